What follows belongs to an exercise in optimizing a design on an open flow for small area; a production flow would make more cautious choices.
At most, simulation tests tie the RTL to the original design; equivalence was not proved.
Order is by start time. A run may have started before the one above it ended, and the first run may already hold edits.
Some runs may be left out. An edit can pass the tests and still lose a function that they never use.
No functional check of the RTL was part of run 1.

[run.sh]
#!/bin/bash
# synth_recipe.tcl (not shown) runs the flow's synth.tcl, then flattens the netlist and writes it again
# the make line also repeats each setting of config.mk as NAME=value (left out here)
make -C /OpenROAD-flow-scripts/flow DESIGN_CONFIG=/design/flow/config.mk WORK_HOME=/design/flow/orfs CLKGATE_MAP_FILE= SYNTH_SCRIPT=/design/flow/synth_recipe.tcl finish
[config.mk]
export PLATFORM = sky130hd
export DESIGN_NAME = alarmclock
export DESIGN_NICKNAME = alarmclock
export VERILOG_FILES = /design/flow/design.v
export SDC_FILE = /design/flow/constraint.sdc
export NUM_CORES = 4
export LEC_CHECK = 0
export CAP_MARGIN = 20
export CORE_MARGIN = 2
export CORE_UTILIZATION = 40
export SLEW_MARGIN = 20
[constraint.sdc]
create_clock -name core_clock -period 10.0 [get_ports {clk}]
set_input_delay 2.0000 -clock core_clock [delete_from_list [all_inputs] [get_ports {clk}]]
set_output_delay 2.0000 -clock core_clock [all_outputs]
set_load 0.01 [all_outputs]
[design.v]
module keyunit (		
	input      clk   ,		  
	input      rstn  ,    
	input      key   ,       
	output reg shape         
	);
	parameter delay=99;  
	reg [19:0]t20ms;
	reg       t    ;
	reg [ 1:0]cm   ;
	always@(posedge clk or negedge rstn)     
		if(!rstn) t <= 1'b1;
		else t <= key;
	wire thl = t&&(!key);     
	wire tlh = (!t)&&key;     
	always@(posedge clk or negedge rstn)
		begin
			if(!rstn)begin
				shape <= 0;
				t20ms <= 0;
				cm    <= 0;
			end else case(cm)
				0:begin
					if(thl)begin   
						cm    <= 1;
						shape <= 0;
						t20ms <= 0;
					end else begin
						shape <= 0;
						t20ms <= 0;
						cm    <= 0;
					end 
				end
				1:begin
					if(t20ms == delay)begin     
						shape <= 0;
						t20ms <= 0;
						cm    <= 2;
					end else begin
						shape <= 0;
						t20ms <= t20ms+1;
						cm    <= 1;
					end
				end
				2:begin 
					if(tlh)begin   
						shape <= 0;
						t20ms <= 0;
						cm    <= 3;
					end else begin
						shape <= 0;
						t20ms <= 0;
						cm    <= 2;
					end
				end
				3:begin
					if(t20ms == delay)begin     
						shape <= 1;
						t20ms <= 0;
						cm    <= 0;
					end else begin
						shape <= 0;
						t20ms <= t20ms+1;
						cm    <= 3;
					end
				end
				default:begin
					shape <= 0;
					t20ms <= 0;
					cm    <= 0;
				end
			endcase
		end
endmodule
module clock (clk,set,reset,Less_in,Middle_in,Big_in,Sec,Min,Hour,sign_out,Less_uart,Middle_uart,Big_uart,uart_sign);
input set,reset,Less_in,Middle_in,Big_in,clk,uart_sign;
output reg sign_out;
output reg [6:0]Sec;
output reg [6:0] Min;
output reg [6:0] Hour;
input [6:0]Less_uart,Middle_uart,Big_uart;
integer count;
wire flag;
reg clk2;
always@ (posedge clk,negedge reset)
begin
if (!reset)
begin
count <= 0;
clk2 <= 1'b0;
end
else
begin
if (count == 5000)
begin
count <= 1'b0;
clk2 <= 1'b1;
end
else 
begin
count <= count + 1;
clk2 <= 1'b0;
end
end
end 
assign flag = clk2;
always@ (posedge clk , negedge reset)
begin
if (!reset)
begin
Sec <= 6'd58;
Min <= 6'd58;
Hour <= 6'd23;
sign_out <= 1'b0;
end
else if (flag && !set)
begin
if(Sec == 59 && Min != 59 && Hour <=23)  
begin 
Min <= Min + 1;
Sec <= 0;
end
else if (Hour == 23 && Min == 59 && Sec == 59 )  
begin
Hour <= 0;
Min <= 0;
Sec <= 0;
sign_out <= 1'b1;
end
else if (Hour < 23 && Min == 59 && Sec == 59 )  
begin
Hour <= Hour + 1 ;
Min <= 0;
Sec <= 0;
end
else  
begin
Sec <= Sec + 1;
sign_out <= 1'b0;
end
end
else if(set && !uart_sign)
begin
if(Less_in == 1'b1 && Middle_in == 1'b0 && Big_in == 1'b0)
begin
if(Sec == 59) Sec <= 6'b0;
else Sec <= Sec + 1;
end
else if(Less_in == 1'b0 && Middle_in == 1'b1 && Big_in == 1'b0)
begin
if(Min == 59) Min <= 6'b0;
else Min <= Min + 1;
end
else if(Less_in == 1'b0 && Middle_in == 1'b0 && Big_in == 1'b1)
begin
if(Hour == 23) Hour <= 6'b0;
else Hour <= Hour + 1;
end
end
else if (set && uart_sign)
begin
Sec <= Less_uart;
Min <= Middle_uart;
Hour <= Big_uart;
end
end
endmodule
module claendar (clk,Less,Middle,Big,Day,Month,Year,sign_in,reset,set,Less_uart,Middle_uart,Big_uart,uart_sign);
input clk,Less,Middle,Big,sign_in,reset,set,uart_sign;
input [6:0]Less_uart,Middle_uart,Big_uart;
output reg [6:0]Year;
output reg [6:0]Day;
output reg [6:0]Month;
integer x;
wire sign2;
reg flag;
integer y;
always@ (posedge clk,negedge reset)
begin
if (!reset)
begin
x <= 0;
flag <= 1'b0;
end
else if (sign_in == 1'b1 && flag == 0)
begin
x <= 1'b1;
flag <= 1'b1;
end
else if (sign_in == 1'b1 && flag == 1) x <= 1'b0;
else if (sign_in == 1'b0 && flag == 1) flag <= 1'b0;
end
assign sign2 = x[0];
always@ (posedge clk,negedge reset)
begin
if (!reset) y <= 1;
else
case (Month)
7'd1 : y <= 1;
7'd2 : begin if (Year % 4 == 0)y <= 2;else y<=3; end
7'd3 : y <= 1;
7'd4 : y <= 4;
7'd5 : y <= 1;
7'd6 : y <= 4;
7'd7 : y <= 1;
7'd8 : y <= 1;
7'd9 : y <= 4;
7'd10 : y <= 1;
7'd11  : y <= 4;
7'd12 : y <= 1;
default y <= 0;
endcase
end
always@(posedge clk,negedge reset)
begin
if (!reset)
begin
Year <= 7'd24;
Day <= 7'd3;
Month <= 7'd3;
end
else if (set == 1 && uart_sign == 0)
begin
if (Less == 1'b1 && Middle == 1'b0 && Big == 1'b0)
begin
if (Day >= 30 && y==4) Day <= 1;
else if (Day >=31 && y==1) Day <= 1;
else if (Day >= 28 && y==3) Day <= 1;
else if (Day >= 29 && y==2) Day <= 1;
else Day <= Day + 1;
end
else if (Less == 1'b0 && Middle == 1'b1 && Big == 1'b0)
begin
if (Month >= 12)
begin
Month <= 7'd1;
end
else Month <= Month + 1;
end
else if (Less == 1'b0 && Middle ==1'b0 && Big == 1'b1) Year <= Year + 1;
end
else if (set == 1 && uart_sign == 1)
begin
Day <= Less_uart;
Month <= Middle_uart;
Year <= Big_uart;
end
else if (sign2 == 1)
begin
if (Day >= 30 && y==4) 
begin
Day <= 1;
Month <= Month + 1;
end
else if (Day >=31 && y==1) 
begin
Day <= 1;
Month <= Month +1;
end
else if (Day >= 28 && y==3)
begin
Day <= 1;
Month <= Month +1;
end
else if (Day >= 29 && y==2) 
begin
Day <= 1;
Month <= Month +1;
end
else if (Month >12)
begin
Year <= Year + 1;
Month <= 1'b1;
end
else Day <= Day + 1;
end
end
endmodule
module alarm (clk,set,reset,Sec,Min,Hour,Less_in,Big_in,Middle_in,stop,Sec_in,Min_in,Hour_in,music_out,Less_uart,Middle_uart,Big_uart,uart_sign);
input [6:0]Sec_in,Min_in,Hour_in;
input uart_sign;
input set,reset,Less_in,Big_in,Middle_in,clk,stop;
input [6:0] Less_uart,Middle_uart,Big_uart;
output reg [6:0]Sec;
output reg [6:0]Min;
output reg [6:0]Hour;
output reg music_out;
always@ (posedge clk,negedge reset) 
begin
if(!reset)
begin
Sec <= 6'd00;
Min <= 6'd59;
Hour <= 6'd23;
end
else if (set == 1 && uart_sign == 0)
begin
if (Less_in == 1'b1 && Middle_in == 1'b0 && Big_in == 1'b0)
begin
if (Sec >= 6'd59) Sec <= 6'd0;
else Sec <= Sec + 1;
end
else if (Less_in == 1'b0 && Middle_in == 1'b1 && Big_in == 1'b0)
begin
if (Min >= 6'd59) Min <= 6'd0;
else Min <= Min + 1;
end
else if (Less_in == 1'b0 && Middle_in == 1'b0 && Big_in == 1'b1)
begin
if (Hour >= 6'd23) Hour <= 6'd0;
else Hour <= Hour + 1;
end
end
else if (set == 1 && uart_sign == 1)
begin
Sec <= Less_uart;
Min <= Middle_uart;
Hour <=Big_uart;
end 
end
always@(posedge clk , negedge reset)
begin
if (!reset)
begin
music_out <= 1'b0;
end
else if (!stop)
begin
music_out <= 1'b0;
end
else if(Sec == Sec_in && Min == Min_in && Hour == Hour_in)
begin
music_out <= 1'b1;
end
end
endmodule
module baoshi (clk,reset,S_in,M_in,buzz,set_time);
input [6:0] S_in,M_in;
input set_time;
input clk,reset;
output reg buzz;
integer count1,count2;
reg clk_1,clk_2;
always@ (posedge clk,negedge reset)
	begin
		if (!reset)
			begin
				count1 <= 0;
				clk_1 <= 1'b0;
			end
		else if (count1 == 62) 
			begin
				count1 <= 0;
				clk_1 <= ~clk_1;
			end
		else count1 <= count1 +  1;
	end
always@ (posedge clk,negedge reset)
	begin
		if (!reset)
			begin
				count2 <= 0;
				clk_2 <= 1'b0;
			end
		else if (count2 == 50 ) 
			begin
				count2 <= 0;
				clk_2 <= ~clk_2;
			end
		else count2 <= count2 +  1;
	end
always@ (posedge clk,negedge reset)
	begin
	if (!reset) buzz <= 1'b0;
	else if(set_time == 0)
	begin
		if(S_in == 50 && M_in ==59) buzz <= clk_2;
		else if(S_in == 52 && M_in ==59) buzz <= clk_2;
		else if(S_in == 54 && M_in ==59) buzz <= clk_2;
		else if(S_in == 56 && M_in ==59) buzz <= clk_2;
		else if(S_in == 58 && M_in ==59) buzz <= clk_2;
		else if(S_in == 0 && M_in ==0) buzz <= clk_1;
	end
	end
endmodule
module choosedisplay (clk,clock,calendar,set_time,set_clock,set_calendar,out,reset);
input clk,clock,calendar,set_time,set_clock,set_calendar,reset;
output reg [2:0]out;
integer x;
reg flag;
always@ (posedge clk,negedge reset)
begin
if (!reset)
begin
flag <= 1'b0;
x <= 0;
out <= 3'b000;
end
else if (flag == 1'b1)
begin
if (x + 1 == 32'd15000)
begin
flag <= 1'b0;
x <= 0;
end
else x <= x + 1;
end
else if (calendar == 1'b0)
begin
out <= 3'b100;
flag <= 1'b1;
end
else if (clock == 1'b0)
begin
out <= 3'b010;
flag <= 1'b1;
end
else if (set_time == 1'b1) out <= 3'b000;
else if (set_calendar == 1'b1) out <= 3'b100;
else if (set_clock == 1'b1) out <= 3'b010;
else
begin
out <= 3'b000;
flag <= 1'b0;
end
end 
endmodule
module choosesend (
input [6:0]Less,
input [6:0]Middle,
input [6:0]Big,
input set_clock,
input set_ala,
input set_cla,
output [6:0]Less_clock,
output [6:0]Middle_clock,
output [6:0]Big_clock,
output [6:0]Less_cla,
output [6:0]Middle_cla,
output [6:0]Big_cla,
output [6:0]Less_ala,
output [6:0]Middle_ala,
output [6:0]Big_ala
);
assign Less_clock = Less;
assign Middle_clock = Middle;
assign Big_clock = Big;
assign Less_ala = Less;
assign Middle_ala = Middle;
assign Big_ala = Big;
assign Less_cla = Less;
assign Middle_cla = Middle;
assign Big_cla = Big;
endmodule
module distributor (clk,reset,Less_clock,Middle_clock,Big_clock,Less_cla,Middle_cla,Big_cla,Less_ala,Middle_ala,Big_ala,address,Less_out,Middle_out,Big_out);
input reset,clk;
input [6:0] Less_clock,Middle_clock,Big_clock,Less_cla,Middle_cla,Big_cla,Less_ala,Middle_ala,Big_ala;
output reg [6:0] Less_out,Middle_out,Big_out;
input [2:0]address;
always@ (posedge clk,negedge reset)
begin
if (!reset)
begin
Less_out <= 7'd0;
Middle_out <= 7'd0;
Big_out <= 7'd0;
end
else if (address == 3'b000)
begin
Less_out <= Less_clock;
Middle_out <= Middle_clock;
Big_out <= Big_clock;
end 
else if (address == 3'b010)
begin
Less_out <= Less_ala;
Middle_out <= Middle_ala;
Big_out <= Big_ala;
end 
else if (address == 3'b100)
begin
Less_out <= Less_cla;
Middle_out <= Middle_cla;
Big_out <= Big_cla;
end 
end 
endmodule
module display (clk,reset,L,M,B,DIG,Digitron_Out,stop,in);
input stop;
input[2:0]in;
input clk,reset;
input [6:0]L;
input [6:0]M;
input [6:0]B;
output reg [5:0]DIG;
output reg [7:0]Digitron_Out;
integer x,count;
reg clk_out;
always@ (posedge clk,negedge reset)
begin
if (!reset)
begin
x <= 0;
clk_out <= 1'b0;
end
else if (x == 24)
begin
clk_out <= ~clk_out;
x <= 0;
end
else x <= x + 1;
end
always@ (posedge clk,negedge reset)   
begin
if (!reset) DIG <= 6'b111110;
else if (x == 24 && !clk_out) DIG <= {DIG[0],DIG[5:1]};
end
always@ (posedge clk,negedge reset)
begin
if (!reset)
begin
count <= 0;
Digitron_Out <= 8'b00000000;
end
else if (L != 60 && !(stop ==0 && in == 3'b010))
begin
if (DIG[0]==0)
begin
count <= L%10;
case (count)
4'b0000 : {Digitron_Out[7:0]} <= 8'b00111111;
4'b0001 : {Digitron_Out[7:0]} <= 8'b00000110;
4'b0010 : {Digitron_Out[7:0]} <= 8'b01011011;
4'b0011 : {Digitron_Out[7:0]} <= 8'b01001111;
4'b0100 : {Digitron_Out[7:0]} <= 8'b01100110;
4'b0101 : {Digitron_Out[7:0]} <= 8'b01101101;
4'b0110 : {Digitron_Out[7:0]} <= 8'b01111101;
4'b0111 : {Digitron_Out[7:0]} <= 8'b00000111;
4'b1000 : {Digitron_Out[7:0]} <= 8'b01111111;
4'b1001 : {Digitron_Out[7:0]} <= 8'b01101111;
default;
endcase
end
else if (DIG[1]==0)
begin
count <= L/10;
case (count)
4'b0000 : {Digitron_Out[7:0]} <= 8'b00111111;
4'b0001 : {Digitron_Out[7:0]} <= 8'b00000110;
4'b0010 : {Digitron_Out[7:0]} <= 8'b01011011;
4'b0011 : {Digitron_Out[7:0]} <= 8'b01001111;
4'b0100 : {Digitron_Out[7:0]} <= 8'b01100110;
4'b0101 : {Digitron_Out[7:0]} <= 8'b01101101;
4'b0110 : {Digitron_Out[7:0]} <= 8'b01111101;
4'b0111 : {Digitron_Out[7:0]} <= 8'b00000111;
4'b1000 : {Digitron_Out[7:0]} <= 8'b01111111;
4'b1001 : {Digitron_Out[7:0]} <= 8'b01101111;
default;
endcase
end
else if (DIG[2]==0)
begin
count <= M%10;
case (count)
4'b0000 : {Digitron_Out[7:0]} <= 8'b10111111;
4'b0001 : {Digitron_Out[7:0]} <= 8'b10000110;
4'b0010 : {Digitron_Out[7:0]} <= 8'b11011011;
4'b0011 : {Digitron_Out[7:0]} <= 8'b11001111;
4'b0100 : {Digitron_Out[7:0]} <= 8'b11100110;
4'b0101 : {Digitron_Out[7:0]} <= 8'b11101101;
4'b0110 : {Digitron_Out[7:0]} <= 8'b11111101;
4'b0111 : {Digitron_Out[7:0]} <= 8'b10000111;
4'b1000 : {Digitron_Out[7:0]} <= 8'b11111111;
4'b1001 : {Digitron_Out[7:0]} <= 8'b11101111;
default;
endcase
end
else if (DIG[3]==0)
begin
count <= M/10;
case (count)
4'b0000 : {Digitron_Out[7:0]} <= 8'b00111111;
4'b0001 : {Digitron_Out[7:0]} <= 8'b00000110;
4'b0010 : {Digitron_Out[7:0]} <= 8'b01011011;
4'b0011 : {Digitron_Out[7:0]} <= 8'b01001111;
4'b0100 : {Digitron_Out[7:0]} <= 8'b01100110;
4'b0101 : {Digitron_Out[7:0]} <= 8'b01101101;
4'b0110 : {Digitron_Out[7:0]} <= 8'b01111101;
4'b0111 : {Digitron_Out[7:0]} <= 8'b00000111;
4'b1000 : {Digitron_Out[7:0]} <= 8'b01111111;
4'b1001 : {Digitron_Out[7:0]} <= 8'b01101111;
default;
endcase
end
else if (DIG[4]==0)
begin
count <= B%10;
case (count)
4'b0000 : {Digitron_Out[7:0]} <= 8'b10111111;
4'b0001 : {Digitron_Out[7:0]} <= 8'b10000110;
4'b0010 : {Digitron_Out[7:0]} <= 8'b11011011;
4'b0011 : {Digitron_Out[7:0]} <= 8'b11001111;
4'b0100 : {Digitron_Out[7:0]} <= 8'b11100110;
4'b0101 : {Digitron_Out[7:0]} <= 8'b11101101;
4'b0110 : {Digitron_Out[7:0]} <= 8'b11111101;
4'b0111 : {Digitron_Out[7:0]} <= 8'b10000111;
4'b1000 : {Digitron_Out[7:0]} <= 8'b11111111;
4'b1001 : {Digitron_Out[7:0]} <= 8'b11101111;
default;
endcase
end
else if (DIG[5]==0)
begin
count <= B/10;
case (count)
4'b0000 : {Digitron_Out[7:0]} <= 8'b00111111;
4'b0001 : {Digitron_Out[7:0]} <= 8'b00000110;
4'b0010 : {Digitron_Out[7:0]} <= 8'b01011011;
4'b0011 : {Digitron_Out[7:0]} <= 8'b01001111;
4'b0100 : {Digitron_Out[7:0]} <= 8'b01100110;
4'b0101 : {Digitron_Out[7:0]} <= 8'b01101101;
4'b0110 : {Digitron_Out[7:0]} <= 8'b01111101;
4'b0111 : {Digitron_Out[7:0]} <= 8'b00000111;
4'b1000 : {Digitron_Out[7:0]} <= 8'b01111111;
4'b1001 : {Digitron_Out[7:0]} <= 8'b01101111;
default;
endcase
end
end
else if (L == 60|| (stop ==0 && in == 3'b010))  
begin
Digitron_Out <= 8'b01000000;
end
end
endmodule 
module music (
  input key,
  input clk,
  input reset,
  output reg beep
);
  parameter C4 = 262;
  parameter D4 = 294;
  parameter E4 = 330;
  parameter F4 = 349;
  parameter G4 = 392;
  parameter A4 = 440;
  parameter B4 = 494;
  parameter C5 = 523;
  parameter D5 = 587;
  parameter E5 = 659;
  parameter F5 = 698;
  parameter G5 = 784;
  parameter A5 = 880;
  parameter B5 = 988;
  parameter C6 = 1047;
  parameter D6 = 1175;
  parameter E6 = 1319;
  parameter F6 = 1397;
  parameter G6 = 1568;
  parameter A6 = 1760;
  parameter B6 = 1976;
  parameter C7 = 2093;
  parameter D7 = 2349;
  parameter E7 = 2637;
  parameter F7 = 2794;
  parameter G7 = 3136;
  parameter A7 = 3520;
  parameter B7 = 3951;
  parameter D8 = 4699;
  parameter E8 = 5274;
  parameter C8 = 4186;
  parameter F8 = 5588;
  parameter R = 0;
  parameter WHOLE = 5000 / 4;
  parameter HALF = WHOLE / 2;
  parameter QUARTER = HALF / 2;
  parameter EIGHTH = QUARTER / 2;
  parameter SIXTEENTH = EIGHTH / 2;
  parameter THIRTYSECOND = SIXTEENTH / 2;
  reg [31:0] clk2;
  reg quarter;
  integer counter2;
  integer count1,count2,count3,count4,count5,count6,count7,count8,count9,count10,count11,count12,count13,count14,count15,count16,count17,count18,count19,count20,count21,count0,count22,count23,count24,count25,count26,count27,count28,count29,count30,count31;
  always@ (posedge clk,negedge reset)  
	begin
		if (!reset) begin clk2[0] <= 1'b0; count0 <= 0; end
		else if (count0 == 25000/C4-1) begin clk2[0] <= ~clk2[0]; count0 <= 0; end
		else count0 <= count0 + 1;
	end
  always@ (posedge clk,negedge reset)  
	begin
		if (!reset) begin clk2[1] <= 1'b0; count1 <= 0; end
		else if (count1 == 25000/D4-1) begin clk2[1] <= ~clk2[1]; count1 <= 0; end
		else count1 <= count1 + 1;
	end
  always@ (posedge clk,negedge reset)  
	begin
		if (!reset) begin clk2[2] <= 1'b0; count2 <= 0; end
		else if (count2 == 25000/E4-1) begin clk2[2] <= ~clk2[2]; count2 <= 0; end
		else count2 <= count2 + 1;
	end
  always@ (posedge clk,negedge reset)  
	begin
		if (!reset) begin clk2[3] <= 1'b0; count3 <= 0; end
		else if (count3 == 25000/F4-1) begin clk2[3] <= ~clk2[3]; count3 <= 0; end
		else count3 <= count3 + 1;
	end
  always@ (posedge clk,negedge reset)  
	begin
		if (!reset) begin clk2[4] <= 1'b0; count4 <= 0; end
		else if (count4 == 25000/G4-1) begin clk2[4] <= ~clk2[4]; count4 <= 0; end
		else count4 <= count4 + 1;
	end
  always@ (posedge clk,negedge reset)  
	begin
		if (!reset) begin clk2[5] <= 1'b0; count5 <= 0; end
		else if (count5 == 25000/A4-1) begin clk2[5] <= ~clk2[5]; count5 <= 0; end
		else count5 <= count5 + 1;
	end
  always@ (posedge clk,negedge reset)  
	begin
		if (!reset) begin clk2[6] <= 1'b0; count6 <= 0; end
		else if (count6 == 25000/B4-1) begin clk2[6] <= ~clk2[6]; count6 <= 0; end
		else count6 <= count6 + 1;
	end
  always@ (posedge clk,negedge reset)  
	begin
		if (!reset) begin clk2[7] <= 1'b0; count7 <= 0; end
		else if (count7 == 25000/C5-1) begin clk2[7] <= ~clk2[7]; count7 <= 0; end
		else count7 <= count7 + 1;
	end
  always@ (posedge clk,negedge reset)  
	begin
		if (!reset) begin clk2[8] <= 1'b0; count8 <= 0; end
		else if (count8 == 25000/D5-1) begin clk2[8] <= ~clk2[8]; count8 <= 0; end
		else count8 <= count8 + 1;
	end
  always@ (posedge clk,negedge reset)  
	begin
		if (!reset) begin clk2[9] <= 1'b0; count9 <= 0; end
		else if (count9 == 25000/E5-1) begin clk2[9] <= ~clk2[9]; count9 <= 0; end
		else count9 <= count9 + 1;
	end
  always@ (posedge clk,negedge reset)  
	begin
		if (!reset) begin clk2[10] <= 1'b0; count10 <= 0; end
		else if (count10 == 25000/F5-1) begin clk2[10] <= ~clk2[10]; count10 <= 0; end
		else count10 <= count10 + 1;
	end
  always@ (posedge clk,negedge reset)  
	begin
		if (!reset) begin clk2[11] <= 1'b0; count11 <= 0; end
		else if (count11 == 25000/G5-1) begin clk2[11] <= ~clk2[11]; count11 <= 0; end
		else count11 <= count11 + 1;
	end
  always@ (posedge clk,negedge reset)  
	begin
		if (!reset) begin clk2[12] <= 1'b0; count12 <= 0; end
		else if (count12 == 25000/A5-1) begin clk2[12] <= ~clk2[12]; count12 <= 0; end
		else count12 <= count12 + 1;
	end
  always@ (posedge clk,negedge reset)  
	begin
		if (!reset) begin clk2[13] <= 1'b0; count13 <= 0; end
		else if (count13 == 25000/B5-1) begin clk2[13] <= ~clk2[13]; count13 <= 0; end
		else count13 <= count13 + 1;
	end
  always@ (posedge clk,negedge reset)  
	begin
		if (!reset) begin clk2[14] <= 1'b0; count14 <= 0; end
		else if (count14 == 25000/C6-1) begin clk2[14] <= ~clk2[14]; count14 <= 0; end
		else count14 <= count14 + 1;
	end
  always@ (posedge clk,negedge reset)  
	begin
		if (!reset) begin clk2[15] <= 1'b0; count15 <= 0; end
		else if (count15 == 25000/D6-1) begin clk2[15] <= ~clk2[15]; count15 <= 0; end
		else count15 <= count15 + 1;
	end
  always@ (posedge clk,negedge reset)  
	begin
		if (!reset) begin clk2[16] <= 1'b0; count16 <= 0; end
		else if (count16 == 25000/E6-1) begin clk2[16] <= ~clk2[16]; count16 <= 0; end
		else count16 <= count16 + 1;
	end
  always@ (posedge clk,negedge reset)  
	begin
		if (!reset) begin clk2[17] <= 1'b0; count17 <= 0; end
		else if (count17 == 25000/F6-1) begin clk2[17] <= ~clk2[17]; count17 <= 0; end
		else count17 <= count17 + 1;
	end
  always@ (posedge clk,negedge reset)  
	begin
		if (!reset) begin clk2[18] <= 1'b0; count18 <= 0; end
		else if (count18 == 25000/G6-1) begin clk2[18] <= ~clk2[18]; count18 <= 0; end
		else count18 <= count18 + 1;
	end
  always@ (posedge clk,negedge reset)  
	begin
		if (!reset) begin clk2[19] <= 1'b0; count19 <= 0; end
		else if (count19 == 25000/A6-1) begin clk2[19] <= ~clk2[19]; count19 <= 0; end
		else count19 <= count19 + 1;
	end
  always@ (posedge clk,negedge reset)  
	begin
		if (!reset) begin clk2[20] <= 1'b0; count20 <= 0; end
		else if (count20 == 25000/B6-1) begin clk2[20] <= ~clk2[20]; count20 <= 0; end
		else count20 <= count20 + 1;
	end
  always@ (posedge clk,negedge reset)  
	begin
		if (!reset) begin clk2[21] <= 1'b0; count21 <= 0; end
		else if (count21 == 25000/C7-1) begin clk2[21] <= ~clk2[21]; count21 <= 0; end
		else count21 <= count21 + 1;
	end
  always@ (posedge clk,negedge reset)  
	begin
		if (!reset) begin clk2[22] <= 1'b0; count22 <= 0; end
		else if (count22 == 25000/D7-1) begin clk2[22] <= ~clk2[22]; count22 <= 0; end
		else count22 <= count22 + 1;
	end
  always@ (posedge clk,negedge reset)  
	begin
		if (!reset) begin clk2[23] <= 1'b0; count23 <= 0; end
		else if (count23 == 25000/E7-1) begin clk2[23] <= ~clk2[23]; count23 <= 0; end
		else count23 <= count23 + 1;
	end
  always@ (posedge clk,negedge reset)  
	begin
		if (!reset) begin clk2[24] <= 1'b0; count24 <= 0; end
		else if (count24 == 25000/F7-1) begin clk2[24] <= ~clk2[24]; count24 <= 0; end
		else count24 <= count24 + 1;
	end
  always@ (posedge clk,negedge reset)  
	begin
		if (!reset) begin clk2[25] <= 1'b0; count25 <= 0; end
		else if (count25 == 25000/G7-1) begin clk2[25] <= ~clk2[25]; count25 <= 0; end
		else count25 <= count25 + 1;
	end
  always@ (posedge clk,negedge reset)  
	begin
		if (!reset) begin clk2[26] <= 1'b0; count26 <= 0; end
		else if (count26 == 25000/A7-1) begin clk2[26] <= ~clk2[26]; count26 <= 0; end
		else count26 <= count26 + 1;
	end
  always@ (posedge clk,negedge reset)  
	begin
		if (!reset) begin clk2[27] <= 1'b0; count27 <= 0; end
		else if (count27 == 25000/B7-1) begin clk2[27] <= ~clk2[27]; count27 <= 0; end
		else count27 <= count27 + 1;
	end
  always@ (posedge clk,negedge reset)  
	begin
		if (!reset) begin clk2[28] <= 1'b0; count28 <= 0; end
		else if (count28 == 25000/D8-1) begin clk2[28] <= ~clk2[28]; count28 <= 0; end
		else count28 <= count28 + 1;
	end
  always@ (posedge clk,negedge reset)  
	begin
		if (!reset) begin clk2[29] <= 1'b0; count29 <= 0; end
		else if (count29 == 25000/E8-1) begin clk2[29] <= ~clk2[29]; count29 <= 0; end
		else count29 <= count29 + 1;
	end
  always@ (posedge clk,negedge reset)  
	begin
		if (!reset) begin clk2[30] <= 1'b0; count30 <= 0; end
		else if (count30 == 25000/C8-1) begin clk2[30] <= ~clk2[30]; count30 <= 0; end
		else count30 <= count30 + 1;
	end
  always@ (posedge clk,negedge reset)  
	begin
		if (!reset) begin clk2[31] <= 1'b0; count31 <= 0; end
		else if (count31 == 25000/F8-1) begin clk2[31] <= ~clk2[31]; count31 <= 0; end
		else count31 <= count31 + 1;
	end
  always@ (posedge clk,negedge reset)  
	begin 
		if (!reset)
			begin
				counter2 <= 0;
				quarter <= 1'b0;
			end
		else if (counter2 == 2747)
			begin
				counter2 <= 0;
				quarter <= 1'b1;
			end
		else
			begin
				counter2 <= counter2 + 1;
				quarter <= 1'b0;
			end
	end
  integer flag;
	always@ (posedge clk,negedge reset)
		begin
			if (!reset) flag <= 97;
			else if (quarter) begin
			if (flag <= 0)  flag <= 97;
			else if (key == 1'b0) flag <= 97;
			else flag <= flag - 1;
			end
		end
	always@ (posedge clk,negedge reset)
		begin
		if (!reset) beep <= 1'b0;
		else if(key == 1'b1)begin
			case (flag)
				96 : beep <= clk2 [9];
				95 : beep <= clk2[11];
				94 : beep <= clk2[14];
				93 : beep <= clk2[16];
				92 : beep <= clk2[16];
				91 : beep <= clk2[16];
				90 : beep <= clk2[16];
				89 : beep <= clk2[17];
				88 : beep <= clk2[15];
				87 : beep <= clk2[15];
				86 : beep <= clk2[15];
				85 : beep <= clk2[15];
				84 : beep <= 0;
				83 : beep <= clk2[15];
				82 : beep <= clk2[15];
				81 : beep <= clk2[18];
				80 : beep <= clk2[13];
				79 : beep <= clk2[14];
				78 : beep <= clk2[14];
				77 : beep <= clk2[14];
				76 : beep <= clk2[14];
				75 : beep <= clk2[16];
				74 : beep <= clk2[17];
				73 : beep <= clk2[18];
				72 : beep <= clk2[14];
				71 : beep <= clk2[14];
				70 : beep <= clk2[14];
				69 : beep <= clk2[15];
				68 : beep <= clk2[15];
				67 : beep <= clk2[16];
				66 : beep <= clk2[16];
				65 : beep <= clk2[16];
				64 : beep <= clk2[16];
				63 : beep <= clk2[9];
				62 : beep <= clk2[11];
				61 : beep <= clk2[14];
				60 : beep <= clk2[16];
				59 : beep <= clk2[16];
				58 : beep <= clk2[16];
				57 : beep <= clk2[16];
				56 : beep <= clk2[17];
				55 : beep <= clk2[15];
				54 : beep <= clk2[15];
				53 : beep <= clk2[15];
				52 : beep <= clk2[15];
				51 : beep <= clk2[15];
				50 : beep <= clk2[15];
				49 : beep <= clk2[18];
				48 : beep <= clk2[13];
				47 : beep <= clk2[14];
				46 : beep <= clk2[14];
				45 : beep <= clk2[14];
				44 : beep <= clk2[14];
				43 : beep <= clk2[16];
				42 : beep <= clk2[17];
				41 : beep <= clk2[18];
				40 : beep <= clk2[14];
				39 : beep <= clk2[14];
				38 : beep <= clk2[14];
				37 : beep <= clk2[15];
				36 : beep <= clk2[15];
				35 : beep <= clk2[14];
				34 : beep <= clk2[14];
				33 : beep <= clk2[8];
				32 : beep <= clk2[10];
				31 : beep <= clk2[9];
				30 : beep <= clk2[9];
				29 : beep <= clk2[10];
				28 : beep <= clk2[11];
				27 : beep <= clk2[11];
				26 : beep <= clk2[11];
				25 : beep <= clk2[11];
				24 : beep <= clk2[11];
				23 : beep <= clk2[11];
				22 : beep <= clk2[12];
				21 : beep <= clk2[13];
				20 : beep <= clk2[14];
				19 : beep <= clk2[14];
				18 : beep <= clk2[14];
				17 : beep <= clk2[14];
				16 : beep <= clk2[14];  
				15 : beep <= clk2[14];
				14 : beep <= clk2[13];
				13 : beep <= clk2[15];
				12 : beep <= clk2[12];
				11 : beep <= clk2[12];
				10 : beep <= clk2[11];
				9  : beep <= clk2[11];
				8  : beep <= clk2[15];
				7  : beep <= clk2[15];
				6  : beep <= clk2[14];
				5  : beep <= clk2[16];
				4  : beep <= clk2[16];
				3  : beep <= clk2[16];
				2  : beep <= clk2[16];
				1  : beep <= clk2[16];
				0  : beep <= clk2[16];
				default;
				endcase 
		end
		end
  endmodule 
module receive (
input uart,
input clk,
input reset,
output reg [6:0]Less,
output reg [6:0]Middle,
output reg [6:0]Big
);
reg [47:0]led_out;
reg uart_d;  
integer x;
reg clk_2;  
integer cnt;  
reg flag;
always@ (posedge clk,negedge reset)  
begin
if (!reset)
begin
x <= 0;
clk_2 <= 1'b0;
end
else if (x == 25)  
begin
x <= 1'b0;
clk_2 <= 1'b1;
end
else 
begin
x <= x + 1;
clk_2 <= 1'b0;
end 
end 
always@ (posedge clk,negedge reset)
begin
if (!reset)
begin
uart_d <= 1'b1;
flag <= 1'b0;
cnt <= 0;
led_out <= 48'd0;
Big <= 7'd0;
Middle <= 7'd0;
Less <= 7'd0;
end
else if (clk_2)
begin
uart_d <= uart;
if (uart_d == 1'b1 && uart == 1'b0)
begin 
flag <= 1'b1;
end 
else flag <= 1'b0;
if (flag==1'b1 && cnt == 1'b0)
begin
cnt <= cnt + 1;
end
else if (cnt >= 119) cnt <= 1'b0;
else if (cnt != 0 && cnt <= 118) cnt <= cnt + 1;
case (cnt)
1 : led_out[47] <= uart;
3 : led_out[46] <= uart;
5 : led_out[45] <= uart;
7 : led_out[44] <= uart;
9 : led_out[43] <= uart;
11 : led_out[42] <= uart;
13 : led_out[41] <= uart;
15 : led_out[40] <= uart;
21 : led_out[39] <= uart;
23 : led_out[38] <= uart;
25 : led_out[37] <= uart;
27 : led_out[36] <= uart;
29 : led_out[35] <= uart;
31 : led_out[34] <= uart;
33 : led_out[33] <= uart;
35 : led_out[32] <= uart;
41 : led_out[31] <= uart;
43 : led_out[30] <= uart;
45 : led_out[29] <= uart;
47 : led_out[28] <= uart;
49 : led_out[27] <= uart;
51 : led_out[26] <= uart;
53 : led_out[25] <= uart;
55 : led_out[24] <= uart;
61 : led_out[23] <= uart;
63 : led_out[22] <= uart;
65 : led_out[21] <= uart;
67 : led_out[20] <= uart;
69 : led_out[19] <= uart;
71 : led_out[18] <= uart;
73 : led_out[17] <= uart;
75 : led_out[16] <= uart;
81 : led_out[15] <= uart;
83 : led_out[14] <= uart;
85 : led_out[13] <= uart;
87 : led_out[12] <= uart;
89 : led_out[11] <= uart;
91 : led_out[10] <= uart;
93 : led_out[9] <= uart;
95 : led_out[8] <= uart;
101 : led_out[7] <= uart;
103 : led_out[6] <= uart;
105 : led_out[5] <= uart;
107 : led_out[4] <= uart;
109 : led_out[3] <= uart;
111 : led_out[2] <= uart;
113 : led_out[1] <= uart;
115 : led_out[0] <= uart;
default ;
endcase
if (cnt == 116)  
begin
Big <= {led_out[44],led_out[45],led_out[46],led_out[47]}*10 + {led_out[36],led_out[37],led_out[38],led_out[39]};
Middle <= {led_out[28],led_out[29],led_out[30],led_out[31]}*10 + {led_out[20],led_out[21],led_out[22],led_out[23]};
Less <= {led_out[12],led_out[13],led_out[14],led_out[15]}*10 + {led_out[4],led_out[5],led_out[6],led_out[7]};
end
end
end
endmodule
module send (
input clk,
input reset,
input [6:0]Sec,
input [6:0]Min,
input [6:0]Hour,
input [6:0]Day,
input [6:0]Month,
input [6:0]Year,
output  uart
);
reg [169:0]remember;
integer x;
reg clk_2;
reg uart_wire;
wire [3:0] Min_low,Min_high,Hour_low,Hour_high,Day_low,Day_high,Month_low,Month_high,Year_low,Year_high;
assign Min_low = Min%10;
assign Min_high = Min/10;
assign Hour_low = Hour%10;
assign Hour_high = Hour/10;
assign Day_low = Day%10;
assign Day_high = Day/10;
assign Month_low = Month%10;
assign Month_high = Month/10;
assign Year_low = Year%10;
assign Year_high = Year/10;
always@ (posedge clk,negedge reset)  
begin
if (!reset)
remember <= 170'b0010011001_0000011001_0010011001_0001011001_0101101001_0000011001_0010011001_0101101001_0100011001_0101011001_0000001001_0010011001_0100011001_0010111001_0001011001_0101011001_0101100001;
else begin
remember[148:145] <= {Year_high[0],Year_high[1],Year_high[2],Year_high[3]};
remember[138:135] <= {Year_low[0],Year_low[1],Year_low[2],Year_low[3]};
remember[118:115] <= {Month_high[0],Month_high[1],Month_high[2],Month_high[3]};
remember[108:105] <= {Month_low[0],Month_low[1],Month_low[2],Month_low[3]};
remember[88:85] <= {Day_high[0],Day_high[1],Day_high[2],Day_high[3]};
remember[78:75] <= {Day_low[0],Day_low[1],Day_low[2],Day_low[3]};
remember[58:55] <= {Hour_high[0],Hour_high[1],Hour_high[2],Hour_high[3]};
remember[48:45] <= {Hour_low[0],Hour_low[1],Hour_low[2],Hour_low[3]};
remember[28:25] <= {Min_high[0],Min_high[1],Min_high[2],Min_high[3]};
remember[18:15] <= {Min_low[0],Min_low[1],Min_low[2],Min_low[3]};
end
end
always@ (posedge clk,negedge reset)  
begin
if (!reset)
begin
clk_2 <= 1'b0;
x <= 0;
end
else if (x == 51)
begin
clk_2 <= 1'b1;
x <= 1'b0;
end 
else 
begin
clk_2 <= 1'b0;
x <= x + 1;
end
end
integer y;
reg flag;  
always@(posedge clk,negedge reset)
begin
if (!reset)
begin
y <= 339;
flag <= 1'b0;
uart_wire <= 1'b1;
end
else if (clk_2)
begin
if (Sec == 0) flag <= 0;
else if (y <= 0)
begin
y <= 339;
flag <= 1;
end
else if (y > 0 && flag == 0)
begin
y <= y - 1;
end
if (Sec == 0) uart_wire <= 1'b1;
else if(flag == 0 && y>169) uart_wire <= remember[y - 170];
else if (flag == 0 && y<=169) uart_wire <= remember[y];
end
end
assign uart =(y<=169)? uart_wire : 1'b1;
endmodule
module alarmclock (clk,set_time,set_clock,set_calendar,reset,Less_in,Middle_in,Big_in,DIG,Digitron_Out,buzz,stop,clock,calendar,uart,uart_sign,uart_out);
input clk,reset,Less_in,Middle_in,Big_in,stop,uart,uart_sign;
input set_time,set_clock,set_calendar;
input clock,calendar;
output wire uart_out;
output [5:0]DIG;
output [7:0]Digitron_Out;
wire [6:0] Sec,Min,Hour,Sec_out,Min_out,Hour_out,Less_out,Middle_out,Big_out,Day,Month,Year;
wire sign_out;
wire pressa,pressb,pressc;
output buzz;
wire music_out;
wire beep1,beep2;
wire [2:0]out;
wire [6:0]Less_uart,Middle_uart,Big_uart;
wire [6:0]Less_clock_uart, Middle_clock_uart,Big_clock_uart,Less_cla_uart,Middle_cla_uart,Big_cla_uart,Less_ala_uart,Middle_ala_uart,Big_ala_uart;
clock U1 (clk,set_time,reset,pressa,pressb,pressc,Sec,Min,Hour,sign_out,Less_clock_uart,Middle_clock_uart,Big_clock_uart,uart_sign);
display U2 (clk,reset,Less_out,Middle_out,Big_out,DIG,Digitron_Out,stop,out);
keyunit U3 (clk,reset,Less_in,pressa);
keyunit U10 (clk,reset,Middle_in,pressb);
keyunit U11 (clk,reset,Big_in,pressc);
baoshi U4 (clk,reset,Sec,Min,beep1,set_time);
claendar U5 (clk,pressa,pressb,pressc,Day,Month,Year,sign_out,reset,set_calendar,Less_cla_uart,Middle_cla_uart,Big_cla_uart,uart_sign);
alarm U7 (clk,set_clock,reset,Sec_out,Min_out,Hour_out,pressa,pressc,pressb,stop,Sec,Min,Hour,music_out,Less_ala_uart,Middle_ala_uart,Big_ala_uart,uart_sign);
music U6 (music_out,clk,reset,beep2);
distributor U8 (clk,reset,Sec,Min,Hour,Day,Month,Year,Sec_out,Min_out,Hour_out,out,Less_out,Middle_out,Big_out);
choosedisplay U9 (clk,clock,calendar,set_time,set_clock,set_calendar,out,reset);
receive U12 (uart,clk,reset,Less_uart,Middle_uart,Big_uart);
choosesend U13 (Less_uart,Middle_uart,Big_uart,set_time,set_clock,set_calendar,Less_clock_uart,Middle_clock_uart,Big_clock_uart,Less_cla_uart,Middle_cla_uart,Big_cla_uart,Less_ala_uart,Middle_ala_uart,Big_ala_uart);
send U14 (clk,reset,Sec,Min,Hour,Day,Month,Year, uart_out);
assign buzz = (music_out ==1'b1)? beep2:beep1;
endmodule
==> run summary, run 1 <==
Status = finished clean
Congestion Overflow GR = 0
List of most frequent post-synthesis cells = 968 x dfrtp_1, 534 x xnor2_1, 525 x nor2_1
Largest Register = U14.remember
DRC = 0
Clk Latency, worst-skew pair = 720 ps
Warnings from Yosys = 11
TritonCTS Buffers = 112
Syn_area_per_cell = 9.80 sq um
DR WL met3 = 5060 um
Nets = 5629
Crit path capture type = output pin
WL final = 115000 um
Synth Area in XOR/XNOR = 0.125
Fin. Hold Viols = 0
DIE AREA = 139000 sq um
Crit-path slowest cell = a211oi_4
Worst-path maximum fanout = 25
Synth Area in Adders = 0.0306
GRT Util Overall = 0.167
HPWL after DPL = 77400 um
I/O pins = 29
Largest register FFs = 40
Period Utilization, post-route = 0.585
Final Skew = 23.4 ps
Initial Util = 0.402
FILL cells = 12.8k
DRT iter0 DRCs = 2629
Post-synth EDFFs = 0
Synth Area in Simple Gates = 0.226
Initial antenna violation count = 2
P&R area growth vs syn = 10.9%
CTS Root Cell = clkbuf_16
CTS Hold Bufs = 0
Final Max Tran Viols = 0
Syn Std Cell Area = 54300 sq um
Main synth FF type = dfrtp_1
Port-buffer cells = 28
Met2 wire length = 52500 um
DR WL/cell = 15.7 um
Unrepaired setup endpoints after global routing = no
Tmin final = 5850 ps
CTS clk-pin slew, worst paths = 70 ps
Vias in the first global route = 38.9k
Max Fclk = 0.171 GHz
Least-Margin Pin Slew = 973 ps
Worst endpoint required time = 8000 ps
Max Cap Viol = 0
Main combinational cell family by area after synthesis = simple AND/OR/NAND/NOR gates
Synthesized net count = 5668
Clock sinks = 1025
Routability cong. = 0.877
Sequential area share after synthesis = 0.474
Core area = 135000 sq um
Critical path class = flop to output pin
Die H = 372 um
Post-DRT Antenna Nets = 0
Top sig layer = met4
CP arrival = 3850 ps
Critical Path, Cell by Cell = inv_1, ha_1, and4bb_1, a211o_4, a211oi_4, o21bai_1, clkdlybuf4s50_1
Post-CTS setup buffer count = 0
Slew Limit Headroom = 0.351
Hold WC Path Type = flop to flop
Largest net degree at the start of global routing = 169
Synth Area in Compound Gates = 0.0929
Max stage delay on crit path = 570 ps
Global-route wire length before repair = 196000 um
Final setup violation count = 0
Yosys top cell area share = 0.446
Die W = 372 um
H-tree Lvls = 3
Gate Count Post-Synth = 5538
Mux cell area share after synthesis = 0.0233
Distinct cells, synth = 113
M1 WL = 55200 um
Clock buffer depth = 3
Synthesis-stage register bit count = 1025
Ys async rst share = 1.00
Area contributors post-synth = dfrtp_1 45%, xnor2_1 8.6%, xor2_1 3.9%
Pre-Repair DR Iteration Count = 5
Row count = 135
Yosys top cell by area = dfrtp_1
CTS tree = done
Setup TNS = 0 ps
Post-CTS resize count = 0
Startpoint types = flop
Most frequent cell after synthesis = dfrtp_1
Vias = 40.0k
Vias/cell = 5.42
Layout cell share with drive strength beyond 1 = 0.0758
==> worst max-delay path: cells and delay by family, from the launching register on <==
kind                     cells  cell delay (ps)
buffers and inverters        2              940
adder cells (fa/ha/maj)      1              320
flip-flops                   1              520
AO/OA/AOI/OAI                3             1110
AND/OR/NAND/NOR              1              240
==> cell families after synthesis <==
logic type	Yosys count
buffers and inverters	367
AND/OR/NAND/NOR	2366
adder cells (fa/ha/maj)	132
multiplexers	94
XOR/XNOR	775
flip-flops	1025
AO/OA/AOI/OAI	779
==> final timing paths <==
kind	startpoint	to	slack, ps	depth (start not counted)
worst max register to register	U8.Less_out[5]	U2.count[21]	5450	17
min in group asynchronous	reset	U6.count11[24]	1320	1
worst max-delay path	U14.y[0]	uart_out	4150	7
worst min register to register	U5.Day[0]	U14.remember[78]	450	0
max in group asynchronous	reset	U9.x[20]	6440	3
worst min-delay path	U5.Day[0]	U14.remember[78]	450	0
==> layout make-up <==
class	count	area, sq um	share of cell area
Timing Repair Buffer	57	561	0.00931
Clock buffer	171	3350	0.0556
Inverter	157	589	0.00979
Tap cell	1781	2230	0.0370
Multi-Input combinational cell	4146	27000	0.449
Sequential cell	1025	25700	0.427
Antenna cell	2	5.00	0.0000832
Clock inverter	40	701	0.0116
==> per-stage QoR <==
stage | hold slack [ps] | cell area [sq um] | util | cells | setup WS [ps]
floorplan | 393 | 54300 | - | 5538 | 5550
global placement | 444 | 56100 | 0.415 | 7165 | 4990
detailed placement | 446 | 56100 | 0.415 | 7165 | 4910
CTS | 456 | 60100 | 0.445 | 7376 | 4130
global route | 459 | 60200 | 0.445 | 7377 | 3900
finish | 453 | 60200 | 0.445 | 7379 | 4150
==> placed cells by master (no fill, tap or decap), drive strengths merged, types with 47 or more instances in the layout <==
cell type  synthesis  routed
nand4            186     186
mux2              47      47
nand2b            49      49
and4              65      65
and2              57      57
xnor2            535     535
clkbuf           184     171
xor2             240     240
inv              156     160
ha               111     111
nor4             151     151
dfrtp            968     968
o21ai            245     245
nand3            357     357
and3             161     161
nand2            463     463
dfstp             57      57
nor2             526     526
nor3             120     120
a21oi            187     187
nor2b             59      59
or3               48      48
==> layer usage <==
layer / GRT usage / vias to the layer above
met1: 0.236 / 19500
met5: 0 / -
li1: - / 19500
met4: 0.0443 / 0
met2: 0.266 / 745
met3: 0.0262 / 199
Power of run 1 is not shown: the default activity estimate is doubtful for this run.
==> inputs of run 2 (changes only) <==
--- a/design.v
+++ b/design.v
@@ -5,7 +5,7 @@
 	output reg shape         
 	);
 	parameter delay=99;  
-	reg [19:0]t20ms;
+	reg [6:0]t20ms;
 	reg       t    ;
 	reg [ 1:0]cm   ;
 	always@(posedge clk or negedge rstn)     
@@ -79,7 +79,7 @@
 output reg [6:0] Min;
 output reg [6:0] Hour;
 input [6:0]Less_uart,Middle_uart,Big_uart;
-integer count;
+reg [12:0] count;
 wire flag;
 reg clk2;
 always@ (posedge clk,negedge reset)
@@ -171,10 +171,10 @@
 output reg [6:0]Year;
 output reg [6:0]Day;
 output reg [6:0]Month;
-integer x;
+reg [0:0] x;
 wire sign2;
 reg flag;
-integer y;
+reg [2:0] y;
 always@ (posedge clk,negedge reset)
 begin
 if (!reset)
@@ -339,7 +339,7 @@
 input set_time;
 input clk,reset;
 output reg buzz;
-integer count1,count2;
+reg [5:0] count1,count2;
 reg clk_1,clk_2;
 always@ (posedge clk,negedge reset)
 	begin
@@ -386,7 +386,7 @@
 module choosedisplay (clk,clock,calendar,set_time,set_clock,set_calendar,out,reset);
 input clk,clock,calendar,set_time,set_clock,set_calendar,reset;
 output reg [2:0]out;
-integer x;
+reg [13:0] x;
 reg flag;
 always@ (posedge clk,negedge reset)
 begin
@@ -494,7 +494,7 @@
 input [6:0]B;
 output reg [5:0]DIG;
 output reg [7:0]Digitron_Out;
-integer x,count;
+reg [4:0] x; reg [3:0] count;
 reg clk_out;
 always@ (posedge clk,negedge reset)
 begin
@@ -680,8 +680,8 @@
   parameter THIRTYSECOND = SIXTEENTH / 2;
   reg [31:0] clk2;
   reg quarter;
-  integer counter2;
-  integer count1,count2,count3,count4,count5,count6,count7,count8,count9,count10,count11,count12,count13,count14,count15,count16,count17,count18,count19,count20,count21,count0,count22,count23,count24,count25,count26,count27,count28,count29,count30,count31;
+  reg [11:0] counter2;
+  reg [5:0] count1,count2,count3,count4,count5,count6,count7,count8,count9,count10,count11,count12,count13,count14,count15,count16,count17,count18,count19,count20,count21,count0,count22,count23,count24,count25,count26,count27,count28,count29,count30,count31;
   always@ (posedge clk,negedge reset)  
 	begin
 		if (!reset) begin clk2[0] <= 1'b0; count0 <= 0; end
@@ -892,7 +892,7 @@
 				quarter <= 1'b0;
 			end
 	end
-  integer flag;
+  reg [6:0] flag;
 	always@ (posedge clk,negedge reset)
 		begin
 			if (!reset) flag <= 97;
@@ -1019,9 +1019,9 @@
 );
 reg [47:0]led_out;
 reg uart_d;  
-integer x;
+reg [4:0] x;
 reg clk_2;  
-integer cnt;  
+reg [6:0] cnt;
 reg flag;
 always@ (posedge clk,negedge reset)  
 begin
@@ -1139,7 +1139,7 @@
 output  uart
 );
 reg [169:0]remember;
-integer x;
+reg [5:0] x;
 reg clk_2;
 reg uart_wire;
 wire [3:0] Min_low,Min_high,Hour_low,Hour_high,Day_low,Day_high,Month_low,Month_high,Year_low,Year_high;
@@ -1188,7 +1188,7 @@
 x <= x + 1;
 end
 end
-integer y;
+reg [8:0] y;
 reg flag;  
 always@(posedge clk,negedge reset)
 begin
--- a/config.mk
+++ b/config.mk
@@ -5,6 +5,7 @@
 export SDC_FILE = /design/flow/constraint.sdc
 export NUM_CORES = 4
 export LEC_CHECK = 0
+export ABC_AREA = 1
 export CAP_MARGIN = 20
 export CORE_MARGIN = 2
 export CORE_UTILIZATION = 40
==> run summary, run 2 <==
Status = finished clean (unchanged)
Post-CTS resize count = 0 (unchanged)
Vias/cell = 5.14 (was 5.42)
Worst-path maximum fanout = 25 (unchanged)
H-tree Lvls = 2 (was 3)
Slew Limit Headroom = 0.268 (was 0.351)
Core area = 63000 sq um (was 135000 sq um)
Row count = 92 (was 135)
Setup TNS = 0 ps (unchanged)
Gate Count Post-Synth = 3288 (was 5538)
Crit path capture type = output pin (unchanged)
GRT Util Overall = 0.191 (was 0.167)
Final Skew = 22.6 ps (was 23.4 ps)
Synth Area in Adders = 0.0624 (was 0.0306)
Finished Layout Cells = 4196 (was 7379)
Period Utilization, post-route = 0.575 (was 0.585)
Nets = 3443 (was 5629)
Clock buffer depth = 3 (unchanged)
Initial Util = 0.403 (was 0.402)
RR Startpoint = U14.y[1] (was U8.Less_out[5])
DRT iter0 DRCs = 1826 (was 2629)
Vias = 21.6k (was 40.0k)
Main synth FF type = dfrtp_1 (unchanged)
Congestion Overflow GR = 0 (unchanged)
Hold Crit Start = U1.Hour[0] (was U5.Day[0])
Fin. Hold Viols = 0 (unchanged)
P&R area growth vs syn = 11.6% (was 10.9%)
Port-buffer cells = 28 (unchanged)
Hold Slack = 419 ps (was 453 ps)
Yosys top cell area share = 0.348 (was 0.446)
Critical path class = flop to output pin (unchanged)
Synth Area in Simple Gates = 0.246 (was 0.226)
Die W = 256 um (was 372 um)
Inst Count DP = 4101 (was 7165)
Max Fclk = 0.174 GHz (was 0.171 GHz)
Final setup violation count = 0 (unchanged)
Synth Area in Compound Gates = 0.143 (was 0.0929)
Unrepaired setup endpoints after global routing = no (unchanged)
Hold WC Path Type = flop to flop (unchanged)
CTS tree = done (unchanged)
Vias in the first global route = 20.2k (was 38.9k)
Commonest non-fill, non-tap cells in the layout = 595 x nand2_1, 490 x inv_1, 353 x dfrtp_1 (was 968 x dfrtp_1, 534 x xnor2_1, 523 x nor2_1)
Synth Area in XOR/XNOR = 0.0488 (was 0.125)
Worst endpoint required time = 8000 ps (about the same)
Main combinational cell family by area after synthesis = simple AND/OR/NAND/NOR gates (unchanged)
HPWL after DPL = 45700 um (was 77400 um)
Syn_area_per_cell = 7.73 sq um (was 9.80 sq um)
Routability cong. = 0.949 (was 0.877)
Global-route wire length before repair = 104000 um (was 196000 um)
Mux cell area share after synthesis = 0.00557 (was 0.0233)
Tmin final = 5750 ps (was 5850 ps)
Synthesized net count = 3424 (was 5668)
Yosys top cell by area = dfrtp_1 (unchanged)
CTS Root Cell = clkbuf_16 (unchanged)
I/O pins = 29 (unchanged)
Largest net degree at the start of global routing = 145 (was 169)
Hold EP = U14.remember[48] (was U14.remember[78])
Pre-Repair DR Iteration Count = 6 (was 5)
FILL cells = 6313 (was 12.8k)
Commonest non-fill, non-tap cell in the layout = nand2_1 (was dfrtp_1)
Startpoint types = flop (unchanged)
Ys async rst share = 1.00 (unchanged)
Clock sinks = 410 (was 1025)
DIE AREA = 65500 sq um (was 139000 sq um)
RR Endpoint = U14.uart_wire (was U2.count[21])
R2R setup slack = 5980 ps (was 5450 ps)
Largest Register = U14.remember (unchanged)
WL final = 62400 um (was 115000 um)
CTS Hold Bufs = 0 (unchanged)
Area contributors post-synth = dfrtp_1 35%, nand2_1 8.8%, inv_1 7.2% (was dfrtp_1 45%, xnor2_1 8.6%, xor2_1 3.9%)
Post-synth EDFFs = 0 (unchanged)
List of most frequent post-synthesis cells = 595 x nand2_1, 490 x inv_1, 353 x dfrtp_1 (was 968 x dfrtp_1, 534 x xnor2_1, 525 x nor2_1)
Warnings from Yosys = 11 (unchanged)
Synthesis-stage register bit count = 410 (was 1025)
Least-Margin Pin Slew = 1090 ps (was 973 ps)
TritonCTS Buffers = 50 (was 112)
Syn Std Cell Area = 25400 sq um (was 54300 sq um)
Post-DRT Antenna Nets = 0 (unchanged)
Final Max Tran Viols = 0 (unchanged)
Final Core Density = 0.450 (was 0.445)
CP arrival = 3750 ps (was 3850 ps)
DRC = 0 (unchanged)
Largest registers = U14.remember (40), U12.led_out (24), U9.x (14)
Clk Latency, worst-skew pair = 610 ps (was 720 ps)
Max Cap Viol = 0 (unchanged)
Largest register FFs = 40 (unchanged)
DR WL/cell = 14.9 um (was 15.7 um)
Worst reg2reg path depth = 20 (was 17)
Post-CTS setup buffer count = 0 (unchanged)
Layout cell share with drive strength beyond 1 = 0.0851 (was 0.0758)
Sequential area share after synthesis = 0.407 (was 0.474)
Die H = 256 um (was 372 um)
Initial antenna violation count = 2 (unchanged)
Most frequent cell after synthesis = nand2_1 (was dfrtp_1)
Distinct cells, synth = 76 (was 113)
CTS clk-pin slew, worst paths = 60 ps (was 70 ps)
Hold Path Stages = 0 (unchanged)
==> run 2: changes by cell type after synthesis, sizes merged, moves of 158 or more <==
cell / before / now
nand2: 463 / 622
dfrtp: 968 / 353
nand3: 357 / 198
xnor2: 535 / 31
nor2: 526 / 368
inv: 156 / 507
==> run 2: cell families after synthesis <==
logic type	count (synthesis)
compound gates	614
xor+xnor	139
fa+ha+maj	123
buf+inv	583
flops	410
mux	14
simple gates	1405
==> run 2: worst max path at each step <==
stage	cells after the start	end	from	slack, ps
detailed placement	11	uart_out	U14.y[1]	4880
global placement	11	uart_out	U14.y[1]	4940
floorplan	12	uart_out	U14.y[2]	5850
finish	11	uart_out	U14.y[1]	4250
CTS	11	uart_out	U14.y[1]	4240
global route	11	uart_out	U14.y[1]	4010
==> run 2: through the flow <==
stage	setup WS [ps]	cell area [sq um]
3_5_place_dp	4880	26500
2_1_floorplan	5850	25400
5_1_grt	4010	28400
3_3_place_gp	4940	26500
4_1_cts	4240	28300
6_report	4250	28400
==> run 2: cell type report <==
class	count	area (sq um)	share of cell area
clock buffers	67	1470	0.0517
multi-input cells	2295	12900	0.454
flip-flops and latches	410	10300	0.364
repair buffers	36	370	0.0131
well taps	846	1060	0.0373
diodes	1	2.50	0.0000882
inverters	514	1930	0.0680
clock inverters	27	330	0.0116
==> run 2: worst max-delay path, stage by stage, from the launching register on <==
cell	delay (ps)
dfstp_2	760
inv_1	430
ha_1	370
or2_2	320
nand2_1	60
nand2_1	60
nand2_1	90
a21oi_1	100
inv_1	140
o21ai_0	180
nand2_1	100
clkdlybuf4s50_1	530
==> run 2: layer usage <==
layer | routed length (um) | vias to the layer above | global-route usage | part of all wire
li1 | - | 10900 | - | -
met1 | 29100 | 9907 | 0.266 | 0.47
met2 | 27000 | 570 | 0.294 | 0.43
met3 | 3550 | 167 | 0.0300 | 0.057
met4 | 2710 | 4 | 0.0820 | 0.043
met5 | 26 | - | 0 | 0.00042
Power of run 2 is not shown: the default activity estimate is doubtful for this run.
==> inputs of run 3 (changes only) <==
==> design.v (replaced) <==
module keyunit (
	input      clk   ,
	input      rstn  ,
	input      key   ,       
	output reg shape         
	);
	reg [6:0] t20ms;
	reg       t    ;
	reg [1:0] cm   ;
	wire done = t20ms == 7'd99;
	always@(posedge clk or negedge rstn)     
		if(!rstn) t <= 1'b1;
		else t <= key;
	always@(posedge clk or negedge rstn)
		if(!rstn) begin
			shape <= 0;
			t20ms <= 0;
			cm    <= 0;
		end else begin
			shape <= cm == 2'd3 && done;
			t20ms <= (cm[0] && !done) ? t20ms + 1'b1 : 7'd0;
			case (cm)
				2'd0: if (t && !key) cm <= 2'd1;
				2'd1: if (done) cm <= 2'd2;
				2'd2: if (!t && key) cm <= 2'd3;
				2'd3: if (done) cm <= 2'd0;
			endcase
		end
endmodule
module timebase (
  input  clk,
  input  reset,
  output ev_sec,      
  output ev_rx,       
  output ev_tx,       
  output ev_q,        
  output ev_x24,      
  output scan,        
  output [10:0] tone, 
  output bs_long,     
  output bs_short     
);
  reg started;
  reg [1:0] c4;
  reg [1:0] c3a, c3b;
  reg [2:0] c5a, c5b;
  reg [2:0] c7;
  reg [3:0] c13;
  reg [4:0] c17, c23, c31;
  reg [5:0] c37;
  reg [7:0] c229;
  reg [10:0] c1667;
  reg t42, t35, t28, t21, t18, t15, t63, t51;
  wire m3  = c3a == 2'd2;
  wire m9  = m3 && c3b == 2'd2;
  wire m5  = c5a == 3'd4;
  wire m25 = m5 && c5b == 3'd4;
  wire m7  = c7 == 3'd6;
  wire m13 = c13 == 4'd12;
  wire m17 = c17 == 5'd16;
  wire m23 = c23 == 5'd22;
  wire m31 = c31 == 5'd30;
  wire m37 = c37 == 6'd36;
  wire m229 = c229 == 8'd228;
  wire m1667 = c1667 == 11'd1666;
  always @(posedge clk, negedge reset)
    if (!reset) begin
      started <= 1'b0;
      c4 <= 0; c3a <= 0; c3b <= 0; c5a <= 0; c5b <= 0; c7 <= 0; c13 <= 0;
      c17 <= 0; c23 <= 0; c31 <= 0; c37 <= 0; c229 <= 0; c1667 <= 0;
      t42 <= 0; t35 <= 0; t28 <= 0; t21 <= 0; t18 <= 0; t15 <= 0; t63 <= 0; t51 <= 0;
    end else begin
      started <= 1'b1;
      c4 <= c4 + 1'b1;
      c3a <= m3 ? 2'd0 : c3a + 1'b1;
      if (m3) c3b <= (c3b == 2'd2) ? 2'd0 : c3b + 1'b1;
      c5a <= m5 ? 3'd0 : c5a + 1'b1;
      if (m5) c5b <= (c5b == 3'd4) ? 3'd0 : c5b + 1'b1;
      c7 <= m7 ? 3'd0 : c7 + 1'b1;
      c13 <= m13 ? 4'd0 : c13 + 1'b1;
      c17 <= m17 ? 5'd0 : c17 + 1'b1;
      c23 <= m23 ? 5'd0 : c23 + 1'b1;
      c31 <= m31 ? 5'd0 : c31 + 1'b1;
      c37 <= m37 ? 6'd0 : c37 + 1'b1;
      c229 <= m229 ? 8'd0 : c229 + 1'b1;
      c1667 <= m1667 ? 11'd0 : c1667 + 1'b1;
      t42 <= t42 ^ (c4[0] && m3 && m7);
      t35 <= t35 ^ (m5 && m7);
      t28 <= t28 ^ (c4 == 2'd3 && m7);
      t21 <= t21 ^ (m3 && m7);
      t18 <= t18 ^ (c4[0] && m9);
      t15 <= t15 ^ (m3 && m5);
      t63 <= t63 ^ (m9 && m7);
      t51 <= t51 ^ (m3 && m17);
    end
  assign ev_sec = started && c3a == 2'd0 && c1667 == 11'd0;
  assign ev_rx  = started && !c4[0] && c13 == 4'd0;
  assign ev_tx  = started && c4 == 2'd0 && c13 == 4'd0;
  assign ev_q   = started && c4 == 2'd0 && c3a == 2'd0 && c229 == 8'd0;
  assign ev_x24 = m25;
  assign scan = c5a[0] ^ c5b[0] ^ c4[0];
  assign tone = {t15, c17[0] ^ c4[0], t18, t21, c23[0] ^ c4[0], scan, t28,
                 c31[0] ^ c4[0], t35, c37[0] ^ c4[0], t42};
  assign bs_long = t63;
  assign bs_short = t51;
endmodule
module clock (clk,set,reset,Less_in,Middle_in,Big_in,Sec,Min,Hour,sign_out,Less_uart,Middle_uart,Big_uart,uart_sign,flag);
input set,reset,Less_in,Middle_in,Big_in,clk,uart_sign,flag;
output reg sign_out;
output reg [6:0]Sec;
output reg [6:0] Min;
output reg [6:0] Hour;
input [6:0]Less_uart,Middle_uart,Big_uart;
always@ (posedge clk , negedge reset)
begin
if (!reset)
begin
Sec <= 7'd58;
Min <= 7'd58;
Hour <= 7'd23;
sign_out <= 1'b0;
end
else if (flag && !set)
begin
if(Sec == 59 && Min != 59 && Hour <=23)  
begin
Min <= Min + 1'b1;
Sec <= 0;
end
else if (Hour == 23 && Min == 59 && Sec == 59 )  
begin
Hour <= 0;
Min <= 0;
Sec <= 0;
sign_out <= 1'b1;
end
else if (Hour < 23 && Min == 59 && Sec == 59 )  
begin
Hour <= Hour + 1'b1;
Min <= 0;
Sec <= 0;
end
else  
begin
Sec <= Sec + 1'b1;
sign_out <= 1'b0;
end
end
else if(set && !uart_sign)
begin
if(Less_in && !Middle_in && !Big_in)
Sec <= (Sec == 59) ? 7'd0 : Sec + 1'b1;
else if(!Less_in && Middle_in && !Big_in)
Min <= (Min == 59) ? 7'd0 : Min + 1'b1;
else if(!Less_in && !Middle_in && Big_in)
Hour <= (Hour == 23) ? 7'd0 : Hour + 1'b1;
end
else if (set && uart_sign)
begin
Sec <= Less_uart;
Min <= Middle_uart;
Hour <= Big_uart;
end
end
endmodule
module claendar (clk,Less,Middle,Big,Day,Month,Year,sign_in,reset,set,Less_uart,Middle_uart,Big_uart,uart_sign);
input clk,Less,Middle,Big,sign_in,reset,set,uart_sign;
input [6:0]Less_uart,Middle_uart,Big_uart;
output reg [6:0]Year;
output reg [6:0]Day;
output reg [6:0]Month;
reg x;
reg flag;
reg v, f, l;
always@ (posedge clk,negedge reset)
begin
if (!reset)
begin
x <= 1'b0;
flag <= 1'b0;
end
else
begin
flag <= sign_in;
x <= sign_in ? !flag : x;
end
end
always@ (posedge clk,negedge reset)
begin
if (!reset) begin v <= 1'b1; f <= 1'b0; l <= 1'b1; end
else
case (Month)
7'd1, 7'd3, 7'd5, 7'd7, 7'd8, 7'd10, 7'd12 : begin v <= 1'b1; f <= 1'b0; l <= 1'b1; end
7'd4, 7'd6, 7'd9, 7'd11 : begin v <= 1'b1; f <= 1'b0; l <= 1'b0; end
7'd2 : begin v <= 1'b1; f <= 1'b1; l <= (Year[1:0] == 2'b00); end
default begin v <= 1'b0; f <= 1'b0; l <= 1'b0; end
endcase
end
wire last = v && Day >= {2'b00, 5'd28} + {f ? 2'd0 : 2'd2} + l;
always@(posedge clk,negedge reset)
begin
if (!reset)
begin
Year <= 7'd24;
Day <= 7'd3;
Month <= 7'd3;
end
else if (set && !uart_sign)
begin
if (Less && !Middle && !Big)
Day <= last ? 7'd1 : Day + 1'b1;
else if (!Less && Middle && !Big)
Month <= (Month >= 12) ? 7'd1 : Month + 1'b1;
else if (!Less && !Middle && Big)
Year <= Year + 1'b1;
end
else if (set && uart_sign)
begin
Day <= Less_uart;
Month <= Middle_uart;
Year <= Big_uart;
end
else if (x)
begin
if (last)
begin
Day <= 7'd1;
Month <= Month + 1'b1;
end
else if (Month > 12)
begin
Year <= Year + 1'b1;
Month <= 7'd1;
end
else Day <= Day + 1'b1;
end
end
endmodule
module alarm (clk,set,reset,Sec,Min,Hour,Less_in,Big_in,Middle_in,stop,Sec_in,Min_in,Hour_in,music_out,Less_uart,Middle_uart,Big_uart,uart_sign);
input [6:0]Sec_in,Min_in,Hour_in;
input uart_sign;
input set,reset,Less_in,Big_in,Middle_in,clk,stop;
input [6:0] Less_uart,Middle_uart,Big_uart;
output reg [6:0]Sec;
output reg [6:0]Min;
output reg [6:0]Hour;
output reg music_out;
always@ (posedge clk,negedge reset)
begin
if(!reset)
begin
Sec <= 7'd0;
Min <= 7'd59;
Hour <= 7'd23;
end
else if (set && !uart_sign)
begin
if (Less_in && !Middle_in && !Big_in)
Sec <= (Sec >= 59) ? 7'd0 : Sec + 1'b1;
else if (!Less_in && Middle_in && !Big_in)
Min <= (Min >= 59) ? 7'd0 : Min + 1'b1;
else if (!Less_in && !Middle_in && Big_in)
Hour <= (Hour >= 23) ? 7'd0 : Hour + 1'b1;
end
else if (set && uart_sign)
begin
Sec <= Less_uart;
Min <= Middle_uart;
Hour <= Big_uart;
end
end
always@(posedge clk , negedge reset)
begin
if (!reset) music_out <= 1'b0;
else if (!stop) music_out <= 1'b0;
else if (Sec == Sec_in && Min == Min_in && Hour == Hour_in) music_out <= 1'b1;
end
endmodule
module baoshi (clk,reset,S_in,M_in,buzz,set_time,clk_1,clk_2);
input [6:0] S_in,M_in;
input set_time;
input clk,reset;
input clk_1,clk_2;    
output reg buzz;
always@ (posedge clk,negedge reset)
	begin
	if (!reset) buzz <= 1'b0;
	else if(set_time == 0)
	begin
		if (M_in == 59 && (S_in == 50 || S_in == 52 || S_in == 54 || S_in == 56 || S_in == 58)) buzz <= clk_2;
		else if (S_in == 0 && M_in == 0) buzz <= clk_1;
	end
	end
endmodule
module choosedisplay (clk,clock,calendar,set_time,set_clock,set_calendar,cal,ala,reset);
input clk,clock,calendar,set_time,set_clock,set_calendar,reset;
output reg cal, ala;    
reg [13:0] x;
reg flag;
always@ (posedge clk,negedge reset)
begin
if (!reset)
begin
flag <= 1'b0;
x <= 14'd0;
cal <= 1'b0;
ala <= 1'b0;
end
else if (flag)
begin
if (x == 14'd14999)
begin
flag <= 1'b0;
x <= 14'd0;
end
else x <= x + 1'b1;
end
else if (!calendar) begin cal <= 1'b1; ala <= 1'b0; flag <= 1'b1; end
else if (!clock) begin cal <= 1'b0; ala <= 1'b1; flag <= 1'b1; end
else if (set_time) begin cal <= 1'b0; ala <= 1'b0; end
else if (set_calendar) begin cal <= 1'b1; ala <= 1'b0; end
else if (set_clock) begin cal <= 1'b0; ala <= 1'b1; end
else begin cal <= 1'b0; ala <= 1'b0; end
end
endmodule
module choosesend (
input [6:0]Less,
input [6:0]Middle,
input [6:0]Big,
output [6:0]Less_o,
output [6:0]Middle_o,
output [6:0]Big_o
);
assign Less_o = Less;
assign Middle_o = Middle;
assign Big_o = Big;
endmodule
module dec2 (input [6:0] v, output [3:0] q, output [3:0] r);
  wire       q3 = v >= 7'd80;
  wire [6:0] v1 = q3 ? v - 7'd80 : v;
  wire       q2 = v1 >= 7'd40;
  wire [5:0] v2 = q2 ? v1 - 7'd40 : v1;
  wire       q1 = v2 >= 6'd20;
  wire [4:0] v3 = q1 ? v2 - 6'd20 : v2;
  wire       q0 = v3 >= 5'd10;
  wire [3:0] v4 = q0 ? v3 - 5'd10 : v3;
  assign q = {q3, q2, q1, q0};
  assign r = v4;
endmodule
module display (clk,reset,
  Sec,Min,Hour,aSec,aMin,aHour,Day,Month,Year,cal,ala,
  ev_x24,scan,DIG,Digitron_Out,stop);
input clk,reset,stop;
input [6:0] Sec,Min,Hour,aSec,aMin,aHour,Day,Month,Year;
input cal, ala;
input ev_x24, scan;
output reg [5:0]DIG;
output reg [7:0]Digitron_Out;
reg [3:0] count;
reg [3:0] P;
reg L60;
wire [5:0] DIG_n = (ev_x24 && !scan) ? {DIG[0],DIG[5:1]} : DIG;
wire [6:0] Ls = cal ? Day   : ala ? aSec  : Sec;
wire [6:0] Ms = cal ? Month : ala ? aMin  : Min;
wire [6:0] Bs = cal ? Year  : ala ? aHour : Hour;
wire [6:0] v = (!DIG_n[0] || !DIG_n[1]) ? Ls : (!DIG_n[2] || !DIG_n[3]) ? Ms : Bs;
wire hi = !DIG_n[1] || !DIG_n[3] || !DIG_n[5];
wire [3:0] q, r;
dec2 conv (.v(v), .q(q), .r(r));
wire cond = !L60 && !(!stop && ala);
wire dp = !DIG[2] || !DIG[4];
always@ (posedge clk,negedge reset)
begin
if (!reset)
begin
DIG <= 6'b111110;
P <= 4'd0;
L60 <= 1'b0;
count <= 4'd0;
Digitron_Out <= 8'b00000000;
end
else
begin
DIG <= DIG_n;
P <= hi ? q : r;
L60 <= Ls == 7'd60;
if (cond)
begin
count <= P;
case (count)
4'd0 : Digitron_Out <= {dp, 7'b0111111};
4'd1 : Digitron_Out <= {dp, 7'b0000110};
4'd2 : Digitron_Out <= {dp, 7'b1011011};
4'd3 : Digitron_Out <= {dp, 7'b1001111};
4'd4 : Digitron_Out <= {dp, 7'b1100110};
4'd5 : Digitron_Out <= {dp, 7'b1101101};
4'd6 : Digitron_Out <= {dp, 7'b1111101};
4'd7 : Digitron_Out <= {dp, 7'b0000111};
4'd8 : Digitron_Out <= {dp, 7'b1111111};
4'd9 : Digitron_Out <= {dp, 7'b1101111};
default;
endcase
end
else Digitron_Out <= 8'b01000000;  
end
end
endmodule
module music (
  input key,
  input clk,
  input reset,
  input quarter,
  input [10:0] tone,
  output reg beep
);
  reg [6:0] flag;
  always@ (posedge clk,negedge reset)
    if (!reset) flag <= 7'd97;
    else if (quarter) flag <= (flag == 7'd0 || !key) ? 7'd97 : flag - 1'b1;
  always@ (posedge clk,negedge reset)
    if (!reset) beep <= 1'b0;
    else if (key)
      case (flag)
      7'd0: beep <= tone[8];
      7'd1: beep <= tone[8];
      7'd2: beep <= tone[8];
      7'd3: beep <= tone[8];
      7'd4: beep <= tone[8];
      7'd5: beep <= tone[8];
      7'd6: beep <= tone[6];
      7'd7: beep <= tone[7];
      7'd8: beep <= tone[7];
      7'd9: beep <= tone[3];
      7'd10: beep <= tone[3];
      7'd11: beep <= tone[4];
      7'd12: beep <= tone[4];
      7'd13: beep <= tone[7];
      7'd14: beep <= tone[5];
      7'd15: beep <= tone[6];
      7'd16: beep <= tone[6];
      7'd17: beep <= tone[6];
      7'd18: beep <= tone[6];
      7'd19: beep <= tone[6];
      7'd20: beep <= tone[6];
      7'd21: beep <= tone[5];
      7'd22: beep <= tone[4];
      7'd23: beep <= tone[3];
      7'd24: beep <= tone[3];
      7'd25: beep <= tone[3];
      7'd26: beep <= tone[3];
      7'd27: beep <= tone[3];
      7'd28: beep <= tone[3];
      7'd29: beep <= tone[2];
      7'd30: beep <= tone[1];
      7'd31: beep <= tone[1];
      7'd32: beep <= tone[2];
      7'd33: beep <= tone[0];
      7'd34: beep <= tone[6];
      7'd35: beep <= tone[6];
      7'd36: beep <= tone[7];
      7'd37: beep <= tone[7];
      7'd38: beep <= tone[6];
      7'd39: beep <= tone[6];
      7'd40: beep <= tone[6];
      7'd41: beep <= tone[10];
      7'd42: beep <= tone[9];
      7'd43: beep <= tone[8];
      7'd44: beep <= tone[6];
      7'd45: beep <= tone[6];
      7'd46: beep <= tone[6];
      7'd47: beep <= tone[6];
      7'd48: beep <= tone[5];
      7'd49: beep <= tone[10];
      7'd50: beep <= tone[7];
      7'd51: beep <= tone[7];
      7'd52: beep <= tone[7];
      7'd53: beep <= tone[7];
      7'd54: beep <= tone[7];
      7'd55: beep <= tone[7];
      7'd56: beep <= tone[9];
      7'd57: beep <= tone[8];
      7'd58: beep <= tone[8];
      7'd59: beep <= tone[8];
      7'd60: beep <= tone[8];
      7'd61: beep <= tone[6];
      7'd62: beep <= tone[3];
      7'd63: beep <= tone[1];
      7'd64: beep <= tone[8];
      7'd65: beep <= tone[8];
      7'd66: beep <= tone[8];
      7'd67: beep <= tone[8];
      7'd68: beep <= tone[7];
      7'd69: beep <= tone[7];
      7'd70: beep <= tone[6];
      7'd71: beep <= tone[6];
      7'd72: beep <= tone[6];
      7'd73: beep <= tone[10];
      7'd74: beep <= tone[9];
      7'd75: beep <= tone[8];
      7'd76: beep <= tone[6];
      7'd77: beep <= tone[6];
      7'd78: beep <= tone[6];
      7'd79: beep <= tone[6];
      7'd80: beep <= tone[5];
      7'd81: beep <= tone[10];
      7'd82: beep <= tone[7];
      7'd83: beep <= tone[7];
      7'd84: beep <= 1'b0;
      7'd85: beep <= tone[7];
      7'd86: beep <= tone[7];
      7'd87: beep <= tone[7];
      7'd88: beep <= tone[7];
      7'd89: beep <= tone[9];
      7'd90: beep <= tone[8];
      7'd91: beep <= tone[8];
      7'd92: beep <= tone[8];
      7'd93: beep <= tone[8];
      7'd94: beep <= tone[6];
      7'd95: beep <= tone[3];
      7'd96: beep <= tone[1];
      default;
      endcase
endmodule
module receive (
input uart,
input clk,
input reset,
input clk_2,           
output reg [6:0]Less,
output reg [6:0]Middle,
output reg [6:0]Big
);
reg [3:0] bh, bl, mh, ml, lh, ll;
reg uart_d;
reg [6:0] cnt;
reg flag;
always@ (posedge clk,negedge reset)
begin
if (!reset)
begin
uart_d <= 1'b1;
flag <= 1'b0;
cnt <= 7'd0;
bh <= 4'd0; bl <= 4'd0; mh <= 4'd0; ml <= 4'd0; lh <= 4'd0; ll <= 4'd0;
Big <= 7'd0;
Middle <= 7'd0;
Less <= 7'd0;
end
else if (clk_2)
begin
uart_d <= uart;
flag <= uart_d && !uart;
if (cnt == 7'd0) cnt <= {6'd0, flag};
else if (cnt >= 7'd119) cnt <= 7'd0;
else cnt <= cnt + 1'b1;
case (cnt)
1 : bh[0] <= uart;
3 : bh[1] <= uart;
5 : bh[2] <= uart;
7 : bh[3] <= uart;
21 : bl[0] <= uart;
23 : bl[1] <= uart;
25 : bl[2] <= uart;
27 : bl[3] <= uart;
41 : mh[0] <= uart;
43 : mh[1] <= uart;
45 : mh[2] <= uart;
47 : mh[3] <= uart;
61 : ml[0] <= uart;
63 : ml[1] <= uart;
65 : ml[2] <= uart;
67 : ml[3] <= uart;
81 : lh[0] <= uart;
83 : lh[1] <= uart;
85 : lh[2] <= uart;
87 : lh[3] <= uart;
101 : ll[0] <= uart;
103 : ll[1] <= uart;
105 : ll[2] <= uart;
107 : ll[3] <= uart;
default ;
endcase
if (cnt == 7'd116)  
begin
Big <= bh * 7'd10 + bl;
Middle <= mh * 7'd10 + ml;
Less <= lh * 7'd10 + ll;
end
end
end
endmodule
module send (
input clk,
input reset,
input clk_2,              
input [6:0]Sec,
input [6:0]Min,
input [6:0]Hour,
input [6:0]Day,
input [6:0]Month,
input [6:0]Year,
output reg uart
);
reg half;
reg [4:0] c;
reg [3:0] b;
reg flag;    
reg nb;      
reg [6:0] val;
reg isdig, hi;
reg [7:0] ch;
always @* begin
  isdig = 1'b1; hi = 1'b0; val = Min; ch = 8'h00;
  case (c)
    5'd16: begin isdig = 1'b0; ch = 8'h32; end
    5'd15: begin isdig = 1'b0; ch = 8'h30; end
    5'd14: begin val = Year; hi = 1'b1; end
    5'd13: begin val = Year; end
    5'd12: begin isdig = 1'b0; ch = 8'h2d; end
    5'd11: begin val = Month; hi = 1'b1; end
    5'd10: begin val = Month; end
    5'd9:  begin isdig = 1'b0; ch = 8'h2d; end
    5'd8:  begin val = Day; hi = 1'b1; end
    5'd7:  begin val = Day; end
    5'd6:  begin isdig = 1'b0; ch = 8'h20; end
    5'd5:  begin val = Hour; hi = 1'b1; end
    5'd4:  begin val = Hour; end
    5'd3:  begin isdig = 1'b0; ch = 8'h3a; end
    5'd2:  begin val = Min; hi = 1'b1; end
    5'd1:  begin val = Min; end
    default: begin isdig = 1'b0; ch = 8'h0d; end
  endcase
end
wire [3:0] q, r;
dec2 conv (.v(val), .q(q), .r(r));
wire [7:0] chr = isdig ? {4'h3, hi ? q : r} : ch;
wire fbit = (b == 4'd9) ? 1'b0 : (b == 4'd0) ? 1'b1 : chr[4'd8 - b];
wire y0 = !half && c == 5'd0 && b == 4'd0;
wire show = !half || (c == 5'd0 && b == 4'd0);    
always@(posedge clk,negedge reset)
begin
if (!reset)
begin
half <= 1'b1; c <= 5'd16; b <= 4'd9;
flag <= 1'b0;
nb <= 1'b0;
uart <= 1'b1;
end
else
begin
nb <= fbit;
if (clk_2)
begin
uart <= (Sec != 7'd0 && !y0 && show) ? nb : 1'b1;
if (Sec == 7'd0) flag <= 1'b0;
else if (y0)
begin
half <= 1'b1; c <= 5'd16; b <= 4'd9;
flag <= 1'b1;
end
else if (!flag)
begin
if (b != 4'd0) b <= b - 1'b1;
else
begin
b <= 4'd9;
if (c != 5'd0) c <= c - 1'b1;
else begin c <= 5'd16; half <= 1'b0; end
end
end
end
end
end
endmodule
module alarmclock (clk,set_time,set_clock,set_calendar,reset,Less_in,Middle_in,Big_in,DIG,Digitron_Out,buzz,stop,clock,calendar,uart,uart_sign,uart_out);
input clk,reset,Less_in,Middle_in,Big_in,stop,uart,uart_sign;
input set_time,set_clock,set_calendar;
input clock,calendar;
output wire uart_out;
output [5:0]DIG;
output [7:0]Digitron_Out;
output buzz;
wire [6:0] Sec,Min,Hour,aSec,aMin,aHour,Day,Month,Year;
wire [6:0] Less_uart,Middle_uart,Big_uart,Less_r,Middle_r,Big_r;
wire sign_out;
wire pressa,pressb,pressc;
wire music_out;
wire beep1,beep2;
wire cal, ala;
wire ev_sec, ev_rx, ev_tx, ev_q, ev_x24, scan, bs_long, bs_short;
wire [10:0] tone;
timebase TB (.clk(clk), .reset(reset), .ev_sec(ev_sec), .ev_rx(ev_rx), .ev_tx(ev_tx), .ev_q(ev_q),
  .ev_x24(ev_x24), .scan(scan), .tone(tone), .bs_long(bs_long), .bs_short(bs_short));
clock U1 (clk,set_time,reset,pressa,pressb,pressc,Sec,Min,Hour,sign_out,Less_uart,Middle_uart,Big_uart,uart_sign,ev_sec);
display U2 (.clk(clk), .reset(reset), .Sec(Sec), .Min(Min), .Hour(Hour), .aSec(aSec), .aMin(aMin), .aHour(aHour),
  .Day(Day), .Month(Month), .Year(Year), .cal(cal), .ala(ala), .ev_x24(ev_x24), .scan(scan),
  .DIG(DIG), .Digitron_Out(Digitron_Out), .stop(stop));
keyunit U3 (clk,reset,Less_in,pressa);
keyunit U10 (clk,reset,Middle_in,pressb);
keyunit U11 (clk,reset,Big_in,pressc);
baoshi U4 (clk,reset,Sec,Min,beep1,set_time,bs_long,bs_short);
claendar U5 (clk,pressa,pressb,pressc,Day,Month,Year,sign_out,reset,set_calendar,Less_uart,Middle_uart,Big_uart,uart_sign);
alarm U7 (clk,set_clock,reset,aSec,aMin,aHour,pressa,pressc,pressb,stop,Sec,Min,Hour,music_out,Less_uart,Middle_uart,Big_uart,uart_sign);
music U6 (.key(music_out), .clk(clk), .reset(reset), .quarter(ev_q), .tone(tone), .beep(beep2));
choosedisplay U9 (clk,clock,calendar,set_time,set_clock,set_calendar,cal,ala,reset);
receive U12 (.uart(uart), .clk(clk), .reset(reset), .clk_2(ev_rx), .Less(Less_r), .Middle(Middle_r), .Big(Big_r));
choosesend U13 (Less_r,Middle_r,Big_r,Less_uart,Middle_uart,Big_uart);
send U14 (.clk(clk), .reset(reset), .clk_2(ev_tx), .Sec(Sec), .Min(Min), .Hour(Hour), .Day(Day), .Month(Month), .Year(Year), .uart(uart_out));
assign buzz = music_out ? beep2 : beep1;
endmodule
--- a/config.mk
+++ b/config.mk
@@ -8,5 +8,5 @@
 export ABC_AREA = 1
 export CAP_MARGIN = 20
 export CORE_MARGIN = 2
-export CORE_UTILIZATION = 40
+export CORE_UTILIZATION = 60
 export SLEW_MARGIN = 20
==> run summary, run 3 <==
Status = finished clean (unchanged)
Critical path class = flop to flop (was flop to output pin)
TritonCTS Buffers = 31 (was 50)
Fin. Hold Viols = 0 (unchanged)
Hold Path Stages = 1 (was 0)
Nets = 2535 (was 3443)
CTS Root Cell = clkbuf_16 (unchanged)
Top cell by count, worst path = nand2_1 (unchanged)
Pre-CTS setup slack = 5030 ps (was 4880 ps)
WL final = 47000 um (was 62400 um)
HPWL after DPL = 35600 um (was 45700 um)
Clock buffer depth = 3 (unchanged)
Crit path capture type = flop (was output pin)
Grt peak-use layer = met2 (unchanged)
Synthesis-stage register bit count = 287 (was 410)
Pre-Repair DR Iteration Count = 6 (unchanged)
Grt met1 use = 0.410 (was 0.266)
Layout cell share with drive strength beyond 1 = 0.0844 (was 0.0851)
Die W = 178 um (was 256 um)
DR WL/cell = 16.6 um (was 14.9 um)
GRT met3 Usage = 0.0431 (was 0.0300)
Vias/cell = 5.76 (was 5.14)
Die H = 178 um (was 256 um)
Initial Util = 0.611 (was 0.403)
Clock sinks = 287 (was 410)
Global-route wire length before repair = 78200 um (was 104000 um)
DRC = 0 (unchanged)
Worst reg2reg path depth = 29 (was 20)
Hold WC Path Type = flop to flop (unchanged)
Largest registers = U9.x (14), TB.c1667 (11) (was U14.remember (40), U12.led_out (24), U9.x (14))
Setup TNS = 0 ps (unchanged)
Sequential area share after synthesis = 0.399 (was 0.407)
Least-Margin Pin Slew = 1090 ps (about the same)
Max Cap Viol = 0 (unchanged)
Inst Count DP = 2772 (was 4101)
Worst endpoint required time = 10450 ps (was 8000 ps)
DRT iter0 DRCs = 1472 (was 1826)
Post-CTS setup buffer count = 0 (unchanged)
Yosys top cell area share = 0.332 (was 0.348)
I/O pins = 29 (unchanged)
Ys async rst share = 1.00 (unchanged)
Period Utilization, post-route = 0.461 (was 0.575)
Max Fclk = 0.217 GHz (was 0.174 GHz)
GRT Util Overall = 0.304 (was 0.191)
Unrepaired setup endpoints after global routing = no (unchanged)
Hold Crit Start = U5.flag (was U1.Hour[0])
Commonest non-fill, non-tap cells in the layout = 457 x nand2_1, 336 x inv_1, 265 x nor2_1 (was 595 x nand2_1, 490 x inv_1, 353 x dfrtp_1)
Final Skew = 11.5 ps (was 22.6 ps)
Slew Limit Headroom = 0.276 (was 0.268)
Largest net degree at the start of global routing = 85 (was 145)
Initial antenna violation count = 0 (was 2)
Hold EP = U5.x (was U14.remember[48])
RR Startpoint = U9.cal (was U14.y[1])
Commonest non-fill, non-tap cell in the layout = nand2_1 (unchanged)
Placed Area = 18800 sq um (was 26500 sq um)
Largest register FFs = 14 (was 40)
Port-buffer cells = 28 (unchanged)
CTS clk-pin slew, worst paths = 60 ps (about the same)
Final setup violation count = 0 (unchanged)
Tmin final = 4610 ps (was 5750 ps)
Worst-path maximum fanout = 28 (was 25)
Post-synth EDFFs = 0 (unchanged)
CP arrival = 5060 ps (was 3750 ps)
M2 GR Usage = 0.506 (was 0.294)
Syn Std Cell Area = 18200 sq um (was 25400 sq um)
Crit-path slowest cell = clkinv_1 (was dfstp_2)
Clk Latency, worst-skew pair = 570 ps (was 610 ps)
Largest Register = U9.x (was U14.remember)
Max stage delay on crit path = 690 ps (was 760 ps)
Post-CTS resize count = 0 (unchanged)
Post-route cell area = 19900 sq um (was 28400 sq um)
Final worst setup slack = 5390 ps (was 4250 ps)
RR Endpoint = U2.P[1] (was U14.uart_wire)
Synthesized net count = 2504 (was 3424)
Warnings from Yosys = 11 (unchanged)
Routability cong. = 0.977 (was 0.949)
CTS tree = done (unchanged)
Vias in the first global route = 15.9k (was 20.2k)
CTS Hold Bufs = 0 (unchanged)
Core area = 29700 sq um (was 63000 sq um)
Row count = 63 (was 92)
Congestion Overflow GR = 0 (unchanged)
Area contributors post-synth = dfrtp_1 33%, nand2_1 9.4%, inv_1 6.9% (was dfrtp_1 35%, nand2_1 8.8%, inv_1 7.2%)
Startpoint types = flop (unchanged)
Distinct cells, synth = 67 (was 76)
List of most frequent post-synthesis cells = 457 x nand2_1, 336 x inv_1, 265 x nor2_1 (was 595 x nand2_1, 490 x inv_1, 353 x dfrtp_1)
Post-DRT Antenna Nets = 0 (unchanged)
Gate Count Post-Synth = 2385 (was 3288)
Ant diodes = 0 (was 1)
DIE AREA = 31700 sq um (was 65500 sq um)
H-tree Lvls = 1 (was 2)
Main synth FF type = dfrtp_1 (unchanged)
P&R area growth vs syn = 9.77% (was 11.6%)
Vias = 16.3k (was 21.6k)
Syn_area_per_cell = 7.62 sq um (was 7.73 sq um)
Most frequent cell after synthesis = nand2_1 (unchanged)
Final Max Tran Viols = 0 (unchanged)
R2R setup slack = 5390 ps (was 5980 ps)
Yosys top cell by area = dfrtp_1 (unchanged)
Finished Layout Cells = 2831 (was 4196)
run 3: cells by family after synthesis:
family,count (synthesis),share of synthesized area
simple gates,1061,0.260
buf+inv,401,0.0842
flops,287,0.399
fa+ha+maj,106,0.0755
xor+xnor,68,0.0328
other cells,1,0.000206
mux,2,0.00124
compound gates,459,0.147
run 3: worst max-delay path by stage:
stage	startpoint	end	cells after the start	slack, ps
after floorplan	U14.c[0]	U14.nb	39	6150
after global placement	set_clock	U7.Hour[5]	7	5060
after detailed placement	uart_sign	U7.Hour[5]	6	5030
after CTS	U9.cal	U2.P[1]	29	5480
after global routing	U9.cal	U2.P[1]	30	4920
final	U9.cal	U2.P[1]	29	5390
run 3: through the flow:
step / hold WS, ps / utilization
5_1_grt: 455 / 0.671
2_1_floorplan: 393 / -
4_1_cts: 426 / 0.670
3_3_place_gp: 396 / 0.634
3_5_place_dp: 427 / 0.634
6_report: 425 / 0.671
run 3: worst max-delay path, delay by kind of cell (launching register included):
family                   cells  cell delay (ps)
AO/OA/AOI/OAI                3              560
flip-flops                   1              630
AND/OR/NAND/NOR             20             1920
adder cells (fa/ha/maj)      3              580
buffers and inverters        3              790
run 3: layout make-up:
type	instances	area (sq um)
multi-input cells	1697	9410
well taps	390	488
flip-flops and latches	287	7240
clock buffers	42	917
repair buffers	34	334
clock inverters	16	169
fillers	2529	9780
inverters	365	1380
run 3: layer usage:
layer  share of wire  up-vias  wire (um)
met1            0.43     7650      20400
met4           0.035        0       1660
met5               0        -          0
li1                -     7944          -
met3           0.070      122       3300
met2            0.46      590      21700
Power of run 3 is not shown: the default activity estimate is doubtful for this run.
==> inputs of run 4 (changes only) <==
--- a/design.v
+++ b/design.v
@@ -7,7 +7,7 @@
 	reg [6:0] t20ms;
 	reg       t    ;
 	reg [1:0] cm   ;
-	wire done = t20ms == 7'd99;
+	wire done = t20ms[0] && t20ms[1] && t20ms[2] && !t20ms[3] && !t20ms[4] && !t20ms[5] && !t20ms[6];
 	always@(posedge clk or negedge rstn)     
 		if(!rstn) t <= 1'b1;
 		else t <= key;
@@ -18,7 +18,7 @@
 			cm    <= 0;
 		end else begin
 			shape <= cm == 2'd3 && done;
-			t20ms <= (cm[0] && !done) ? t20ms + 1'b1 : 7'd0;
+			t20ms <= (cm[0] && !done) ? {t20ms[5:0], ~^{t20ms[0], t20ms[6]}} : 7'd0;
 			case (cm)
 				2'd0: if (t && !key) cm <= 2'd1;
 				2'd1: if (done) cm <= 2'd2;
@@ -27,83 +27,6 @@
 			endcase
 		end
 endmodule
-module timebase (
-  input  clk,
-  input  reset,
-  output ev_sec,      
-  output ev_rx,       
-  output ev_tx,       
-  output ev_q,        
-  output ev_x24,      
-  output scan,        
-  output [10:0] tone, 
-  output bs_long,     
-  output bs_short     
-);
-  reg started;
-  reg [1:0] c4;
-  reg [1:0] c3a, c3b;
-  reg [2:0] c5a, c5b;
-  reg [2:0] c7;
-  reg [3:0] c13;
-  reg [4:0] c17, c23, c31;
-  reg [5:0] c37;
-  reg [7:0] c229;
-  reg [10:0] c1667;
-  reg t42, t35, t28, t21, t18, t15, t63, t51;
-  wire m3  = c3a == 2'd2;
-  wire m9  = m3 && c3b == 2'd2;
-  wire m5  = c5a == 3'd4;
-  wire m25 = m5 && c5b == 3'd4;
-  wire m7  = c7 == 3'd6;
-  wire m13 = c13 == 4'd12;
-  wire m17 = c17 == 5'd16;
-  wire m23 = c23 == 5'd22;
-  wire m31 = c31 == 5'd30;
-  wire m37 = c37 == 6'd36;
-  wire m229 = c229 == 8'd228;
-  wire m1667 = c1667 == 11'd1666;
-  always @(posedge clk, negedge reset)
-    if (!reset) begin
-      started <= 1'b0;
-      c4 <= 0; c3a <= 0; c3b <= 0; c5a <= 0; c5b <= 0; c7 <= 0; c13 <= 0;
-      c17 <= 0; c23 <= 0; c31 <= 0; c37 <= 0; c229 <= 0; c1667 <= 0;
-      t42 <= 0; t35 <= 0; t28 <= 0; t21 <= 0; t18 <= 0; t15 <= 0; t63 <= 0; t51 <= 0;
-    end else begin
-      started <= 1'b1;
-      c4 <= c4 + 1'b1;
-      c3a <= m3 ? 2'd0 : c3a + 1'b1;
-      if (m3) c3b <= (c3b == 2'd2) ? 2'd0 : c3b + 1'b1;
-      c5a <= m5 ? 3'd0 : c5a + 1'b1;
-      if (m5) c5b <= (c5b == 3'd4) ? 3'd0 : c5b + 1'b1;
-      c7 <= m7 ? 3'd0 : c7 + 1'b1;
-      c13 <= m13 ? 4'd0 : c13 + 1'b1;
-      c17 <= m17 ? 5'd0 : c17 + 1'b1;
-      c23 <= m23 ? 5'd0 : c23 + 1'b1;
-      c31 <= m31 ? 5'd0 : c31 + 1'b1;
-      c37 <= m37 ? 6'd0 : c37 + 1'b1;
-      c229 <= m229 ? 8'd0 : c229 + 1'b1;
-      c1667 <= m1667 ? 11'd0 : c1667 + 1'b1;
-      t42 <= t42 ^ (c4[0] && m3 && m7);
-      t35 <= t35 ^ (m5 && m7);
-      t28 <= t28 ^ (c4 == 2'd3 && m7);
-      t21 <= t21 ^ (m3 && m7);
-      t18 <= t18 ^ (c4[0] && m9);
-      t15 <= t15 ^ (m3 && m5);
-      t63 <= t63 ^ (m9 && m7);
-      t51 <= t51 ^ (m3 && m17);
-    end
-  assign ev_sec = started && c3a == 2'd0 && c1667 == 11'd0;
-  assign ev_rx  = started && !c4[0] && c13 == 4'd0;
-  assign ev_tx  = started && c4 == 2'd0 && c13 == 4'd0;
-  assign ev_q   = started && c4 == 2'd0 && c3a == 2'd0 && c229 == 8'd0;
-  assign ev_x24 = m25;
-  assign scan = c5a[0] ^ c5b[0] ^ c4[0];
-  assign tone = {t15, c17[0] ^ c4[0], t18, t21, c23[0] ^ c4[0], scan, t28,
-                 c31[0] ^ c4[0], t35, c37[0] ^ c4[0], t42};
-  assign bs_long = t63;
-  assign bs_short = t51;
-endmodule
 module clock (clk,set,reset,Less_in,Middle_in,Big_in,Sec,Min,Hour,sign_out,Less_uart,Middle_uart,Big_uart,uart_sign,flag);
 input set,reset,Less_in,Middle_in,Big_in,clk,uart_sign,flag;
 output reg sign_out;
@@ -295,8 +218,9 @@
 module choosedisplay (clk,clock,calendar,set_time,set_clock,set_calendar,cal,ala,reset);
 input clk,clock,calendar,set_time,set_clock,set_calendar,reset;
 output reg cal, ala;    
-reg [13:0] x;
+reg [13:0] x;           
 reg flag;
+wire done = !x[0] && !x[1] && x[3] && !x[4] && !x[5] && x[6] && x[7] && x[8] && !x[9] && !x[10] && x[11] && x[12] && !x[13];  
 always@ (posedge clk,negedge reset)
 begin
 if (!reset)
@@ -306,14 +230,12 @@
 cal <= 1'b0;
 ala <= 1'b0;
 end
-else if (flag)
+else
 begin
-if (x == 14'd14999)
+x <= (flag && !done) ? {x[12:0], ~^{x[0], x[1], x[9], x[13]}} : 14'd0;
+if (flag)
 begin
-flag <= 1'b0;
-x <= 14'd0;
-end
-else x <= x + 1'b1;
+if (done) flag <= 1'b0;
 end
 else if (!calendar) begin cal <= 1'b1; ala <= 1'b0; flag <= 1'b1; end
 else if (!clock) begin cal <= 1'b0; ala <= 1'b1; flag <= 1'b1; end
@@ -322,6 +244,7 @@
 else if (set_clock) begin cal <= 1'b0; ala <= 1'b1; end
 else begin cal <= 1'b0; ala <= 1'b0; end
 end
+end
 endmodule
 module choosesend (
 input [6:0]Less,
@@ -335,6 +258,100 @@
 assign Middle_o = Middle;
 assign Big_o = Big;
 endmodule
+  module timebase (
+    input  clk,
+    input  reset,
+    output ev_sec,      
+    output ev_rx,       
+    output ev_tx,       
+    output ev_q,        
+    output ev_x24,      
+    output scan,        
+    output [10:0] tone, 
+    output bs_long,     
+    output bs_short     
+  );
+    reg started;
+    reg [1:0] c4;
+    reg [1:0] c3a;
+  reg [1:0] c3b;
+  reg [2:0] c5a;
+  reg [2:0] c5b;
+  reg [2:0] c7;
+  reg [3:0] c13;
+  reg [4:0] c17;
+  reg [4:0] c23;
+  reg [4:0] c31;
+  reg [5:0] c37;
+  reg [7:0] c229;
+  reg [10:0] c1667;
+  reg t42, t37, t35, t31, t28, t25, t23, t21, t18, t17, t15, t63, t51;
+    wire m3  = (c3a[1]);
+    wire m9  = m3 && (c3b[1]);
+    wire m5  = (c5a[0] && !c5a[1]);
+    wire m25 = m5 && (c5b[0] && !c5b[1]);
+    wire m7  = (!c7[0] && !c7[1] && c7[2]);
+    wire m17 = (c17[0] && c17[1] && c17[2] && !c17[3]);
+    wire m23 = (c23[0] && c23[1] && !c23[2] && !c23[3]);
+    wire m31 = (!c31[0] && !c31[1] && !c31[2] && !c31[3] && c31[4]);
+    wire m37 = (!c37[1] && !c37[2] && !c37[3] && !c37[4]);
+    always @(posedge clk, negedge reset)
+      if (!reset) begin
+        started <= 1'b0;
+        c4 <= 2'd0;
+        c3a <= 2'd0;
+      c3b <= 2'd0;
+      c5a <= 3'd3;
+      c5b <= 3'd3;
+      c7 <= 3'd0;
+      c13 <= 4'd4;
+      c17 <= 5'd15;
+      c23 <= 5'd6;
+      c31 <= 5'd0;
+      c37 <= 6'd2;
+      c229 <= 8'd197;
+      c1667 <= 11'd1784;
+      t42 <= 0; t37 <= 0; t35 <= 0; t31 <= 0; t28 <= 0; t25 <= 0; t23 <= 0;
+        t21 <= 0; t18 <= 0; t17 <= 0; t15 <= 0; t63 <= 0; t51 <= 0;
+      end else begin
+        started <= 1'b1;
+        c4 <= c4 + 1'b1;
+        c3a <= {c3a[0:0], ~^{c3a[0], c3a[1]}};
+      if (m3) c3b <= {c3b[0:0], ~^{c3b[0], c3b[1]}};
+      c5a <= {c5a[1:0], ~^{c5a[0], c5a[2]} ^ (c5a[0] && !c5a[1])};
+      if (m5) c5b <= {c5b[1:0], ~^{c5b[0], c5b[2]} ^ (c5b[0] && !c5b[1])};
+      c7 <= {c7[1:0], ~^{c7[0], c7[2]}};
+      c13 <= {c13[2:0], ~^{c13[0], c13[3]} ^ (!c13[0] && c13[1] && !c13[2])};
+      c17 <= {c17[3:0], ~^{c17[0], c17[4]} ^ (c17[0] && c17[1] && c17[2] && !c17[3])};
+      c23 <= {c23[3:0], ~^{c23[1], c23[4]} ^ (c23[0] && c23[1] && !c23[2] && !c23[3])};
+      c31 <= {c31[3:0], ~^{c31[1], c31[4]}};
+      c37 <= {c37[4:0], ~^{c37[0], c37[5]} ^ (!c37[1] && !c37[2] && !c37[3] && !c37[4])};
+      c229 <= {c229[6:0], ~^{c229[0], c229[1], c229[6], c229[7]} ^ (!c229[0] && c229[1] && !c229[2] && !c229[3] && !c229[4] && c229[5] && c229[6])};
+      c1667 <= {c1667[9:0], ~^{c1667[1], c1667[10]} ^ (!c1667[0] && !c1667[1] && c1667[2] && c1667[3] && c1667[4] && c1667[5] && c1667[6] && !c1667[7] && c1667[8])};
+      t42 <= t42 ^ (c4[0] && m3 && m7);
+        t37 <= t37 ^ m37;
+        t35 <= t35 ^ (m5 && m7);
+        t31 <= t31 ^ m31;
+        t28 <= t28 ^ (c4 == 2'd3 && m7);
+        t25 <= t25 ^ m25;
+        t23 <= t23 ^ m23;
+        t21 <= t21 ^ (m3 && m7);
+        t18 <= t18 ^ (c4[0] && m9);
+        t17 <= t17 ^ m17;
+        t15 <= t15 ^ (m3 && m5);
+        t63 <= t63 ^ (m9 && m7);
+        t51 <= t51 ^ (m3 && m17);
+      end
+    assign ev_sec = started && (!c3a[0] && !c3a[1]) && (!c1667[0] && !c1667[2] && c1667[3] && c1667[4] && c1667[5] && c1667[6] && c1667[7] && !c1667[8] && c1667[9]);
+    assign ev_rx  = started && !c4[0] && (!c13[1] && c13[2] && !c13[3]);
+    assign ev_tx  = started && c4 == 2'd0 && (!c13[1] && c13[2] && !c13[3]);
+    assign ev_q   = started && c4 == 2'd0 && (!c3a[0] && !c3a[1]) && (!c229[1] && c229[2] && !c229[3] && !c229[4] && !c229[5] && c229[6] && c229[7]);
+    assign ev_x24 = m25;
+    assign scan = t25;
+    assign tone = {t15, t17, t18, t21, t23, t25, t28, t31, t35, t37, t42};
+    assign bs_long = t63;
+    assign bs_short = t51;
+  endmodule
 module dec2 (input [6:0] v, output [3:0] q, output [3:0] r);
   wire       q3 = v >= 7'd80;
   wire [6:0] v1 = q3 ? v - 7'd80 : v;
@@ -354,12 +371,18 @@
 input [6:0] Sec,Min,Hour,aSec,aMin,aHour,Day,Month,Year;
 input cal, ala;
 input ev_x24, scan;
-output reg [5:0]DIG;
+output [5:0]DIG;
 output reg [7:0]Digitron_Out;
 reg [3:0] count;
 reg [3:0] P;
 reg L60;
-wire [5:0] DIG_n = (ev_x24 && !scan) ? {DIG[0],DIG[5:1]} : DIG;
+reg [2:0] js;
+wire [2:0] js_n = (ev_x24 && !scan) ? {js[1:0], !js[2]} : js;
+function [5:0] digsel(input [2:0] s);
+  digsel = {s[0] && !s[1], s[1] && !s[2], s[2] && s[0], s[1] && !s[0], s[2] && !s[1], !s[2] && !s[0]};
+endfunction
+assign DIG = ~digsel(js);
+wire [5:0] DIG_n = ~digsel(js_n);
 wire [6:0] Ls = cal ? Day   : ala ? aSec  : Sec;
 wire [6:0] Ms = cal ? Month : ala ? aMin  : Min;
 wire [6:0] Bs = cal ? Year  : ala ? aHour : Hour;
@@ -373,7 +396,7 @@
 begin
 if (!reset)
 begin
-DIG <= 6'b111110;
+js <= 3'b000;
 P <= 4'd0;
 L60 <= 1'b0;
 count <= 4'd0;
@@ -381,7 +404,7 @@
 end
 else
 begin
-DIG <= DIG_n;
+js <= js_n;
 P <= hi ? q : r;
 L60 <= Ls == 7'd60;
 if (cond)
@@ -530,10 +553,15 @@
 output reg [6:0]Middle,
 output reg [6:0]Big
 );
-reg [3:0] bh, bl, mh, ml, lh, ll;
+reg [23:0] sr;
 reg uart_d;
 reg [6:0] cnt;
 reg flag;
+reg take;
+always @* case (cnt)
+  7'd1, 7'd3, 7'd5, 7'd7, 7'd21, 7'd23, 7'd25, 7'd27, 7'd41, 7'd43, 7'd45, 7'd47, 7'd61, 7'd63, 7'd65, 7'd67, 7'd81, 7'd83, 7'd85, 7'd87, 7'd101, 7'd103, 7'd105, 7'd107: take = 1'b1;
+  default: take = 1'b0;
+endcase
 always@ (posedge clk,negedge reset)
 begin
 if (!reset)
@@ -541,7 +569,7 @@
 uart_d <= 1'b1;
 flag <= 1'b0;
 cnt <= 7'd0;
-bh <= 4'd0; bl <= 4'd0; mh <= 4'd0; ml <= 4'd0; lh <= 4'd0; ll <= 4'd0;
+sr <= 24'd0;
 Big <= 7'd0;
 Middle <= 7'd0;
 Less <= 7'd0;
@@ -553,38 +581,12 @@
 if (cnt == 7'd0) cnt <= {6'd0, flag};
 else if (cnt >= 7'd119) cnt <= 7'd0;
 else cnt <= cnt + 1'b1;
-case (cnt)
-1 : bh[0] <= uart;
-3 : bh[1] <= uart;
-5 : bh[2] <= uart;
-7 : bh[3] <= uart;
-21 : bl[0] <= uart;
-23 : bl[1] <= uart;
-25 : bl[2] <= uart;
-27 : bl[3] <= uart;
-41 : mh[0] <= uart;
-43 : mh[1] <= uart;
-45 : mh[2] <= uart;
-47 : mh[3] <= uart;
-61 : ml[0] <= uart;
-63 : ml[1] <= uart;
-65 : ml[2] <= uart;
-67 : ml[3] <= uart;
-81 : lh[0] <= uart;
-83 : lh[1] <= uart;
-85 : lh[2] <= uart;
-87 : lh[3] <= uart;
-101 : ll[0] <= uart;
-103 : ll[1] <= uart;
-105 : ll[2] <= uart;
-107 : ll[3] <= uart;
-default ;
-endcase
+if (take) sr <= {sr[22:0], uart};
 if (cnt == 7'd116)  
 begin
-Big <= bh * 7'd10 + bl;
-Middle <= mh * 7'd10 + ml;
-Less <= lh * 7'd10 + ll;
+Big <= {sr[20],sr[21],sr[22],sr[23]} * 7'd10 + {sr[16],sr[17],sr[18],sr[19]};
+Middle <= {sr[12],sr[13],sr[14],sr[15]} * 7'd10 + {sr[8],sr[9],sr[10],sr[11]};
+Less <= {sr[4],sr[5],sr[6],sr[7]} * 7'd10 + {sr[0],sr[1],sr[2],sr[3]};
 end
 end
 end
--- a/config.mk
+++ b/config.mk
@@ -8,5 +8,5 @@
 export ABC_AREA = 1
 export CAP_MARGIN = 20
 export CORE_MARGIN = 2
-export CORE_UTILIZATION = 60
+export CORE_UTILIZATION = 70
 export SLEW_MARGIN = 20
==> run summary, run 4 <==
CTS clk-pin slew, worst paths = 60 ps (about the same)
Startpoint types = flop (unchanged)
Worst-path maximum fanout = 11 (was 28)
Fin. Hold Viols = 0 (unchanged)
CTS Root Cell = clkbuf_16 (unchanged)
Row count = 56 (was 63)
DRC = 0 (unchanged)
Clock buffer depth = 3 (unchanged)
Post-DRT Antenna Nets = 0 (unchanged)
Crit path capture type = flop (unchanged)
CP arrival = 5640 ps (was 5060 ps)
Top sig layer = met4 (unchanged)
Least-Margin Pin Slew = 1010 ps (was 1090 ps)
Global-route wire length before repair = 71000 um (was 78200 um)
DR WL/cell = 17.3 um (was 16.6 um)
RR Endpoint = U2.P[2] (was U2.P[1])
Nets = 2244 (was 2535)
Largest Register = U12.sr (was U9.x)
Largest register FFs = 24 (was 14)
Final Skew = 17.6 ps (was 11.5 ps)
Syn_area_per_cell = 8.00 sq um (was 7.62 sq um)
Worst endpoint required time = 10460 ps (was 10450 ps)
Unrepaired setup endpoints after global routing = no (unchanged)
I/O pins = 29 (unchanged)
Max Fclk = 0.193 GHz (was 0.217 GHz)
Vias in the first global route = 14.4k (was 15.9k)
Post-synth EDFFs = 0 (unchanged)
Final Max Tran Viols = 0 (unchanged)
Hold EP = TB.c17[3] (was U5.x)
Post-CTS setup buffer count = 0 (unchanged)
Crit-path slowest cell = dfstp_2 (was clkinv_1)
Layout cell share with drive strength beyond 1 = 0.0954 (was 0.0844)
Yosys top cell by area = dfrtp_1 (unchanged)
Most frequent cell after synthesis = nand2_1 (unchanged)
Die W = 159 um (was 178 um)
Critical path class = flop to flop (unchanged)
Distinct cells, synth = 68 (was 67)
DRT iter0 DRCs = 1844 (was 1472)
Hold Path Stages = 0 (was 1)
List of most frequent post-synthesis cells = 398 x nand2_1, 307 x inv_1, 227 x nor2_1 (was 457 x nand2_1, 336 x inv_1, 265 x nor2_1)
Final setup violation count = 0 (unchanged)
Period Utilization, post-route = 0.518 (was 0.461)
Commonest non-fill, non-tap cell in the layout = nand2_1 (unchanged)
Commonest non-fill, non-tap cells in the layout = 398 x nand2_1, 307 x inv_1, 227 x nor2_1 (was 457 x nand2_1, 336 x inv_1, 265 x nor2_1)
Initial antenna violation count = 0 (unchanged)
M1 WL = 17800 um (was 20400 um)
WL final = 42900 um (was 47000 um)
Synthesized net count = 2215 (was 2504)
Finished Layout Cells = 2488 (was 2831)
Met2 wire length = 20300 um (was 21700 um)
Synthesis-stage register bit count = 289 (was 287)
Sequential area share after synthesis = 0.432 (was 0.399)
Inst Count DP = 2430 (was 2772)
DR WL met3 = 3180 um (was 3300 um)
Clk Latency, worst-skew pair = 580 ps (was 570 ps)
Yosys top cell area share = 0.333 (was 0.332)
Clock sinks = 289 (was 287)
Vias = 14.9k (was 16.3k)
Ant diodes = 0 (unchanged)
Routability cong. = 1.02 (was 0.977)
Main synth FF type = dfrtp_1 (unchanged)
Largest net degree at the start of global routing = 171 (was 85)
FILL cells = 1638 (was 2529)
Core area = 23600 sq um (was 29700 sq um)
R2R setup slack = 4820 ps (was 5390 ps)
Tmin final = 5180 ps (was 4610 ps)
CTS Hold Bufs = 0 (unchanged)
Post-CTS resize count = 0 (unchanged)
Congestion Overflow GR = 0 (unchanged)
Area contributors post-synth = dfrtp_1 33%, dfstp_2 9.9%, nand2_1 8.8% (was dfrtp_1 33%, nand2_1 9.4%, inv_1 6.9%)
Port-buffer cells = 28 (unchanged)
Top cell by count, worst path = nand2_1 (unchanged)
Warnings from Yosys = 11 (unchanged)
Max Cap Viol = 0 (unchanged)
HPWL after DPL = 30400 um (was 35600 um)
Ys async rst share = 1.00 (unchanged)
Hold Crit Start = TB.c17[2] (was U5.flag)
Status = finished clean (unchanged)
Syn Std Cell Area = 16900 sq um (was 18200 sq um)
Max stage delay on crit path = 540 ps (was 690 ps)
Vias/cell = 5.99 (was 5.76)
Setup TNS = 0 ps (unchanged)
Pre-Repair DR Iteration Count = 8 (was 6)
H-tree Lvls = 1 (unchanged)
TritonCTS Buffers = 31 (unchanged)
P&R area growth vs syn = 9.74% (was 9.77%)
Die H = 159 um (was 178 um)
Gate Count Post-Synth = 2115 (was 2385)
DIE AREA = 25400 sq um (was 31700 sq um)
CTS tree = done (unchanged)
Largest registers = U12.sr (24), U9.x (14), TB.c1667 (11) (was U9.x (14), TB.c1667 (11))
Worst reg2reg path depth = 35 (was 29)
RR Startpoint = TB.c5a[0] (was U9.cal)
Slew Limit Headroom = 0.327 (was 0.276)
GRT Util Overall = 0.337 (was 0.304)
Initial Util = 0.717 (was 0.611)
Hold WC Path Type = flop to flop (unchanged)
==> run 4: cell types whose count changed after synthesis, moves of 9 or more <==
| cell | previous run | this run |
|---|---|---|
| nand2_1 | 457 | 398 |
| nor2_1 | 265 | 227 |
| nand3_1 | 133 | 96 |
| nor3_1 | 71 | 37 |
| a21oi_1 | 122 | 92 |
| inv_1 | 336 | 307 |
| o21ai_0 | 195 | 169 |
| ha_1 | 100 | 81 |
| dfstp_2 | 46 | 64 |
| dfrtp_1 | 241 | 225 |
| a31oi_1 | 6 | 21 |
| nand4_1 | 29 | 19 |
| nor3b_1 | 13 | 4 |
| xor2_1 | 46 | 55 |
==> run 4: worst max path at each step <==
stage                   start   endpoint  slack (ps)  depth (start not counted)
finish              TB.c5a[0]    U2.P[2]        4820                         35
CTS                 TB.c5a[0]    U2.P[2]        4820                         35
global route        TB.c5a[0]    U2.P[2]        4270                         35
global placement     set_time  U1.Sec[0]        5090                         13
floorplan           TB.c5a[0]    U2.P[2]        5570                         38
detailed placement  TB.c5a[0]    U2.P[2]        4860                         35
==> run 4: layout make-up <==
type | count | area [sq um] | share of cell area
multi-input combinational | 1461 | 8230 | 0.443
sequential | 289 | 7310 | 0.394
inverter | 326 | 1230 | 0.0661
clock buffer | 44 | 875 | 0.0471
tap | 319 | 399 | 0.0215
timing repair buffer | 35 | 350 | 0.0189
clock inverter | 14 | 181 | 0.00977
==> run 4: cell families after synthesis <==
logic type / Yosys count / synth area share
AOI/OAI and AO/OA: 431 / 0.153
xor gates and xnor gates: 80 / 0.0418
adders and majority gates: 87 / 0.0670
buffers and inverters: 365 / 0.0820
DFF: 289 / 0.432
muxes: 6 / 0.00399
other: 1 / 0.000222
and+or+nand+nor: 856 / 0.220
==> run 4: worst max-delay path: cells and delay by family (launching register included) <==
family,cells,cell delay (ps)
AO/OA/AOI/OAI,5,890
XOR/XNOR,2,470
adder cells (fa/ha/maj),4,890
buffers and inverters,5,320
flip-flops,1,540
AND/OR/NAND/NOR,19,1940
==> run 4: per-layer routing <==
layer	track usage	vias to the layer above
li1	-	7014
met4	0.112	0
met5	0	-
met1	0.458	7090
met3	0.0485	144
met2	0.562	665
==> run 4: stage by stage <==
| step | util | worst slack [ps] | hold WS, ps | cell area [sq um] |
|---|---|---|---|---|
| 6_report | 0.787 | 4820 | 366 | 18600 |
| 5_1_grt | 0.787 | 4270 | 372 | 18600 |
| 4_1_cts | 0.787 | 4820 | 366 | 18600 |
| 3_5_place_dp | 0.742 | 4860 | 357 | 17500 |
| 3_3_place_gp | 0.742 | 5090 | 353 | 17500 |
| 2_1_floorplan | - | 5570 | 346 | 16900 |
Power of run 4 is not shown: the default activity estimate is doubtful for this run.
==> inputs of run 5 (changes only) <==
==> flow/run.sh (new file) <==
#!/bin/bash
# Own flow: the standard layout (standard.sh, all ORFS steps and settings unchanged),
# except that synthesis maps the logic with the area-oriented ABC script
# flow/abc_area2.script instead of ORFS's abc_area.script. Everything else in
# synthesis (front end, -nofsm -noshare, flip-flop mapping, flatten, renames) is
# synth_recipe.tcl's, so the registers are the standard synthesis's.
set -euo pipefail
W=$(pwd)
F=$W/flow
# copy of ORFS synth.tcl whose abc call uses our script
sed 's|^  log_cmd abc {\*}\$abc_args|  set abc_args [lreplace $abc_args 1 1 $::env(OWN_ABC_SCRIPT)]\n  log_cmd abc {*}$abc_args|' \
  "$FLOW_HOME/scripts/synth.tcl" > "$W/own_synth_core.tcl"
grep -q OWN_ABC_SCRIPT "$W/own_synth_core.tcl"
# synth_recipe.tcl, sourcing that copy
sed "s|^source \$::env(SCRIPTS_DIR)/synth.tcl|source $W/own_synth_core.tcl|" synth_recipe.tcl > "$W/own_synth.tcl"
grep -q own_synth_core.tcl "$W/own_synth.tcl"
# standard.sh with that synthesis script
sed -E "s|SYNTH_SCRIPT=[^ ]+|SYNTH_SCRIPT=$W/own_synth.tcl|" standard.sh > "$W/own_standard.sh"
grep -q own_synth.tcl "$W/own_standard.sh"
export OWN_ABC_SCRIPT=$F/abc_area2.script
bash "$W/own_standard.sh" > "$W/own_flow.log" 2>&1
==> flow/abc_area2.script (new file) <==
strash
scorr
dc2
dch -f
amap -m
topo
==> standard.sh (new file) <==
#!/bin/bash
# synth_recipe.tcl (not shown) runs the flow's synth.tcl, then flattens the netlist and writes it again
# the make line also repeats each setting of config.mk as NAME=value (left out here)
make -C /OpenROAD-flow-scripts/flow DESIGN_CONFIG=/design/flow/config.mk WORK_HOME=/design/flow/orfs CLKGATE_MAP_FILE= SYNTH_SCRIPT=/design/flow/synth_recipe.tcl "${@:-finish}"
removed: run.sh
==> run summary, run 5 <==
Status = finished clean (unchanged)
Max Fclk = 0.131 GHz (was 0.193 GHz)
RR Endpoint = U2.P[2] (unchanged)
Slew Limit Headroom = 0.337 (was 0.327)
Initial antenna violation count = 0 (unchanged)
Period Utilization, post-route = 0.762 (was 0.518)
DIE AREA = 23500 sq um (was 25400 sq um)
Setup TNS = 0 ps (unchanged)
Hold Path Stages = 0 (unchanged)
P&R area growth vs syn = 11.8% (was 9.74%)
Largest registers = U12.sr (24), U9.x (14), TB.c1667 (11) (unchanged)
Synthesized net count = 1886 (was 2215)
Crit path capture type = flop (unchanged)
Yosys top cell by area = dfrtp_1 (unchanged)
Vias/cell = 6.60 (was 5.99)
DR WL/cell = 19.7 um (was 17.3 um)
Max stage delay on crit path = 540 ps (about the same)
CTS clk-pin slew, worst paths = 60 ps (about the same)
Die W = 153 um (was 159 um)
Top cell by count, worst path = clkinv_1 (was nand2_1)
RR Startpoint = TB.c5a[0] (unchanged)
Post-DRT Antenna Nets = 0 (unchanged)
TritonCTS Buffers = 29 (was 31)
Warnings from Yosys = 11 (unchanged)
Max Cap Viol = 0 (unchanged)
WP buf/inv = 8 (was 5)
Area contributors post-synth = dfrtp_1 36%, dfstp_2 11%, clkinv_1 7.4% (was dfrtp_1 33%, dfstp_2 9.9%, nand2_1 8.8%)
Critical path depth = 32 (was 35)
Placed Area = 16300 sq um (was 17500 sq um)
Row count = 54 (was 56)
Startpoint types = flop (unchanged)
DRT iter0 DRCs = 1982 (was 1844)
Synthesis-stage register bit count = 289 (unchanged)
Final setup violation count = 0 (unchanged)
I/O pins = 29 (unchanged)
Sequential area share after synthesis = 0.469 (was 0.432)
Nets = 1959 (was 2244)
CTS Hold Bufs = 0 (unchanged)
List of most frequent post-synthesis cells = 306 x clkinv_1, 254 x nor2_1, 225 x dfrtp_1 (was 398 x nand2_1, 307 x inv_1, 227 x nor2_1)
Most frequent cell after synthesis = clkinv_1 (was nand2_1)
Final Max Tran Viols = 0 (unchanged)
Inst Count DP = 2106 (was 2430)
Clock buffer depth = 3 (unchanged)
Hold Slack = 369 ps (was 366 ps)
Clk Latency, worst-skew pair = 570 ps (was 580 ps)
Port-buffer cells = 28 (unchanged)
Least-Margin Pin Slew = 984 ps (was 1010 ps)
Global-route wire length before repair = 69800 um (was 71000 um)
Critical path class = flop to flop (unchanged)
Core area = 21800 sq um (was 23600 sq um)
Worst endpoint required time = 10490 ps (was 10460 ps)
Yosys top cell area share = 0.361 (was 0.333)
Gate Count Post-Synth = 1786 (was 2115)
Post-synth EDFFs = 0 (unchanged)
CTS tree = done (unchanged)
Syn_area_per_cell = 8.74 sq um (was 8.00 sq um)
Finished Layout Cells = 2162 (was 2488)
CTS Root Cell = clkbuf_16 (unchanged)
Hold WC Path Type = flop to flop (unchanged)
Largest Register = U12.sr (unchanged)
Ant diodes = 0 (unchanged)
Congestion Overflow GR = 0 (unchanged)
Vias in the first global route = 13.8k (was 14.4k)
Initial Util = 0.715 (was 0.717)
Post-CTS resize count = 0 (unchanged)
H-tree Lvls = 1 (unchanged)
Syn Std Cell Area = 15600 sq um (was 16900 sq um)
GRT Util Overall = 0.364 (was 0.337)
Hold EP = TB.c1667[6] (was TB.c17[3])
Worst-path maximum fanout = 15 (was 11)
Crit-path slowest cell = dfstp_2 (unchanged)
R2R setup slack = 2380 ps (was 4820 ps)
WL final = 42600 um (was 42900 um)
Ys async rst share = 1.00 (unchanged)
Vias = 14.3k (was 14.9k)
Unrepaired setup endpoints after global routing = no (unchanged)
Routability cong. = 1.03 (was 1.02)
Clock sinks = 289 (unchanged)
Tmin final = 7620 ps (was 5180 ps)
Distinct cells, synth = 53 (was 68)
Die H = 153 um (was 159 um)
DRC = 0 (unchanged)
Cell family with most CP delay = compound AO/OA/AOI/OAI gates (was simple AND/OR/NAND/NOR gates)
Final Skew = 18.4 ps (was 17.6 ps)
Commonest non-fill, non-tap cells in the layout = 306 x clkinv_1, 254 x nor2_1, 225 x dfrtp_1 (was 398 x nand2_1, 307 x inv_1, 227 x nor2_1)
Pre-Repair DR Iteration Count = 7 (was 8)
HPWL after DPL = 30300 um (was 30400 um)
Worst reg2reg path depth = 32 (was 35)
Post-route cell area = 17400 sq um (was 18600 sq um)
Largest net degree at the start of global routing = 145 (was 171)
Largest register FFs = 24 (unchanged)
Post-CTS setup buffer count = 0 (unchanged)
Hold Crit Start = TB.c1667[5] (was TB.c17[2])
CP arrival = 8110 ps (was 5640 ps)
Fin. Hold Viols = 0 (unchanged)
Main synth FF type = dfrtp_1 (unchanged)
Layout cell share with drive strength beyond 1 = 0.0691 (was 0.0954)
Commonest non-fill, non-tap cell in the layout = clkinv_1 (was nand2_1)
## run 5: area by class of cell
cell class | instances | area, sq um
fillers | 1359 | 4380
flip-flops and latches | 289 | 7310
clock buffers | 39 | 833
multi-input cells | 1191 | 7140
clock inverters | 15 | 243
inverters | 306 | 1150
well taps | 280 | 350
repair buffers | 42 | 408
## run 5: worst max path at each step
| stage | from | to | slack [ps] |
|---|---|---|---|
| floorplan | TB.c5a[0] | U2.P[2] | 2920 |
| global placement | TB.c5a[0] | U2.P[2] | 2850 |
| detailed placement | TB.c5a[0] | U2.P[2] | 2520 |
| CTS | TB.c5a[0] | U2.P[2] | 2450 |
| global route | TB.c5a[0] | U2.P[2] | 1370 |
| finish | TB.c5a[0] | U2.P[2] | 2380 |
## run 5: worst register-to-register path: cells and delay by family (launching register included)
| kind | cells | cell delay [ps] |
|---|---|---|
| AO/OA/AOI/OAI | 15 | 3730 |
| adder cells (fa/ha/maj) | 4 | 950 |
| buffers and inverters | 8 | 1660 |
| AND/OR/NAND/NOR | 5 | 710 |
| flip-flops | 1 | 540 |
## run 5: kinds of logic after synthesis
family,synth area share
other cells,0.000240
mux,0.000722
buf+inv,0.0736
simple gates,0.148
fa+ha+maj,0.0726
compound gates,0.233
flops,0.469
xor+xnor,0.00281
## run 5: metrics by stage
| step | util | worst slack (ps) |
|---|---|---|
| after floorplan | - | 2920 |
| after global placement | 0.748 | 2850 |
| after detailed placement | 0.748 | 2520 |
| after CTS | 0.798 | 2450 |
| after global routing | 0.799 | 1370 |
| final | 0.799 | 2380 |
## run 5: routing by layer
metal	up-vias	part of all wire	global-route usage
met5	-	0	0
met4	0	0.047	0.155
met3	169	0.092	0.0505
met2	801	0.47	0.596
met1	6739	0.39	0.493
li1	6565	-	-
Power of run 5 is not shown: the default activity estimate is doubtful for this run.
==> inputs of run 6 (changes only) <==
--- a/design.v
+++ b/design.v
@@ -553,14 +553,27 @@
 output reg [6:0]Middle,
 output reg [6:0]Big
 );
-reg [23:0] sr;
 reg uart_d;
-reg [6:0] cnt;
 reg flag;
-reg take;
-always @* case (cnt)
-  7'd1, 7'd3, 7'd5, 7'd7, 7'd21, 7'd23, 7'd25, 7'd27, 7'd41, 7'd43, 7'd45, 7'd47, 7'd61, 7'd63, 7'd65, 7'd67, 7'd81, 7'd83, 7'd85, 7'd87, 7'd101, 7'd103, 7'd105, 7'd107: take = 1'b1;
-  default: take = 1'b0;
+reg [2:0] ch;
+reg [4:0] s;
+reg [6:0] acc, preB, preM;
+wire take = s[0] && !s[3] && !s[4];       
+wire s19 = s[4] && s[1] && s[0];
+wire s8 = s[3] && !s[2] && !s[1] && !s[0];
+wire s16 = s[4] && !s[1] && !s[0];
+wire idle = ch == 3'd0 && s == 5'd0;
+wire first = !ch[0] && s[2:1] == 2'd0;     
+reg [6:0] add;
+always @* case ({ch[0], s[2:1]})
+  3'b000: add = 7'd10;
+  3'b001: add = 7'd20;
+  3'b010: add = 7'd40;
+  3'b011: add = 7'd80;
+  3'b100: add = 7'd1;
+  3'b101: add = 7'd2;
+  3'b110: add = 7'd4;
+  default: add = 7'd8;
 endcase
 always@ (posedge clk,negedge reset)
 begin
@@ -568,8 +581,11 @@
 begin
 uart_d <= 1'b1;
 flag <= 1'b0;
-cnt <= 7'd0;
-sr <= 24'd0;
+ch <= 3'd0;
+s <= 5'd0;
+acc <= 7'd0;
+preB <= 7'd0;
+preM <= 7'd0;
 Big <= 7'd0;
 Middle <= 7'd0;
 Less <= 7'd0;
@@ -578,15 +594,17 @@
 begin
 uart_d <= uart;
 flag <= uart_d && !uart;
-if (cnt == 7'd0) cnt <= {6'd0, flag};
-else if (cnt >= 7'd119) cnt <= 7'd0;
-else cnt <= cnt + 1'b1;
-if (take) sr <= {sr[22:0], uart};
-if (cnt == 7'd116)  
+if (idle) s <= {4'd0, flag};
+else if (s19) begin s <= 5'd0; ch <= (ch == 3'd5) ? 3'd0 : ch + 1'b1; end
+else s <= s + 1'b1;
+if (take) acc <= (first ? 7'd0 : acc) + (uart ? add : 7'd0);
+if (s8 && ch == 3'd1) preB <= acc;
+if (s8 && ch == 3'd3) preM <= acc;
+if (ch == 3'd5 && s16)  
 begin
-Big <= {sr[20],sr[21],sr[22],sr[23]} * 7'd10 + {sr[16],sr[17],sr[18],sr[19]};
-Middle <= {sr[12],sr[13],sr[14],sr[15]} * 7'd10 + {sr[8],sr[9],sr[10],sr[11]};
-Less <= {sr[4],sr[5],sr[6],sr[7]} * 7'd10 + {sr[0],sr[1],sr[2],sr[3]};
+Big <= preB;
+Middle <= preM;
+Less <= acc;
 end
 end
 end
==> flow/run.sh (replaced) <==
#!/bin/bash
# Own flow: the standard layout (standard.sh: all ORFS steps, the platform's power grid and
# tap cells, port buffers), with two changes:
#  - synthesis maps the logic with the area-oriented ABC script flow/abc_area2.script instead of
#    ORFS's abc_area.script. Everything else in synthesis (front end, -nofsm -noshare, flip-flop
#    mapping, flatten, renames) is synth_recipe.tcl's, so the registers are the standard synthesis's;
#  - clock tree synthesis runs without dummy loads and with the clustering in flow/cts.mk.
# Each tool's output is in own_flow.log and in ORFS's logs under orfs/logs.
set -euo pipefail
W=$(pwd)
F=$W/flow
# copy of ORFS synth.tcl whose abc call uses our script
sed 's|^  log_cmd abc {\*}\$abc_args|  set abc_args [lreplace $abc_args 1 1 $::env(OWN_ABC_SCRIPT)]\n  log_cmd abc {*}$abc_args|' \
  "$FLOW_HOME/scripts/synth.tcl" > "$W/own_synth_core.tcl"
grep -q OWN_ABC_SCRIPT "$W/own_synth_core.tcl"
# synth_recipe.tcl, sourcing that copy
sed "s|^source \$::env(SCRIPTS_DIR)/synth.tcl|source $W/own_synth_core.tcl|" synth_recipe.tcl > "$W/own_synth.tcl"
grep -q own_synth_core.tcl "$W/own_synth.tcl"
# The standard flow's config.mk plus our clock tree settings
{ echo "include $W/config.mk"; cat "$F/cts.mk"; } > "$W/own_config.mk"
# standard.sh with that synthesis script and config
sed -E -e "s|SYNTH_SCRIPT=[^ ]+|SYNTH_SCRIPT=$W/own_synth.tcl|" -e "s|DESIGN_CONFIG=[^ ]+|DESIGN_CONFIG=$W/own_config.mk|" \
  standard.sh > "$W/own_standard.sh"
grep -q own_synth.tcl "$W/own_standard.sh"
grep -q own_config.mk "$W/own_standard.sh"
export OWN_ABC_SCRIPT=$F/abc_area2.script
bash "$W/own_standard.sh" > "$W/own_flow.log" 2>&1
==> flow/cts.mk (new file) <==
export CTS_ARGS = -sink_clustering_enable -repair_clock_nets -dont_use_dummy_load
==> run summary, run 6 <==
Hold Path Stages = 0 (unchanged)
Warnings from Yosys = 11 (unchanged)
Most frequent cell after synthesis = clkinv_1 (unchanged)
CTS clk-pin slew, worst paths = 60 ps (about the same)
Post-CTS resize count = 0 (unchanged)
Area contributors post-synth = dfrtp_1 37%, dfstp_2 11%, clkinv_1 7.1% (was dfrtp_1 36%, dfstp_2 11%, clkinv_1 7.4%)
Pre-Repair DR Iteration Count = 7 (unchanged)
Unrepaired setup endpoints after global routing = no (unchanged)
Least-Margin Pin Slew = 1040 ps (was 984 ps)
Hold WC Path Type = flop to flop (unchanged)
CTS Hold Bufs = 0 (unchanged)
HPWL after DPL = 30800 um (was 30300 um)
GRT Util Overall = 0.388 (was 0.364)
Routability cong. = 1.07 (was 1.03)
CP arrival = 8380 ps (was 8110 ps)
Vias/cell = 6.72 (was 6.60)
Max Cap Viol = 0 (unchanged)
Distinct cells, synth = 56 (was 53)
Largest Register = U9.x (was U12.sr)
Worst reg2reg path depth = 33 (was 32)
Sequential area share after synthesis = 0.479 (was 0.469)
Slew Limit Headroom = 0.305 (was 0.337)
Post-synth EDFFs = 0 (unchanged)
Hold Crit Start = TB.c23[0] (was TB.c1667[5])
Gate Count Post-Synth = 1742 (was 1786)
WL final = 43300 um (was 42600 um)
Yosys top cell by area = dfrtp_1 (unchanged)
Max Fclk = 0.126 GHz (was 0.131 GHz)
Period Utilization, post-route = 0.793 (was 0.762)
Initial Util = 0.717 (was 0.715)
Hold EP = TB.c23[1] (was TB.c1667[6])
Crit path capture type = flop (unchanged)
TritonCTS Buffers = 29 (unchanged)
Commonest non-fill, non-tap cell in the layout = clkinv_1 (unchanged)
Inst Count DP = 2057 (was 2106)
List of most frequent post-synthesis cells = 286 x clkinv_1, 234 x nor2_1, 223 x dfrtp_1 (was 306 x clkinv_1, 254 x nor2_1, 225 x dfrtp_1)
Clock buffer depth = 3 (unchanged)
RR Endpoint = U2.P[2] (unchanged)
Fin. Hold Viols = 0 (unchanged)
Vias in the first global route = 13.8k (about the same)
Largest net degree at the start of global routing = 159 (was 145)
Clk Latency, worst-skew pair = 570 ps (about the same)
DR WL/cell = 20.7 um (was 19.7 um)
DIE AREA = 22900 sq um (was 23500 sq um)
Ant diodes = 0 (unchanged)
Post-CTS setup buffer count = 0 (unchanged)
Status = finished clean (unchanged)
RR Startpoint = TB.c5a[0] (unchanged)
Cell family with most CP delay = compound AO/OA/AOI/OAI gates (unchanged)
Final Max Tran Viols = 0 (unchanged)
WP buf/inv = 8 (unchanged)
Finished Layout Cells = 2086 (was 2162)
Startpoint types = flop (unchanged)
DRC = 0 (unchanged)
Largest registers = U9.x (14), TB.c1667 (11) (was U12.sr (24), U9.x (14), TB.c1667 (11))
Max stage delay on crit path = 570 ps (was 540 ps)
H-tree Lvls = 1 (unchanged)
R2R setup slack = 2070 ps (was 2380 ps)
Layout cell share with drive strength beyond 1 = 0.0585 (was 0.0691)
M2 GR Usage = 0.636 (was 0.596)
Port-buffer cells = 28 (unchanged)
CTS Root Cell = clkbuf_16 (unchanged)
Tmin final = 7930 ps (was 7620 ps)
Clock sinks = 287 (was 289)
Largest register FFs = 14 (was 24)
Critical path class = flop to flop (unchanged)
Die H = 151 um (was 153 um)
Crit-path slowest cell = o311ai_0 (was dfstp_2)
Synthesized net count = 1825 (was 1886)
Synthesis-stage register bit count = 287 (was 289)
Syn_area_per_cell = 8.71 sq um (was 8.74 sq um)
Core area = 21200 sq um (was 21800 sq um)
I/O pins = 29 (unchanged)
Yosys top cell area share = 0.368 (was 0.361)
Initial antenna violation count = 0 (unchanged)
Ys async rst share = 1.00 (unchanged)
Main synth FF type = dfrtp_1 (unchanged)
CTS tree = done (unchanged)
DRT iter0 DRCs = 1641 (was 1982)
Top cell by count, worst path = clkinv_1 (unchanged)
Global-route wire length before repair = 69900 um (was 69800 um)
Final Skew = 52.7 ps (was 18.4 ps)
GRT met3 Usage = 0.0693 (was 0.0505)
Congestion Overflow GR = 0 (unchanged)
Setup TNS = 0 ps (unchanged)
P&R area growth vs syn = 9.61% (was 11.8%)
Nets = 1896 (was 1959)
Row count = 53 (was 54)
Syn Std Cell Area = 15200 sq um (was 15600 sq um)
Worst endpoint required time = 10450 ps (was 10490 ps)
Grt peak-use layer = met2 (unchanged)
Final setup violation count = 0 (unchanged)
Grt met1 use = 0.507 (was 0.493)
Final Core Density = 0.786 (was 0.799)
Vias = 14.0k (was 14.3k)
Die W = 151 um (was 153 um)
Post-DRT Antenna Nets = 0 (unchanged)
Worst-path maximum fanout = 15 (unchanged)
Commonest non-fill, non-tap cells in the layout = 286 x clkinv_1, 234 x nor2_1, 223 x dfrtp_1 (was 306 x clkinv_1, 254 x nor2_1, 225 x dfrtp_1)
==> run 6: changes by cell type after synthesis, sizes merged, moves of 7 or more <==
cell	change
clkinv	-20
nor2	-20
a211oi	-14
nand2	+14
a21oi	+12
ha	-12
o21a	+10
o21ai	-8
a22oi	+7
o22ai	+7
==> run 6: cell type report <==
type	count	area (sq um)
Clock buffer	29	726
Sequential cell	287	7260
Multi-Input combinational cell	1169	6840
Tap cell	275	344
Timing Repair Buffer	40	388
Inverter	286	1070
Fill cell	1377	4520
==> run 6: metal layers <==
layer  up-vias  share of wire  routed length, um
met5         -              0                  0
met4         0          0.051               2200
met3       198          0.091               3940
met2       857           0.47              20500
met1      6605           0.39              16700
li1       6359              -                  -
==> run 6: logic make-up after synthesis <==
| family | after synthesis | synth area share |
|---|---|---|
| AOI/OAI and AO/OA | 560 | 0.234 |
| xor gates and xnor gates | 2 | 0.00115 |
| adders and majority gates | 70 | 0.0582 |
| buffers and inverters | 286 | 0.0708 |
| DFF | 287 | 0.479 |
| other | 1 | 0.000247 |
| and+or+nand+nor | 536 | 0.157 |
==> run 6: metrics by stage <==
step           area, sq um  hold WS, ps  setup WS (ps)
6_report             16600          330           2070
2_1_floorplan        15200          346           2830
3_3_place_gp         15900          351           2870
5_1_grt              16600          341           1260
4_1_cts              16600          330           2190
3_5_place_dp         15900          362           2300
==> run 6: worst max-delay path by stage <==
stage	endpoint	depth (start not counted)	from	slack (ps)
after floorplan	U2.P[2]	30	TB.c5a[0]	2830
after global placement	U2.P[2]	33	TB.c5a[0]	2870
after detailed placement	U2.P[2]	33	TB.c5a[0]	2300
after CTS	U2.P[2]	33	TB.c5a[0]	2190
after global routing	U2.P[2]	34	TB.c5a[0]	1260
final	U2.P[2]	33	TB.c5a[0]	2070
Power of run 6 is not shown: the default activity estimate is doubtful for this run.
==> inputs of run 7 (changes only) <==
==> flow/cts.mk (replaced) <==
export CTS_ARGS = -sink_clustering_enable -repair_clock_nets -dont_use_dummy_load -buf_list sky130_fd_sc_hd__clkbuf_16 -sink_clustering_size 20 -sink_clustering_max_diameter 60
==> run summary, run 7 <==
Yosys top cell by area = dfrtp_1 (unchanged)
Gate Count Post-Synth = 1742 (unchanged)
Commonest non-fill, non-tap cell in the layout = clkinv_1 (unchanged)
R2R setup slack = 1990 ps (was 2070 ps)
Tmin final = 8010 ps (was 7930 ps)
P&R area growth vs syn = 9.11% (was 9.61%)
Setup TNS = 0 ps (unchanged)
Post-CTS resize count = 0 (unchanged)
Fin. Hold Viols = 0 (unchanged)
Synthesis-stage register bit count = 287 (unchanged)
Slew Limit Headroom = 0.243 (was 0.305)
Post-CTS setup buffer count = 0 (unchanged)
Warnings from Yosys = 11 (unchanged)
I/O pins = 29 (unchanged)
Final Max Tran Viols = 0 (unchanged)
Ys async rst share = 1.00 (unchanged)
Max stage delay on crit path = 590 ps (was 570 ps)
Largest register FFs = 14 (unchanged)
HPWL after DPL = 30800 um (unchanged)
CTS clk-pin slew, worst paths = 80 ps (was 60 ps)
Worst-path maximum fanout = 15 (unchanged)
Routability cong. = 1.07 (unchanged)
Main synth FF type = dfrtp_1 (unchanged)
Largest Register = U9.x (unchanged)
Area contributors post-synth = dfrtp_1 37%, dfstp_2 11%, clkinv_1 7.1% (unchanged)
CTS tree = done (unchanged)
Final setup violation count = 0 (unchanged)
Most frequent cell after synthesis = clkinv_1 (unchanged)
Pre-Repair DR Iteration Count = 9 (was 7)
Max Fclk = 0.125 GHz (was 0.126 GHz)
Largest net degree at the start of global routing = 159 (unchanged)
Hold WC Path Type = flop to flop (unchanged)
Yosys top cell area share = 0.368 (unchanged)
Clk Latency, worst-skew pair = 570 ps (about the same)
WL final = 43000 um (was 43300 um)
Layout cell share with drive strength beyond 1 = 0.0570 (was 0.0585)
List of most frequent post-synthesis cells = 286 x clkinv_1, 234 x nor2_1, 223 x dfrtp_1 (unchanged)
Vias/cell = 6.69 (was 6.72)
Unrepaired setup endpoints after global routing = no (unchanged)
Final Skew = 85.6 ps (was 52.7 ps)
CTS Hold Bufs = 0 (unchanged)
Startpoint types = flop (unchanged)
Post-DRT Antenna Nets = 0 (unchanged)
Nets = 1893 (was 1896)
Die H = 151 um (unchanged)
DRC = 0 (unchanged)
Congestion Overflow GR = 0 (unchanged)
GRT Util Overall = 0.384 (was 0.388)
Syn Std Cell Area = 15200 sq um (unchanged)
Status = finished clean (unchanged)
Initial antenna violation count = 0 (unchanged)
H-tree Lvls = 1 (unchanged)
Clock sinks = 287 (unchanged)
Top cell by count, worst path = clkinv_1 (unchanged)
Ant diodes = 0 (unchanged)
Clock buffer depth = 3 (unchanged)
DIE AREA = 22900 sq um (unchanged)
Distinct cells, synth = 56 (unchanged)
Crit path capture type = flop (unchanged)
TritonCTS Buffers = 26 (was 29)
Sequential area share after synthesis = 0.479 (unchanged)
Port-buffer cells = 28 (unchanged)
Post-synth EDFFs = 0 (unchanged)
Global-route wire length before repair = 69200 um (was 69900 um)
CTS Root Cell = clkbuf_16 (unchanged)
Syn_area_per_cell = 8.71 sq um (unchanged)
Initial Util = 0.717 (unchanged)
Vias in the first global route = 13.5k (was 13.8k)
Core area = 21200 sq um (unchanged)
Largest registers = U9.x (14), TB.c1667 (11) (unchanged)
Least-Margin Pin Slew = 1120 ps (was 1040 ps)
Period Utilization, post-route = 0.801 (was 0.793)
Synthesized net count = 1825 (unchanged)
Max Cap Viol = 0 (unchanged)
Row count = 53 (unchanged)
Crit-path slowest cell = o311ai_0 (unchanged)
CP arrival = 8440 ps (was 8380 ps)
Vias = 13.9k (was 14.0k)
DRT iter0 DRCs = 1848 (was 1641)
Critical path class = flop to flop (unchanged)
DR WL/cell = 20.6 um (was 20.7 um)
Worst endpoint required time = 10440 ps (was 10450 ps)
Die W = 151 um (unchanged)
Commonest non-fill, non-tap cells in the layout = 286 x clkinv_1, 234 x nor2_1, 223 x dfrtp_1 (unchanged)
run 7: cell counts after synthesis:
No cell type changed its count.
run 7: layer usage:
| layer | vias up | track usage | share of wire |
|---|---|---|---|
| li1 | 6365 | - | - |
| met1 | 6636 | 0.505 | 0.40 |
| met2 | 742 | 0.633 | 0.47 |
| met3 | 190 | 0.0620 | 0.083 |
| met4 | 0 | 0.169 | 0.051 |
| met5 | - | 0 | 0 |
run 7: final timing paths:
path	start	to	cells after the start
min in group asynchronous	reset	TB.c31[2]	1
min reg2reg	TB.c1667[9]	TB.c1667[10]	0
min	TB.c1667[9]	TB.c1667[10]	0
max	TB.c5a[0]	U2.P[2]	33
max in group asynchronous	reset	U12.Middle[2]	2
max reg2reg	TB.c5a[0]	U2.P[2]	33
run 7: metrics by stage:
stage | util | cells | setup slack, ps | hold slack (ps) | cell area (sq um)
2_1_floorplan | - | 1742 | 2830 | 346 | 15200
3_3_place_gp | 0.752 | 2057 | 2870 | 351 | 15900
3_5_place_dp | 0.752 | 2057 | 2300 | 362 | 15900
4_1_cts | 0.783 | 2083 | 2140 | 339 | 16600
5_1_grt | 0.783 | 2083 | 1230 | 340 | 16600
6_report | 0.783 | 2083 | 1990 | 341 | 16600
run 7: logic make-up after synthesis:
| kind of cell | share of synthesized area |
|---|---|
| compound gates | 0.234 |
| xor+xnor | 0.00115 |
| fa+ha+maj | 0.0582 |
| buf+inv | 0.0708 |
| flops | 0.479 |
| other cells | 0.000247 |
| simple gates | 0.157 |
run 7: critical path, delay by kind of cell, from the launching register on:
| kind | cells | cell delay [ps] |
|---|---|---|
| AOI/OAI and AO/OA | 14 | 3850 |
| buffers and inverters | 8 | 1570 |
| adders and majority gates | 4 | 1040 |
| and+or+nand+nor | 7 | 900 |
| DFF | 1 | 550 |
run 7: final cells by class:
class,count,area [sq um]
clock buffers,26,651
fillers,1396,4600
inverters,286,1070
multi-input cells,1169,6840
flip-flops and latches,287,7260
well taps,275,344
repair buffers,40,388
Power of run 7 is not shown: the default activity estimate is doubtful for this run.
==> inputs of run 8 (changes only) <==
==> flow/cts.mk (replaced) <==
export CTS_ARGS = -sink_clustering_enable -repair_clock_nets -dont_use_dummy_load -buf_list sky130_fd_sc_hd__clkbuf_16 -sink_clustering_size 30 -sink_clustering_max_diameter 80
==> run summary, run 8 <==
Nets = 1881 (was 1893)
Global-route wire length before repair = 67100 um (was 69200 um)
Clock sinks = 287 (unchanged)
Yosys top cell area share = 0.368 (unchanged)
Gate Count Post-Synth = 1742 (unchanged)
Row count = 53 (unchanged)
Tmin final = 7890 ps (was 8010 ps)
CTS tree = done (unchanged)
Die H = 151 um (unchanged)
Post-CTS setup buffer count = 0 (unchanged)
Period Utilization, post-route = 0.789 (was 0.801)
Slew Limit Headroom = 0.295 (was 0.243)
Post-CTS resize count = 0 (unchanged)
Most frequent cell after synthesis = clkinv_1 (unchanged)
Die W = 151 um (unchanged)
Startpoint types = flop (unchanged)
Commonest non-fill, non-tap cells in the layout = 286 x clkinv_1, 234 x nor2_1, 223 x dfrtp_1 (unchanged)
List of most frequent post-synthesis cells = 286 x clkinv_1, 234 x nor2_1, 223 x dfrtp_1 (unchanged)
Largest Register = U9.x (unchanged)
CTS clk-pin slew, worst paths = 110 ps (was 80 ps)
P&R area growth vs syn = 7.13% (was 9.11%)
Main synth FF type = dfrtp_1 (unchanged)
Yosys top cell by area = dfrtp_1 (unchanged)
Hold Slack = 334 ps (was 341 ps)
Largest register FFs = 14 (unchanged)
Post-DRT Antenna Nets = 0 (unchanged)
DRC = 0 (unchanged)
Post-synth EDFFs = 0 (unchanged)
HPWL after DPL = 30800 um (unchanged)
Commonest non-fill, non-tap cell in the layout = clkinv_1 (unchanged)
GRT Util Overall = 0.370 (was 0.384)
Largest registers = U9.x (14), TB.c1667 (11) (unchanged)
DIE AREA = 22900 sq um (unchanged)
Crit path capture type = flop (unchanged)
Congestion Overflow GR = 0 (unchanged)
Core area = 21200 sq um (unchanged)
WL final = 41100 um (was 43000 um)
Clk Latency, worst-skew pair = 510 ps (was 570 ps)
Port-buffer cells = 28 (unchanged)
Status = finished clean (unchanged)
TritonCTS Buffers = 14 (was 26)
CTS Root Cell = clkbuf_16 (unchanged)
Ys async rst share = 1.00 (unchanged)
Critical path class = flop to flop (unchanged)
Layout cell share with drive strength beyond 1 = 0.0507 (was 0.0570)
Syn Std Cell Area = 15200 sq um (unchanged)
Final Max Tran Viols = 0 (unchanged)
Initial antenna violation count = 0 (unchanged)
I/O pins = 29 (unchanged)
Unrepaired setup endpoints after global routing = no (unchanged)
Vias in the first global route = 13.4k (was 13.5k)
Least-Margin Pin Slew = 1050 ps (was 1120 ps)
Warnings from Yosys = 11 (unchanged)
Distinct cells, synth = 56 (unchanged)
Vias = 13.7k (was 13.9k)
DRT iter0 DRCs = 1528 (was 1848)
Clock buffer depth = 3 (unchanged)
Crit-path slowest cell = dfstp_2 (was o311ai_0)
Vias/cell = 6.61 (was 6.69)
Top cell by count, worst path = clkinv_1 (unchanged)
Initial Util = 0.717 (unchanged)
Final setup violation count = 0 (unchanged)
Synthesis-stage register bit count = 287 (unchanged)
H-tree Lvls = 1 (unchanged)
Max Cap Viol = 0 (unchanged)
Largest net degree at the start of global routing = 159 (unchanged)
Fin. Hold Viols = 0 (unchanged)
Max Fclk = 0.127 GHz (was 0.125 GHz)
Pre-Repair DR Iteration Count = 8 (was 9)
Worst endpoint required time = 10410 ps (was 10440 ps)
Ant diodes = 0 (unchanged)
Sequential area share after synthesis = 0.479 (unchanged)
Worst-path maximum fanout = 15 (unchanged)
CTS Hold Bufs = 0 (unchanged)
Setup TNS = 0 ps (unchanged)
CP arrival = 8300 ps (was 8440 ps)
Syn_area_per_cell = 8.71 sq um (unchanged)
Synthesized net count = 1825 (unchanged)
Max stage delay on crit path = 560 ps (was 590 ps)
Area contributors post-synth = dfrtp_1 37%, dfstp_2 11%, clkinv_1 7.1% (unchanged)
Hold WC Path Type = flop to flop (unchanged)
DR WL/cell = 19.8 um (was 20.6 um)
Routability cong. = 1.07 (unchanged)
Final Skew = 46.2 ps (was 85.6 ps)
-- run 8: cell types whose count changed in the layout (fill, tap and decap cells not counted), sizes merged --
cell,delta
clkbuf,-12
-- run 8: per-layer routing --
layer  share of wire  up-vias  track usage
met3           0.087      157       0.0608
met5               0        -            0
li1                -     6331            -
met1            0.40     6498        0.494
met4           0.047        0        0.154
met2            0.47      709        0.604
-- run 8: layout make-up --
class | count | area, sq um
Timing Repair Buffer | 40 | 388
Fill cell | 1454 | 4900
Inverter | 286 | 1070
Tap cell | 275 | 344
Sequential cell | 287 | 7260
Multi-Input combinational cell | 1169 | 6840
Clock buffer | 14 | 350
-- run 8: path summary, 6_finish.rpt --
path / startpoint / end / slack, ps / cells past startpoint
max reg2reg: TB.c5a[0] / U2.P[2] / 2110 / 33
min: TB.c17[0] / TB.c17[1] / 330 / 0
max in group asynchronous: reset / U12.Middle[1] / 7120 / 2
min in group asynchronous: reset / TB.c31[2] / 1600 / 1
max: TB.c5a[0] / U2.P[2] / 2110 / 33
min reg2reg: TB.c17[0] / TB.c17[1] / 330 / 0
-- run 8: logic make-up (layout without fill, tap and decap cells) --
family	count (synthesis)	count (layout)	synth area share
AOI/OAI and AO/OA	560	560	0.234
xor gates and xnor gates	2	2	0.00115
adders and majority gates	70	70	0.0582
buffers and inverters	286	340	0.0708
DFF	287	287	0.479
other	1	1	0.000247
and+or+nand+nor	536	536	0.157
-- run 8: critical path, delay by kind of cell, from the launching register on --
| family | cells | cell delay, ps |
|---|---|---|
| fa+ha+maj | 4 | 1020 |
| flops | 1 | 560 |
| simple gates | 7 | 900 |
| compound gates | 14 | 3740 |
| buf+inv | 8 | 1560 |
-- run 8: per-stage QoR --
stage	util	setup WS, ps	cell area (sq um)	instances
2_1_floorplan	-	2830	15200	1742
3_3_place_gp	0.752	2870	15900	2057
3_5_place_dp	0.752	2300	15900	2057
4_1_cts	0.768	2210	16300	2071
5_1_grt	0.768	1270	16300	2071
6_report	0.768	2110	16300	2071
Power of run 8 is not shown: the default activity estimate is doubtful for this run.
==> inputs of run 9 (changes only) <==
==> flow/cts.mk (replaced) <==
export CTS_ARGS = -sink_clustering_enable -repair_clock_nets -dont_use_dummy_load -buf_list sky130_fd_sc_hd__clkbuf_8 -sink_clustering_size 18 -sink_clustering_max_diameter 60
==> run summary, run 9 <==
Clock sinks = 287 (unchanged)
TritonCTS Buffers = 26 (was 14)
Clock buffer depth = 3 (unchanged)
Final setup violation count = 0 (unchanged)
Largest register FFs = 14 (unchanged)
DIE AREA = 22900 sq um (unchanged)
Clk Latency, worst-skew pair = 620 ps (was 510 ps)
Post-CTS resize count = 0 (unchanged)
Initial antenna violation count = 0 (unchanged)
Setup TNS = 0 ps (unchanged)
Max Fclk = 0.127 GHz (about the same)
Worst endpoint required time = 10470 ps (was 10410 ps)
Fin. Hold Viols = 0 (unchanged)
Area contributors post-synth = dfrtp_1 37%, dfstp_2 11%, clkinv_1 7.1% (unchanged)
DRT iter0 DRCs = 1499 (was 1528)
DR WL/cell = 19.7 um (was 19.8 um)
Global-route wire length before repair = 66900 um (was 67100 um)
Vias = 13.7k (about the same)
Port-buffer cells = 28 (unchanged)
Cell family with most CP delay = compound AO/OA/AOI/OAI gates (unchanged)
Largest Register = U9.x (unchanged)
Yosys top cell area share = 0.368 (unchanged)
Commonest non-fill, non-tap cell in the layout = clkinv_1 (unchanged)
Startpoint types = flop (unchanged)
Tmin final = 7870 ps (was 7890 ps)
Synthesized net count = 1825 (unchanged)
Sequential area share after synthesis = 0.479 (unchanged)
Main synth FF type = dfrtp_1 (unchanged)
Largest net degree at the start of global routing = 159 (unchanged)
Final Max Tran Viols = 0 (unchanged)
CTS tree = done (unchanged)
Routability cong. = 1.07 (unchanged)
Max stage delay on crit path = 560 ps (about the same)
Post-DRT Antenna Nets = 0 (unchanged)
CP arrival = 8340 ps (was 8300 ps)
I/O pins = 29 (unchanged)
CTS Root Cell = clkbuf_8 (was clkbuf_16)
Worst-path maximum fanout = 15 (unchanged)
CTS clk-pin slew, worst paths = 110 ps (about the same)
Syn_area_per_cell = 8.71 sq um (unchanged)
Slew Limit Headroom = 0.279 (was 0.295)
CTS Hold Bufs = 0 (unchanged)
Hold WC Path Type = flop to flop (unchanged)
Row count = 53 (unchanged)
Period Utilization, post-route = 0.787 (was 0.789)
GRT Util Overall = 0.370 (about the same)
H-tree Lvls = 1 (unchanged)
Die H = 151 um (unchanged)
Ant diodes = 0 (unchanged)
Vias/cell = 6.57 (was 6.61)
Most frequent cell after synthesis = clkinv_1 (unchanged)
Commonest non-fill, non-tap cells in the layout = 286 x clkinv_1, 234 x nor2_1, 223 x dfrtp_1 (unchanged)
Pre-Repair DR Iteration Count = 7 (was 8)
FILL cells = 1458 (was 1454)
Post-synth EDFFs = 0 (unchanged)
Yosys top cell by area = dfrtp_1 (unchanged)
WL final = 41100 um (about the same)
Ys async rst share = 1.00 (unchanged)
WP buf/inv = 8 (unchanged)
Warnings from Yosys = 11 (unchanged)
HPWL after DPL = 30800 um (unchanged)
Largest registers = U9.x (14), TB.c1667 (11) (unchanged)
Gate Count Post-Synth = 1742 (unchanged)
Vias in the first global route = 13.3k (was 13.4k)
Top cell by count, worst path = clkinv_1 (unchanged)
Final Skew = 119 ps (was 46.2 ps)
Initial Util = 0.717 (unchanged)
Synthesis-stage register bit count = 287 (unchanged)
Core area = 21200 sq um (unchanged)
Distinct cells, synth = 56 (unchanged)
Crit-path slowest cell = dfstp_2 (unchanged)
Unrepaired setup endpoints after global routing = no (unchanged)
Nets = 1893 (was 1881)
Status = finished clean (unchanged)
DRC = 0 (unchanged)
Least-Margin Pin Slew = 1070 ps (was 1050 ps)
Congestion Overflow GR = 0 (unchanged)
Layout cell share with drive strength beyond 1 = 0.0570 (was 0.0507)
P&R area growth vs syn = 7.18% (was 7.13%)
Max Cap Viol = 0 (unchanged)
Crit path capture type = flop (unchanged)
Pre-CTS setup slack = 2300 ps (unchanged)
Critical path class = flop to flop (unchanged)
Final worst setup slack = 2130 ps (was 2110 ps)
Die W = 151 um (unchanged)
Post-CTS setup buffer count = 0 (unchanged)
List of most frequent post-synthesis cells = 286 x clkinv_1, 234 x nor2_1, 223 x dfrtp_1 (unchanged)
Syn Std Cell Area = 15200 sq um (unchanged)
[run 9: worst register-to-register path: cells and delay by family (launching register included)]
family | cells | cell delay, ps
buf+inv | 8 | 1590
fa+ha+maj | 4 | 1020
compound gates | 14 | 3720
flops | 1 | 560
simple gates | 7 | 920
[run 9: kinds of logic (layout without fill, tap and decap cells)]
kind of cell               count (synthesis)  in the layout  synth area share
DFF                                      287            287             0.479
and+or+nand+nor                          536            536             0.157
adders and majority gates                 70             70            0.0582
AOI/OAI and AO/OA                        560            560             0.234
buffers and inverters                    286            352            0.0708
xor gates and xnor gates                   2              2           0.00115
other                                      1              1          0.000247
[run 9: path summary, 6_finish.rpt]
check                               start           to  slack (ps)  depth (start not counted)
max in group asynchronous           reset  U12.preB[5]        7170                          2
worst max register to register  TB.c5a[0]      U2.P[2]        2130                         33
worst max-delay path            TB.c5a[0]      U2.P[2]        2130                         33
worst min-delay path            TB.c23[0]    TB.c23[1]         330                          0
worst min register to register  TB.c23[0]    TB.c23[1]         330                          0
min in group asynchronous           reset    TB.c31[0]        1530                          1
[run 9: layer usage]
metal	share of wire	track usage	up-vias
li1	-	-	6340
met1	0.40	0.496	6450
met2	0.46	0.602	723
met3	0.087	0.0581	176
met4	0.050	0.160	0
met5	0	0	-
[run 9: through the flow]
step | instances | utilization | hold WS [ps] | instance area [sq um]
detailed placement | 2057 | 0.752 | 362 | 15900
global route | 2083 | 0.769 | 340 | 16300
finish | 2083 | 0.769 | 329 | 16300
CTS | 2083 | 0.769 | 334 | 16300
global placement | 2057 | 0.752 | 351 | 15900
floorplan | 1742 | - | 346 | 15200
[run 9: cell type report]
cell class,instances,area [sq um],area share
clock buffer,26,358,0.0220
multi-input combinational,1169,6840,0.420
timing repair buffer,40,388,0.0239
sequential,287,7260,0.447
inverter,286,1070,0.0660
tap,275,344,0.0212
Power of run 9 is not shown: the default activity estimate is doubtful for this run.
==> inputs of run 10 (changes only) <==
--- a/flow/run.sh
+++ b/flow/run.sh
@@ -4,7 +4,8 @@
 #  - synthesis maps the logic with the area-oriented ABC script flow/abc_area2.script instead of
 #    ORFS's abc_area.script. Everything else in synthesis (front end, -nofsm -noshare, flip-flop
 #    mapping, flatten, renames) is synth_recipe.tcl's, so the registers are the standard synthesis's;
-#  - clock tree synthesis runs without dummy loads and with the clustering in flow/cts.mk.
+#  - clock tree synthesis runs without dummy loads and with the clustering in flow/cts.mk, and
+#    the port buffers (one on every input and output, as standard) are buf_1 cells (flow/cts.mk).
 # Each tool's output is in own_flow.log and in ORFS's logs under orfs/logs.
 set -euo pipefail
 W=$(pwd)
==> flow/abc_area2.script (replaced) <==
strash
scorr
dc2
&get -n
&deepsyn -T 60
&put
dch -f
amap -m
topo
==> flow/cts.mk (replaced) <==
export CTS_ARGS = -sink_clustering_enable -repair_clock_nets -dont_use_dummy_load -buf_list sky130_fd_sc_hd__clkbuf_16 -sink_clustering_size 24 -sink_clustering_max_diameter 70
export BUFFER_PORTS_ARGS = -inputs -outputs -buffer_cell sky130_fd_sc_hd__buf_1
==> run summary, run 10 <==
Status = finished clean (unchanged)
Port-buffer cells = 28 (unchanged)
Main synth FF type = dfrtp_1 (unchanged)
Max Cap Viol = 0 (unchanged)
Slew Limit Headroom = 0.277 (was 0.279)
Layout cell share with drive strength beyond 1 = 0.0521 (was 0.0570)
R2R setup slack = 2490 ps (was 2130 ps)
Vias/cell = 6.58 (was 6.57)
Ant diodes = 0 (unchanged)
Synthesis-stage register bit count = 287 (unchanged)
Row count = 52 (was 53)
Distinct cells, synth = 57 (was 56)
Hold Crit Start = TB.c1667[5] (was TB.c23[0])
Post-synth EDFFs = 0 (unchanged)
Largest net degree at the start of global routing = 162 (was 159)
Syn_area_per_cell = 8.96 sq um (was 8.71 sq um)
WL final = 38900 um (was 41100 um)
List of most frequent post-synthesis cells = 273 x clkinv_1, 235 x nor2_1, 223 x dfrtp_1 (was 286 x clkinv_1, 234 x nor2_1, 223 x dfrtp_1)
DR WL/cell = 19.9 um (was 19.7 um)
WP buf/inv = 9 (was 8)
Clock buffer depth = 3 (unchanged)
Global-route wire length before repair = 62800 um (was 66900 um)
CTS Root Cell = clkbuf_16 (was clkbuf_8)
DIE AREA = 22200 sq um (was 22900 sq um)
CTS Hold Bufs = 0 (unchanged)
Nets = 1775 (was 1893)
Final setup violation count = 0 (unchanged)
DRC = 0 (unchanged)
Area contributors post-synth = dfrtp_1 38%, dfstp_2 11%, clkinv_1 7.0% (was dfrtp_1 37%, dfstp_2 11%, clkinv_1 7.1%)
H-tree Lvls = 1 (unchanged)
HPWL after DPL = 28500 um (was 30800 um)
Pre-Repair DR Iteration Count = 12 (was 7)
Sequential area share after synthesis = 0.494 (was 0.479)
Max Fclk = 0.133 GHz (was 0.127 GHz)
Period Utilization, post-route = 0.751 (was 0.787)
Gate Count Post-Synth = 1640 (was 1742)
Congestion Overflow GR = 0 (unchanged)
Post-DRT Antenna Nets = 0 (unchanged)
Die H = 149 um (was 151 um)
Hold EP = TB.c1667[6] (was TB.c23[1])
Post-CTS resize count = 0 (unchanged)
I/O pins = 29 (unchanged)
Hold Path Stages = 0 (unchanged)
Synthesized net count = 1723 (was 1825)
Worst endpoint required time = 10350 ps (was 10470 ps)
Clock sinks = 287 (unchanged)
Commonest non-fill, non-tap cell in the layout = clkinv_1 (unchanged)
Syn Std Cell Area = 14700 sq um (was 15200 sq um)
Yosys top cell by area = dfrtp_1 (unchanged)
Worst reg2reg path depth = 32 (was 33)
Final Skew = 59.1 ps (was 119 ps)
Critical path class = flop to flop (unchanged)
CTS tree = done (unchanged)
Unrepaired setup endpoints after global routing = no (unchanged)
Yosys top cell area share = 0.380 (was 0.368)
Core area = 20400 sq um (was 21200 sq um)
Vias = 12.9k (was 13.7k)
Largest Register = U9.x (unchanged)
Initial Util = 0.719 (was 0.717)
GRT Util Overall = 0.356 (was 0.370)
Largest register FFs = 14 (unchanged)
Clk Latency, worst-skew pair = 530 ps (was 620 ps)
Setup TNS = 0 ps (unchanged)
DRT iter0 DRCs = 1352 (was 1499)
TritonCTS Buffers = 17 (was 26)
Crit path capture type = flop (unchanged)
Largest registers = U9.x (14), TB.c1667 (11) (unchanged)
RR Endpoint = U2.P[1] (was U2.P[2])
P&R area growth vs syn = 6.30% (was 7.18%)
Ys async rst share = 1.00 (unchanged)
Hold WC Path Type = flop to flop (unchanged)
Top cell by count, worst path = clkinv_1 (unchanged)
Most frequent cell after synthesis = clkinv_1 (unchanged)
Tmin final = 7510 ps (was 7870 ps)
Post-CTS setup buffer count = 0 (unchanged)
RR Startpoint = TB.c5a[0] (unchanged)
Critical path origin = TB.c5a[0] (unchanged)
Die W = 149 um (was 151 um)
CP arrival = 7860 ps (was 8340 ps)
Warnings from Yosys = 11 (unchanged)
Fin. Hold Viols = 0 (unchanged)
Commonest non-fill, non-tap cells in the layout = 273 x clkinv_1, 234 x nor2_1, 223 x dfrtp_1 (was 286 x clkinv_1, 234 x nor2_1, 223 x dfrtp_1)
Initial antenna violation count = 0 (unchanged)
Max stage delay on crit path = 540 ps (was 560 ps)
Crit-path slowest cell = dfstp_2 (unchanged)
Worst-path maximum fanout = 10 (was 15)
Least-Margin Pin Slew = 1080 ps (was 1070 ps)
Cell family with most CP delay = compound AO/OA/AOI/OAI gates (unchanged)
Startpoint types = flop (unchanged)
Final Max Tran Viols = 0 (unchanged)
CTS clk-pin slew, worst paths = 90 ps (was 110 ps)
Vias in the first global route = 12.5k (was 13.3k)
Routability cong. = 1.02 (was 1.07)
-- run 10: cell types whose count changed after synthesis, sizes merged, moves of 9 or more --
cell,change
a211oi,-9
a21oi,-26
a221oi,-20
a222oi,+13
a22oi,-30
clkinv,-13
nand2,-13
nand3,+12
nor2b,+16
o21a,-14
o21ai,-16
o221ai,+17
o22ai,-38
-- run 10: area by class of cell --
cell class                      instances  area (sq um)
Clock buffer                           17           425
Fill cell                            1423          4820
Inverter                              273          1020
Multi-Input combinational cell       1080          6400
Sequential cell                       287          7260
Tap cell                              270           338
Timing Repair Buffer                   33           159
-- run 10: logic make-up (layout without fill, tap and decap cells) --
logic type      Yosys count  count (layout)  synth area share
simple gates            535             535             0.163
fa+ha+maj                70              70            0.0601
mux                       1               1          0.000682
flops                   287             287             0.494
buf+inv                 273             323            0.0698
compound gates          469             469             0.209
xor+xnor                  4               4           0.00239
other cells               1               1          0.000255
-- run 10: how the worst max path moves through the flow --
stage	end	slack [ps]	cells after the start
4_1_cts	U2.P[1]	2660	32
2_1_floorplan	U2.P[1]	3930	32
3_5_place_dp	U2.P[1]	2740	32
6_report	U2.P[1]	2490	32
3_3_place_gp	U2.P[1]	3300	32
5_1_grt	U2.P[1]	1780	32
-- run 10: per-layer routing --
| metal | vias up | global-route usage | routed length (um) |
|---|---|---|---|
| li1 | 5941 | - | - |
| met1 | 6152 | 0.476 | 15500 |
| met2 | 646 | 0.580 | 18200 |
| met3 | 162 | 0.0645 | 3450 |
| met4 | 0 | 0.146 | 1790 |
| met5 | - | 0 | 0 |
-- run 10: worst register-to-register path: cells and delay by family (launching register included) --
kind,cells,cell delay [ps]
compound gates,13,3350
simple gates,6,910
fa+ha+maj,4,870
flops,1,540
buf+inv,9,1670
-- run 10: per-stage QoR --
step | instances | cell area (sq um) | util | hold slack [ps] | worst slack, ps
5_1_grt | 1960 | 15600 | 0.764 | 345 | 1780
4_1_cts | 1960 | 15600 | 0.764 | 342 | 2660
2_1_floorplan | 1640 | 14700 | - | 346 | 3930
3_3_place_gp | 1943 | 15200 | 0.743 | 351 | 3300
3_5_place_dp | 1943 | 15200 | 0.743 | 354 | 2740
6_report | 1960 | 15600 | 0.764 | 344 | 2490
Power of run 10 is not shown: the default activity estimate is doubtful for this run.
==> inputs of run 11 (changes only) <==
==> flow/cts.mk (replaced) <==
export CTS_ARGS = -sink_clustering_enable -repair_clock_nets -dont_use_dummy_load -buf_list sky130_fd_sc_hd__clkbuf_8 -sink_clustering_size 14 -sink_clustering_max_diameter 50
export BUFFER_PORTS_ARGS = -inputs -outputs -buffer_cell sky130_fd_sc_hd__buf_1
==> run summary, run 11 <==
Commonest non-fill, non-tap cell in the layout = clkinv_1 (unchanged)
Ant diodes = 0 (unchanged)
Congestion Overflow GR = 0 (unchanged)
Final Max Tran Viols = 0 (unchanged)
GRT Util Overall = 0.353 (was 0.356)
RR Endpoint = U2.P[1] (unchanged)
Layout cell share with drive strength beyond 1 = 0.0598 (was 0.0521)
Critical path origin = TB.c5a[0] (unchanged)
Largest Register = U9.x (unchanged)
Core area = 20800 sq um (was 20400 sq um)
Least-Margin Pin Slew = 1040 ps (was 1080 ps)
Setup TNS = 0 ps (unchanged)
Post-CTS resize count = 0 (unchanged)
Yosys top cell area share = 0.379 (was 0.380)
Clk Latency, worst-skew pair = 590 ps (was 530 ps)
Hold EP = TB.c17[2] (was TB.c1667[6])
CP arrival = 7890 ps (was 7860 ps)
Startpoint types = flop (unchanged)
Main synth FF type = dfrtp_1 (unchanged)
Synthesis-stage register bit count = 287 (unchanged)
Tmin final = 7510 ps (about the same)
CTS Hold Bufs = 0 (unchanged)
Yosys top cell by area = dfrtp_1 (unchanged)
Cell family with most CP delay = compound AO/OA/AOI/OAI gates (unchanged)
Largest net degree at the start of global routing = 189 (was 162)
Pre-Repair DR Iteration Count = 9 (was 12)
H-tree Lvls = 1 (unchanged)
WP buf/inv = 8 (was 9)
Final Skew = 63.3 ps (was 59.1 ps)
Period Utilization, post-route = 0.751 (about the same)
DRC = 0 (unchanged)
DRT iter0 DRCs = 1239 (was 1352)
Status = finished clean (unchanged)
Area contributors post-synth = dfrtp_1 38%, dfstp_2 11%, clkinv_1 7.0% (unchanged)
Nets = 1808 (was 1775)
Port-buffer cells = 28 (unchanged)
Crit path capture type = flop (unchanged)
Distinct cells, synth = 52 (was 57)
Initial Util = 0.707 (was 0.719)
Worst endpoint required time = 10380 ps (was 10350 ps)
Gate Count Post-Synth = 1658 (was 1640)
Hold Path Stages = 0 (unchanged)
Worst reg2reg path depth = 32 (unchanged)
CTS tree = done (unchanged)
RR Startpoint = TB.c5a[0] (unchanged)
Die H = 149 um (about the same)
Vias in the first global route = 12.3k (was 12.5k)
Largest register FFs = 14 (unchanged)
Max Cap Viol = 0 (unchanged)
P&R area growth vs syn = 6.32% (was 6.30%)
Final setup violation count = 0 (unchanged)
WL final = 38800 um (was 38900 um)
Clock sinks = 287 (unchanged)
Slew Limit Headroom = 0.304 (was 0.277)
Clock buffer depth = 3 (unchanged)
Critical path class = flop to flop (unchanged)
Unrepaired setup endpoints after global routing = no (unchanged)
Synthesized net count = 1741 (was 1723)
Post-CTS setup buffer count = 0 (unchanged)
R2R setup slack = 2490 ps (about the same)
Syn_area_per_cell = 8.89 sq um (was 8.96 sq um)
TritonCTS Buffers = 29 (was 17)
Sequential area share after synthesis = 0.493 (was 0.494)
Syn Std Cell Area = 14700 sq um (about the same)
Hold WC Path Type = flop to flop (unchanged)
Ys async rst share = 1.00 (unchanged)
Commonest non-fill, non-tap cells in the layout = 276 x clkinv_1, 251 x nor2_1, 223 x dfrtp_1 (was 273 x clkinv_1, 234 x nor2_1, 223 x dfrtp_1)
List of most frequent post-synthesis cells = 276 x clkinv_1, 251 x nor2_1, 223 x dfrtp_1 (was 273 x clkinv_1, 235 x nor2_1, 223 x dfrtp_1)
Routability cong. = 1.03 (was 1.02)
Row count = 53 (was 52)
Largest registers = U9.x (14), TB.c1667 (11) (unchanged)
Post-DRT Antenna Nets = 0 (unchanged)
Post-synth EDFFs = 0 (unchanged)
Fin. Hold Viols = 0 (unchanged)
CTS Root Cell = clkbuf_8 (was clkbuf_16)
Max Fclk = 0.133 GHz (about the same)
HPWL after DPL = 28300 um (was 28500 um)
DR WL/cell = 19.4 um (was 19.9 um)
I/O pins = 29 (unchanged)
Most frequent cell after synthesis = clkinv_1 (unchanged)
Warnings from Yosys = 11 (unchanged)
Die W = 149 um (about the same)
Global-route wire length before repair = 62200 um (was 62800 um)
Crit-path slowest cell = a2111oi_1 (was dfstp_2)
Top cell by count, worst path = clkinv_1 (unchanged)
Worst-path maximum fanout = 8 (was 10)
Vias/cell = 6.47 (was 6.58)
Max stage delay on crit path = 620 ps (was 540 ps)
DIE AREA = 22200 sq um (about the same)
Hold Crit Start = TB.c17[1] (was TB.c1667[5])
Vias = 12.9k (about the same)
Initial antenna violation count = 0 (unchanged)
CTS clk-pin slew, worst paths = 90 ps (about the same)
## run 11: cell types whose count changed in the layout (fill, tap and decap cells not counted), sizes merged, moves of 5 or more
cell / previous run / this run
nor2: 235 / 251
a221oi: 7 / 12
a21oi: 97 / 91
nand2: 112 / 119
and3: 10 / 4
nor3: 51 / 56
clkbuf: 18 / 30
a22oi: 10 / 15
a2111oi: 2 / 7
## run 11: per-layer routing
metal / share of wire / track usage / vias to the layer above
met4: 0.050 / 0.159 / 0
met3: 0.086 / 0.0633 / 125
met2: 0.46 / 0.560 / 626
met5: 0 / 0 / -
met1: 0.40 / 0.481 / 6197
li1: - / - / 5987
## run 11: area by class of cell
| cell class | count | area [sq um] |
|---|---|---|
| inverter | 276 | 1040 |
| multi-input combinational | 1095 | 6440 |
| fill | 1494 | 5160 |
| clock buffer | 29 | 399 |
| tap | 275 | 344 |
| timing repair buffer | 36 | 181 |
| sequential | 287 | 7260 |
## run 11: how the worst max path moves through the flow
stage	slack (ps)	cells past startpoint	end
floorplan	3810	32	U2.P[2]
global placement	3170	32	U2.P[2]
detailed placement	2540	32	U2.P[1]
CTS	2450	32	U2.P[1]
global route	1490	32	U2.P[1]
finish	2490	32	U2.P[1]
## run 11: cell families (layout without fill, tap and decap cells)
| kind of cell | count (synthesis) | after routing | synth area share |
|---|---|---|---|
| fa+ha+maj | 70 | 70 | 0.0600 |
| other cells | 1 | 1 | 0.000255 |
| compound gates | 466 | 466 | 0.208 |
| simple gates | 554 | 554 | 0.166 |
| xor+xnor | 3 | 3 | 0.00178 |
| flops | 287 | 287 | 0.493 |
| buf+inv | 276 | 341 | 0.0703 |
| mux | 1 | 1 | 0.000764 |
## run 11: worst register-to-register path: cells and delay by family (launching register included)
| family | cells | cell delay (ps) |
|---|---|---|
| AO/OA/AOI/OAI | 14 | 3260 |
| AND/OR/NAND/NOR | 6 | 1400 |
| buffers and inverters | 8 | 1200 |
| adder cells (fa/ha/maj) | 4 | 910 |
| flip-flops | 1 | 540 |
## run 11: stage by stage
step | instances | utilization | cell area [sq um] | worst slack [ps] | hold slack [ps]
after floorplan | 1658 | - | 14700 | 3810 | 346
after global placement | 1969 | 0.733 | 15300 | 3170 | 351
after detailed placement | 1969 | 0.733 | 15300 | 2540 | 358
after CTS | 1998 | 0.752 | 15700 | 2450 | 353
after global routing | 1998 | 0.752 | 15700 | 1490 | 361
final | 1998 | 0.752 | 15700 | 2490 | 359
Power of run 11 is not shown: the default activity estimate is doubtful for this run.
==> inputs of run 12 (changes only) <==
--- a/design.v
+++ b/design.v
@@ -6,8 +6,10 @@
 	);
 	reg [6:0] t20ms;
 	reg       t    ;
-	reg [1:0] cm   ;
-	wire done = t20ms[0] && t20ms[1] && t20ms[2] && !t20ms[3] && !t20ms[4] && !t20ms[5] && !t20ms[6];
+	reg       rel  ;
+	wire busy  = |t20ms;
+	wire done  = !t20ms[0] && t20ms[1] && t20ms[2] && t20ms[3] && !t20ms[4] && !t20ms[5] && !t20ms[6];
+	wire start = rel ? (!t && key) : (t && !key);    
 	always@(posedge clk or negedge rstn)     
 		if(!rstn) t <= 1'b1;
 		else t <= key;
@@ -15,16 +17,11 @@
 		if(!rstn) begin
 			shape <= 0;
 			t20ms <= 0;
-			cm    <= 0;
+			rel   <= 0;
 		end else begin
-			shape <= cm == 2'd3 && done;
-			t20ms <= (cm[0] && !done) ? {t20ms[5:0], ~^{t20ms[0], t20ms[6]}} : 7'd0;
-			case (cm)
-				2'd0: if (t && !key) cm <= 2'd1;
-				2'd1: if (done) cm <= 2'd2;
-				2'd2: if (!t && key) cm <= 2'd3;
-				2'd3: if (done) cm <= 2'd0;
-			endcase
+			shape <= rel && done;
+			t20ms <= ((busy || start) && !done) ? {t20ms[5:0], ~^{t20ms[0], t20ms[6]}} : 7'd0;
+			if (done) rel <= !rel;
 		end
 endmodule
 module clock (clk,set,reset,Less_in,Middle_in,Big_in,Sec,Min,Hour,sign_out,Less_uart,Middle_uart,Big_uart,uart_sign,flag);
@@ -372,7 +369,7 @@
 input cal, ala;
 input ev_x24, scan;
 output [5:0]DIG;
-output reg [7:0]Digitron_Out;
+output [7:0]Digitron_Out;
 reg [3:0] count;
 reg [3:0] P;
 reg L60;
@@ -392,6 +389,24 @@
 dec2 conv (.v(v), .q(q), .r(r));
 wire cond = !L60 && !(!stop && ala);
 wire dp = !DIG[2] || !DIG[4];
+reg [3:0] sc;
+reg sdp;
+reg [6:0] seg;
+always @* case (sc)
+4'd0 : seg = 7'b0111111;
+4'd1 : seg = 7'b0000110;
+4'd2 : seg = 7'b1011011;
+4'd3 : seg = 7'b1001111;
+4'd4 : seg = 7'b1100110;
+4'd5 : seg = 7'b1101101;
+4'd6 : seg = 7'b1111101;
+4'd7 : seg = 7'b0000111;
+4'd8 : seg = 7'b1111111;
+4'd9 : seg = 7'b1101111;
+4'd15: seg = 7'b1000000;
+default: seg = 7'b0000000;
+endcase
+assign Digitron_Out = {sdp, seg};
 always@ (posedge clk,negedge reset)
 begin
 if (!reset)
@@ -400,7 +415,8 @@
 P <= 4'd0;
 L60 <= 1'b0;
 count <= 4'd0;
-Digitron_Out <= 8'b00000000;
+sc <= 4'd14;
+sdp <= 1'b0;
 end
 else
 begin
@@ -410,21 +426,9 @@
 if (cond)
 begin
 count <= P;
-case (count)
-4'd0 : Digitron_Out <= {dp, 7'b0111111};
-4'd1 : Digitron_Out <= {dp, 7'b0000110};
-4'd2 : Digitron_Out <= {dp, 7'b1011011};
-4'd3 : Digitron_Out <= {dp, 7'b1001111};
-4'd4 : Digitron_Out <= {dp, 7'b1100110};
-4'd5 : Digitron_Out <= {dp, 7'b1101101};
-4'd6 : Digitron_Out <= {dp, 7'b1111101};
-4'd7 : Digitron_Out <= {dp, 7'b0000111};
-4'd8 : Digitron_Out <= {dp, 7'b1111111};
-4'd9 : Digitron_Out <= {dp, 7'b1101111};
-default;
-endcase
+if (count <= 4'd9) begin sc <= count; sdp <= dp; end    
 end
-else Digitron_Out <= 8'b01000000;  
+else begin sc <= 4'd15; sdp <= 1'b0; end  
 end
 end
 endmodule
==> flow/run.sh (replaced) <==
#!/bin/bash
# Own flow: the standard layout (standard.sh: all ORFS steps, the platform's power grid and
# tap cells, a buffer on every port), with these changes:
#  - synthesis maps the logic with the area-oriented ABC script flow/abc_area2.script instead of
#    ORFS's abc_area.script, and leaves adders to ABC (no half/full adder cell mapping first).
#    Everything else in synthesis (front end, -nofsm -noshare, flip-flop mapping, flatten,
#    renames) is synth_recipe.tcl's, so the registers are the standard synthesis's;
#  - clock tree synthesis runs without dummy loads and with the clustering in flow/own.mk;
#  - the port buffers are buf_1 cells (flow/own.mk).
# Each tool's output is in own_flow.log and in ORFS's logs under orfs/logs.
set -euo pipefail
W=$(pwd)
F=$W/flow
# copy of ORFS synth.tcl whose abc call uses our script
sed 's|^  log_cmd abc {\*}\$abc_args|  set abc_args [lreplace $abc_args 1 1 $::env(OWN_ABC_SCRIPT)]\n  log_cmd abc {*}$abc_args|' \
  "$FLOW_HOME/scripts/synth.tcl" > "$W/own_synth_core.tcl"
grep -q OWN_ABC_SCRIPT "$W/own_synth_core.tcl"
# synth_recipe.tcl, sourcing that copy
sed "s|^source \$::env(SCRIPTS_DIR)/synth.tcl|source $W/own_synth_core.tcl|" synth_recipe.tcl > "$W/own_synth.tcl"
grep -q own_synth_core.tcl "$W/own_synth.tcl"
# The standard flow's config.mk plus our settings
{ echo "include $W/config.mk"; cat "$F/own.mk"; } > "$W/own_config.mk"
# standard.sh with that synthesis script and config
sed -E -e "s|SYNTH_SCRIPT=[^ ]+|SYNTH_SCRIPT=$W/own_synth.tcl|" -e "s|DESIGN_CONFIG=[^ ]+|DESIGN_CONFIG=$W/own_config.mk|" \
  standard.sh > "$W/own_standard.sh"
grep -q own_synth.tcl "$W/own_standard.sh"
grep -q own_config.mk "$W/own_standard.sh"
export OWN_ABC_SCRIPT=$F/abc_area2.script
bash "$W/own_standard.sh" > "$W/own_flow.log" 2>&1
==> flow/own.mk (new file) <==
# clock tree: no dummy loads, clkbuf_8 buffers, clusters of at most 14 sinks within 50 um
export CTS_ARGS = -sink_clustering_enable -repair_clock_nets -dont_use_dummy_load -buf_list sky130_fd_sc_hd__clkbuf_8 -sink_clustering_size 14 -sink_clustering_max_diameter 50
# one buffer on every input and output port, as standard, but a buf_1
export BUFFER_PORTS_ARGS = -inputs -outputs -buffer_cell sky130_fd_sc_hd__buf_1
# adders are left to ABC instead of being mapped to half/full adder cells first
export ADDER_MAP_FILE =
removed: flow/cts.mk
==> run summary, run 12 <==
Sequential area share after synthesis = 0.538 (was 0.493)
Routability cong. = 1.05 (was 1.03)
Clock sinks = 281 (was 287)
Vias in the first global route = 11.2k (was 12.3k)
DR WL/cell = 20.5 um (was 19.4 um)
Hold WC Path Type = flop to flop (unchanged)
Clock buffer depth = 3 (unchanged)
Ant diodes = 0 (unchanged)
Critical path class = flop to flop (unchanged)
Top sig layer = met4 (unchanged)
List of most frequent post-synthesis cells = 289 x nor2_1, 246 x clkinv_1, 214 x dfrtp_1 (was 276 x clkinv_1, 251 x nor2_1, 223 x dfrtp_1)
Nets = 1559 (was 1808)
I/O pins = 29 (unchanged)
Gate Count Post-Synth = 1495 (was 1658)
Top cell by count, worst path = clkinv_1 (unchanged)
Unrepaired setup endpoints after global routing = no (unchanged)
Final Skew = 76.5 ps (was 63.3 ps)
Critical Path, Cell by Cell = nor2b_1, clkinv_1, nor3_1, nand2_1, o22ai_1, clkinv_1, nor2_1, clkinv_1, nand2_1, o22a_1, o221ai_1, nor4_1, clkinv_1, nor2_1, clkinv_1, o22ai_1, clkinv_1, o22ai_1, o21ai_0, o32ai_1
Met2 wire length = 16900 um (was 17800 um)
Post-DRT Antenna Nets = 0 (unchanged)
Worst-path maximum fanout = 8 (unchanged)
WP buf/inv = 6 (was 8)
WL final = 36400 um (was 38800 um)
Synthesized net count = 1508 (was 1741)
Synthesis-stage register bit count = 281 (was 287)
Ys async rst share = 1.00 (unchanged)
Initial antenna violation count = 0 (unchanged)
Syn Std Cell Area = 13200 sq um (was 14700 sq um)
Pre-Repair DR Iteration Count = 10 (was 9)
M1 WL = 14700 um (was 15600 um)
Post-CTS setup buffer count = 0 (unchanged)
Final setup violation count = 0 (unchanged)
Largest register FFs = 14 (unchanged)
Largest registers = U9.x (14), TB.c1667 (11), TB.c229 (8) (was U9.x (14), TB.c1667 (11))
Yosys top cell area share = 0.405 (was 0.379)
Largest net degree at the start of global routing = 185 (was 189)
Main synth FF type = dfrtp_1 (unchanged)
Port-buffer cells = 28 (unchanged)
Largest Register = U9.x (unchanged)
Tmin final = 4850 ps (was 7510 ps)
Final Max Tran Viols = 0 (unchanged)
Register Area = 7120 sq um (was 7260 sq um)
Warnings from Yosys = 11 (unchanged)
Post-synth EDFFs = 0 (unchanged)
Clk Latency, worst-skew pair = 610 ps (was 590 ps)
CTS Hold Bufs = 0 (unchanged)
H-tree Lvls = 1 (unchanged)
Hold Slack = 321 ps (was 359 ps)
TritonCTS Buffers = 27 (was 29)
Post-CTS resize count = 0 (unchanged)
Yosys top cell by area = dfrtp_1 (unchanged)
DRT iter0 DRCs = 1315 (was 1239)
Congestion Overflow GR = 0 (unchanged)
Area contributors post-synth = dfrtp_1 41%, dfstp_2 13%, nor2_1 8.2% (was dfrtp_1 38%, dfstp_2 11%, clkinv_1 7.0%)
Crit path capture type = flop (unchanged)
DIE AREA = 20000 sq um (was 22200 sq um)
GRT Util Overall = 0.367 (was 0.353)
Die H = 141 um (was 149 um)
Worst endpoint required time = 10460 ps (was 10380 ps)
DRC = 0 (unchanged)
CP arrival = 5310 ps (was 7890 ps)
Area of the multi-input gates = 5150 sq um (was 6440 sq um)
FILL cells = 1309 (was 1494)
Vias/cell = 6.63 (was 6.47)
HPWL after DPL = 26800 um (was 28300 um)
Cell family with most CP delay = compound AO/OA/AOI/OAI gates (unchanged)
Layout cell share with drive strength beyond 1 = 0.0654 (was 0.0598)
Commonest non-fill, non-tap cells in the layout = 289 x nor2_1, 246 x clkinv_1, 214 x dfrtp_1 (was 276 x clkinv_1, 251 x nor2_1, 223 x dfrtp_1)
Status = finished clean (unchanged)
DR WL met3 = 3260 um (was 3320 um)
Period Utilization, post-route = 0.485 (was 0.751)
CTS tree = done (unchanged)
Slew Limit Headroom = 0.328 (was 0.304)
Syn_area_per_cell = 8.84 sq um (was 8.89 sq um)
Most frequent cell after synthesis = nor2_1 (was clkinv_1)
Least-Margin Pin Slew = 1000 ps (was 1040 ps)
CTS Root Cell = clkbuf_8 (unchanged)
P&R area growth vs syn = 5.94% (was 6.32%)
Die W = 141 um (was 149 um)
Distinct cells, synth = 52 (unchanged)
Max Cap Viol = 0 (unchanged)
Commonest non-fill, non-tap cell in the layout = nor2_1 (was clkinv_1)
Max stage delay on crit path = 560 ps (was 620 ps)
Core area = 18600 sq um (was 20800 sq um)
CTS clk-pin slew, worst paths = 90 ps (about the same)
Setup TNS = 0 ps (unchanged)
Crit-path slowest cell = dfstp_2 (was a2111oi_1)
Fin. Hold Viols = 0 (unchanged)
Global-route wire length before repair = 57900 um (was 62200 um)
Row count = 50 (was 53)
Max Fclk = 0.206 GHz (was 0.133 GHz)
Startpoint types = flop (unchanged)
Initial Util = 0.709 (was 0.707)
Vias = 11.8k (was 12.9k)
-- run 12: worst register-to-register path: cells and delay by family (launching register included) --
kind / cells / cell delay, ps
AOI/OAI and AO/OA: 7 / 1630
buffers and inverters: 6 / 960
DFF: 1 / 560
and+or+nand+nor: 7 / 1590
-- run 12: logic make-up after synthesis --
kind of cell	Yosys count	synth area share
and+or+nand+nor	541	0.178
other	1	0.000284
buffers and inverters	256	0.0730
DFF	281	0.538
AOI/OAI and AO/OA	416	0.210
-- run 12: final cells by class --
type / instances / area share
Timing Repair Buffer: 32 / 0.0108
Multi-Input combinational cell: 958 / 0.368
Inverter: 246 / 0.0659
Sequential cell: 281 / 0.508
Clock buffer: 27 / 0.0265
Tap cell: 234 / 0.0209
-- run 12: metrics by stage --
stage | cell area (sq um) | setup WS, ps | cells | utilization
floorplan | 13200 | 5660 | 1495 | -
global placement | 13600 | 4970 | 1751 | 0.731
detailed placement | 13600 | 4930 | 1751 | 0.731
CTS | 14000 | 5260 | 1778 | 0.751
global route | 14000 | 4560 | 1778 | 0.751
finish | 14000 | 5150 | 1778 | 0.751
-- run 12: path summary, 6_finish.rpt --
| kind | start | to | slack, ps | depth (start not counted) |
|---|---|---|---|---|
| setup / recovery | TB.c5a[0] | U2.P[3] | 5150 | 20 |
| hold / removal | TB.c17[2] | TB.c17[3] | 320 | 0 |
| setup reg to reg | TB.c5a[0] | U2.P[3] | 5150 | 20 |
| hold reg to reg | TB.c17[2] | TB.c17[3] | 320 | 0 |
| max in group asynchronous | reset | U1.Sec[6] | 7320 | 2 |
| min in group asynchronous | reset | TB.t18 | 1420 | 1 |
-- run 12: routing by layer --
| layer | up-vias | track usage |
|---|---|---|
| met5 | - | 0 |
| met4 | 0 | 0.142 |
| met3 | 140 | 0.0577 |
| met2 | 681 | 0.596 |
| met1 | 5600 | 0.505 |
| li1 | 5375 | - |
Power of run 12 is not shown: the default activity estimate is doubtful for this run.
==> inputs of run 13 (changes only) <==
==> design.v: back to that of run 6 <==
==> run summary, run 13 <==
Status = finished clean (unchanged)
Ys async rst share = 1.00 (unchanged)
Synthesized net count = 1534 (was 1508)
Global-route wire length before repair = 55300 um (was 57900 um)
DIE AREA = 20300 sq um (was 20000 sq um)
Largest register FFs = 14 (unchanged)
Row count = 50 (unchanged)
Yosys top cell area share = 0.415 (was 0.405)
Hold Slack = 358 ps (was 321 ps)
Core area = 18800 sq um (was 18600 sq um)
Max Fclk = 0.177 GHz (was 0.206 GHz)
Sequential area share after synthesis = 0.540 (was 0.538)
CTS clk-pin slew, worst paths = 90 ps (about the same)
Clock buffer depth = 3 (unchanged)
Setup TNS = 0 ps (unchanged)
Gate Count Post-Synth = 1521 (was 1495)
Die H = 143 um (was 141 um)
Syn Std Cell Area = 13400 sq um (was 13200 sq um)
Critical path class = flop to flop (unchanged)
WL final = 34300 um (was 36400 um)
Least-Margin Pin Slew = 985 ps (was 1000 ps)
HPWL after DPL = 25800 um (was 26800 um)
Commonest non-fill, non-tap cells in the layout = 300 x nor2_1, 253 x clkinv_1, 223 x dfrtp_1 (was 289 x nor2_1, 246 x clkinv_1, 214 x dfrtp_1)
Hold Path Stages = 0 (unchanged)
Main synth FF type = dfrtp_1 (unchanged)
Largest registers = U9.x (14), TB.c1667 (11) (was U9.x (14), TB.c1667 (11), TB.c229 (8))
Layout cell share with drive strength beyond 1 = 0.0631 (was 0.0654)
Yosys top cell by area = dfrtp_1 (unchanged)
Synthesis-stage register bit count = 287 (was 281)
Crit path capture type = flop (unchanged)
Port-buffer cells = 28 (unchanged)
I/O pins = 29 (unchanged)
CP arrival = 6120 ps (was 5310 ps)
Worst-path maximum fanout = 7 (was 8)
CTS Root Cell = clkbuf_8 (unchanged)
Setup crit end = U2.P[2] (was U2.P[3])
GRT Util Overall = 0.344 (was 0.367)
Routability cong. = 1.04 (was 1.05)
Commonest non-fill, non-tap cell in the layout = nor2_1 (unchanged)
Warnings from Yosys = 11 (unchanged)
CTS Hold Bufs = 0 (unchanged)
Tmin final = 5650 ps (was 4850 ps)
Area contributors post-synth = dfrtp_1 42%, dfstp_2 13%, nor2_1 8.4% (was dfrtp_1 41%, dfstp_2 13%, nor2_1 8.2%)
Period Utilization, post-route = 0.565 (was 0.485)
DRC = 0 (unchanged)
Unrepaired setup endpoints after global routing = no (unchanged)
Startpoint types = flop (unchanged)
Most frequent cell after synthesis = nor2_1 (unchanged)
CTS tree = done (unchanged)
Hold WC Path Type = flop to flop (unchanged)
Final Max Tran Viols = 0 (unchanged)
Largest Register = U9.x (unchanged)
RR Endpoint = U2.P[2] (was U2.P[3])
Fin. Hold Viols = 0 (unchanged)
Congestion Overflow GR = 0 (unchanged)
Clock sinks = 287 (was 281)
Pre-Repair DR Iteration Count = 10 (unchanged)
Post-CTS setup buffer count = 0 (unchanged)
List of most frequent post-synthesis cells = 300 x nor2_1, 253 x clkinv_1, 223 x dfrtp_1 (was 289 x nor2_1, 246 x clkinv_1, 214 x dfrtp_1)
H-tree Lvls = 1 (unchanged)
Post-DRT Antenna Nets = 0 (unchanged)
Vias in the first global route = 11.1k (was 11.2k)
RR Startpoint = TB.c5a[0] (unchanged)
Clk Latency, worst-skew pair = 600 ps (was 610 ps)
Distinct cells, synth = 56 (was 52)
Initial antenna violation count = 0 (unchanged)
Largest net degree at the start of global routing = 162 (was 185)
Nets = 1599 (was 1559)
Post-synth EDFFs = 0 (unchanged)
Critical path origin = TB.c5a[0] (unchanged)
Slew Limit Headroom = 0.344 (was 0.328)
Post-CTS resize count = 0 (unchanged)
DR WL/cell = 18.9 um (was 20.5 um)
R2R setup slack = 4350 ps (was 5150 ps)
TritonCTS Buffers = 28 (was 27)
Vias/cell = 6.44 (was 6.63)
Vias = 11.7k (was 11.8k)
Max Cap Viol = 0 (unchanged)
Syn_area_per_cell = 8.84 sq um (about the same)
DRT iter0 DRCs = 1214 (was 1315)
P&R area growth vs syn = 6.34% (was 5.94%)
Initial Util = 0.716 (was 0.709)
Ant diodes = 0 (unchanged)
Die W = 143 um (was 141 um)
Worst reg2reg path depth = 24 (was 20)
Final Skew = 76.5 ps (about the same)
Worst endpoint required time = 10470 ps (was 10460 ps)
Final setup violation count = 0 (unchanged)
run 13: cell types whose count changed after synthesis, moves of 9 or more:
cell / previous run / this run
a31oi_1: 15 / 29
nor3_1: 44 / 31
nor4_1: 24 / 11
a222oi_1: 20 / 9
nor2_1: 289 / 300
buf_1: 9 / 0
dfrtp_1: 214 / 223
run 13: worst min path at each step:
stage                      from          end  slack [ps]
finish                TB.c5a[0]    TB.c5a[1]         360
global route          TB.c5a[0]    TB.c5a[1]         370
CTS                   TB.c5a[0]    TB.c5a[1]         370
detailed placement  TB.c1667[3]  TB.c1667[4]         360
global placement       TB.c7[1]     TB.c7[2]         350
floorplan           TB.c1667[0]  TB.c1667[1]         350
run 13: routing by layer:
layer	vias up	part of all wire	global-route usage
li1	5481	-	-
met1	5519	0.41	0.473
met2	577	0.45	0.538
met3	131	0.093	0.0797
met4	0	0.043	0.137
met5	-	0	0
run 13: cell type report:
type / count / area, sq um
timing repair buffer: 35 / 174
inverter: 253 / 950
fill: 1312 / 4470
multi-input combinational: 981 / 5230
sequential: 287 / 7260
tap: 234 / 293
clock buffer: 28 / 385
run 13: logic make-up after synthesis:
family                 count (synthesis)  share of synthesized area
XOR/XNOR                               2                    0.00130
AO/OA/AOI/OAI                        425                      0.208
other                                  1                   0.000279
AND/OR/NAND/NOR                      553                      0.179
buffers and inverters                253                     0.0706
flip-flops                           287                      0.540
run 13: stage by stage:
step           worst slack (ps)  area (sq um)  instances   util
2_1_floorplan              5350         13400       1521      -
3_3_place_gp               4880         13900       1790  0.741
3_5_place_dp               4520         13900       1790  0.741
4_1_cts                    4480         14300       1818  0.762
5_1_grt                    3680         14300       1818  0.762
6_report                   4350         14300       1818  0.762
run 13: critical path, cell delays in order (launching register included):
cell and delay (ps):
dfstp_2 540, nor2b_1 180, clkinv_1 180, nor3_1 250
nand2_1 160, o22ai_1 320, clkinv_1 260, nor2_1 390
nand2_1 140, o32a_1 180, o21ai_0 450, nor2_1 200
nor2_1 190, clkinv_1 110, o21ai_0 270, nand2_1 150
clkinv_1 130, nand2_1 60, a31o_1 230, a221oi_1 380
a211oi_1 190, o21a_1 180, a31oi_1 200, a31oi_1 110
o22ai_1 110
Power of run 13 is not shown: the default activity estimate is doubtful for this run.
==> inputs of run 14 (changes only) <==
--- a/design.v
+++ b/design.v
@@ -6,8 +6,10 @@
 	);
 	reg [6:0] t20ms;
 	reg       t    ;
-	reg [1:0] cm   ;
-	wire done = t20ms[0] && t20ms[1] && t20ms[2] && !t20ms[3] && !t20ms[4] && !t20ms[5] && !t20ms[6];
+	reg       rel  ;
+	wire busy  = |t20ms;
+	wire done  = !t20ms[0] && t20ms[1] && t20ms[2] && t20ms[3] && !t20ms[4] && !t20ms[5] && !t20ms[6];
+	wire start = rel ? (!t && key) : (t && !key);    
 	always@(posedge clk or negedge rstn)     
 		if(!rstn) t <= 1'b1;
 		else t <= key;
@@ -15,16 +17,11 @@
 		if(!rstn) begin
 			shape <= 0;
 			t20ms <= 0;
-			cm    <= 0;
+			rel   <= 0;
 		end else begin
-			shape <= cm == 2'd3 && done;
-			t20ms <= (cm[0] && !done) ? {t20ms[5:0], ~^{t20ms[0], t20ms[6]}} : 7'd0;
-			case (cm)
-				2'd0: if (t && !key) cm <= 2'd1;
-				2'd1: if (done) cm <= 2'd2;
-				2'd2: if (!t && key) cm <= 2'd3;
-				2'd3: if (done) cm <= 2'd0;
-			endcase
+			shape <= rel && done;
+			t20ms <= ((busy || start) && !done) ? {t20ms[5:0], ~^{t20ms[0], t20ms[6]}} : 7'd0;
+			if (done) rel <= !rel;
 		end
 endmodule
 module clock (clk,set,reset,Less_in,Middle_in,Big_in,Sec,Min,Hour,sign_out,Less_uart,Middle_uart,Big_uart,uart_sign,flag);
@@ -372,7 +369,7 @@
 input cal, ala;
 input ev_x24, scan;
 output [5:0]DIG;
-output reg [7:0]Digitron_Out;
+output [7:0]Digitron_Out;
 reg [3:0] count;
 reg [3:0] P;
 reg L60;
@@ -392,6 +389,24 @@
 dec2 conv (.v(v), .q(q), .r(r));
 wire cond = !L60 && !(!stop && ala);
 wire dp = !DIG[2] || !DIG[4];
+reg [3:0] sc;
+reg sdp;
+reg [6:0] seg;
+always @* case (sc)
+4'd0 : seg = 7'b0111111;
+4'd1 : seg = 7'b0000110;
+4'd2 : seg = 7'b1011011;
+4'd3 : seg = 7'b1001111;
+4'd4 : seg = 7'b1100110;
+4'd5 : seg = 7'b1101101;
+4'd6 : seg = 7'b1111101;
+4'd7 : seg = 7'b0000111;
+4'd8 : seg = 7'b1111111;
+4'd9 : seg = 7'b1101111;
+4'd15: seg = 7'b1000000;
+default: seg = 7'b0000000;
+endcase
+assign Digitron_Out = {sdp, seg};
 always@ (posedge clk,negedge reset)
 begin
 if (!reset)
@@ -400,31 +415,20 @@
 P <= 4'd0;
 L60 <= 1'b0;
 count <= 4'd0;
-Digitron_Out <= 8'b00000000;
+sc <= 4'd14;
+sdp <= 1'b0;
 end
 else
 begin
 js <= js_n;
 P <= hi ? q : r;
-L60 <= Ls == 7'd60;
+L60 <= cal ? Day == 7'd60 : ala ? aSec == 7'd60 : Sec == 7'd60;
 if (cond)
 begin
 count <= P;
-case (count)
-4'd0 : Digitron_Out <= {dp, 7'b0111111};
-4'd1 : Digitron_Out <= {dp, 7'b0000110};
-4'd2 : Digitron_Out <= {dp, 7'b1011011};
-4'd3 : Digitron_Out <= {dp, 7'b1001111};
-4'd4 : Digitron_Out <= {dp, 7'b1100110};
-4'd5 : Digitron_Out <= {dp, 7'b1101101};
-4'd6 : Digitron_Out <= {dp, 7'b1111101};
-4'd7 : Digitron_Out <= {dp, 7'b0000111};
-4'd8 : Digitron_Out <= {dp, 7'b1111111};
-4'd9 : Digitron_Out <= {dp, 7'b1101111};
-default;
-endcase
+if (count <= 4'd9) begin sc <= count; sdp <= dp; end    
 end
-else Digitron_Out <= 8'b01000000;  
+else begin sc <= 4'd15; sdp <= 1'b0; end  
 end
 end
 endmodule
@@ -436,111 +440,111 @@
   input [10:0] tone,
   output reg beep
 );
-  reg [6:0] flag;
+  reg [6:0] i;
   always@ (posedge clk,negedge reset)
-    if (!reset) flag <= 7'd97;
-    else if (quarter) flag <= (flag == 7'd0 || !key) ? 7'd97 : flag - 1'b1;
+    if (!reset) i <= 7'd0;
+    else if (quarter) i <= (i == 7'd97 || !key) ? 7'd0 : i + 1'b1;
   always@ (posedge clk,negedge reset)
     if (!reset) beep <= 1'b0;
     else if (key)
-      case (flag)
-      7'd0: beep <= tone[8];
-      7'd1: beep <= tone[8];
-      7'd2: beep <= tone[8];
-      7'd3: beep <= tone[8];
+      case (i)
+      7'd1: beep <= tone[1];
+      7'd2: beep <= tone[3];
+      7'd3: beep <= tone[6];
       7'd4: beep <= tone[8];
       7'd5: beep <= tone[8];
-      7'd6: beep <= tone[6];
-      7'd7: beep <= tone[7];
-      7'd8: beep <= tone[7];
-      7'd9: beep <= tone[3];
-      7'd10: beep <= tone[3];
-      7'd11: beep <= tone[4];
-      7'd12: beep <= tone[4];
-      7'd13: beep <= tone[7];
-      7'd14: beep <= tone[5];
-      7'd15: beep <= tone[6];
-      7'd16: beep <= tone[6];
-      7'd17: beep <= tone[6];
+      7'd6: beep <= tone[8];
+      7'd7: beep <= tone[8];
+      7'd8: beep <= tone[9];
+      7'd9: beep <= tone[7];
+      7'd10: beep <= tone[7];
+      7'd11: beep <= tone[7];
+      7'd12: beep <= tone[7];
+      7'd13: beep <= 1'b0;
+      7'd14: beep <= tone[7];
+      7'd15: beep <= tone[7];
+      7'd16: beep <= tone[10];
+      7'd17: beep <= tone[5];
       7'd18: beep <= tone[6];
       7'd19: beep <= tone[6];
       7'd20: beep <= tone[6];
-      7'd21: beep <= tone[5];
-      7'd22: beep <= tone[4];
-      7'd23: beep <= tone[3];
-      7'd24: beep <= tone[3];
-      7'd25: beep <= tone[3];
-      7'd26: beep <= tone[3];
-      7'd27: beep <= tone[3];
-      7'd28: beep <= tone[3];
-      7'd29: beep <= tone[2];
-      7'd30: beep <= tone[1];
-      7'd31: beep <= tone[1];
-      7'd32: beep <= tone[2];
-      7'd33: beep <= tone[0];
-      7'd34: beep <= tone[6];
-      7'd35: beep <= tone[6];
-      7'd36: beep <= tone[7];
-      7'd37: beep <= tone[7];
-      7'd38: beep <= tone[6];
-      7'd39: beep <= tone[6];
-      7'd40: beep <= tone[6];
-      7'd41: beep <= tone[10];
-      7'd42: beep <= tone[9];
-      7'd43: beep <= tone[8];
-      7'd44: beep <= tone[6];
-      7'd45: beep <= tone[6];
-      7'd46: beep <= tone[6];
-      7'd47: beep <= tone[6];
-      7'd48: beep <= tone[5];
-      7'd49: beep <= tone[10];
-      7'd50: beep <= tone[7];
-      7'd51: beep <= tone[7];
-      7'd52: beep <= tone[7];
-      7'd53: beep <= tone[7];
-      7'd54: beep <= tone[7];
-      7'd55: beep <= tone[7];
-      7'd56: beep <= tone[9];
-      7'd57: beep <= tone[8];
-      7'd58: beep <= tone[8];
-      7'd59: beep <= tone[8];
-      7'd60: beep <= tone[8];
-      7'd61: beep <= tone[6];
-      7'd62: beep <= tone[3];
-      7'd63: beep <= tone[1];
-      7'd64: beep <= tone[8];
-      7'd65: beep <= tone[8];
-      7'd66: beep <= tone[8];
-      7'd67: beep <= tone[8];
-      7'd68: beep <= tone[7];
-      7'd69: beep <= tone[7];
-      7'd70: beep <= tone[6];
-      7'd71: beep <= tone[6];
-      7'd72: beep <= tone[6];
-      7'd73: beep <= tone[10];
-      7'd74: beep <= tone[9];
-      7'd75: beep <= tone[8];
-      7'd76: beep <= tone[6];
+      7'd21: beep <= tone[6];
+      7'd22: beep <= tone[8];
+      7'd23: beep <= tone[9];
+      7'd24: beep <= tone[10];
+      7'd25: beep <= tone[6];
+      7'd26: beep <= tone[6];
+      7'd27: beep <= tone[6];
+      7'd28: beep <= tone[7];
+      7'd29: beep <= tone[7];
+      7'd30: beep <= tone[8];
+      7'd31: beep <= tone[8];
+      7'd32: beep <= tone[8];
+      7'd33: beep <= tone[8];
+      7'd34: beep <= tone[1];
+      7'd35: beep <= tone[3];
+      7'd36: beep <= tone[6];
+      7'd37: beep <= tone[8];
+      7'd38: beep <= tone[8];
+      7'd39: beep <= tone[8];
+      7'd40: beep <= tone[8];
+      7'd41: beep <= tone[9];
+      7'd42: beep <= tone[7];
+      7'd43: beep <= tone[7];
+      7'd44: beep <= tone[7];
+      7'd45: beep <= tone[7];
+      7'd46: beep <= tone[7];
+      7'd47: beep <= tone[7];
+      7'd48: beep <= tone[10];
+      7'd49: beep <= tone[5];
+      7'd50: beep <= tone[6];
+      7'd51: beep <= tone[6];
+      7'd52: beep <= tone[6];
+      7'd53: beep <= tone[6];
+      7'd54: beep <= tone[8];
+      7'd55: beep <= tone[9];
+      7'd56: beep <= tone[10];
+      7'd57: beep <= tone[6];
+      7'd58: beep <= tone[6];
+      7'd59: beep <= tone[6];
+      7'd60: beep <= tone[7];
+      7'd61: beep <= tone[7];
+      7'd62: beep <= tone[6];
+      7'd63: beep <= tone[6];
+      7'd64: beep <= tone[0];
+      7'd65: beep <= tone[2];
+      7'd66: beep <= tone[1];
+      7'd67: beep <= tone[1];
+      7'd68: beep <= tone[2];
+      7'd69: beep <= tone[3];
+      7'd70: beep <= tone[3];
+      7'd71: beep <= tone[3];
+      7'd72: beep <= tone[3];
+      7'd73: beep <= tone[3];
+      7'd74: beep <= tone[3];
+      7'd75: beep <= tone[4];
+      7'd76: beep <= tone[5];
       7'd77: beep <= tone[6];
       7'd78: beep <= tone[6];
       7'd79: beep <= tone[6];
-      7'd80: beep <= tone[5];
-      7'd81: beep <= tone[10];
-      7'd82: beep <= tone[7];
-      7'd83: beep <= tone[7];
-      7'd84: beep <= 1'b0;
-      7'd85: beep <= tone[7];
-      7'd86: beep <= tone[7];
-      7'd87: beep <= tone[7];
-      7'd88: beep <= tone[7];
-      7'd89: beep <= tone[9];
-      7'd90: beep <= tone[8];
-      7'd91: beep <= tone[8];
+      7'd80: beep <= tone[6];
+      7'd81: beep <= tone[6];
+      7'd82: beep <= tone[6];
+      7'd83: beep <= tone[5];
+      7'd84: beep <= tone[7];
+      7'd85: beep <= tone[4];
+      7'd86: beep <= tone[4];
+      7'd87: beep <= tone[3];
+      7'd88: beep <= tone[3];
+      7'd89: beep <= tone[7];
+      7'd90: beep <= tone[7];
+      7'd91: beep <= tone[6];
       7'd92: beep <= tone[8];
       7'd93: beep <= tone[8];
-      7'd94: beep <= tone[6];
-      7'd95: beep <= tone[3];
-      7'd96: beep <= tone[1];
+      7'd94: beep <= tone[8];
+      7'd95: beep <= tone[8];
+      7'd96: beep <= tone[8];
+      7'd97: beep <= tone[8];
       default;
       endcase
 endmodule
@@ -622,46 +626,42 @@
 output reg uart
 );
 reg half;
-reg [4:0] c;
+reg [2:0] g;
+reg [1:0] j;
 reg [3:0] b;
 reg flag;    
 reg nb;      
 reg [6:0] val;
-reg isdig, hi;
-reg [7:0] ch;
-always @* begin
-  isdig = 1'b1; hi = 1'b0; val = Min; ch = 8'h00;
-  case (c)
-    5'd16: begin isdig = 1'b0; ch = 8'h32; end
-    5'd15: begin isdig = 1'b0; ch = 8'h30; end
-    5'd14: begin val = Year; hi = 1'b1; end
-    5'd13: begin val = Year; end
-    5'd12: begin isdig = 1'b0; ch = 8'h2d; end
-    5'd11: begin val = Month; hi = 1'b1; end
-    5'd10: begin val = Month; end
-    5'd9:  begin isdig = 1'b0; ch = 8'h2d; end
-    5'd8:  begin val = Day; hi = 1'b1; end
-    5'd7:  begin val = Day; end
-    5'd6:  begin isdig = 1'b0; ch = 8'h20; end
-    5'd5:  begin val = Hour; hi = 1'b1; end
-    5'd4:  begin val = Hour; end
-    5'd3:  begin isdig = 1'b0; ch = 8'h3a; end
-    5'd2:  begin val = Min; hi = 1'b1; end
-    5'd1:  begin val = Min; end
-    default: begin isdig = 1'b0; ch = 8'h0d; end
-  endcase
-end
+always @* case (g)
+  3'd0: val = Min;
+  3'd1: val = Hour;
+  3'd2: val = Day;
+  3'd3: val = Month;
+  default: val = Year;
+endcase
+reg [7:0] ch;    
+always @* case ({g, j[0]})
+  4'b0000: ch = 8'h0d;    
+  4'b0010: ch = 8'h3a;    
+  4'b0100: ch = 8'h20;    
+  4'b0110: ch = 8'h2d;    
+  4'b1000: ch = 8'h2d;    
+  4'b1010: ch = 8'h30;    
+  default: ch = 8'h32;    
+endcase
+wire isdig = j != 2'd0 && g != 3'd5;
 wire [3:0] q, r;
 dec2 conv (.v(val), .q(q), .r(r));
-wire [7:0] chr = isdig ? {4'h3, hi ? q : r} : ch;
+wire [7:0] chr = isdig ? {4'h3, j[1] ? q : r} : ch;
 wire fbit = (b == 4'd9) ? 1'b0 : (b == 4'd0) ? 1'b1 : chr[4'd8 - b];
-wire y0 = !half && c == 5'd0 && b == 4'd0;
-wire show = !half || (c == 5'd0 && b == 4'd0);    
+wire c0 = g == 3'd0 && j == 2'd0;
+wire y0 = !half && c0 && b == 4'd0;
+wire show = !half || (c0 && b == 4'd0);    
 always@(posedge clk,negedge reset)
 begin
 if (!reset)
 begin
-half <= 1'b1; c <= 5'd16; b <= 4'd9;
+half <= 1'b1; g <= 3'd5; j <= 2'd1; b <= 4'd9;
 flag <= 1'b0;
 nb <= 1'b0;
 uart <= 1'b1;
@@ -675,7 +675,7 @@
 if (Sec == 7'd0) flag <= 1'b0;
 else if (y0)
 begin
-half <= 1'b1; c <= 5'd16; b <= 4'd9;
+half <= 1'b1; g <= 3'd5; j <= 2'd1; b <= 4'd9;
 flag <= 1'b1;
 end
 else if (!flag)
@@ -684,8 +684,9 @@
 else
 begin
 b <= 4'd9;
-if (c != 5'd0) c <= c - 1'b1;
-else begin c <= 5'd16; half <= 1'b0; end
+if (j != 2'd0) j <= j - 1'b1;
+else if (g != 3'd0) begin j <= 2'd2; g <= g - 1'b1; end
+else begin g <= 3'd5; j <= 2'd1; half <= 1'b0; end
 end
 end
 end
==> flow/abc_area2.script (replaced) <==
strash
scorr
dc2
&get -n
&deepsyn -T 60
&put
dch -f
amap -m -F 2 -A 8
topo
==> run summary, run 14 <==
Final setup violation count = 0 (unchanged)
Slew Limit Headroom = 0.364 (was 0.344)
Max stage delay on crit path = 550 ps (was 540 ps)
CP arrival = 6010 ps (was 6120 ps)
CTS clk-pin slew, worst paths = 90 ps (about the same)
Warnings from Yosys = 11 (unchanged)
Period Utilization, post-route = 0.556 (was 0.565)
WL final = 33500 um (was 34300 um)
Initial Util = 0.707 (was 0.716)
Critical Path, Cell by Cell = nor2b_1, clkinv_1, nor2_1, clkinv_1, nor2b_1, nand2_1, o22ai_1, clkinv_1, o22ai_1, o22ai_1, nor4_1, and2_0, o21ai_0, nor2_1, nor2_1, o21ai_0, o22ai_1, or3_1, a31oi_1, a21oi_1, o32ai_1 (was nor2b_1, clkinv_1, nor3_1, nand2_1, o22ai_1, clkinv_1, nor2_1, nand2_1, o32a_1, o21ai_0, nor2_1, nor2_1, clkinv_1, o21ai_0, nand2_1, clkinv_1, nand2_1, a31o_1, a221oi_1, a211oi_1, o21a_1, a31oi_1, a31oi_1, o22ai_1)
Die H = 141 um (was 143 um)
Port-buffer cells = 28 (unchanged)
Largest registers = U9.x (14), TB.c1667 (11), TB.c229 (8) (was U9.x (14), TB.c1667 (11))
Clk Latency, worst-skew pair = 590 ps (was 600 ps)
CTS Root Cell = clkbuf_8 (unchanged)
GRT Util Overall = 0.344 (about the same)
Startpoint types = flop (unchanged)
Post-CTS setup buffer count = 0 (unchanged)
Most frequent cell after synthesis = clkinv_1 (was nor2_1)
Syn_area_per_cell = 8.88 sq um (was 8.84 sq um)
Least-Margin Pin Slew = 945 ps (was 985 ps)
Row count = 50 (unchanged)
Congestion Overflow GR = 0 (unchanged)
HPWL after DPL = 25000 um (was 25800 um)
Status = finished clean (unchanged)
Crit-path slowest cell = dfstp_2 (unchanged)
P&R area growth vs syn = 6.14% (was 6.34%)
Global-route wire length before repair = 54500 um (was 55300 um)
WP buf/inv = 3 (was 4)
Critical path class = flop to flop (unchanged)
Nets = 1540 (was 1599)
I/O pins = 29 (unchanged)
Hold WC Path Type = flop to flop (unchanged)
Vias/cell = 6.43 (was 6.44)
Largest Register = U9.x (unchanged)
Commonest non-fill, non-tap cell in the layout = clkinv_1 (was nor2_1)
Finished Layout Cells = 1759 (was 1818)
Yosys top cell by area = dfrtp_1 (unchanged)
Final Skew = 74.5 ps (was 76.5 ps)
Clock buffer depth = 3 (unchanged)
Main synth FF type = dfrtp_1 (unchanged)
Largest net degree at the start of global routing = 178 (was 162)
Routability cong. = 1.08 (was 1.04)
Synthesis-stage register bit count = 281 (was 287)
List of most frequent post-synthesis cells = 242 x clkinv_1, 239 x nor2_1, 215 x dfrtp_1 (was 300 x nor2_1, 253 x clkinv_1, 223 x dfrtp_1)
Yosys top cell area share = 0.411 (was 0.415)
Distinct cells, synth = 57 (was 56)
Core area = 18500 sq um (was 18800 sq um)
DR WL/cell = 19.0 um (was 18.9 um)
Unrepaired setup endpoints after global routing = no (unchanged)
Max Fclk = 0.180 GHz (was 0.177 GHz)
DIE AREA = 19800 sq um (was 20300 sq um)
H-tree Lvls = 1 (unchanged)
Vias in the first global route = 11.0k (was 11.1k)
Pre-Repair DR Iteration Count = 8 (was 10)
Post-route cell area = 13900 sq um (was 14300 sq um)
Syn Std Cell Area = 13100 sq um (was 13400 sq um)
DRT iter0 DRCs = 1087 (was 1214)
TritonCTS Buffers = 29 (was 28)
Max Cap Viol = 0 (unchanged)
Placed Area = 13500 sq um (was 13900 sq um)
Layout cell share with drive strength beyond 1 = 0.0656 (was 0.0631)
CTS tree = done (unchanged)
Vias = 11.3k (was 11.7k)
Area contributors post-synth = dfrtp_1 41%, dfstp_2 13%, clkinv_1 6.9% (was dfrtp_1 42%, dfstp_2 13%, nor2_1 8.4%)
Final Max Tran Viols = 0 (unchanged)
Inst Count DP = 1730 (was 1790)
Die W = 141 um (was 143 um)
Post-CTS resize count = 0 (unchanged)
Commonest non-fill, non-tap cells in the layout = 242 x clkinv_1, 239 x nor2_1, 215 x dfrtp_1 (was 300 x nor2_1, 253 x clkinv_1, 223 x dfrtp_1)
Setup TNS = 0 ps (unchanged)
Fin. Hold Viols = 0 (unchanged)
Worst endpoint required time = 10450 ps (was 10470 ps)
Crit path capture type = flop (unchanged)
Sequential area share after synthesis = 0.544 (was 0.540)
Cell family with most CP delay = compound AO/OA/AOI/OAI gates (unchanged)
Synthesized net count = 1487 (was 1534)
Post-synth EDFFs = 0 (unchanged)
Top cell by count, worst path = o22ai_1
Initial antenna violation count = 0 (unchanged)
Worst-path maximum fanout = 7 (unchanged)
DRC = 0 (unchanged)
Largest register FFs = 14 (unchanged)
Ys async rst share = 1.00 (unchanged)
Tmin final = 5560 ps (was 5650 ps)
Post-DRT Antenna Nets = 0 (unchanged)
CTS Hold Bufs = 0 (unchanged)
Ant diodes = 0 (unchanged)
Gate Count Post-Synth = 1474 (was 1521)
Clock sinks = 281 (was 287)
-- run 14: cell types whose count changed after synthesis, moves of 11 or more --
cell	delta
a221oi_1	-15
o32ai_1	-23
nor4_1	+16
a31oi_1	-14
clkinv_1	-11
nor2_1	-61
o22ai_1	+29
o22a_1	+12
o21ai_0	+45
-- run 14: per-stage QoR --
stage	util	hold WS [ps]	setup slack, ps
finish	0.750	361	4440
global route	0.750	368	3640
CTS	0.750	361	4470
detailed placement	0.728	357	4600
global placement	0.728	349	4810
floorplan	-	345	5340
-- run 14: cell type report --
cell class                 count  area (sq um)
tap                          234           293
fill                        1346          4630
inverter                     242           908
clock buffer                  29           399
timing repair buffer          32           151
sequential                   281          7110
multi-input combinational    941          5020
-- run 14: per-layer routing --
| metal | wire [um] | share of wire | GRT usage |
|---|---|---|---|
| met1 | 13800 | 0.41 | 0.469 |
| met3 | 2900 | 0.087 | 0.0669 |
| met5 | 0 | 0 | 0 |
| met4 | 1390 | 0.041 | 0.145 |
| met2 | 15400 | 0.46 | 0.550 |
-- run 14: worst paths after layout --
| check | start | end | slack, ps | depth (start not counted) |
|---|---|---|---|---|
| worst max-delay path | TB.c5a[0] | U2.P[3] | 4440 | 21 |
| worst min-delay path | TB.c37[1] | TB.c37[2] | 360 | 0 |
| worst max register to register | TB.c5a[0] | U2.P[3] | 4440 | 21 |
| worst min register to register | TB.c37[1] | TB.c37[2] | 360 | 0 |
| max in group asynchronous | reset | U5.Year[6] | 7250 | 2 |
| min in group asynchronous | reset | TB.c37[5] | 1400 | 1 |
-- run 14: logic make-up (layout without fill, tap and decap cells) --
logic type             count (synthesis)  after routing  synth area share
AO/OA/AOI/OAI                        463            463             0.223
flip-flops                           281            281             0.544
buffers and inverters                252            303            0.0726
XOR/XNOR                               1              1          0.000669
AND/OR/NAND/NOR                      476            476             0.159
other                                  1              1          0.000287
Power of run 14 is not shown: the default activity estimate is doubtful for this run.
==> inputs of run 15 (changes only) <==
==> flow/own.mk (replaced) <==
# clock tree: no dummy loads, clkbuf_4 buffers, clusters of at most 10 sinks within 40 um
export CTS_ARGS = -sink_clustering_enable -repair_clock_nets -dont_use_dummy_load -buf_list sky130_fd_sc_hd__clkbuf_4 -sink_clustering_size 10 -sink_clustering_max_diameter 40
# one buffer on every input and output port, as standard, but a buf_1
export BUFFER_PORTS_ARGS = -inputs -outputs -buffer_cell sky130_fd_sc_hd__buf_1
# adders are left to ABC instead of being mapped to half/full adder cells first
export ADDER_MAP_FILE =
==> run summary, run 15 <==
Pre-Repair DR Iteration Count = 10 (was 8)
FILL cells = 1361 (was 1346)
Largest Register = U9.x (unchanged)
Tmin final = 5570 ps (was 5560 ps)
Max Fclk = 0.179 GHz (was 0.180 GHz)
Distinct cells, synth = 57 (unchanged)
Largest register FFs = 14 (unchanged)
HPWL after DPL = 25000 um (unchanged)
CTS clk-pin slew, worst paths = 100 ps (was 90 ps)
RR Endpoint = U2.P[3] (unchanged)
Nets = 1550 (was 1540)
Top cell by count, worst path = o22ai_1 (unchanged)
DIE AREA = 19800 sq um (unchanged)
Unrepaired setup endpoints after global routing = no (unchanged)
Post-DRT Antenna Nets = 0 (unchanged)
Crit path capture type = flop (unchanged)
Worst endpoint required time = 10540 ps (was 10450 ps)
Clock buffer depth = 3 (unchanged)
Max stage delay on crit path = 550 ps (about the same)
Ys async rst share = 1.00 (unchanged)
Commonest non-fill, non-tap cell in the layout = clkinv_1 (unchanged)
Vias in the first global route = 11.0k (about the same)
Crit-path slowest cell = dfstp_2 (unchanged)
I/O pins = 29 (unchanged)
Cell family with most CP delay = compound AO/OA/AOI/OAI gates (unchanged)
Die W = 141 um (unchanged)
CTS Hold Bufs = 0 (unchanged)
Syn Std Cell Area = 13100 sq um (unchanged)
Post-CTS setup buffer count = 0 (unchanged)
Routability cong. = 1.08 (unchanged)
RR Startpoint = TB.c5a[0] (unchanged)
Yosys top cell by area = dfrtp_1 (unchanged)
Vias/cell = 6.47 (was 6.43)
Startpoint types = flop (unchanged)
Fin. Hold Viols = 0 (unchanged)
Period Utilization, post-route = 0.557 (was 0.556)
Port-buffer cells = 28 (unchanged)
Status = finished clean (unchanged)
Vias = 11.4k (was 11.3k)
Hold Path Stages = 0 (unchanged)
Finished Layout Cells = 1770 (was 1759)
R2R setup slack = 4430 ps (was 4440 ps)
H-tree Lvls = 2 (was 1)
Clock sinks = 281 (unchanged)
Sequential area share after synthesis = 0.544 (unchanged)
Hold Slack = 369 ps (was 361 ps)
Die H = 141 um (unchanged)
Core area = 18500 sq um (unchanged)
CTS Root Cell = clkbuf_4 (was clkbuf_8)
Area contributors post-synth = dfrtp_1 41%, dfstp_2 13%, clkinv_1 6.9% (unchanged)
Critical path class = flop to flop (unchanged)
Post-CTS resize count = 0 (unchanged)
Synthesized net count = 1487 (unchanged)
Clk Latency, worst-skew pair = 670 ps (was 590 ps)
Yosys top cell area share = 0.411 (unchanged)
DR WL/cell = 19.0 um (about the same)
Final Skew = 59.5 ps (was 74.5 ps)
WL final = 33600 um (was 33500 um)
Critical Path, Cell by Cell = nor2b_1, clkinv_1, nor2_1, clkinv_1, nor2b_1, nand2_1, o22ai_1, clkinv_1, o22ai_1, o22ai_1, nor4_1, and2_0, o21ai_0, nor2_1, nor2_1, o21ai_0, o22ai_1, or3_1, a31oi_1, a21oi_1, o32ai_1 (unchanged)
Post-synth EDFFs = 0 (unchanged)
Setup TNS = 0 ps (unchanged)
Most frequent cell after synthesis = clkinv_1 (unchanged)
Warnings from Yosys = 11 (unchanged)
DRT iter0 DRCs = 1113 (was 1087)
Initial antenna violation count = 1 (was 0)
Hold Crit Start = TB.c229[1] (was TB.c37[1])
WP buf/inv = 3 (unchanged)
Max Cap Viol = 0 (unchanged)
Row count = 50 (unchanged)
Gate Count Post-Synth = 1474 (unchanged)
Synthesis-stage register bit count = 281 (unchanged)
DRC = 0 (unchanged)
Largest net degree at the start of global routing = 178 (unchanged)
CP arrival = 6110 ps (was 6010 ps)
Hold EP = TB.c229[2] (was TB.c37[2])
TritonCTS Buffers = 39 (was 29)
CTS tree = done (unchanged)
List of most frequent post-synthesis cells = 242 x clkinv_1, 239 x nor2_1, 215 x dfrtp_1 (unchanged)
Initial Util = 0.707 (unchanged)
Final setup violation count = 0 (unchanged)
Worst-path maximum fanout = 7 (unchanged)
Hold WC Path Type = flop to flop (unchanged)
Global-route wire length before repair = 54700 um (was 54500 um)
Slew Limit Headroom = 0.390 (was 0.364)
Congestion Overflow GR = 0 (unchanged)
Commonest non-fill, non-tap cells in the layout = 242 x clkinv_1, 239 x nor2_1, 215 x dfrtp_1 (unchanged)
Syn_area_per_cell = 8.88 sq um (unchanged)
Largest registers = U9.x (14), TB.c1667 (11), TB.c229 (8) (unchanged)
GRT Util Overall = 0.348 (was 0.344)
Final Max Tran Viols = 0 (unchanged)
Main synth FF type = dfrtp_1 (unchanged)
Inst Count DP = 1730 (unchanged)
Least-Margin Pin Slew = 910 ps (was 945 ps)
Worst reg2reg path depth = 21 (unchanged)
Layout cell share with drive strength beyond 1 = 0.0717 (was 0.0656)
P&R area growth vs syn = 5.35% (was 6.14%)
==> run 15: cell count changes in the layout (fill, tap and decap cells not counted), sizes merged <==
cell    previous run  this run
clkbuf            30        40
diode              0         1
==> run 15: worst max-delay path by stage <==
stage                          from       to  slack [ps]  cells after the start
final                     TB.c5a[0]  U2.P[3]        4430                     21
after global routing      TB.c5a[0]  U2.P[3]        3650                     21
after CTS                 TB.c5a[0]  U2.P[3]        4490                     21
after detailed placement  TB.c5a[0]  U2.P[3]        4600                     21
after global placement    TB.c5a[0]  U2.P[1]        4810                     21
after floorplan           TB.c5a[0]  U2.P[1]        5340                     23
==> run 15: worst register-to-register path, cell delays in order, from the launching register on <==
cell and delay (ps):
dfstp_2 550, nor2b_1 300, clkinv_1 210, nor2_1 170
clkinv_1 120, nor2b_1 150, nand2_1 140, o22ai_1 390
clkinv_1 290, o22ai_1 460, o22ai_1 170, nor4_1 510
and2_0 350, o21ai_0 160, nor2_1 140, nor2_1 50
o21ai_0 140, o22ai_1 170, or3_1 320, a31oi_1 270
a21oi_1 140, o32ai_1 270
==> run 15: layout make-up <==
class,instances,area [sq um],share of cell area
clock buffers,39,293,0.0212
diodes,1,2.50,0.000182
multi-input cells,941,5020,0.364
flip-flops and latches,281,7110,0.516
repair buffers,32,151,0.0110
inverters,242,908,0.0659
well taps,234,293,0.0212
==> run 15: layer usage <==
metal  vias up  global-route usage  part of all wire
li1       5355                   -                 -
met5         -                   0                 0
met4         0               0.146             0.038
met1      5422               0.475              0.41
met2       561               0.550              0.46
met3       108              0.0734             0.084
==> run 15: per-stage QoR <==
stage	setup WS [ps]	instance area (sq um)	utilization
3_5_place_dp	4600	13500	0.728
3_3_place_gp	4810	13500	0.728
4_1_cts	4490	13800	0.744
2_1_floorplan	5340	13100	-
5_1_grt	3650	13800	0.744
6_report	4430	13800	0.744
==> run 15: cells by family after synthesis <==
group	Yosys count	share of synthesized area
XOR/XNOR	1	0.000669
AO/OA/AOI/OAI	463	0.223
flip-flops	281	0.544
other	1	0.000287
AND/OR/NAND/NOR	476	0.159
buffers and inverters	252	0.0726
Power of run 15 is not shown: the default activity estimate is doubtful for this run.
==> inputs of run 16 (changes only) <==
==> flow/own.mk (replaced) <==
# clock tree: no dummy loads, clkbuf_4 buffers, clusters of at most 8 sinks within 35 um
export CTS_ARGS = -sink_clustering_enable -repair_clock_nets -dont_use_dummy_load -buf_list sky130_fd_sc_hd__clkbuf_4 -sink_clustering_size 8 -sink_clustering_max_diameter 35
# one buffer on every input and output port, as standard, but a buf_1
export BUFFER_PORTS_ARGS = -inputs -outputs -buffer_cell sky130_fd_sc_hd__buf_1
# adders are left to ABC instead of being mapped to half/full adder cells first
export ADDER_MAP_FILE =
==> run summary, run 16 <==
Status = finished clean (unchanged)
Final setup violation count = 0 (unchanged)
Yosys top cell area share = 0.411 (unchanged)
Initial antenna violation count = 1 (unchanged)
CP arrival = 6090 ps (was 6110 ps)
HPWL after DPL = 25000 um (unchanged)
Slew Limit Headroom = 0.367 (was 0.390)
Clock sinks = 281 (unchanged)
Period Utilization, post-route = 0.554 (was 0.557)
Hold Crit Start = TB.c17[2] (was TB.c229[1])
Most frequent cell after synthesis = clkinv_1 (unchanged)
Global-route wire length before repair = 54800 um (was 54700 um)
DRC = 0 (unchanged)
I/O pins = 29 (unchanged)
Largest net degree at the start of global routing = 178 (unchanged)
Post-DRT Antenna Nets = 0 (unchanged)
H-tree Lvls = 2 (unchanged)
Pre-Repair DR Iteration Count = 12 (was 10)
Worst reg2reg path depth = 21 (unchanged)
Max Cap Viol = 0 (unchanged)
Hold Path Stages = 0 (unchanged)
Final Max Tran Viols = 0 (unchanged)
Congestion Overflow GR = 0 (unchanged)
Max Fclk = 0.181 GHz (was 0.179 GHz)
Least-Margin Pin Slew = 950 ps (was 910 ps)
Unrepaired setup endpoints after global routing = no (unchanged)
Core area = 18500 sq um (unchanged)
DR WL/cell = 18.9 um (was 19.0 um)
Area contributors post-synth = dfrtp_1 41%, dfstp_2 13%, clkinv_1 6.9% (unchanged)
Largest registers = U9.x (14), TB.c1667 (11), TB.c229 (8) (unchanged)
Row count = 50 (unchanged)
Post-synth EDFFs = 0 (unchanged)
Syn_area_per_cell = 8.88 sq um (unchanged)
Final Skew = 52.8 ps (was 59.5 ps)
DIE AREA = 19800 sq um (unchanged)
R2R setup slack = 4460 ps (was 4430 ps)
Hold EP = TB.c17[3] (was TB.c229[2])
Commonest non-fill, non-tap cells in the layout = 242 x clkinv_1, 239 x nor2_1, 215 x dfrtp_1 (unchanged)
Worst endpoint required time = 10550 ps (was 10540 ps)
Critical path class = flop to flop (unchanged)
Layout cell share with drive strength beyond 1 = 0.0759 (was 0.0717)
Post-CTS setup buffer count = 0 (unchanged)
Nets = 1557 (was 1550)
Vias = 11.5k (was 11.4k)
Sequential area share after synthesis = 0.544 (unchanged)
WL final = 33600 um (about the same)
Largest Register = U9.x (unchanged)
Startpoint types = flop (unchanged)
Synthesized net count = 1487 (unchanged)
Tmin final = 5540 ps (was 5570 ps)
Gate Count Post-Synth = 1474 (unchanged)
Commonest non-fill, non-tap cell in the layout = clkinv_1 (unchanged)
Die W = 141 um (unchanged)
Initial Util = 0.707 (unchanged)
Ys async rst share = 1.00 (unchanged)
RR Endpoint = U2.P[3] (unchanged)
List of most frequent post-synthesis cells = 242 x clkinv_1, 239 x nor2_1, 215 x dfrtp_1 (unchanged)
RR Startpoint = TB.c5a[0] (unchanged)
Distinct cells, synth = 57 (unchanged)
DRT iter0 DRCs = 1047 (was 1113)
Main synth FF type = dfrtp_1 (unchanged)
Clk Latency, worst-skew pair = 670 ps (about the same)
Post-CTS resize count = 0 (unchanged)
TritonCTS Buffers = 46 (was 39)
Syn Std Cell Area = 13100 sq um (unchanged)
Crit path capture type = flop (unchanged)
Warnings from Yosys = 11 (unchanged)
Hold WC Path Type = flop to flop (unchanged)
CTS Root Cell = clkbuf_4 (unchanged)
Worst-path maximum fanout = 7 (unchanged)
Yosys top cell by area = dfrtp_1 (unchanged)
Clock buffer depth = 3 (unchanged)
CTS Hold Bufs = 0 (unchanged)
Synthesis-stage register bit count = 281 (unchanged)
CTS clk-pin slew, worst paths = 90 ps (was 100 ps)
Port-buffer cells = 28 (unchanged)
P&R area growth vs syn = 5.75% (was 5.35%)
Vias in the first global route = 11.1k (was 11.0k)
GRT Util Overall = 0.348 (about the same)
Routability cong. = 1.08 (unchanged)
Vias/cell = 6.45 (was 6.47)
Setup TNS = 0 ps (unchanged)
CTS tree = done (unchanged)
Fin. Hold Viols = 0 (unchanged)
Die H = 141 um (unchanged)
Largest register FFs = 14 (unchanged)
run 16: layout make-up:
class / instances / area [sq um]
clock buffer: 46 / 345
timing repair buffer: 32 / 151
sequential: 281 / 7110
multi-input combinational: 941 / 5020
antenna: 1 / 2.50
tap: 234 / 293
fill: 1362 / 4680
inverter: 242 / 908
run 16: worst max-delay path by stage:
stage	start	to	slack (ps)
after detailed placement	TB.c5a[0]	U2.P[3]	4600
after CTS	TB.c5a[0]	U2.P[3]	4530
after global placement	TB.c5a[0]	U2.P[1]	4810
after floorplan	TB.c5a[0]	U2.P[1]	5340
after global routing	TB.c5a[0]	U2.P[3]	3680
final	TB.c5a[0]	U2.P[3]	4460
run 16: cells by family after synthesis:
| logic type | count (synthesis) | share of synthesized area |
|---|---|---|
| simple gates | 476 | 0.159 |
| compound gates | 463 | 0.223 |
| flops | 281 | 0.544 |
| buf+inv | 252 | 0.0726 |
| xor+xnor | 1 | 0.000669 |
| other cells | 1 | 0.000287 |
run 16: routing by layer:
metal	global-route usage	part of all wire	vias to the layer above
li1	-	-	5349
met1	0.472	0.42	5426
met2	0.550	0.46	559
met3	0.0734	0.079	124
met4	0.152	0.043	0
met5	0	0	-
run 16: per-stage QoR:
stage / util / setup WS (ps) / hold slack [ps] / std cells / cell area, sq um
final: 0.747 / 4460 / 367 / 1777 / 13800
after floorplan: - / 5340 / 345 / 1474 / 13100
after global routing: 0.747 / 3680 / 376 / 1777 / 13800
after global placement: 0.728 / 4810 / 349 / 1730 / 13500
after CTS: 0.747 / 4530 / 372 / 1776 / 13800
after detailed placement: 0.728 / 4600 / 357 / 1730 / 13500
run 16: worst max-delay path, cell delays in order, from the launching register on:
cell	delay (ps)
dfstp_2	550
nor2b_1	300
clkinv_1	210
nor2_1	180
clkinv_1	130
nor2b_1	150
nand2_1	140
o22ai_1	390
clkinv_1	290
o22ai_1	450
o22ai_1	160
nor4_1	500
and2_0	340
o21ai_0	160
nor2_1	140
nor2_1	50
o21ai_0	140
o22ai_1	170
or3_1	320
a31oi_1	270
a21oi_1	140
o32ai_1	270
Power of run 16 is not shown: the default activity estimate is doubtful for this run.
==> inputs of run 17 (changes only) <==
--- a/design.v
+++ b/design.v
@@ -215,33 +215,32 @@
 module choosedisplay (clk,clock,calendar,set_time,set_clock,set_calendar,cal,ala,reset);
 input clk,clock,calendar,set_time,set_clock,set_calendar,reset;
 output reg cal, ala;    
-reg [13:0] x;           
-reg flag;
-wire done = !x[0] && !x[1] && x[3] && !x[4] && !x[5] && x[6] && x[7] && x[8] && !x[9] && !x[10] && x[11] && x[12] && !x[13];  
+reg [13:0] x;
+wire busy = |x;
+wire done = x[0] && !x[1] && !x[2] && x[4] && !x[5] && !x[6] && x[7] && x[8] && x[9] && !x[10] && !x[11] && x[12] && x[13];
+wire trig = !calendar || !clock;
 always@ (posedge clk,negedge reset)
 begin
 if (!reset)
 begin
-flag <= 1'b0;
 x <= 14'd0;
 cal <= 1'b0;
 ala <= 1'b0;
 end
 else
 begin
-x <= (flag && !done) ? {x[12:0], ~^{x[0], x[1], x[9], x[13]}} : 14'd0;
-if (flag)
+x <= ((busy || trig) && !done) ? {x[12:0], ~^{x[0], x[1], x[9], x[13]}} : 14'd0;
+if (!busy)
 begin
-if (done) flag <= 1'b0;
-end
-else if (!calendar) begin cal <= 1'b1; ala <= 1'b0; flag <= 1'b1; end
-else if (!clock) begin cal <= 1'b0; ala <= 1'b1; flag <= 1'b1; end
+if (!calendar) begin cal <= 1'b1; ala <= 1'b0; end
+else if (!clock) begin cal <= 1'b0; ala <= 1'b1; end
 else if (set_time) begin cal <= 1'b0; ala <= 1'b0; end
 else if (set_calendar) begin cal <= 1'b1; ala <= 1'b0; end
 else if (set_clock) begin cal <= 1'b0; ala <= 1'b1; end
 else begin cal <= 1'b0; ala <= 1'b0; end
 end
 end
+end
 endmodule
 module choosesend (
 input [6:0]Less,
==> run summary, run 17 <==
Ys async rst share = 1.00 (unchanged)
Synthesis-stage register bit count = 280 (was 281)
Max Fclk = 0.199 GHz (was 0.181 GHz)
Post-CTS resize count = 0 (unchanged)
Post-synth EDFFs = 0 (unchanged)
Post-route cell area = 13800 sq um (about the same)
Sequential area share after synthesis = 0.542 (was 0.544)
Pre-Repair DR Iteration Count = 9 (was 12)
Largest registers = U9.x (14), TB.c1667 (11), TB.c229 (8) (unchanged)
DRC = 0 (unchanged)
Nets = 1556 (was 1557)
Commonest non-fill, non-tap cells in the layout = 249 x clkinv_1, 245 x nor2_1, 214 x dfrtp_1 (was 242 x clkinv_1, 239 x nor2_1, 215 x dfrtp_1)
WP buf/inv = 4 (was 3)
Congestion Overflow GR = 0 (unchanged)
Vias/cell = 6.54 (was 6.45)
Crit path capture type = flop (unchanged)
Critical path class = flop to flop (unchanged)
Top cell by count, worst path = nor2_1 (was o22ai_1)
Critical Path, Cell by Cell = nor2b_1, clkinv_1, nor3_1, nand2_1, o22ai_1, clkinv_1, nor2_1, nor2_1, nand2_1, o21ai_0, nor4_1, clkinv_1, nor2_1, clkinv_1, nor2_1, o22ai_1, a21oi_1, a21oi_1, o21ai_0, nor2_1, a21oi_1, o21ai_0, o32ai_1 (was nor2b_1, clkinv_1, nor2_1, clkinv_1, nor2b_1, nand2_1, o22ai_1, clkinv_1, o22ai_1, o22ai_1, nor4_1, and2_0, o21ai_0, nor2_1, nor2_1, o21ai_0, o22ai_1, or3_1, a31oi_1, a21oi_1, o32ai_1)
Least-Margin Pin Slew = 949 ps (was 950 ps)
Fin. Hold Viols = 0 (unchanged)
Critical path depth = 23 (was 21)
Largest Register = U9.x (unchanged)
Startpoint types = flop (unchanged)
Distinct cells, synth = 56 (was 57)
Tmin final = 5030 ps (was 5540 ps)
CP arrival = 5590 ps (was 6090 ps)
Period Utilization, post-route = 0.503 (was 0.554)
Largest register FFs = 14 (unchanged)
Main synth FF type = dfrtp_1 (unchanged)
Pre-CTS setup slack = 4790 ps (was 4600 ps)
Global-route wire length before repair = 55400 um (was 54800 um)
Unrepaired setup endpoints after global routing = no (unchanged)
Clock buffer depth = 3 (unchanged)
Synthesized net count = 1490 (was 1487)
Final Max Tran Viols = 0 (unchanged)
DR WL/cell = 19.2 um (was 18.9 um)
Clock sinks = 280 (was 281)
Hold Path Stages = 0 (unchanged)
GRT Util Overall = 0.350 (was 0.348)
Status = finished clean (unchanged)
Syn_area_per_cell = 8.85 sq um (was 8.88 sq um)
I/O pins = 29 (unchanged)
Commonest non-fill, non-tap cell in the layout = clkinv_1 (unchanged)
Final setup violation count = 0 (unchanged)
Final worst setup slack = 4970 ps (was 4460 ps)
Worst reg2reg path depth = 23 (was 21)
Placed Area = 13400 sq um (was 13500 sq um)
Vias in the first global route = 11.1k (about the same)
Row count = 49 (was 50)
WL final = 33900 um (was 33600 um)
HPWL after DPL = 25200 um (was 25000 um)
Layout cell share with drive strength beyond 1 = 0.0779 (was 0.0759)
Worst-path maximum fanout = 8 (was 7)
TritonCTS Buffers = 46 (unchanged)
Die H = 141 um (about the same)
Die W = 141 um (about the same)
Largest net degree at the start of global routing = 82 (was 178)
Worst endpoint required time = 10560 ps (was 10550 ps)
CTS Root Cell = clkbuf_4 (unchanged)
Routability cong. = 1.03 (was 1.08)
Max Cap Viol = 0 (unchanged)
Clk Latency, worst-skew pair = 700 ps (was 670 ps)
Inst Count DP = 1722 (was 1730)
Initial Util = 0.720 (was 0.707)
DIE AREA = 19800 sq um (about the same)
Cell family with most CP delay = simple AND/OR/NAND/NOR gates (was compound AO/OA/AOI/OAI gates)
Warnings from Yosys = 11 (unchanged)
Post-DRT Antenna Nets = 0 (unchanged)
DRT iter0 DRCs = 1353 (was 1047)
Yosys top cell area share = 0.410 (was 0.411)
Ant diodes = 0 (was 1)
Max stage delay on crit path = 550 ps (about the same)
Final Skew = 81.3 ps (was 52.8 ps)
Area contributors post-synth = dfrtp_1 41%, dfstp_2 13%, clkinv_1 7.1% (was dfrtp_1 41%, dfstp_2 13%, clkinv_1 6.9%)
Syn Std Cell Area = 13100 sq um (about the same)
Yosys top cell by area = dfrtp_1 (unchanged)
Initial antenna violation count = 0 (was 1)
H-tree Lvls = 2 (unchanged)
CTS clk-pin slew, worst paths = 90 ps (about the same)
Port-buffer cells = 28 (unchanged)
List of most frequent post-synthesis cells = 249 x clkinv_1, 245 x nor2_1, 214 x dfrtp_1 (was 242 x clkinv_1, 239 x nor2_1, 215 x dfrtp_1)
Vias = 11.6k (was 11.5k)
P&R area growth vs syn = 5.88% (was 5.75%)
Core area = 18100 sq um (was 18500 sq um)
Finished Layout Cells = 1770 (was 1777)
CTS tree = done (unchanged)
Most frequent cell after synthesis = clkinv_1 (unchanged)
Post-CTS setup buffer count = 0 (unchanged)
Setup TNS = 0 ps (unchanged)
Hold WC Path Type = flop to flop (unchanged)
CTS Hold Bufs = 0 (unchanged)
Slew Limit Headroom = 0.358 (was 0.367)
Crit-path slowest cell = dfstp_2 (unchanged)
Gate Count Post-Synth = 1477 (was 1474)
run 17: changes by cell type after synthesis, sizes merged, moves of 6 or more:
cell    before  now
a221oi       4   18
o22a        15    3
nor4        27   17
nand2      101   92
o21a         9   18
o21ai      121  112
clkinv     242  249
buf         10   16
nor2       239  245
run 17: worst paths after layout:
check	start	endpoint	slack, ps
min in group asynchronous	reset	TB.c37[0]	1490
max	TB.c5a[0]	U2.P[3]	4970
max in group asynchronous	reset	U5.Year[4]	7220
max reg2reg	TB.c5a[0]	U2.P[3]	4970
min reg2reg	TB.c23[1]	TB.c23[2]	350
min	TB.c23[1]	TB.c23[2]	350
run 17: routing by layer:
layer  GRT usage  wire [um]  vias up  part of all wire
met2       0.551      15600      593              0.46
met3      0.0822       3320      119             0.098
li1            -          -     5362                 -
met4       0.121       1230        0             0.036
met5           0          0        -                 0
met1       0.486      13800     5499              0.41
run 17: cell families after synthesis:
family / share of synthesized area
compound gates: 0.223
xor+xnor: 0.00201
buf+inv: 0.0764
flops: 0.542
mux: 0.000861
other cells: 0.000287
simple gates: 0.155
run 17: final cells by class:
class	instances	area (sq um)
flip-flops and latches	280	7090
multi-input cells	932	4990
fillers	1293	4310
inverters	249	935
clock buffers	46	345
well taps	229	287
repair buffers	34	194
run 17: metrics by stage:
| step | hold WS (ps) | utilization |
|---|---|---|
| finish | 355 | 0.763 |
| global route | 348 | 0.763 |
| CTS | 358 | 0.759 |
| detailed placement | 353 | 0.740 |
| global placement | 349 | 0.740 |
| floorplan | 345 | - |
Power of run 17 is not shown: the default activity estimate is doubtful for this run.
==> inputs of run 18 (changes only) <==
--- a/design.v
+++ b/design.v
@@ -284,10 +284,10 @@
   reg t42, t37, t35, t31, t28, t25, t23, t21, t18, t17, t15, t63, t51;
     wire m3  = (c3a[1]);
     wire m9  = m3 && (c3b[1]);
-    wire m5  = (c5a[0] && !c5a[1]);
-    wire m25 = m5 && (c5b[0] && !c5b[1]);
+    wire m5  = (!c5a[0] && c5a[1]);
+    wire m25 = m5 && (!c5b[0] && c5b[1]);
     wire m7  = (!c7[0] && !c7[1] && c7[2]);
-    wire m17 = (c17[0] && c17[1] && c17[2] && !c17[3]);
+    wire m17 = (c17[0] && c17[1] && c17[2]);
     wire m23 = (c23[0] && c23[1] && !c23[2] && !c23[3]);
     wire m31 = (!c31[0] && !c31[1] && !c31[2] && !c31[3] && c31[4]);
     wire m37 = (!c37[1] && !c37[2] && !c37[3] && !c37[4]);
@@ -297,15 +297,15 @@
         c4 <= 2'd0;
         c3a <= 2'd0;
       c3b <= 2'd0;
-      c5a <= 3'd3;
-      c5b <= 3'd3;
+      c5a <= 3'd4;
+      c5b <= 3'd4;
       c7 <= 3'd0;
       c13 <= 4'd4;
-      c17 <= 5'd15;
+      c17 <= 5'd14;
       c23 <= 5'd6;
       c31 <= 5'd0;
       c37 <= 6'd2;
-      c229 <= 8'd197;
+      c229 <= 8'd190;
       c1667 <= 11'd1784;
       t42 <= 0; t37 <= 0; t35 <= 0; t31 <= 0; t28 <= 0; t25 <= 0; t23 <= 0;
         t21 <= 0; t18 <= 0; t17 <= 0; t15 <= 0; t63 <= 0; t51 <= 0;
@@ -314,15 +314,15 @@
         c4 <= c4 + 1'b1;
         c3a <= {c3a[0:0], ~^{c3a[0], c3a[1]}};
       if (m3) c3b <= {c3b[0:0], ~^{c3b[0], c3b[1]}};
-      c5a <= {c5a[1:0], ~^{c5a[0], c5a[2]} ^ (c5a[0] && !c5a[1])};
-      if (m5) c5b <= {c5b[1:0], ~^{c5b[0], c5b[2]} ^ (c5b[0] && !c5b[1])};
+      c5a <= {c5a[1:0], ~^{c5a[1], c5a[2]} ^ (!c5a[0] && c5a[1])};
+      if (m5) c5b <= {c5b[1:0], ~^{c5b[1], c5b[2]} ^ (!c5b[0] && c5b[1])};
       c7 <= {c7[1:0], ~^{c7[0], c7[2]}};
       c13 <= {c13[2:0], ~^{c13[0], c13[3]} ^ (!c13[0] && c13[1] && !c13[2])};
-      c17 <= {c17[3:0], ~^{c17[0], c17[4]} ^ (c17[0] && c17[1] && c17[2] && !c17[3])};
+      c17 <= {c17[3:0], ~^{c17[1], c17[4]} ^ (c17[0] && c17[1] && c17[2])};
       c23 <= {c23[3:0], ~^{c23[1], c23[4]} ^ (c23[0] && c23[1] && !c23[2] && !c23[3])};
       c31 <= {c31[3:0], ~^{c31[1], c31[4]}};
       c37 <= {c37[4:0], ~^{c37[0], c37[5]} ^ (!c37[1] && !c37[2] && !c37[3] && !c37[4])};
-      c229 <= {c229[6:0], ~^{c229[0], c229[1], c229[6], c229[7]} ^ (!c229[0] && c229[1] && !c229[2] && !c229[3] && !c229[4] && c229[5] && c229[6])};
+      c229 <= {c229[6:0], ~^{c229[0], c229[2], c229[4], c229[7]} ^ (c229[0] && c229[1] && c229[2] && c229[3] && c229[4] && c229[6])};
       c1667 <= {c1667[9:0], ~^{c1667[1], c1667[10]} ^ (!c1667[0] && !c1667[1] && c1667[2] && c1667[3] && c1667[4] && c1667[5] && c1667[6] && !c1667[7] && c1667[8])};
       t42 <= t42 ^ (c4[0] && m3 && m7);
         t37 <= t37 ^ m37;
@@ -341,7 +341,7 @@
     assign ev_sec = started && (!c3a[0] && !c3a[1]) && (!c1667[0] && !c1667[2] && c1667[3] && c1667[4] && c1667[5] && c1667[6] && c1667[7] && !c1667[8] && c1667[9]);
     assign ev_rx  = started && !c4[0] && (!c13[1] && c13[2] && !c13[3]);
     assign ev_tx  = started && c4 == 2'd0 && (!c13[1] && c13[2] && !c13[3]);
-    assign ev_q   = started && c4 == 2'd0 && (!c3a[0] && !c3a[1]) && (!c229[1] && c229[2] && !c229[3] && !c229[4] && !c229[5] && c229[6] && c229[7]);
+    assign ev_q   = started && c4 == 2'd0 && (!c3a[0] && !c3a[1]) && (c229[1] && c229[2] && c229[3] && c229[4] && c229[5] && c229[7]);
     assign ev_x24 = m25;
     assign scan = t25;
     assign tone = {t15, t17, t18, t21, t23, t25, t28, t31, t35, t37, t42};
==> run summary, run 18 <==
Clock sinks = 280 (unchanged)
Main synth FF type = dfrtp_1 (unchanged)
Port-buffer cells = 28 (unchanged)
Setup TNS = 0 ps (unchanged)
Post-route cell area = 13800 sq um (about the same)
Initial Util = 0.721 (was 0.720)
Most frequent cell after synthesis = clkinv_1 (unchanged)
Vias = 11.8k (was 11.6k)
DIE AREA = 19700 sq um (was 19800 sq um)
Vias/cell = 6.76 (was 6.54)
List of most frequent post-synthesis cells = 238 x clkinv_1, 223 x nor2_1, 215 x dfrtp_1 (was 249 x clkinv_1, 245 x nor2_1, 214 x dfrtp_1)
Gate Count Post-Synth = 1459 (was 1477)
Fin. Hold Viols = 0 (unchanged)
Yosys top cell area share = 0.413 (was 0.410)
Die H = 140 um (was 141 um)
Commonest non-fill, non-tap cell in the layout = clkinv_1 (unchanged)
Critical path class = flop to flop (unchanged)
WL final = 36400 um (was 33900 um)
Distinct cells, synth = 51 (was 56)
HPWL after DPL = 27400 um (was 25200 um)
Vias in the first global route = 11.4k (was 11.1k)
Startpoint types = flop (unchanged)
Core area = 18100 sq um (about the same)
Worst-path maximum fanout = 9 (was 8)
Slew Limit Headroom = 0.322 (was 0.358)
Syn_area_per_cell = 8.93 sq um (was 8.85 sq um)
CTS Hold Bufs = 0 (unchanged)
CTS Root Cell = clkbuf_4 (unchanged)
Die W = 140 um (was 141 um)
Post-DRT Antenna Nets = 0 (unchanged)
Routability cong. = 1.03 (about the same)
Post-synth EDFFs = 0 (unchanged)
Post-CTS resize count = 0 (unchanged)
Unrepaired setup endpoints after global routing = no (unchanged)
Nets = 1535 (was 1556)
Placed Area = 13400 sq um (about the same)
Largest net degree at the start of global routing = 169 (was 82)
I/O pins = 29 (unchanged)
RR Endpoint = U2.P[2] (was U2.P[3])
Least-Margin Pin Slew = 1010 ps (was 949 ps)
Tmin final = 5320 ps (was 5030 ps)
CTS clk-pin slew, worst paths = 90 ps (about the same)
TritonCTS Buffers = 44 (was 46)
DR WL/cell = 20.8 um (was 19.2 um)
Global-route wire length before repair = 58900 um (was 55400 um)
Layout cell share with drive strength beyond 1 = 0.0770 (was 0.0779)
Pre-Repair DR Iteration Count = 7 (was 9)
Syn Std Cell Area = 13000 sq um (was 13100 sq um)
CP arrival = 5860 ps (was 5590 ps)
Final setup violation count = 0 (unchanged)
Largest register FFs = 14 (unchanged)
CTS tree = done (unchanged)
Ys async rst share = 1.00 (unchanged)
Final worst setup slack = 4680 ps (was 4970 ps)
Status = finished clean (unchanged)
Synthesis-stage register bit count = 280 (unchanged)
Crit path capture type = flop (unchanged)
P&R area growth vs syn = 5.52% (was 5.88%)
Area contributors post-synth = dfrtp_1 41%, dfstp_2 13%, clkinv_1 6.9% (was dfrtp_1 41%, dfstp_2 13%, clkinv_1 7.1%)
Commonest non-fill, non-tap cells in the layout = 238 x clkinv_1, 221 x nor2_1, 215 x dfrtp_1 (was 249 x clkinv_1, 245 x nor2_1, 214 x dfrtp_1)
R2R setup slack = 4680 ps (was 4970 ps)
Max Fclk = 0.188 GHz (was 0.199 GHz)
Period Utilization, post-route = 0.532 (was 0.503)
FILL cells = 1240 (was 1293)
Congestion Overflow GR = 0 (unchanged)
Clock buffer depth = 3 (unchanged)
DRC = 0 (unchanged)
Initial antenna violation count = 1 (was 0)
Largest Register = U9.x (unchanged)
Final Max Tran Viols = 0 (unchanged)
DRT iter0 DRCs = 1610 (was 1353)
Synthesized net count = 1472 (was 1490)
GRT Util Overall = 0.377 (was 0.350)
Worst endpoint required time = 10540 ps (was 10560 ps)
Final Skew = 105 ps (was 81.3 ps)
Max Cap Viol = 0 (unchanged)
Warnings from Yosys = 11 (unchanged)
Post-CTS setup buffer count = 0 (unchanged)
Clk Latency, worst-skew pair = 710 ps (was 700 ps)
Hold WC Path Type = flop to flop (unchanged)
Critical path origin = TB.c5a[0] (unchanged)
Setup crit end = U2.P[2] (was U2.P[3])
Yosys top cell by area = dfrtp_1 (unchanged)
Largest registers = U9.x (14), TB.c1667 (11), TB.c229 (8) (unchanged)
RR Startpoint = TB.c5a[0] (unchanged)
Sequential area share after synthesis = 0.544 (was 0.542)
Row count = 49 (unchanged)
Worst reg2reg path depth = 23 (unchanged)
Pre-CTS setup slack = 4920 ps (was 4790 ps)
H-tree Lvls = 2 (unchanged)
run 18: changes by cell type in the layout (fill, tap and decap cells not counted), sizes merged, moves of 4 or more:
cell     previous run  this run
nor2              245       223
clkinv            249       238
nor3               40        51
a21oi             101        92
a222oi             10        18
nand2              92        99
a2111oi             8         2
a31oi              20        15
o22a                3         8
nor4b               2         6
o21a               18        14
o31ai               3         7
run 18: layout make-up:
| type | instances | area (sq um) | share of cell area |
|---|---|---|---|
| flip-flops and latches | 280 | 7090 | 0.515 |
| multi-input cells | 925 | 4990 | 0.363 |
| inverters | 238 | 893 | 0.0650 |
| clock buffers | 44 | 330 | 0.0240 |
| well taps | 229 | 287 | 0.0208 |
| repair buffers | 33 | 159 | 0.0116 |
| diodes | 1 | 2.50 | 0.000182 |
run 18: cells by family (layout without fill, tap and decap cells):
group	after synthesis	in the layout	share of synthesized area
other	1	2	0.000288
AO/OA/AOI/OAI	457	457	0.225
flip-flops	280	280	0.544
AND/OR/NAND/NOR	467	467	0.157
buffers and inverters	254	315	0.0734
run 18: worst min-delay path by stage:
stage | endpoint | slack (ps) | from | cells after the start
2_1_floorplan | TB.c1667[1] | 350 | TB.c1667[0] | 0
3_3_place_gp | U11.t20ms[6] | 350 | U11.t20ms[5] | 0
3_5_place_dp | TB.c1667[6] | 360 | TB.c1667[5] | 0
4_1_cts | TB.c17[3] | 360 | TB.c17[2] | 0
5_1_grt | TB.c1667[7] | 360 | TB.c1667[6] | 0
6_report | TB.c1667[7] | 350 | TB.c1667[6] | 0
run 18: metrics by stage:
step	std cells	hold WS, ps	utilization
after floorplan	1459	345	-
after global placement	1705	349	0.742
after detailed placement	1705	360	0.742
after CTS	1749	362	0.760
after global routing	1750	361	0.760
final	1750	353	0.760
run 18: per-layer routing:
layer	wire, um	track usage
met2	17000	0.602
met1	13900	0.506
met4	1810	0.177
met3	3700	0.0749
met5	0	0
run 18: critical path, stage by stage, from the launching register on:
cell      delay [ps]
dfrtp_1          400
nor2b_1          210
clkinv_1         200
nor2_1           160
nand2_1           80
nor2_1           240
clkinv_1         210
o22ai_1          410
clkinv_1         250
nor2_1           500
clkinv_1         230
a221oi_1         270
a211oi_1          90
a31oi_1          280
nand2_1          170
a21oi_1          230
clkinv_1         130
o21ai_0          250
nor3_1            70
a21oi_1          190
o22ai_1          130
a21oi_1          230
nand2_1          110
a32oi_1          170
Power of run 18 is not shown: the default activity estimate is doubtful for this run.
==> inputs of run 19 (changes only) <==
==> flow/abc_area2.script (replaced) <==
strash
scorr
dc2
&get -n
&deepsyn -T 60
&put
dch -f
amap -m
strash
dch -f
amap -m -F 2 -A 8
topo
==> run summary, run 19 <==
Congestion Overflow GR = 0 (unchanged)
Post-CTS resize count = 0 (unchanged)
Sequential area share after synthesis = 0.545 (was 0.544)
Layout cell share with drive strength beyond 1 = 0.0788 (was 0.0770)
Die W = 140 um (about the same)
Nets = 1512 (was 1535)
Largest net degree at the start of global routing = 177 (was 169)
Gate Count Post-Synth = 1434 (was 1459)
Post-CTS setup buffer count = 0 (unchanged)
Commonest non-fill, non-tap cells in the layout = 240 x clkinv_1, 215 x dfrtp_1, 199 x nor2_1 (was 238 x clkinv_1, 221 x nor2_1, 215 x dfrtp_1)
Commonest non-fill, non-tap cell in the layout = clkinv_1 (unchanged)
Clock sinks = 280 (unchanged)
Status = finished clean (unchanged)
RR Endpoint = U2.P[2] (unchanged)
Unrepaired setup endpoints after global routing = no (unchanged)
Fin. Hold Viols = 0 (unchanged)
Distinct cells, synth = 56 (was 51)
DR WL/cell = 20.3 um (was 20.8 um)
Ys async rst share = 1.00 (unchanged)
Hold Path Stages = 0 (unchanged)
Clock buffer depth = 3 (unchanged)
GRT Util Overall = 0.364 (was 0.377)
Period Utilization, post-route = 0.506 (was 0.532)
CTS Root Cell = clkbuf_4 (unchanged)
CTS clk-pin slew, worst paths = 90 ps (about the same)
Max Cap Viol = 0 (unchanged)
Global-route wire length before repair = 56700 um (was 58900 um)
Final Skew = 70.2 ps (was 105 ps)
Worst-path maximum fanout = 9 (unchanged)
Hold Crit Start = TB.c31[2] (was TB.c1667[6])
Max Fclk = 0.198 GHz (was 0.188 GHz)
Vias = 11.6k (was 11.8k)
Routability cong. = 1.10 (was 1.03)
Largest registers = U9.x (14), TB.c1667 (11), TB.c229 (8) (unchanged)
DRT iter0 DRCs = 1611 (was 1610)
Worst reg2reg path depth = 24 (was 23)
CTS tree = done (unchanged)
List of most frequent post-synthesis cells = 240 x clkinv_1, 215 x dfrtp_1, 199 x nor2_1 (was 238 x clkinv_1, 223 x nor2_1, 215 x dfrtp_1)
Critical path origin = TB.c5a[0] (unchanged)
Vias in the first global route = 10.9k (was 11.4k)
DIE AREA = 19700 sq um (about the same)
HPWL after DPL = 25700 um (was 27400 um)
Final setup violation count = 0 (unchanged)
WL final = 35100 um (was 36400 um)
Warnings from Yosys = 11 (unchanged)
Yosys top cell area share = 0.413 (about the same)
Most frequent cell after synthesis = clkinv_1 (unchanged)
RR Startpoint = TB.c5a[0] (unchanged)
Post-synth EDFFs = 0 (unchanged)
Critical path class = flop to flop (unchanged)
CP arrival = 5610 ps (was 5860 ps)
Initial Util = 0.720 (was 0.721)
Setup TNS = 0 ps (unchanged)
DRC = 0 (unchanged)
Row count = 49 (unchanged)
Pre-Repair DR Iteration Count = 10 (was 7)
Final Max Tran Viols = 0 (unchanged)
Port-buffer cells = 28 (unchanged)
Clk Latency, worst-skew pair = 680 ps (was 710 ps)
TritonCTS Buffers = 46 (was 44)
CTS Hold Bufs = 0 (unchanged)
Syn_area_per_cell = 9.08 sq um (was 8.93 sq um)
Area contributors post-synth = dfrtp_1 41%, dfstp_2 13%, clkinv_1 6.9% (unchanged)
R2R setup slack = 4940 ps (was 4680 ps)
Post-DRT Antenna Nets = 0 (unchanged)
FILL cells = 1272 (was 1240)
Core area = 18100 sq um (unchanged)
Slew Limit Headroom = 0.312 (was 0.322)
Startpoint types = flop (unchanged)
Synthesis-stage register bit count = 280 (unchanged)
Least-Margin Pin Slew = 1030 ps (was 1010 ps)
Main synth FF type = dfrtp_1 (unchanged)
Largest Register = U9.x (unchanged)
Worst endpoint required time = 10550 ps (was 10540 ps)
Tmin final = 5060 ps (was 5320 ps)
I/O pins = 29 (unchanged)
Yosys top cell by area = dfrtp_1 (unchanged)
Die H = 140 um (about the same)
Largest register FFs = 14 (unchanged)
Synthesized net count = 1447 (was 1472)
Vias/cell = 6.69 (was 6.76)
Crit path capture type = flop (unchanged)
Initial antenna violation count = 1 (unchanged)
P&R area growth vs syn = 5.67% (was 5.52%)
Hold EP = TB.c31[3] (was TB.c1667[7])
H-tree Lvls = 2 (unchanged)
Hold WC Path Type = flop to flop (unchanged)
Syn Std Cell Area = 13000 sq um (about the same)
run 19: cell count changes in the layout (fill, tap and decap cells not counted), moves of 5 or more:
cell      change
nor3_1        +7
or4_1         +6
a22oi_1      +15
o32ai_1       +5
a21oi_1      -11
a221oi_1      -8
nand2_1      -10
nor2_1       -22
nand3_1      -11
run 19: critical path, cell delays in order (launching register included):
cell,delay [ps]
dfrtp_1,410
nor2b_1,210
clkinv_1,210
nor2_1,170
nand2_1,90
nor2_1,240
clkinv_1,190
o22ai_1,300
clkinv_1,140
nor2_1,500
clkinv_1,250
a221oi_1,280
a211oi_1,80
a31oi_1,270
nand2_1,170
a21oi_1,210
clkinv_1,120
o21ai_0,220
o21ai_0,110
o21ai_0,140
o22a_1,190
o21ai_0,120
nor2_1,200
nand2_1,70
o31ai_1,60
run 19: logic make-up after synthesis:
kind of cell | Yosys count | synth area share
flip-flops | 280 | 0.545
AO/OA/AOI/OAI | 460 | 0.229
XOR/XNOR | 2 | 0.00135
AND/OR/NAND/NOR | 433 | 0.149
multiplexers | 2 | 0.00163
buffers and inverters | 256 | 0.0741
other | 1 | 0.000288
run 19: layout make-up:
class / instances / area, sq um / area share
diodes: 2 / 5.00 / 0.000364
flip-flops and latches: 280 / 7090 / 0.515
clock buffers: 46 / 345 / 0.0251
well taps: 229 / 287 / 0.0208
multi-input cells: 898 / 4970 / 0.361
repair buffers: 33 / 159 / 0.0116
inverters: 240 / 901 / 0.0655
run 19: stage by stage:
stage	hold WS [ps]	instance area, sq um	utilization	setup WS, ps	std cells
after floorplan	346	13000	-	5540	1434
after global placement	350	13400	0.741	5420	1680
after detailed placement	356	13400	0.741	5140	1680
after CTS	351	13700	0.760	5060	1726
after global routing	339	13800	0.760	4210	1728
final	352	13800	0.760	4940	1728
run 19: worst max path at each step:
stage	end	depth (start not counted)
6_report	U2.P[2]	24
5_1_grt	U2.P[2]	24
4_1_cts	U2.P[2]	24
3_5_place_dp	U2.P[2]	24
3_3_place_gp	U14.nb	20
2_1_floorplan	U12.Less[6]	9
run 19: routing by layer:
layer | wire length, um | vias to the layer above | track usage
met3 | 3490 | 135 | 0.0687
met4 | 1740 | 0 | 0.167
met1 | 14100 | 5460 | 0.507
met5 | 0 | - | 0
met2 | 15700 | 684 | 0.564
li1 | - | 5277 | -
Power of run 19 is not shown: the default activity estimate is doubtful for this run.
==> inputs of run 20 (changes only) <==
==> flow/own.mk (replaced) <==
# clock tree: no dummy loads, clkbuf_2 and clkbuf_4 buffers, clusters of at most 6 sinks within 30 um
export CTS_ARGS = -sink_clustering_enable -repair_clock_nets -dont_use_dummy_load -buf_list "sky130_fd_sc_hd__clkbuf_2 sky130_fd_sc_hd__clkbuf_4" -sink_clustering_size 6 -sink_clustering_max_diameter 30
# one buffer on every input and output port, as standard, but a buf_1
export BUFFER_PORTS_ARGS = -inputs -outputs -buffer_cell sky130_fd_sc_hd__buf_1
# adders are left to ABC instead of being mapped to half/full adder cells first
export ADDER_MAP_FILE =
==> run summary, run 20 <==
Max stage delay on crit path = 520 ps (was 500 ps)
Commonest non-fill, non-tap cells in the layout = 240 x clkinv_1, 215 x dfrtp_1, 199 x nor2_1 (unchanged)
Synth Area in Simple Gates = 0.149 (unchanged)
CTS Hold Bufs = 0 (unchanged)
Yosys top cell by area = dfrtp_1 (unchanged)
Status = finished clean (unchanged)
Port-buffer cells = 28 (unchanged)
Initial antenna violation count = 1 (unchanged)
Setup TNS = 0 ps (unchanged)
HPWL after DPL = 25700 um (unchanged)
Synthesized net count = 1447 (unchanged)
Fin. Hold Viols = 0 (unchanged)
Clk Latency, worst-skew pair = 710 ps (was 680 ps)
DRC = 0 (unchanged)
Crit-path slowest cell = nor2_1 (unchanged)
Largest net degree at the start of global routing = 177 (unchanged)
Gate Count Post-Synth = 1434 (unchanged)
CTS clk-pin slew, worst paths = 70 ps (was 90 ps)
Least-Margin Pin Slew = 1060 ps (was 1030 ps)
Main combinational cell family by area after synthesis = compound AO/OA/AOI/OAI gates (unchanged)
Layout cell share with drive strength beyond 1 = 0.0855 (was 0.0788)
H-tree Lvls = 2 (unchanged)
Post-DRT Antenna Nets = 0 (unchanged)
List of most frequent post-synthesis cells = 240 x clkinv_1, 215 x dfrtp_1, 199 x nor2_1 (unchanged)
Yosys top cell area share = 0.413 (unchanged)
Synth Area in Adders = 0 (unchanged)
Inst Count DP = 1680 (unchanged)
Sequential area share after synthesis = 0.545 (unchanged)
CTS Root Cell = clkbuf_4 (unchanged)
Max Fclk = 0.194 GHz (was 0.198 GHz)
Die W = 140 um (unchanged)
Ys async rst share = 1.00 (unchanged)
Most frequent cell after synthesis = clkinv_1 (unchanged)
GRT Util Overall = 0.368 (was 0.364)
Row count = 49 (unchanged)
Synth Area in XOR/XNOR = 0.00135 (unchanged)
Post-synth EDFFs = 0 (unchanged)
Critical path class = flop to flop (unchanged)
Hold Crit Start = TB.c17[3] (was TB.c31[2])
Largest register FFs = 14 (unchanged)
Area contributors post-synth = dfrtp_1 41%, dfstp_2 13%, clkinv_1 6.9% (unchanged)
DR WL/cell = 20.4 um (was 20.3 um)
Crit path capture type = flop (unchanged)
Mux cell area share after synthesis = 0.00163 (unchanged)
TritonCTS Buffers = 57 (was 46)
Routability cong. = 1.10 (unchanged)
Finished Layout Cells = 1738 (was 1728)
Final Core Density = 0.765 (was 0.760)
Vias = 11.7k (was 11.6k)
Initial Util = 0.720 (unchanged)
Core area = 18100 sq um (unchanged)
Synthesis-stage register bit count = 280 (unchanged)
Post-CTS setup buffer count = 0 (unchanged)
Warnings from Yosys = 11 (unchanged)
Hold Path Stages = 0 (unchanged)
Commonest non-fill, non-tap cell in the layout = clkinv_1 (unchanged)
Final Max Tran Viols = 0 (unchanged)
CP arrival = 5700 ps (was 5610 ps)
Final setup violation count = 0 (unchanged)
Slew Limit Headroom = 0.292 (was 0.312)
Worst endpoint required time = 10550 ps (about the same)
Hold EP = TB.c17[4] (was TB.c31[3])
Synth Area in Compound Gates = 0.229 (unchanged)
Largest registers = U9.x (14), TB.c1667 (11), TB.c229 (8) (unchanged)
P&R area growth vs syn = 6.29% (was 5.67%)
Syn Std Cell Area = 13000 sq um (unchanged)
Syn_area_per_cell = 9.08 sq um (unchanged)
Die H = 140 um (unchanged)
Nets = 1523 (was 1512)
Distinct cells, synth = 56 (unchanged)
Final Skew = 97.4 ps (was 70.2 ps)
Max Cap Viol = 0 (unchanged)
Global-route wire length before repair = 57200 um (was 56700 um)
Largest Register = U9.x (unchanged)
Congestion Overflow GR = 0 (unchanged)
I/O pins = 29 (unchanged)
Tmin final = 5150 ps (was 5060 ps)
Unrepaired setup endpoints after global routing = no (unchanged)
Vias in the first global route = 11.1k (was 10.9k)
FILL cells = 1244 (was 1272)
Worst reg2reg path depth = 24 (unchanged)
RR Endpoint = U2.P[2] (unchanged)
Top cell by count, worst path = clkinv_1 (unchanged)
RR Startpoint = TB.c5a[0] (unchanged)
DIE AREA = 19700 sq um (unchanged)
Period Utilization, post-route = 0.515 (was 0.506)
Pre-Repair DR Iteration Count = 9 (was 10)
DRT iter0 DRCs = 1732 (was 1611)
WL final = 35500 um (was 35100 um)
Worst-path maximum fanout = 9 (unchanged)
Post-CTS resize count = 0 (unchanged)
Hold WC Path Type = flop to flop (unchanged)
R2R setup slack = 4850 ps (was 4940 ps)
Startpoint types = flop (unchanged)
Vias/cell = 6.71 (was 6.69)
Main synth FF type = dfrtp_1 (unchanged)
Critical Path, Cell by Cell = nor2b_1, clkinv_1, nor2_1, nand2_1, nor2_1, clkinv_1, o22ai_1, clkinv_1, nor2_1, clkinv_1, a221oi_1, a211oi_1, a31oi_1, nand2_1, a21oi_1, clkinv_1, o21ai_0, o21ai_0, o21ai_0, o22a_1, o21ai_0, nor2_1, nand2_1, o31ai_1 (unchanged)
Clock buffer depth = 3 (unchanged)
CTS tree = done (unchanged)
Clock sinks = 280 (unchanged)
[run 20: cell counts after synthesis]
Identical to the previous run, type by type.
[run 20: layout make-up]
class,instances,area [sq um],area share
sequential,280,7090,0.512
multi-input combinational,898,4970,0.359
inverter,240,901,0.0651
clock buffer,57,428,0.0309
tap,229,287,0.0207
timing repair buffer,33,159,0.0115
antenna,1,2.50,0.000181
[run 20: metrics by stage]
stage	hold slack, ps	area, sq um	setup WS, ps
after floorplan	346	13000	5540
after global placement	350	13400	5420
after detailed placement	356	13400	5140
after CTS	362	13800	4980
after global routing	352	13800	4150
final	355	13800	4850
[run 20: logic make-up (layout without fill, tap and decap cells)]
kind of cell / Yosys count / in the layout
muxes: 2 / 2
AOI/OAI and AO/OA: 460 / 460
and+or+nand+nor: 433 / 433
xor gates and xnor gates: 2 / 2
buffers and inverters: 256 / 330
DFF: 280 / 280
other: 1 / 2
[run 20: worst max-delay path: cells and delay by family (launching register included)]
kind,cells,cell delay (ps)
AO/OA/AOI/OAI,11,2070
flip-flops,1,410
buffers and inverters,5,890
AND/OR/NAND/NOR,8,1660
[run 20: routing by layer]
metal  track usage  vias to the layer above  wire length, um
li1              -                     5274                -
met1         0.502                     5508            14000
met2         0.564                      723            15900
met3        0.0824                      150             3710
met4         0.183                        0             1800
met5             0                        -                0
[run 20: worst max path at each step]
stage	end	startpoint	slack (ps)	cells past startpoint
detailed placement	U2.P[2]	TB.c5a[0]	5140	24
global route	U2.P[2]	TB.c5a[0]	4150	24
global placement	U14.nb	U14.g[2]	5420	20
floorplan	U12.Less[6]	TB.c13[2]	5540	9
CTS	U2.P[2]	TB.c5a[0]	4980	24
finish	U2.P[2]	TB.c5a[0]	4850	24
Power of run 20 is not shown: the default activity estimate is doubtful for this run.

-- what the ideal ports hide --
No port has a modelled driver above. Below, the same layouts with a new extraction and two added sets of constraints. Step 1 assumes that a clkbuf_16 drives the clock port and a buf_2 every other input. Step 2 adds t to the input delays and takes it off the output delays; t is the mean of the earliest and latest rising clock arrival at the registers after step 1. Input paths then give back, and output paths get back, about the clock's delay inside the block. Slacks: ideal ports / drivers / drivers and shift; pairs: ideal ports / drivers.
run | t, ns | setup slack, ns | clock arrival spread, ns | worst register clock-pin slew, ns | pins driven straight from the clock port
run 1 | 0.778 | 4.149 / 4.078 / 4.857 | 0.031 / 0.031 | 0.07 / 0.07 | 1
run 2 | 0.651 | 4.252 / 4.193 / 4.845 | 0.029 / 0.029 | 0.06 / 0.06 | 1
run 3 | 0.613 | 5.391 / 5.391 / 5.189 | 0.016 / 0.016 | 0.07 / 0.07 | 1
run 4 | 0.623 | 4.820 / 4.820 / 4.638 | 0.018 / 0.018 | 0.07 / 0.07 | 1
run 5 | 0.609 | 2.381 / 2.381 / 2.381 | 0.021 / 0.021 | 0.07 / 0.07 | 1
run 6 | 0.594 | 2.070 / 2.070 / 2.070 | 0.054 / 0.054 | 0.06 / 0.06 | 1
run 7 | 0.575 | 1.993 / 1.993 / 1.993 | 0.087 / 0.088 | 0.08 / 0.08 | 1
run 8 | 0.537 | 2.114 / 2.114 / 2.114 | 0.054 / 0.053 | 0.12 / 0.12 | 1
run 9 | 0.606 | 2.129 / 2.129 / 2.129 | 0.119 / 0.118 | 0.11 / 0.11 | 1
run 10 | 0.545 | 2.493 / 2.493 / 2.493 | 0.061 / 0.061 | 0.10 / 0.10 | 1
run 11 | 0.607 | 2.487 / 2.487 / 2.487 | 0.063 / 0.063 | 0.09 / 0.09 | 1
run 12 | 0.605 | 5.151 / 5.151 / 4.799 | 0.098 / 0.098 | 0.09 / 0.09 | 1
run 13 | 0.607 | 4.352 / 4.352 / 4.352 | 0.080 / 0.080 | 0.09 / 0.09 | 1
run 14 | 0.607 | 4.436 / 4.436 / 4.436 | 0.078 / 0.078 | 0.09 / 0.09 | 1
run 15 | 0.682 | 4.427 / 4.427 / 4.427 | 0.061 / 0.062 | 0.11 / 0.11 | 1
run 16 | 0.683 | 4.460 / 4.460 / 4.460 | 0.053 / 0.053 | 0.10 / 0.10 | 1
run 17 | 0.700 | 4.969 / 4.969 / 4.560 | 0.081 / 0.082 | 0.09 / 0.09 | 1
run 18 | 0.695 | 4.676 / 4.676 / 4.676 | 0.105 / 0.105 | 0.09 / 0.09 | 1
run 19 | 0.690 | 4.939 / 4.939 / 4.939 | 0.085 / 0.085 | 0.11 / 0.11 | 1
run 20 | 0.704 | 4.851 / 4.851 / 4.851 | 0.111 / 0.112 | 0.08 / 0.08 | 1
After both steps every run listed still meets setup and hold. For run 17, which loses most, drivers alone change the setup slack by 0.000 ns; drivers and shift together by -0.409 ns.
